Source: an optimization exercise on an open RTL-to-GDS flow (aim: small area, a short achievable clock period and few clock cycles). Production flows keep margins and buffers that such runs may drop.
RTL that was checked went through simulation tests only; none was proved equivalent to the original.
The runs stand in the order in which they began. Some may have run side by side, so a run need not build on the results above it, and the first need not be the original design.
Not every run is shown, and edits may drop behaviour that the tests do not exercise.
No functional check of the RTL was part of runs 2 to 4 and 8.
Power and IR drop assume default switching activity.

===== design/flow/constraint.sdc =====
create_clock -name core_clock -period 9.5 [get_ports {clk}]
set_input_delay 1.9000 -clock core_clock [delete_from_list [all_inputs] [get_ports {clk}]]
set_output_delay 1.9000 -clock core_clock [all_outputs]
set_load 0.01 [all_outputs]

===== design/flow/design.v =====
`timescale 1ns / 1ps
module PC(reset, clk, PCWrite, PC_i, PC_o);
    input reset;             
    input clk;
    input PCWrite;
    input [31:0] PC_i;
    output reg [31:0] PC_o; 
    always@(posedge reset or posedge clk)
    begin
        if(reset) begin
            PC_o <= 0;
        end else if (PCWrite) begin
            PC_o <= PC_i;
        end else begin
            PC_o <= PC_o;
        end
    end
endmodule
`timescale 1ns / 1ps
module RegTemp(reset, clk, Data_i, Data_o);
    input reset;
    input clk;
    input [31:0] Data_i;
    output reg [31:0] Data_o;
    always@(posedge reset or posedge clk) begin
        if (reset) begin
            Data_o <= 32'h00000000;
        end else begin
            Data_o <= Data_i;
        end
    end
endmodule
`timescale 1ns / 1ps
module InstReg(reset, clk, IRWrite, Instruction, OpCode, rs, rt, rd, Shamt, Funct);
    input reset;
    input clk;
    input IRWrite;
    input [31:0] Instruction;
    output reg [5:0]  OpCode;
    output reg [4:0]  rs;
    output reg [4:0]  rt;
    output reg [4:0]  rd;
    output reg [4:0]  Shamt;
    output reg [5:0]  Funct;
    reg [31:0] instruction;
    always @(posedge reset or posedge clk) begin
        if (reset) begin
            OpCode <= 6'b000000;
            rs <= 5'b00000;
            rt <= 5'b00000;
            rd <= 5'b00000;
            Shamt <= 5'b00000;
            Funct <= 6'b000000;
            instruction <= 32'b0;
        end
        else if (IRWrite) begin
            OpCode <= Instruction[31:26];
            rs <= Instruction[25:21];
            rt <= Instruction[20:16];
            rd <= Instruction[15:11];
            Shamt <= Instruction[10:6];
            Funct <= Instruction[5:0];
            instruction <= Instruction;
        end
        else begin
            OpCode <= OpCode;
            rs <= rs;
            rt <= rt;
            rd <= rd;
            Shamt <= Shamt;
            Funct <= Funct;
            instruction <= instruction;
        end
    end
endmodule
`timescale 1ns / 1ps
module RegisterFile(reset, clk, RegWrite, Read_register1, Read_register2, Write_register, Write_data, Read_data1, Read_data2);
	input reset;
	input clk;
	input RegWrite;
	input [4:0] Read_register1;
	input [4:0] Read_register2; 
	input [4:0] Write_register;
	input [31:0] Write_data;
	output [31:0] Read_data1;
	output [31:0] Read_data2;
	reg [31:0] RF_data[31:0];
	assign Read_data1 = (Read_register1 == 5'b00000)? 32'h00000000: RF_data[Read_register1];
	assign Read_data2 = (Read_register2 == 5'b00000)? 32'h00000000: RF_data[Read_register2];
	integer i;
	always @(posedge reset or posedge clk) begin
		if (reset) begin
			for (i = 1; i < 32; i = i + 1) begin
				RF_data[i] <= 32'h00000000;
			end
		end else if (RegWrite && (Write_register != 5'b00000)) begin
			RF_data[Write_register] <= Write_data;
		end
	end
endmodule
`timescale 1ns / 1ps
module ImmProcess(ExtOp, LuiOp, Immediate, ImmExtOut, ImmExtShift); 
    input ExtOp;  
    input LuiOp;  
    input [15:0] Immediate;
    output [31:0] ImmExtOut;
    output [31:0] ImmExtShift;
    wire [31:0] ImmExt;
    assign ImmExt = {ExtOp? {16{Immediate[15]}}: 16'h0000, Immediate};
    assign ImmExtShift = ImmExt << 2;
    assign ImmExtOut = LuiOp? {Immediate, 16'h0000}: ImmExt;
endmodule
module ALU (
    ALUCtrl,
    Sign,
    in1,
    in2,
    out,
    zero
);
parameter ADD = 0;
parameter SUB = 1;
parameter AND = 2;
parameter OR = 3;
parameter XOR = 4;
parameter NOR = 5;
parameter SLL = 6;
parameter SRL = 7;
parameter SRA = 8;
parameter SLT = 9;
input [4:0] ALUCtrl;
input Sign;
input [31:0] in1;
input [31:0] in2;
output [31:0] out;
output zero;
reg [31:0] out;
assign zero = (out == 0);
wire lt_low31;
wire lt_sign;
assign lt_low31 = (in1[30:0] < in2[30:0]);
assign lt_sign = (
    (in1[31] ^ in2[31]) ? 
    (in1[31] > in2[31] ? 1 : 0)
    : lt_low31
);
always @(*) begin
    case(ALUCtrl)
    ADD: out <= in1 + in2;
    SUB: out <= in1 - in2;
    AND: out <= in1 & in2;
    OR: out <= in1 | in2;
    XOR: out <= in1 ^ in2;
    NOR: out <= ~(in1 | in2);
    SLL: out <= in2 << in1[4:0];
    SRL: out <= in2 >> in1[4:0];
    SRA: out <= {{32{in2[31]}}, in2} >> in1[4:0];
    SLT: out <= {31'h00000000, Sign ? lt_sign : in1 < in2};
    default: out <= 0;
    endcase
end
endmodule
module ALUControl (
    ALUOp,
    Funct,
    ALUCtrl,
    Sign
);
parameter ADD = 0;
parameter SUB = 1;
parameter AND = 2;
parameter OR = 3;
parameter XOR = 4;
parameter NOR = 5;
parameter SLL = 6;
parameter SRL = 7;
parameter SRA = 8;
parameter SLT = 9;
parameter ALUOp_ADD = 3'b000;
parameter ALUOp_NULL = 3'b001;
parameter ALUOp_SLT = 3'b010;
parameter ALUOp_SUB = 3'b011;
parameter ALUOp_AND = 3'b100;
input [3:0] ALUOp;
input [5:0] Funct;
output [4:0] ALUCtrl;
output Sign;
reg [4:0] ALUCtrl;
wire Sign;
assign Sign = (ALUOp[2:0] == ALUOp_NULL)? ~Funct[0]: ~ALUOp[3];   
reg [4:0] ALUConf;
always @(*) begin
    case(ALUOp[2:0]) 
        ALUOp_ADD: ALUCtrl <= ADD; 
        ALUOp_SUB: ALUCtrl <= SUB;  
        ALUOp_AND: ALUCtrl <= AND; 
        ALUOp_SLT: ALUCtrl <= SLT;  
        ALUOp_NULL: ALUCtrl <= ALUConf;
        default: ALUCtrl <= ADD;         
    endcase
end
always @(*) begin
    case(Funct)
        6'h20: ALUConf <= ADD;
        6'h21: ALUConf <= ADD;
        6'h22: ALUConf <= SUB;
        6'h23: ALUConf <= SUB;
        6'h24: ALUConf <= AND;
        6'h25: ALUConf <= OR;
        6'h26: ALUConf <= XOR;
        6'h27: ALUConf <= NOR;
        6'h00: ALUConf <= SLL;
        6'h02: ALUConf <= SRL;
        6'h03: ALUConf <= SRA;
        6'h2a: ALUConf <= SLT;
        6'h2b: ALUConf <= SLT;
        6'h08: ALUConf <= ADD;   
        6'h09: ALUConf <= ADD;   
        default: ALUConf <= ADD;
    endcase
end
endmodule
`timescale 1ns / 1ps
module Controller(reset, clk, OpCode, Funct, 
                PCWrite, PCWriteCond, IorD, MemWrite, MemRead,
                IRWrite, MemtoReg, RegDst, RegWrite, ExtOp, LuiOp,
                ALUSrcA, ALUSrcB, ALUOp, PCSource);
    input reset;
    input clk;
    input  [5:0] OpCode;
    input  [5:0] Funct;
    output reg PCWrite;
    output reg PCWriteCond;
    output reg IorD;
    output reg MemWrite;
    output reg MemRead;
    output reg IRWrite;
    output reg [1:0] MemtoReg;
    output reg [1:0] RegDst;
    output reg RegWrite;
    output reg ExtOp;
    output reg LuiOp;
    output reg [1:0] ALUSrcA;
    output reg [1:0] ALUSrcB;
    output reg [3:0] ALUOp;
    output reg [1:0] PCSource;
     reg [2:0] state;  
     reg [2:0] next_state;  
     parameter sIF = 3'b0 ,sID = 3'b1; 
    always @(posedge reset or posedge clk) 
    begin
        if (reset) 
            begin
                state <= 3'b0;
                next_state <=3'b0;
                PCWrite <= 1'b0;
                PCWriteCond <= 1'b0;
                IorD <= 1'b0;
                MemWrite <= 1'b0;
                MemRead <= 1'b0;
                IRWrite <= 1'b0;
                MemtoReg <= 2'b00;
                RegDst <= 2'b0;
                RegWrite <= 1'b0;
                ExtOp <= 1'b0;
                LuiOp <= 1'b0;
                ALUSrcA <= 2'b0;
                ALUSrcB <= 2'b0;
                PCSource <=2'b0;
            end
        else
        begin
            if (next_state == sIF) 
                begin
                    state <= next_state;
                    next_state <= next_state + 3'b1;
                    MemRead <= 1'b1;
                    IRWrite <= 1'b1;
                    PCWrite <= 1'b1;
                    PCSource <= 2'b00;
                    ALUSrcA <= 2'b00;
                    IorD <= 1'b0;
                    ALUSrcB <= 2'b01;
                    PCWriteCond <= 1'b0;
                    MemWrite <= 1'b0;
                    MemtoReg <= 2'b00;
                    RegDst <= 2'b0;
                    RegWrite <= 1'b0;
                    ExtOp <= 1'b0;
                    LuiOp <= 1'b0;
                end
            else if (next_state == sID) 
                begin
                    state <= next_state;
                    next_state <= next_state + 3'b1;
                    ALUSrcA <= 2'b00;
                    ALUSrcB <= 2'b11;    
                    ExtOp <= 1'b1;
                    PCWrite <= 1'b0;
                    PCWriteCond <= 1'b0;
                    IorD <= 1'b0;
                    MemWrite <= 1'b0;
                    MemRead <= 1'b0;
                    IRWrite <= 1'b0;
                    MemtoReg <= 2'b00;
                    RegDst <= 2'b0;
                    RegWrite <= 1'b0;
                    LuiOp <= 1'b0;
                    PCSource <=2'b0;
                end
            else if (next_state == 3'd2) 
                begin
                    state <= next_state;
                    case(OpCode)
                        6'h00: 
                            begin
                                ALUSrcA <= (Funct==6'h00 || Funct==6'h02 || Funct==6'h03 ) ? 2'b10 : 2'b01; 
                                ALUSrcB <= 2'b00;                       
                                case(Funct)
                                    6'h08:      
                                        begin
                                            PCSource <= 2'b11;
                                            PCWrite  <= 1'b1;
                                            next_state <= sIF;
                                        end
                                    6'h09:        
                                        begin
                                            PCSource <= 2'b11;
                                            PCWrite  <= 1'b1;
                                            next_state <= sIF;
                                            RegDst <= 2'b01;   
                                            MemtoReg <= 2'b10;
                                            RegWrite <= 1'b1;
                                        end
                                    default:
                                        begin
                                            next_state <= next_state + 3'b1;
                                        end
                                endcase
                            end
                        6'h23,6'h2b,6'h0f,6'h08,6'h09,6'h0c,6'h0b,6'h0a:      
                            begin
                                ALUSrcA <= 2'b01;   
                                ALUSrcB <= 2'b10;   
                                ExtOp <=((OpCode==6'h0c)? 0 : 1);      
                                LuiOp <=((OpCode==6'h0f)? 1 : 0);      
                                next_state <= next_state +3'b1;
                            end
                        6'h04: 
                            begin
                                PCWriteCond <= 1'b1;
                                ALUSrcA <= 2'b01;
                                ALUSrcB <= 2'b00;
                                PCSource <= 2'b01;
                                next_state <= sIF;
                            end
                        6'h02: 
                            begin
                                PCWrite <= 1'b1;
                                PCSource <= 2'b10;
                                next_state <= sIF;
                            end
                        6'h03: 
                            begin
                                PCWrite <= 1'b1;
                                PCSource <= 2'b10;
                                RegDst <=  2'b10;   
                                MemtoReg <= 2'b10;
                                RegWrite <= 1'b1;
                                next_state <= sIF;
                            end 
                        default: 
                            begin
                                next_state <= sIF;
                            end
                    endcase
                end
            else if (next_state == 3'd3) 
                begin
                    state<=next_state;
                    case(OpCode)
                        6'h00: 
                            begin
                                RegWrite <= 1'b1;
                                RegDst <= 2'b01;
                                MemtoReg <= 2'b01;
                                next_state <= sIF;
                            end
                        6'h2b:      
                            begin
                                MemWrite<=1'b1;
                                IorD <=1'b1;
                                next_state <= sIF;
                            end
                        6'h08,6'h09,6'h0c,6'h0b,6'h0a,6'h0f:      
                            begin
                                RegWrite <= 1'b1;
                                RegDst <= 2'b00;
                                MemtoReg <= 2'b01;
                                next_state <= sIF;
                            end
                        6'h23:      
                            begin
                                MemRead <= 1'b1;
                                IorD <= 1'b1;
                                IRWrite <=1'b0;
                                next_state <= next_state +3'b001;
                            end
                        default: 
                            begin
                                next_state <= sIF;
                            end
                    endcase
                end
            else if (next_state == 3'd4) 
                begin
                    state<=next_state;
                    case(OpCode)
                        6'h23: 
                            begin
                                RegWrite <= 1'b1;
                                RegDst <= 2'b00;
                                MemtoReg <= 2'b00;
                                next_state <= sIF;
                            end
                        default: 
                            begin
                                next_state <= sIF;
                            end
                    endcase
                end
         end
    end
    parameter ALUOp_ADD = 3'b000;
    parameter ALUOp_NULL = 3'b001;
    parameter ALUOp_SLT = 3'b010;
    parameter ALUOp_SUB = 3'b011;
    parameter ALUOp_AND = 3'b100;
    always @(*) begin
        ALUOp[3] = OpCode[0];           
        if (state == sIF || state == sID)    
            ALUOp[2:0] = ALUOp_ADD;
        else if (OpCode == 6'h00)    
            ALUOp[2:0] = ALUOp_NULL;
        else if (OpCode == 6'h0a || OpCode == 6'h0b)   
            ALUOp[2:0] = ALUOp_SLT;
        else if (OpCode == 6'h04)    
            ALUOp[2:0] = ALUOp_SUB;
        else if (OpCode == 6'h0c)    
            ALUOp[2:0] = ALUOp_AND;
        else 
            ALUOp[2:0] = ALUOp_ADD;     
    end
endmodule
`timescale 1ns / 1ps
module MultiCycleCPU (reset, clk, mem_addr, mem_wdata, mem_we, mem_rdata);
    input reset;
    input clk;
    output [31:0] mem_addr;
    output [31:0] mem_wdata;
    output mem_we;
    input [31:0] mem_rdata;
    wire reset;
    wire clk;
    wire  [5:0] OpCode;
    wire [4:0] rs;
    wire [4:0] rt;
    wire [4:0] rd;
    wire [4:0] Shamt;
    wire  [5:0] Funct;
    wire PCWrite;
    wire PCWriteCond;
    wire IorD;
    wire MemWrite;
    wire MemRead;
    wire IRWrite;
    wire [1:0] MemtoReg;
    wire [1:0] RegDst;
    wire RegWrite;
    wire ExtOp;
    wire LuiOp;
    wire [1:0] ALUSrcA;
    wire [1:0] ALUSrcB;
    wire [3:0] ALUOp;
    wire [1:0] PCSource;
    wire [31:0] Instruction;
    wire [31:0] Address;
    wire [31:0] MemData;
    wire [31:0] PC_now;
    wire [31:0] PC_new;
    wire [31:0] dataB;
    wire [31:0] dataA;
    assign Address = IorD ? ALUOutbeq : PC_now;
    assign mem_addr = Address;
    assign mem_wdata = dataB;
    assign mem_we = MemWrite;
    assign MemData = MemRead ? mem_rdata : 32'h00000000;
    assign Instruction = MemData;
    wire [31:0] MDRout;
    RegTemp MDR(reset, clk, MemData, MDRout);
    InstReg Decoder(reset, clk, IRWrite, Instruction, OpCode, 
                        rs, rt, rd, Shamt, Funct);
    Controller Ctrl1(reset, clk, OpCode, Funct, PCWrite, 
                        PCWriteCond, IorD, MemWrite, MemRead, IRWrite, 
                            MemtoReg, RegDst, RegWrite, ExtOp, LuiOp,
                                ALUSrcA, ALUSrcB, ALUOp, PCSource);
    wire [31:0] ImmExtOut;
    wire [31:0] ImmExtShift;
    ImmProcess Imm1(ExtOp, LuiOp, {rd, Shamt, Funct}, ImmExtOut, ImmExtShift);
    wire [4:0] Rw;     
    assign Rw = RegDst == 2'b00 ? rt : 
                    RegDst == 2'b01 ? rd : 31;
    wire [31:0] Write_data;
    assign Write_data = MemtoReg == 2'b10 ? PC_now:       
                           MemtoReg == 2'b00 ? MDRout : ALUOutput;
    RegisterFile RF1(reset, clk, RegWrite, rs, rt, 
                        Rw, Write_data, dataA, dataB);
    wire [31:0] dataA_out;
    wire [31:0] dataB_out;
    RegTemp dataAReg(reset, clk, dataA, dataA_out);
    RegTemp dataBReg(reset, clk, dataB, dataB_out);
    wire Sign;
    wire [4:0] ALUCtrl;
    ALUControl ALUController(ALUOp, Funct, ALUCtrl, Sign);
    wire [31:0] ALUinA;
    wire [31:0] ALUinB;
    assign ALUinA = ALUSrcA == 2'b10 ? {27'h0000000, Shamt} :
                        ALUSrcA == 2'b00 ? PC_now : dataA_out;
    assign ALUinB = ALUSrcB == 2'b11 ? ImmExtShift :
                        ALUSrcB == 2'b10 ? ImmExtOut :
                            ALUSrcB == 2'b01 ? 32'd04 : dataB_out;
    wire [31:0] ALUOutput;
    wire Zero;
    ALU ALU1(ALUCtrl, Sign, ALUinA, ALUinB, ALUOutput, Zero);
    wire [31:0] ALUOutbeq;
    RegTemp ALUOut1(reset, clk, ALUOutput, ALUOutbeq);
    assign PC_new = PCSource == 2'b10 ? {PC_now[31:28], rs, rt, rd, Shamt, Funct, 2'b00} : 
                        PCSource == 2'b01 ? ALUOutbeq : 
                            PCSource == 2'b11 ? dataA_out : ALUOutput;
    wire PCWrite_hat;
    assign PCWrite_hat = PCWrite | (Zero & PCWriteCond);
    PC PCController(reset, clk, PCWrite_hat, PC_new, PC_now);
endmodule

===== design/flow/config.mk =====
export PLATFORM = sky130hd
export DESIGN_NAME = MultiCycleCPU
export DESIGN_NICKNAME = MultiCycleCPU
export VERILOG_FILES = /design/flow/design.v
export SDC_FILE = /design/flow/constraint.sdc
export NUM_CORES = 8
export LEC_CHECK = 0
export CAP_MARGIN = 20
export CORE_MARGIN = 2
export CORE_UTILIZATION = 40
export SLEW_MARGIN = 20

===== design/flow/run.sh =====
#!/bin/bash
# synth_recipe.tcl (not shown) runs the flow's synth.tcl, then flattens the netlist and writes it again
# the make line also repeats each setting of config.mk as NAME=value (left out here)
make -C /OpenROAD-flow-scripts/flow DESIGN_CONFIG=/design/flow/config.mk WORK_HOME=/design/flow/orfs CLKGATE_MAP_FILE= SYNTH_SCRIPT=/design/flow/synth_recipe.tcl finish

==> results of run 1 <==
critical path, cell delays in order, from the launching register on:
cell and delay, ns:
dfrtp_1 0.67, buf_4 0.39, nand2b_1 0.33, a211oi_1 0.62, nor2_1 0.25, inv_1 0.13, ha_1 0.40, nor4_1 0.34
buf_4 0.19, nand3_1 0.08, a311o_1 0.39, and4_1 0.19, a21oi_1 0.36, a221oi_1 0.19, nor2_1 0.12, nor2_1 0.05
nor2_1 0.09, nor2_1 0.07, fa_1 0.54, nor3_1 0.06, o2111ai_1 0.22, nand4_1 0.10, or4b_2 0.74, nor2_1 0.13
nand4_1 0.19, o41a_4 0.75, mux2_4 0.40
path summary, 6_finish.rpt:
| path | start | end | cells after the start |
|---|---|---|---|
| worst max-delay path | Ctrl1.ALUSrcB[1] | PCController.PC_o[10] | 26 |
| worst min-delay path | RF1.RF_data[1][28] | RF1.RF_data[1][28] | 2 |
| worst max register to register | Ctrl1.ALUSrcB[1] | PCController.PC_o[10] | 26 |
| worst min register to register | RF1.RF_data[1][28] | RF1.RF_data[1][28] | 2 |
| max in group asynchronous | reset | RF1.RF_data[17][20] | 4 |
| min in group asynchronous | reset | RF1.RF_data[16][3] | 2 |
registers in the layout, indices dropped and copies added (netlist names), 2 cells and up:
| signal | count |
|---|---|
| Ctrl1.RegDst | 2 |
| Ctrl1.ALUSrcA | 2 |
| PCController.PC_o | 32 |
| MDR.Data_o | 32 |
| RF1.RF_data | 992 |
| dataAReg.Data_o | 32 |
| Ctrl1.MemtoReg | 2 |
| ALUOut1.Data_o | 32 |
| Ctrl1.PCSource | 2 |
| Decoder.rs | 5 |
| Decoder.Funct | 6 |
| Ctrl1.ALUSrcB | 2 |
| Ctrl1.next_state | 3 |
| Decoder.rt | 5 |
| Ctrl1.state | 2 |
| dataBReg.Data_o | 32 |
| Decoder.OpCode | 6 |
| Decoder.rd | 5 |
| Decoder.Shamt | 5 |
power breakdown:
part,switching (mW),internal [mW],leakage (nW)
registers,1.95,7.05,16.2
logic,11.8,4.93,13.1
clock network,2.20,2.81,1.99
total,16.0,14.8,31.2
cells by family after synthesis:
family,after synthesis,share of synthesized area
fa+ha+maj,104,0.0201
flops,1208,0.459
compound gates,2764,0.278
mux,215,0.0411
simple gates,2260,0.153
xor+xnor,22,0.00292
buf+inv,791,0.0464
cell type report:
type / instances / area (sq um)
diodes: 17 / 42.5
clock buffers: 176 / 3570
clock inverters: 46 / 508
fillers: 15700 / 89000
inverters: 121 / 458
multi-input cells: 5365 / 33600
flip-flops and latches: 1208 / 30200
well taps: 2175 / 2720
repair buffers: 351 / 3010
metrics by stage:
step	instance area [sq um]	setup WS [ns]	util	hold WS, ns
detailed placement	69900	1.50	0.429	0.488
finish	74200	1.33	0.455	0.500
global route	74100	1.07	0.454	0.525
floorplan	65900	-9.09	-	0.462
global placement	69900	1.32	0.428	0.480
CTS	74000	1.49	0.454	0.502
cell usage in the layout, fill, tap and decap left out, types with 123 or more instances in the layout:
master / Yosys / final
a22oi_1: 394 / 394
dfrtp_1: 1208 / 1201
clkbuf_16: 0 / 123
o21ai_0: 1146 / 1146
buf_4: 5 / 243
a221oi_1: 269 / 269
nor3_1: 168 / 153
a22o_1: 263 / 263
a21oi_1: 274 / 240
nand2_1: 1251 / 1226
nand4_1: 141 / 141
nor2_1: 317 / 253
layer usage:
layer  GRT usage  up-vias
li1            -    26900
met1       0.503    32100
met2       0.610     5322
met3       0.158     1772
met4       0.323       30
met5      0.0106        -
==> flow_metrics.py, run 1 <==
metrics = {
    "outcome": {
        "status": "complete, no violations",
    },
    "worst_setup_path": {
        "critPathLaunchType": "flip-flop",
        "cp-end-kind": "flip-flop",
        "cp_max_fo": 32,
        "reg2reg_setup_slack_ns": 1.33,
        "worstPathArrival_ns": 8.80,
        "crit_required_ns": 10.13,
        "crit_type": "reg -> reg",
    },
    "floorplanning": {
        "coreArea_sq_um": 163000,
        "row_count": 148,
        "dieArea_sq_um": 168000,
        "ios": 99,
        "start_util": 0.404,
        "die_x_um": 410,
        "die_h_um": 410,
    },
    "clock_network": {
        "cts_setup_buffers": 0,
        "clk_path_buf_depth": 3,
        "ctsHoldBuffers": 0,
        "ctsHtreeMaxLevel": 3,
        "worstSkewPairLatency_ns": 0.80,
        "cts_sinks": 1208,
        "ctsResizeCount": 0,
        "cts_buffers": 121,
        "tritoncts": "done",
        "path_clk_slew_ns": 0.06,
        "cts-root-buf": "clkbuf_16",
    },
    "detailed_routing": {
        "drc": 0,
        "dr_wl_met2_um": 150000,
        "wl_met3_um": 49300,
        "vias": 66100,
        "dr.pass1.iters": 10,
        "routed_via_density": 6.99,
        "drtIter0Drc": 10700,
        "met1_length_um": 126000,
        "ant_nets": 0,
        "drt-total-wl_um": 361000,
        "wl_per_cell_um": 38.2,
        "highest_layer": "met5",
    },
    "synthesis": {
        "yosysTopAreaCellShare": 0.459,
        "synth_seq_cells": 1208,
        "synth_edf_count": 0,
        "avgSynthCellArea_sq_um": 8.95,
        "syn_nets": 7502,
        "synthArstFlopShare": 1.00,
        "yosysTopAreaCell": "dfrtp_1",
        "synthTopCellsByCount": "nand2_1, dfrtp_1, o21ai_0",
        "synthCells": 7364,
        "yosysMostFrequentCell": "nand2_1",
        "synth.distinct_cells": 106,
        "netlist_area_sq_um": 65900,
        "yosysWarnings": 8,
        "synth_seq_area_share": 0.459,
        "ys.flop_type": "dfrtp_1",
        "synth_area_leaders": "dfrtp_1, o21ai_0, nand2_1",
    },
    "power": {
        "peakVddDrop_mv": 0.253,
        "powerDensity_nw_per_um2": 415,
        "power_leakage_nw": 31.2,
        "power_mw": 30.8,
    },
    "placed_design": {
        "io_buffers": 98,
        "dp.cells": 9219,
        "post-dp-hpwl_um": 229000,
        "gp_congestion": 1.02,
    },
    "timing": {
        "slew_violations": 0,
        "setup_viol": 0,
        "hold_viol": 0,
        "fin_skew_ns": 0.0563,
        "slew_headroom": 0.0859,
        "fin_tns_setup_ns": 0,
        "rsz0062_at_grt": "no",
        "period_needed_ns": 8.17,
        "finalCritPeriodShare": 0.860,
        "tightest_slew_ns": 1.36,
        "fmax_mhz": 122,
    },
    "global_routing": {
        "gr-total-overflow": 0,
        "grt_use_total": 0.420,
        "grt_max_degree": 162,
        "grt_pass1_vias": 62600,
        "antenna_found_initial": 30,
        "grt_pass1_wl_um": 501000,
    },
    "cells_and_area": {
        "area_growth_pct": 12.5,
        "final_nets": 7306,
        "fin_cells": 9459,
        "drive_gt1_frac": 0.109,
    },
    "run": {
        "drv_cap": 0,
    },
    "hold_path": {
        "hold_path_class": "reg -> reg",
    },
}
Testbench counts, summed over its fixed seeds: cycles 405,921.
==> inputs of run 2 (changes only) <==
==> design/flow/design.v (replaced) <==
`timescale 1ns / 1ps
module RegisterFile(reset, clk, we, wa, wd, nra1, nra2, rd1, rd2);
    input reset;
    input clk;
    input we;
    input [4:0] wa;
    input [31:0] wd;
    input [4:0] nra1;        
    input [4:0] nra2;
    output [31:0] rd1;
    output [31:0] rd2;
    reg [31:0] data [1:31];
    reg [31:1] valid;
    integer i;
    always @(posedge clk) begin
        for (i = 1; i < 32; i = i + 1)
            if (we && wa == i) data[i] <= wd;
    end
    always @(posedge clk or posedge reset) begin
        if (reset)
            valid <= 31'b0;
        else
            for (i = 1; i < 32; i = i + 1)
                if (we && wa == i) valid[i] <= 1'b1;
    end
    reg [31:1] s1, s2;
    always @(posedge clk) begin
        for (i = 1; i < 32; i = i + 1) begin
            s1[i] <= (nra1 == i) & (valid[i] | (we && wa == i));
            s2[i] <= (nra2 == i) & (valid[i] | (we && wa == i));
        end
    end
    genvar b, g;
    generate
        for (b = 0; b < 32; b = b + 1) begin : BIT
            wire [9:0] n1, n2;
            for (g = 0; g < 10; g = g + 1) begin : GRP
                wire [2:0] d = {data[3*g+3][b], data[3*g+2][b], data[3*g+1][b]};
                RdSel3 u1(.s(s1[3*g+3:3*g+1]), .d(d), .yn(n1[g]));
                RdSel3 u2(.s(s2[3*g+3:3*g+1]), .d(d), .yn(n2[g]));
            end
            assign rd1[b] = ~&n1 | (s1[31] & data[31][b]);
            assign rd2[b] = ~&n2 | (s2[31] & data[31][b]);
        end
    endgenerate
endmodule
module RdSel3(s, d, yn);
    input [2:0] s;
    input [2:0] d;
    output yn;
    assign yn = ~|(s & d);
endmodule
`timescale 1ns / 1ps
module ALU(a, b, sub, sltu, sel_slt, sel_logic, lop, sel_shift, shamt, sfn, y, sum);
    input [31:0] a;
    input [31:0] b;
    input sub;
    input sltu;
    input sel_slt;
    input sel_logic;
    input [1:0] lop;         
    input sel_shift;
    input [4:0] shamt;
    input [1:0] sfn;         
    output [31:0] y;
    output [31:0] sum;
    wire [31:0] bx = b ^ {32{sub}};
    wire [33:0] s = {1'b0, a, 1'b1} + {1'b0, bx, sub};
    assign sum = s[32:1];
    wire lt = sltu ? ~s[33] : ((a[31] ^ b[31]) ? a[31] : s[32]);
    reg [31:0] lg;
    always @(*) begin
        case (lop)
            2'b00: lg = a & b;
            2'b01: lg = a | b;
            2'b10: lg = a ^ b;
            default: lg = ~(a | b);
        endcase
    end
    wire [31:0] sh;
    Shifter SH1(.x(b), .n(shamt), .left(~sfn[1]), .arith(sfn[0]), .y(sh));
    assign y = sel_slt ? {31'h0, lt} : sel_logic ? lg : sel_shift ? sh : sum;
endmodule
module Shifter(x, n, left, arith, y);
    input [31:0] x;
    input [4:0] n;
    input left;
    input arith;
    output [31:0] y;
    function [31:0] rev(input [31:0] v);
        integer k;
        for (k = 0; k < 32; k = k + 1) rev[k] = v[31 - k];
    endfunction
    wire [31:0] xi = left ? rev(x) : x;
    wire fill = arith & x[31];
    wire [63:0] ext = {{32{fill}}, xi};
    wire [31:0] r = ext >> n;
    assign y = left ? rev(r) : r;
endmodule
`timescale 1ns / 1ps
module MultiCycleCPU (reset, clk, mem_addr, mem_wdata, mem_we, mem_rdata);
    input reset;
    input clk;
    output [31:0] mem_addr;
    output [31:0] mem_wdata;
    output mem_we;
    input [31:0] mem_rdata;
    reg  [29:0] fpc;          
    reg  [31:0] ir;           
    reg         dv;           
    reg  [29:0] dpc4;         
    reg  [31:0] ir2;          
    reg         dv2;
    reg  [29:0] dpc4_2;
    reg         ev;           
    reg  [31:0] e_a, e_b;     
    reg  [31:0] e_sd;         
    reg  [29:0] e_bt;         
    reg  [4:0]  e_wa;         
    reg         e_lw, e_sw, e_beq;
    reg         e_sub, e_sltu, e_slt, e_logic, e_shift;
    reg  [1:0]  e_lop, e_sfn;
    reg  [4:0]  e_sh;
    reg         ld_cyc;       
    reg         st_cyc;       
    reg  [31:0] ea_q;         
    reg  [31:0] sd_q;         
    reg  [4:0]  ldrt_q;       
    wire        m_cyc = ld_cyc | st_cyc;
    wire [5:0] op = ir[31:26];
    wire [4:0] rs = ir[25:21];
    wire [4:0] rt = ir[20:16];
    wire [4:0] rd = ir[15:11];
    wire [5:0] fn = ir[5:0];
    wire d_rtype = ~op[5] & ~op[3] & ~op[2] & ~op[1];       
    wire d_jump  = ~op[5] & ~op[3] & op[1];                 
    wire d_jal   = d_jump & op[0];                          
    wire d_beq   = ~op[5] & ~op[3] & op[2];                 
    wire d_itype = ~op[5] & op[3];                          
    wire d_lw    = op[5] & ~op[3];                          
    wire d_sw    = op[5] & op[3];                           
    wire d_jr    = d_rtype & ~fn[5] & fn[3];                
    wire d_fe    = rs == rt;                                
    wire r_alu   = d_rtype & fn[5];
    wire i_lui   = d_itype & op[2] & op[1];
    wire i_andi  = d_itype & op[2] & ~op[1];
    wire i_slt   = d_itype & ~op[2] & op[1];
    wire [4:0] d_wa = d_rtype ? rd : d_jal ? 5'd31 : (d_itype | d_lw) ? rt : 5'd0;
    wire [31:0] ra, rb;
    wire [31:0] e_y;
    wire        rf_we = ld_cyc | (ev & ~e_lw);
    wire [4:0]  rf_wa = ld_cyc ? ldrt_q : e_wa;
    wire [31:0] rf_wd = ld_cyc ? mem_rdata : e_y;
    wire e_taken    = ev & e_beq & (e_a == e_b);              
    wire e_mem      = ev & (e_lw | e_sw);                     
    wire d_adv      = dv & ~e_taken & ~e_mem;
    wire d_redirect = d_adv & (d_jr | (d_beq & d_fe));
    wire fetch_ok   = ~m_cyc & ~e_taken & ~d_redirect;        
    wire f_jump     = mem_rdata[31:27] == 5'b00001;           
    wire [31:0] nir = (d_adv | ~dv) ? (dv2 ? ir2 : mem_rdata) : ir;
    RegisterFile RF1(.reset(reset), .clk(clk), .we(rf_we), .wa(rf_wa), .wd(rf_wd),
                     .nra1(nir[25:21]), .nra2(nir[20:16]), .rd1(ra), .rd2(rb));
    wire fe_a = ev & ~e_lw & (e_wa == rs) & (rs != 5'd0);
    wire fe_b = ev & ~e_lw & (e_wa == rt) & (rt != 5'd0);
    wire fm_a = ld_cyc & (ldrt_q == rs) & (rs != 5'd0);
    wire fm_b = ld_cyc & (ldrt_q == rt) & (rt != 5'd0);
    wire [31:0] a_fwd = fe_a ? e_y : fm_a ? mem_rdata : ra;
    wire [31:0] b_fwd = fe_b ? e_y : fm_b ? mem_rdata : rb;
    wire [31:0] simm = {{16{ir[15]}}, ir[15:0]};
    wire [31:0] imm  = i_lui ? {ir[15:0], 16'h0000} : i_andi ? {16'h0000, ir[15:0]} : simm;
    wire [29:0] d_bt = dpc4 + simm[29:0];
    wire [29:0] fpc1 = fpc + 30'h1;
    always @(posedge clk or posedge reset) begin
        if (reset)
            fpc <= 30'h0;
        else if (e_taken)
            fpc <= e_bt;
        else if (d_redirect)
            fpc <= d_jr ? a_fwd[31:2] : d_bt;
        else if (fetch_ok)
            fpc <= f_jump ? {fpc[29:26], mem_rdata[25:0]} : fpc1;
    end
    always @(posedge clk or posedge reset) begin
        if (reset) begin
            dv  <= 1'b0;
            dv2 <= 1'b0;
        end else if (e_taken | d_redirect) begin
            dv  <= 1'b0;
            dv2 <= 1'b0;
        end else if (d_adv) begin
            dv  <= dv2 | fetch_ok;
            dv2 <= 1'b0;
        end else if (dv) begin
            dv2 <= dv2 | fetch_ok;
        end else begin
            dv  <= fetch_ok;
        end
    end
    always @(posedge clk) begin
        if (d_adv | ~dv) begin
            ir   <= dv2 ? ir2 : mem_rdata;
            dpc4 <= dv2 ? dpc4_2 : fpc1;
        end
        if (~dv2) begin
            ir2    <= mem_rdata;
            dpc4_2 <= fpc1;
        end
    end
    always @(posedge clk or posedge reset) begin
        if (reset)
            ev <= 1'b0;
        else
            ev <= d_adv;
    end
    always @(posedge clk) begin
        e_a     <= (d_jal | d_jr) ? 32'h0 : a_fwd;
        e_b     <= (d_rtype & ~d_jr) | d_beq ? b_fwd :
                   (d_jal | d_jr) ? {dpc4, 2'b00} : imm;
        e_sd    <= b_fwd;
        e_bt    <= d_bt;
        e_wa    <= d_wa;
        e_lw    <= d_lw;
        e_sw    <= d_sw;
        e_beq   <= d_beq & ~d_fe;
        e_sub   <= (r_alu & fn[1] & ~fn[2]) | (r_alu & fn[3]) | i_slt;
        e_sltu  <= d_rtype ? fn[0] : op[0];
        e_slt   <= (r_alu & fn[3]) | i_slt;
        e_logic <= (r_alu & fn[2] & ~fn[3]) | i_andi;
        e_lop   <= d_rtype ? fn[1:0] : 2'b00;
        e_shift <= d_rtype & ~fn[5] & ~fn[3];
        e_sfn   <= fn[1:0];
        e_sh    <= ir[10:6];
    end
    wire [31:0] e_sum;
    ALU ALU1(.a(e_a), .b(e_b), .sub(e_sub), .sltu(e_sltu),
             .sel_slt(e_slt), .sel_logic(e_logic), .lop(e_lop),
             .sel_shift(e_shift), .shamt(e_sh), .sfn(e_sfn),
             .y(e_y), .sum(e_sum));
    always @(posedge clk or posedge reset) begin
        if (reset) begin
            ld_cyc <= 1'b0;
            st_cyc <= 1'b0;
        end else begin
            ld_cyc <= ev & e_lw;
            st_cyc <= ev & e_sw;
        end
    end
    always @(posedge clk) begin
        ea_q   <= e_sum;
        sd_q   <= e_sd;
        ldrt_q <= e_wa;
    end
    assign mem_addr  = m_cyc ? ea_q : {fpc, 2'b00};
    assign mem_wdata = sd_q;
    assign mem_we    = st_cyc;
endmodule
--- a/design/flow/config.mk
+++ b/design/flow/config.mk
@@ -9,3 +9,6 @@
 export CORE_MARGIN = 2
 export CORE_UTILIZATION = 40
+export SETUP_SLACK_MARGIN = 5
 export SLEW_MARGIN = 20
+export SYNTH_HIERARCHICAL = 1
+export SYNTH_MINIMUM_KEEP_SIZE = 0
==> run 2 against run 1 <==
Compared with the run above: still clean on timing, DRC and antenna; critical path depth is 16 lower; hold slack worse by 0.18 ns; die area is 0.35% lower; maximum frequency is 81% higher; flip-flop and latch count is 251 higher; register-to-register slack gained 3.6 ns; area after synthesis is 0.35% lower.
==> flow_metrics.py, run 2 <==
metrics = {
    "timing": {
        "fin_tns_setup_ns": 0,
        "worst_slack_ns": 4.98,
        "period_needed_ns": 4.52,
        "tightest_slew_ns": 1.24,
        "fin_skew_ns": 0.0472,
        "setup_viol": 0,
        "fmax_mhz": 221,
        "finalCritPeriodShare": 0.476,
        "slew_headroom": 0.163,
        "hold_viol": 0,
        "rsz0062_at_grt": "yes",
        "slew_violations": 0,
    },
    "clock_network": {
        "ctsHoldBuffers": 0,
        "cts-root-buf": "clkbuf_16",
        "worstSkewPairLatency_ns": 0.82,
        "tritoncts": "done",
        "ctsHtreeMaxLevel": 4,
        "path_clk_slew_ns": 0.06,
        "cts_sinks": 1459,
        "cts_buffers": 149,
        "clk_path_buf_depth": 3,
    },
    "synthesis": {
        "synth_area_leaders": "edfxtp_1, dfxtp_1, a222oi_1",
        "yosysWarnings": 11,
        "synth_seq_area_share": 0.609,
        "synthCells": 5087,
        "synth.distinct_cells": 103,
        "syn_nets": 5255,
        "netlist_area_sq_um": 65700,
        "synthTopCellsByCount": "edfxtp_1, a222oi_1, nand2_1",
        "ys.flop_type": "edfxtp_1",
        "synth_seq_cells": 1459,
        "yosysTopAreaCell": "edfxtp_1",
        "synth_edf_count": 1043,
        "yosysMostFrequentCell": "edfxtp_1",
        "avgSynthCellArea_sq_um": 12.9,
        "synthArstFlopShare": 0.0452,
        "yosysTopAreaCellShare": 0.477,
    },
    "cells_and_area": {
        "final_cell_mix": "edfxtp_1, a222oi_1, nand2_1, dfxtp_1, nor2_1",
        "mostFrequentLayoutCell": "edfxtp_1",
        "largest_register_ffs": 992,
        "largest-register": "RF1.data",
        "drive_gt1_frac": 0.122,
        "final_nets": 5446,
        "final_area_sq_um": 75400,
        "area_growth_pct": 14.8,
    },
    "worst_setup_path": {
        "critPathLaunch": "e_sub",
        "crit_required_ns": 9.98,
        "worstPathArrival_ns": 5.00,
        "r2r_end": "RF1.data[1][13]",
        "crit_type": "reg -> reg",
        "reg2reg_setup_slack_ns": 4.98,
        "endpoint": "RF1.data[1][13]",
        "rr_startpoint": "e_sub",
        "cp-end-kind": "flip-flop",
        "ff2ff_path_depth": 10,
        "cp_max_fo": 35,
        "critPathLaunchType": "flip-flop",
    },
    "detailed_routing": {
        "ant_nets": 0,
        "drtIter0Drc": 10800,
        "drt-total-wl_um": 275000,
        "dr.pass1.iters": 12,
        "wl_per_cell_um": 36.3,
        "drc": 0,
        "routed_via_density": 6.93,
        "vias": 52500,
    },
    "floorplanning": {
        "row_count": 148,
        "ios": 99,
        "dieArea_sq_um": 167000,
        "coreArea_sq_um": 163000,
        "die_h_um": 409,
        "die_x_um": 409,
        "start_util": 0.403,
    },
    "global_routing": {
        "grt_use_total": 0.318,
        "grt_pass1_wl_um": 381000,
        "gr-total-overflow": 0,
        "grt_max_degree": 97,
        "antenna_found_initial": 15,
        "grt_pass1_vias": 49900,
    },
    "run": {
        "drv_cap": 0,
    },
    "placed_design": {
        "pre_cts_ws_ns": 4.41,
        "gp_congestion": 0.974,
        "post-dp-hpwl_um": 172000,
        "placed_area_sq_um": 69900,
        "io_buffers": 98,
    },
    "outcome": {
        "status": "complete, no violations",
    },
    "hold_path": {
        "min-delay-start": "e_sd[13]",
        "hold_path_class": "reg -> reg",
    },
}
## run 2: cell count changes after synthesis, sizes merged, moves of 82 or more
| cell | delta |
|---|---|
| nor3 | -82 |
| a222oi | +575 |
| a21oi | -86 |
| clkbuf | -436 |
| edfxtp | +1043 |
| nand2 | -785 |
| dfxtp | +350 |
| a221oi | -259 |
| a22oi | -372 |
| o21ai | -906 |
| dfrtp | -1142 |
| xor2 | +87 |
| a22o | -262 |
## run 2: how the worst min path moves through the flow
stage               endpoint  slack, ns  cells past startpoint
global placement     sd_q[5]       0.31                      0
detailed placement  sd_q[12]       0.31                      0
finish              sd_q[13]       0.32                      0
floorplan            sd_q[0]       0.31                      0
CTS                 sd_q[13]       0.32                      0
global route         sd_q[3]       0.33                      0
## run 2: kinds of logic after synthesis
family          synth area share
flops                      0.609
fa+ha+maj                 0.0257
xor+xnor                  0.0237
simple gates              0.0857
buf+inv                   0.0220
mux                       0.0510
compound gates             0.183
## run 2: critical path, stage by stage (launching register included)
cell       delay [ns]
dfxtp_2          0.34
buf_12           0.24
xor2_1           0.19
ha_1             0.33
a2111oi_4        0.41
o2111ai_1        0.23
a31oi_1          0.36
xnor2_1          0.27
nand2_1          0.09
a311oi_1         0.84
mux2_2           0.83
## run 2: final cells by class
type | count | area [sq um]
inverters | 155 | 596
fillers | 14600 | 87600
clock buffers | 201 | 4110
flip-flops and latches | 1459 | 40000
multi-input cells | 3266 | 24900
repair buffers | 247 | 2310
clock inverters | 73 | 726
well taps | 2175 | 2720
diodes | 3 | 7.51
## run 2: metal layers
layer	wire, um	global-route usage	up-vias
li1	-	-	21500
met1	99000	0.407	25900
met2	118000	0.473	4245
met3	38400	0.100	858
met4	18900	0.182	22
met5	228	0.000575	-
## run 2: repair_timing
item	4_1_cts	5_1_grt
gates cloned	5	0
setup buffers	3	1
gates resized for setup	70	70
pin swaps	2	5
hold endpoints to repair	0	0
setup endpoints to repair	1031	941
## run 2: per-module statistics from Yosys (local to each module, per instance)
module,area (sq um),flops+latches
ALU,4870,0
MultiCycleCPU,16600,374
RdSel3,10.0,0
RegisterFile,34800,1085
Shifter,2990,0
## run 2: per-stage QoR
step                 util  instances  hold WS, ns
finish              0.462       7579        0.325
detailed placement  0.429       7292        0.312
global route        0.462       7577        0.331
global placement    0.429       7292        0.312
floorplan               -       5087        0.310
CTS                 0.461       7574        0.325
Power of run 2 is not shown: the default activity estimate is doubtful for this run.
==> inputs of run 3 (changes only) <==
--- a/design/flow/design.v
+++ b/design/flow/design.v
@@ -52,5 +52,5 @@
 endmodule
 `timescale 1ns / 1ps
-module ALU(a, b, sub, sltu, sel_slt, sel_logic, lop, sel_shift, shamt, sfn, y, sum);
+module ALU(a, b, sub, sltu, sel_slt, sel_logic, lop, sel_shift, shamt, sfn, oth, sum);
     input [31:0] a;
     input [31:0] b;
@@ -63,10 +63,9 @@
     input [4:0] shamt;
     input [1:0] sfn;         
-    output [31:0] y;
+    output [31:0] oth;
     output [31:0] sum;
-    wire [31:0] bx = b ^ {32{sub}};
-    wire [33:0] s = {1'b0, a, 1'b1} + {1'b0, bx, sub};
+    wire [33:0] s = {1'b0, a, 1'b1} + {1'b0, b, sub};
     assign sum = s[32:1];
-    wire lt = sltu ? ~s[33] : ((a[31] ^ b[31]) ? a[31] : s[32]);
+    wire lt = sltu ? ~s[33] : ((a[31] == b[31]) ? a[31] : s[32]);
     reg [31:0] lg;
     always @(*) begin
@@ -80,5 +79,5 @@
     wire [31:0] sh;
     Shifter SH1(.x(b), .n(shamt), .left(~sfn[1]), .arith(sfn[0]), .y(sh));
-    assign y = sel_slt ? {31'h0, lt} : sel_logic ? lg : sel_shift ? sh : sum;
+    assign oth = sel_slt ? {31'h0, lt} : sel_logic ? lg : sh;
 endmodule
 module Shifter(x, n, left, arith, y);
@@ -112,5 +111,5 @@
     reg  [31:0] ir2;          
     reg         dv2;
-    reg  [29:0] dpc4_2;
+    reg         d_jpend;      
     reg         ev;           
     reg  [31:0] e_a, e_b;     
@@ -124,6 +123,5 @@
     reg         ld_cyc;       
     reg         st_cyc;       
-    reg  [31:0] ea_q;         
-    reg  [31:0] sd_q;         
+    reg  [31:0] addr_q;       
     reg  [4:0]  ldrt_q;       
     wire        m_cyc = ld_cyc | st_cyc;
@@ -148,36 +146,52 @@
     wire [4:0] d_wa = d_rtype ? rd : d_jal ? 5'd31 : (d_itype | d_lw) ? rt : 5'd0;
     wire [31:0] ra, rb;
-    wire [31:0] e_y;
+    wire [31:0] e_sum, e_oth;
+    reg         e_is_sum;
     wire        rf_we = ld_cyc | (ev & ~e_lw);
     wire [4:0]  rf_wa = ld_cyc ? ldrt_q : e_wa;
-    wire [31:0] rf_wd = ld_cyc ? mem_rdata : e_y;
+    wire [31:0] rf_wd = (~ld_cyc & e_is_sum) ? e_sum : (ld_cyc ? mem_rdata : e_oth);
     wire e_taken    = ev & e_beq & (e_a == e_b);              
     wire e_mem      = ev & (e_lw | e_sw);                     
-    wire d_adv      = dv & ~e_taken & ~e_mem;
-    wire d_redirect = d_adv & (d_jr | (d_beq & d_fe));
-    wire fetch_ok   = ~m_cyc & ~e_taken & ~d_redirect;        
+    wire fe_a, fm_a;
+    wire jr_wait    = d_jr & fe_a;
+    wire d_adv      = dv & ~e_taken & ~e_mem & ~jr_wait;
+    wire d_redirect = d_adv & (d_jr | (d_beq & d_fe) | (d_jump & d_jpend));
+    wire fetch_ok   = ~m_cyc & ~e_taken & ~d_redirect & ~(dv & jr_wait);
     wire f_jump     = mem_rdata[31:27] == 5'b00001;           
     wire [31:0] nir = (d_adv | ~dv) ? (dv2 ? ir2 : mem_rdata) : ir;
     RegisterFile RF1(.reset(reset), .clk(clk), .we(rf_we), .wa(rf_wa), .wd(rf_wd),
                      .nra1(nir[25:21]), .nra2(nir[20:16]), .rd1(ra), .rd2(rb));
-    wire fe_a = ev & ~e_lw & (e_wa == rs) & (rs != 5'd0);
-    wire fe_b = ev & ~e_lw & (e_wa == rt) & (rt != 5'd0);
-    wire fm_a = ld_cyc & (ldrt_q == rs) & (rs != 5'd0);
+    assign fe_a = ev & ~e_lw & (e_wa == rs) & (rs != 5'd0);
+    wire   fe_b = ev & ~e_lw & (e_wa == rt) & (rt != 5'd0);
+    assign fm_a = ld_cyc & (ldrt_q == rs) & (rs != 5'd0);
     wire fm_b = ld_cyc & (ldrt_q == rt) & (rt != 5'd0);
-    wire [31:0] a_fwd = fe_a ? e_y : fm_a ? mem_rdata : ra;
-    wire [31:0] b_fwd = fe_b ? e_y : fm_b ? mem_rdata : rb;
+    wire [31:0] a_fwd = (fe_a & e_is_sum) ? e_sum : fe_a ? e_oth : fm_a ? mem_rdata : ra;
+    wire [31:0] b_fwd = (fe_b & e_is_sum) ? e_sum : fe_b ? e_oth : fm_b ? mem_rdata : rb;
+    wire        d_sub = (r_alu & fn[1] & ~fn[2]) | (r_alu & fn[3]) | i_slt;
     wire [31:0] simm = {{16{ir[15]}}, ir[15:0]};
     wire [31:0] imm  = i_lui ? {ir[15:0], 16'h0000} : i_andi ? {16'h0000, ir[15:0]} : simm;
     wire [29:0] d_bt = dpc4 + simm[29:0];
     wire [29:0] fpc1 = fpc + 30'h1;
-    always @(posedge clk or posedge reset) begin
-        if (reset)
-            fpc <= 30'h0;
-        else if (e_taken)
-            fpc <= e_bt;
+    wire [31:0] jr_t = fm_a ? mem_rdata : ra;
+    wire        f_jmp_now = fetch_ok & f_jump & (d_adv | ~dv);
+    reg  [29:0] fpc_n;
+    always @(*) begin
+        if (e_taken)
+            fpc_n = e_bt;
         else if (d_redirect)
-            fpc <= d_jr ? a_fwd[31:2] : d_bt;
+            fpc_n = d_jr ? jr_t[31:2] : d_jump ? {dpc4[29:26], ir[25:0]} : d_bt;
         else if (fetch_ok)
-            fpc <= f_jump ? {fpc[29:26], mem_rdata[25:0]} : fpc1;
+            fpc_n = f_jmp_now ? {fpc[29:26], mem_rdata[25:0]} : fpc1;
+        else
+            fpc_n = fpc;
+    end
+    always @(posedge clk or posedge reset) begin
+        if (reset) begin
+            fpc    <= 30'h0;
+            addr_q <= 32'h0;
+        end else begin
+            fpc    <= fpc_n;
+            addr_q <= e_mem ? e_sum : {fpc_n, 2'b00};
+        end
     end
     always @(posedge clk or posedge reset) begin
@@ -199,11 +213,10 @@
     always @(posedge clk) begin
         if (d_adv | ~dv) begin
-            ir   <= dv2 ? ir2 : mem_rdata;
-            dpc4 <= dv2 ? dpc4_2 : fpc1;
-        end
-        if (~dv2) begin
-            ir2    <= mem_rdata;
-            dpc4_2 <= fpc1;
-        end
+            ir      <= dv2 ? ir2 : mem_rdata;
+            dpc4    <= dv2 ? fpc : fpc1;
+            d_jpend <= dv2;
+        end
+        if (~dv2)
+            ir2 <= mem_rdata;
     end
     always @(posedge clk or posedge reset) begin
@@ -214,8 +227,11 @@
     end
     always @(posedge clk) begin
+        if (d_adv)
+            e_sd <= b_fwd;
+    end
+    always @(posedge clk) begin
         e_a     <= (d_jal | d_jr) ? 32'h0 : a_fwd;
-        e_b     <= (d_rtype & ~d_jr) | d_beq ? b_fwd :
-                   (d_jal | d_jr) ? {dpc4, 2'b00} : imm;
-        e_sd    <= b_fwd;
+        e_b     <= ((d_rtype & ~d_jr) | d_beq ? b_fwd :
+                    (d_jal | d_jr) ? {dpc4, 2'b00} : imm) ^ {32{d_sub}};
         e_bt    <= d_bt;
         e_wa    <= d_wa;
@@ -223,5 +239,7 @@
         e_sw    <= d_sw;
         e_beq   <= d_beq & ~d_fe;
-        e_sub   <= (r_alu & fn[1] & ~fn[2]) | (r_alu & fn[3]) | i_slt;
+        e_sub   <= d_sub;
+        e_is_sum <= ~((r_alu & fn[3]) | i_slt | (r_alu & fn[2] & ~fn[3]) | i_andi |
+                      (d_rtype & ~fn[5] & ~fn[3]));
         e_sltu  <= d_rtype ? fn[0] : op[0];
         e_slt   <= (r_alu & fn[3]) | i_slt;
@@ -232,9 +250,8 @@
         e_sh    <= ir[10:6];
     end
-    wire [31:0] e_sum;
     ALU ALU1(.a(e_a), .b(e_b), .sub(e_sub), .sltu(e_sltu),
              .sel_slt(e_slt), .sel_logic(e_logic), .lop(e_lop),
              .sel_shift(e_shift), .shamt(e_sh), .sfn(e_sfn),
-             .y(e_y), .sum(e_sum));
+             .oth(e_oth), .sum(e_sum));
     always @(posedge clk or posedge reset) begin
         if (reset) begin
@@ -247,10 +264,8 @@
     end
     always @(posedge clk) begin
-        ea_q   <= e_sum;
-        sd_q   <= e_sd;
         ldrt_q <= e_wa;
     end
-    assign mem_addr  = m_cyc ? ea_q : {fpc, 2'b00};
-    assign mem_wdata = sd_q;
+    assign mem_addr  = addr_q;
+    assign mem_wdata = e_sd;
     assign mem_we    = st_cyc;
 endmodule
==> design/flow/flow/run.sh (new file) <==
#!/bin/bash
# Standard synthesis, then the standard layout steps with a larger setup
# margin for the timing repair (the constraints are unchanged).
set -euo pipefail
bash standard.sh synth > synth.log 2>&1
bash standard.sh SETUP_SLACK_MARGIN=7 finish > layout.log 2>&1
==> design/flow/standard.sh (new file) <==
#!/bin/bash
# synth_recipe.tcl (not shown) runs the flow's synth.tcl, then flattens the netlist and writes it again
# the make line also repeats each setting of config.mk as NAME=value (left out here)
make -C /OpenROAD-flow-scripts/flow DESIGN_CONFIG=/design/flow/config.mk WORK_HOME=/design/flow/orfs CLKGATE_MAP_FILE= SYNTH_SCRIPT=/design/flow/synth_recipe.tcl "${@:-finish}"
--- a/design/flow/config.mk
+++ b/design/flow/config.mk
@@ -13,2 +13,3 @@
 export SYNTH_HIERARCHICAL = 1
 export SYNTH_MINIMUM_KEEP_SIZE = 0
+export TNS_END_PERCENT = 5
removed: design/flow/run.sh
==> run 3 against run 2 <==
Compared with the run above: still clean; final cell count rose by 1.3%; first-iteration DRC count up 5.8%; sequential share of layout area down 2.8 points; global-route usage increased by 0.21 points; area after synthesis fell by 0.54%; synthesized cell count decreased by 0.88%; register-to-register slack gained 0.83 ns; critical path depth shrank 3; maximum frequency grew 22%; count of clock-buffer cells in the layout grew 4; flip-flop and latch count is 61 lower; critical path type is now in -> reg; highest routed layer unchanged.
==> flow_metrics.py, run 3 <==
metrics = {
    "outcome": {
        "status": "complete, no violations",
    },
    "timing": {
        "fin_tns_setup_ns": 0,
        "slew_violations": 0,
        "fmax_mhz": 270,
        "slew_headroom": 0.168,
        "fin_skew_ns": 0.0468,
        "finalCritPeriodShare": 0.390,
        "setup_viol": 0,
        "tightest_slew_ns": 1.25,
        "hold_viol": 0,
        "period_needed_ns": 3.70,
        "rsz0062_at_grt": "yes",
    },
    "cells_and_area": {
        "mostFrequentLayoutCell": "edfxtp_1",
        "multiInputGateArea_sq_um": 27100,
        "largest_register_ffs": 992,
        "fill_cells": 14200,
        "area_growth_pct": 19.8,
        "largest-register": "RF1.data",
        "final_cell_mix": "edfxtp_1, a222oi_1, nand2_1, nor2_1, buf_4",
        "seqCellArea_sq_um": 39400,
        "drive_gt1_frac": 0.201,
        "final_nets": 5508,
    },
    "run": {
        "drv_cap": 0,
    },
    "worst_setup_path": {
        "worstPathArrival_ns": 4.35,
        "ff2ff_path_depth": 12,
        "crit_slowest_cell": "clkdlybuf4s50_1",
        "cp-end-kind": "flip-flop",
        "reg2reg_setup_slack_ns": 5.81,
        "critPathLaunch": "mem_rdata[19]",
        "slowest_delay_ns": 0.74,
        "crit_required_ns": 10.15,
        "r2r_end": "RF1.data[12][24]",
        "cp_max_fo": 5,
        "critPathLaunchType": "input pin",
        "worstPathCellList": "clkdlybuf4s50_1 > mux2i_2 > a21oi_1 > a31oi_1 > a211oi_1 > a21o_1 > mux2_2",
        "rr_startpoint": "e_sfn[1]",
        "crit_type": "in -> reg",
        "endpoint": "addr_q[19]",
    },
    "floorplanning": {
        "dieArea_sq_um": 167000,
        "row_count": 148,
        "start_util": 0.402,
        "ios": 99,
        "die_h_um": 408,
        "die_x_um": 408,
        "coreArea_sq_um": 162000,
    },
    "clock_network": {
        "cts_sinks": 1398,
        "path_clk_slew_ns": 0.06,
        "ctsHtreeMaxLevel": 4,
        "clk_path_buf_depth": 3,
        "ctsHoldBuffers": 0,
        "cts-root-buf": "clkbuf_16",
        "cts_buffers": 146,
        "tritoncts": "done",
        "worstSkewPairLatency_ns": 0.80,
    },
    "global_routing": {
        "grt_pass1_vias": 50000,
        "antenna_found_initial": 15,
        "grt_use_total": 0.320,
        "gr-total-overflow": 0,
        "grt_pass1_wl_um": 383000,
        "grt_max_degree": 97,
    },
    "detailed_routing": {
        "highest_layer": "met5",
        "wl_met3_um": 44400,
        "wl_per_cell_um": 36.3,
        "ant_nets": 0,
        "drt-total-wl_um": 279000,
        "dr_wl_met2_um": 119000,
        "routed_via_density": 7.00,
        "vias": 53700,
        "met1_length_um": 101000,
        "dr.pass1.iters": 14,
        "drc": 0,
        "drtIter0Drc": 11400,
    },
    "placed_design": {
        "io_buffers": 98,
        "post-dp-hpwl_um": 172000,
        "gp_congestion": 1.05,
    },
    "synthesis": {
        "avgSynthCellArea_sq_um": 13.0,
        "netlist_area_sq_um": 65300,
        "syn_nets": 5176,
        "synthCells": 5042,
        "yosysWarnings": 11,
    },
    "hold_path": {
        "hold_path_class": "reg -> reg",
    },
}
## run 3: repair_timing
item	in CTS	in global routing
pin swaps	62	44
setup endpoints to repair	2436	2467
resized for setup	461	121
buffers inserted	99	24
cloned	40	6
## run 3: how the worst min path moves through the flow
| stage | startpoint | end | slack [ns] | cells past startpoint |
|---|---|---|---|---|
| global placement | e_wa[0] | ldrt_q[0] | 0.40 | 0 |
| finish | e_wa[0] | ldrt_q[0] | 0.42 | 0 |
| detailed placement | e_wa[0] | ldrt_q[0] | 0.41 | 0 |
| CTS | e_wa[0] | ldrt_q[0] | 0.42 | 0 |
| floorplan | e_wa[3] | ldrt_q[3] | 0.38 | 0 |
| global route | e_wa[0] | ldrt_q[0] | 0.43 | 0 |
## run 3: stage by stage
stage               cell area (sq um)  utilization  hold WS (ns)  setup WS, ns  std cells
CTS                             77400        0.477         0.416          5.88       7634
global route                    78200        0.482         0.427          5.80       7664
floorplan                       65600            -         0.382          5.90       5042
global placement                69600        0.429         0.403          4.28       7232
detailed placement              69600        0.429         0.406          4.20       7232
finish                          78300        0.482         0.415          5.80       7674
## run 3: critical path: cells and delay by family
family          cells  cell delay [ns]
buf+inv             1             0.74
compound gates      4             0.82
mux                 2             0.87
## run 3: routing by layer
layer | up-vias | track usage
met2 | 4439 | 0.475
met1 | 26600 | 0.418
li1 | 21900 | -
met3 | 737 | 0.118
met4 | 18 | 0.137
met5 | - | 0.00431
## run 3: layout make-up
type                            count  area share
Tap cell                         2175      0.0348
Sequential cell                  1398       0.503
Clock inverter                     58     0.00819
Timing Repair Buffer              371      0.0460
Clock buffer                      205      0.0527
Inverter                          160     0.00806
Multi-Input combinational cell   3296       0.346
Timing Repair inverter              1    0.000112
Antenna cell                       10    0.000320
Power of run 3 is not shown: the default activity estimate is doubtful for this run.
==> inputs of run 4 (changes only) <==
==> design/flow/run.sh (new file) <==
#!/bin/bash
# synth_recipe.tcl (not shown) runs the flow's synth.tcl, then flattens the netlist and writes it again
# the make line also repeats each setting of config.mk as NAME=value (left out here)
make -C /OpenROAD-flow-scripts/flow DESIGN_CONFIG=/design/flow/config.mk WORK_HOME=/design/flow/orfs CLKGATE_MAP_FILE= SYNTH_SCRIPT=/design/flow/synth_recipe.tcl finish
removed: design/flow/flow/run.sh
removed: design/flow/standard.sh
==> run 4 against run 3 <==
Compared with the run above: maximum frequency fell by 19%; sequential share of layout area rose by 2.5 points; clock skew up 0.029 ns; critical path depth up 8; synthesized cell count unchanged; routed wire length down 4.9%; final cell count is 2.1% lower; global-route usage decreased by 1.2 points; critical endpoint is now e_b[25]; register-to-register slack worse by 0.89 ns; worst setup slack lost 0.88 ns.
==> flow_metrics.py, run 4 <==
metrics = {
    "worst_setup_path": {
        "r2r_end": "e_b[25]",
        "crit_type": "reg -> reg",
        "rr_startpoint": "e_b[1]",
        "critPathLaunch": "e_b[1]",
        "crit_required_ns": 10.16,
        "cp_max_fo": 8,
        "critPathLaunchType": "flip-flop",
        "crit_slowest_cell": "a21oi_1",
        "ff2ff_path_depth": 15,
        "slowest_delay_ns": 0.54,
        "reg2reg_setup_slack_ns": 4.92,
        "worstPathCellList": "inv_1 > ha_1 > nor2b_1 > o31ai_1 > a31oi_1 > a211o_1 > a21oi_2 > o211ai_1 > a21oi_1 > xnor2_1 > mux2_2 > nor2_1 > a21oi_1 > a21oi_1 > xnor2_1",
        "cp-end-kind": "flip-flop",
        "timing.critical_path.mode_cell": "a21oi_1",
        "worstPathArrival_ns": 5.24,
    },
    "detailed_routing": {
        "ant_nets": 0,
        "wl_met3_um": 36400,
        "routed_via_density": 6.94,
        "wl_per_cell_um": 35.3,
        "dr.pass1.iters": 12,
        "highest_layer": "met5",
        "drt-total-wl_um": 265000,
        "drtIter0Drc": 11300,
        "met1_length_um": 97200,
        "dr_wl_met2_um": 116000,
        "drc": 0,
        "vias": 52200,
    },
    "floorplanning": {
        "die_h_um": 408,
        "start_util": 0.402,
        "die_x_um": 408,
        "row_count": 148,
        "dieArea_sq_um": 167000,
        "ios": 99,
        "coreArea_sq_um": 162000,
    },
    "timing": {
        "setup_viol": 0,
        "fin_skew_ns": 0.0760,
        "slew_violations": 0,
        "tightest_slew_ns": 1.05,
        "finalCritPeriodShare": 0.482,
        "slew_headroom": 0.277,
        "fmax_mhz": 218,
        "fin_tns_setup_ns": 0,
        "rsz0062_at_grt": "yes",
        "period_needed_ns": 4.58,
        "hold_viol": 0,
    },
    "global_routing": {
        "grt_pass1_wl_um": 371000,
        "grt_pass1_vias": 49300,
        "gr-total-overflow": 0,
        "grt_max_degree": 97,
        "antenna_found_initial": 7,
        "grt_use_total": 0.308,
    },
    "synthesis": {
        "yosysWarnings": 11,
        "avgSynthCellArea_sq_um": 13.0,
        "synthCells": 5042,
        "netlist_area_sq_um": 65300,
        "syn_nets": 5176,
    },
    "cells_and_area": {
        "mostFrequentLayoutCell": "edfxtp_1",
        "fill_cells": 14600,
        "largest-register": "RF1.data",
        "final_cell_mix": "edfxtp_1, a222oi_1, nor2_1, nand2_1, a21oi_1",
        "drive_gt1_frac": 0.122,
        "largest_register_ffs": 992,
        "final_util": 0.457,
        "final_nets": 5346,
        "area_growth_pct": 13.7,
    },
    "clock_network": {
        "clk_path_buf_depth": 3,
        "cts_buffers": 148,
        "ctsHtreeMaxLevel": 4,
        "worstSkewPairLatency_ns": 0.82,
        "cts_sinks": 1398,
        "cts_setup_buffers": 0,
        "cts-root-buf": "clkbuf_16",
        "tritoncts": "done",
        "path_clk_slew_ns": 0.06,
    },
    "hold_path": {
        "hold_path_class": "reg -> reg",
        "whs_endpoint": "ldrt_q[0]",
        "hold_depth": 0,
        "min-delay-start": "e_wa[0]",
    },
    "outcome": {
        "status": "complete, no violations",
    },
    "run": {
        "drv_cap": 0,
    },
    "placed_design": {
        "post-dp-hpwl_um": 171000,
        "io_buffers": 98,
        "gp_congestion": 1.02,
    },
}
==> run 4: changes by cell type in the layout (fill, tap and decap cells not counted), sizes merged, moves of 2 or more <==
cell / before / now
bufbuf: 5 / 0
clkdlybuf4s15: 2 / 0
inv: 163 / 165
buf: 272 / 144
clkinv: 48 / 59
diode: 10 / 5
clkdlybuf4s50: 57 / 98
dlygate4sd2: 33 / 0
mux2: 195 / 163
clkinvlp: 3 / 1
clkbuf: 207 / 201
==> run 4: area by class of cell <==
| class | instances | area, sq um | area share |
|---|---|---|---|
| clock buffer | 201 | 4090 | 0.0550 |
| sequential | 1398 | 39300 | 0.529 |
| timing repair buffer | 242 | 2090 | 0.0282 |
| multi-input combinational | 3262 | 24800 | 0.334 |
| antenna | 5 | 12.5 | 0.000169 |
| clock inverter | 69 | 672 | 0.00905 |
| tap | 2175 | 2720 | 0.0367 |
| inverter | 160 | 603 | 0.00813 |
==> run 4: worst max-delay path: cells and delay by family (launching register included) <==
kind            cells  cell delay (ns)
compound gates      8             2.40
simple gates        2             0.22
fa+ha+maj           1             0.34
mux                 1             0.41
xor+xnor            2             0.49
flops               1             0.52
buf+inv             1             0.09
==> run 4: timing repair <==
action                     CTS  global route
hold buffers                 0             0
setup endpoints to repair  827           635
gates resized for setup      6             7
==> run 4: worst max-delay path by stage <==
stage | slack [ns] | cells past startpoint | end
2_1_floorplan | 5.70 | 14 | RF1.s1[2]
3_3_place_gp | 4.45 | 8 | addr_q[19]
3_5_place_dp | 4.32 | 8 | addr_q[19]
4_1_cts | 4.91 | 12 | RF1.data[7][29]
5_1_grt | 4.81 | 15 | e_b[27]
6_report | 4.92 | 15 | e_b[25]
==> run 4: per-stage QoR <==
stage,hold slack [ns],area [sq um],cells,setup slack [ns]
floorplan,0.382,65300,5042,5.70
global placement,0.412,69400,7236,4.45
detailed placement,0.411,69400,7236,4.32
CTS,0.421,74200,7506,4.91
global route,0.430,74200,7507,4.81
finish,0.426,74200,7512,4.92
==> run 4: metal layers <==
layer	GRT usage	vias up
met1	0.405	25800
met4	0.164	4
met5	0	-
met3	0.0849	739
met2	0.461	4088
li1	-	21500
Power of run 4 is not shown: the default activity estimate is doubtful for this run.
==> inputs of run 5 (changes only) <==
--- a/design/flow/design.v
+++ b/design/flow/design.v
@@ -150,5 +150,7 @@
     wire        rf_we = ld_cyc | (ev & ~e_lw);
     wire [4:0]  rf_wa = ld_cyc ? ldrt_q : e_wa;
-    wire [31:0] rf_wd = (~ld_cyc & e_is_sum) ? e_sum : (ld_cyc ? mem_rdata : e_oth);
+    wire [31:0] rf_wd = ({32{~ld_cyc & e_is_sum}} & e_sum) |
+                        ({32{~ld_cyc & ~e_is_sum}} & e_oth) |
+                        ({32{ld_cyc}} & mem_rdata);
     wire e_taken    = ev & e_beq & (e_a == e_b);              
     wire e_mem      = ev & (e_lw | e_sw);                     
@@ -166,5 +168,4 @@
     assign fm_a = ld_cyc & (ldrt_q == rs) & (rs != 5'd0);
     wire fm_b = ld_cyc & (ldrt_q == rt) & (rt != 5'd0);
-    wire [31:0] a_fwd = (fe_a & e_is_sum) ? e_sum : fe_a ? e_oth : fm_a ? mem_rdata : ra;
     wire [31:0] b_fwd = (fe_b & e_is_sum) ? e_sum : fe_b ? e_oth : fm_b ? mem_rdata : rb;
     wire        d_sub = (r_alu & fn[1] & ~fn[2]) | (r_alu & fn[3]) | i_slt;
@@ -172,18 +173,32 @@
     wire [31:0] imm  = i_lui ? {ir[15:0], 16'h0000} : i_andi ? {16'h0000, ir[15:0]} : simm;
     wire [29:0] d_bt = dpc4 + simm[29:0];
+    wire        a_zero = d_jal | d_jr;            
+    wire        use_rb = (d_rtype & ~d_jr) | d_beq;
+    wire [31:0] kb     = a_zero ? {dpc4, 2'b00} : imm;
+    wire [31:0] e_a_n  = ({32{~a_zero & fe_a & e_is_sum}} & e_sum) |
+                         ({32{~a_zero & fe_a & ~e_is_sum}} & e_oth) |
+                         ({32{~a_zero & ~fe_a & fm_a}} & mem_rdata) |
+                         ({32{~a_zero & ~fe_a & ~fm_a}} & ra);
+    wire [31:0] e_b_n  = (({32{use_rb & fe_b & e_is_sum}} & e_sum) |
+                          ({32{use_rb & fe_b & ~e_is_sum}} & e_oth) |
+                          ({32{use_rb & ~fe_b & fm_b}} & mem_rdata) |
+                          ({32{use_rb & ~fe_b & ~fm_b}} & rb) |
+                          ({32{~use_rb}} & kb)) ^ {32{d_sub}};
     wire [29:0] fpc1 = fpc + 30'h1;
     wire [31:0] jr_t = fm_a ? mem_rdata : ra;
     wire        f_jmp_now = fetch_ok & f_jump & (d_adv | ~dv);
-    reg  [29:0] fpc_n;
+    wire [29:0] f_jt = {fpc[29:26], mem_rdata[25:0]};
+    reg  [29:0] fpc_b;
     always @(*) begin
         if (e_taken)
-            fpc_n = e_bt;
+            fpc_b = e_bt;
         else if (d_redirect)
-            fpc_n = d_jr ? jr_t[31:2] : d_jump ? {dpc4[29:26], ir[25:0]} : d_bt;
+            fpc_b = d_jr ? jr_t[31:2] : d_jump ? {dpc4[29:26], ir[25:0]} : d_bt;
         else if (fetch_ok)
-            fpc_n = f_jmp_now ? {fpc[29:26], mem_rdata[25:0]} : fpc1;
+            fpc_b = fpc1;
         else
-            fpc_n = fpc;
-    end
+            fpc_b = fpc;
+    end
+    wire [29:0] fpc_n = f_jmp_now ? f_jt : fpc_b;
     always @(posedge clk or posedge reset) begin
         if (reset) begin
@@ -192,5 +207,6 @@
         end else begin
             fpc    <= fpc_n;
-            addr_q <= e_mem ? e_sum : {fpc_n, 2'b00};
+            addr_q <= (f_jmp_now & ~e_mem) ? {f_jt, 2'b00} :
+                      e_mem ? e_sum : {fpc_b, 2'b00};
         end
     end
@@ -231,7 +247,6 @@
     end
     always @(posedge clk) begin
-        e_a     <= (d_jal | d_jr) ? 32'h0 : a_fwd;
-        e_b     <= ((d_rtype & ~d_jr) | d_beq ? b_fwd :
-                    (d_jal | d_jr) ? {dpc4, 2'b00} : imm) ^ {32{d_sub}};
+        e_a     <= e_a_n;
+        e_b     <= e_b_n;
         e_bt    <= d_bt;
         e_wa    <= d_wa;
==> design/flow/flow/run.sh (new file) <==
#!/bin/bash
# Standard synthesis, then the standard layout steps with a larger setup
# margin for the timing repair, sizing not limited to the cell footprint,
# and buf_4 port buffers. The constraints are unchanged.
set -euo pipefail
bash standard.sh synth > synth.log 2>&1
bash standard.sh SETUP_SLACK_MARGIN=7 "MATCH_CELL_FOOTPRINT=" \
    "BUFFER_PORTS_ARGS=-buffer_cell sky130_fd_sc_hd__buf_4" finish > layout.log 2>&1
==> design/flow/standard.sh (new file) <==
#!/bin/bash
# synth_recipe.tcl (not shown) runs the flow's synth.tcl, then flattens the netlist and writes it again
# the make line also repeats each setting of config.mk as NAME=value (left out here)
make -C /OpenROAD-flow-scripts/flow DESIGN_CONFIG=/design/flow/config.mk WORK_HOME=/design/flow/orfs CLKGATE_MAP_FILE= SYNTH_SCRIPT=/design/flow/synth_recipe.tcl "${@:-finish}"
removed: design/flow/run.sh
==> run 5 against run 4 <==
Compared with the run above: core utilization is 1.5 points higher; worst setup slack better by 0.87 ns; synthesized cell count down 0.50%; count of clock-buffer cells in the layout fell by 14; still clean on timing, DRC and antenna; clock skew decreased by 0.0081 ns; flip-flop and latch count did not move; final area increased by 3.2%; sequential share of layout area is 1.5 points lower; die area is 0.22% lower.
==> flow_metrics.py, run 5 <==
metrics = {
    "hold_path": {
        "hold_depth": 0,
        "hold_path_class": "reg -> reg",
        "whs_endpoint": "ldrt_q[1]",
        "min-delay-start": "e_wa[1]",
    },
    "floorplanning": {
        "die_h_um": 408,
        "ios": 99,
        "coreArea_sq_um": 162000,
        "dieArea_sq_um": 166000,
        "start_util": 0.402,
        "row_count": 148,
        "die_x_um": 408,
    },
    "cells_and_area": {
        "largest-register": "RF1.data",
        "drive_gt1_frac": 0.196,
        "mostFrequentLayoutCell": "edfxtp_1",
        "area_growth_pct": 17.6,
        "largest_register_ffs": 992,
        "final_cell_mix": "edfxtp_1, a222oi_1, nand2_1, buf_4, nor2_1",
        "final_nets": 5431,
        "final_area_sq_um": 76600,
    },
    "timing": {
        "hold_viol": 0,
        "setup_viol": 0,
        "finalCritPeriodShare": 0.391,
        "rsz0062_at_grt": "yes",
        "fin_tns_setup_ns": 0,
        "period_needed_ns": 3.71,
        "tightest_slew_ns": 1.23,
        "fmax_mhz": 270,
        "slew_headroom": 0.180,
        "fin_skew_ns": 0.0680,
        "slew_violations": 0,
    },
    "synthesis": {
        "avgSynthCellArea_sq_um": 13.0,
        "netlist_area_sq_um": 65200,
        "synthCells": 5017,
        "syn_nets": 5151,
        "yosysWarnings": 11,
    },
    "placed_design": {
        "io_buffers": 98,
        "gp_congestion": 1.01,
        "placed_area_sq_um": 69100,
        "post-dp-hpwl_um": 175000,
    },
    "clock_network": {
        "cts_buffers": 147,
        "cts_sinks": 1398,
        "clk_path_buf_depth": 3,
        "tritoncts": "done",
        "worstSkewPairLatency_ns": 0.81,
        "path_clk_slew_ns": 0.06,
        "cts-root-buf": "clkbuf_16",
        "ctsHtreeMaxLevel": 4,
    },
    "worst_setup_path": {
        "cp-end-kind": "flip-flop",
        "critPathLaunchType": "flip-flop",
        "crit_type": "reg -> reg",
        "worstPathArrival_ns": 4.37,
        "reg2reg_setup_slack_ns": 5.79,
        "cp_max_fo": 32,
        "r2r_end": "addr_q[19]",
        "crit_required_ns": 10.16,
        "critPathLaunch": "RF1.s1[10]",
        "ff2ff_path_depth": 10,
        "rr_startpoint": "RF1.s1[10]",
    },
    "global_routing": {
        "gr-total-overflow": 0,
        "grt_max_degree": 97,
        "grt_use_total": 0.323,
        "grt_pass1_wl_um": 383000,
        "grt_pass1_vias": 49700,
        "antenna_found_initial": 28,
    },
    "run": {
        "drv_cap": 0,
    },
    "detailed_routing": {
        "vias": 53600,
        "ant_nets": 0,
        "wl_per_cell_um": 37.6,
        "drt-total-wl_um": 285000,
        "drtIter0Drc": 11000,
        "routed_via_density": 7.06,
        "drc": 0,
        "dr.pass1.iters": 11,
    },
    "outcome": {
        "status": "complete, no violations",
    },
}
==> run 5: cell count changes in the layout (fill, tap and decap cells not counted), moves of 49 or more <==
cell	before	now
buf_4	140	268
clkdlybuf4s50_1	98	0
mux2_4	3	88
dfxtp_1	218	159
nor2_1	304	253
mux2_2	150	101
==> run 5: area by class of cell <==
class                   count  area (sq um)
repair inverters            1          8.76
inverters                 158           621
flip-flops and latches   1398         39400
well taps                2175          2720
clock inverters            78           759
multi-input cells        3281         26300
fillers                 14600         85600
diodes                      4          10.0
clock buffers             187          3980
repair buffers            310          2790
==> run 5: repair_timing <==
action                     in CTS  in global routing
setup buffers                  47                 27
pin swaps                      38                 59
setup endpoints to repair    2380               2393
gates resized for setup       226                192
hold buffers                    0                  0
cloned                         23                 20
==> run 5: worst max path at each step <==
| stage | endpoint | cells past startpoint |
|---|---|---|
| CTS | RF1.data[11][0] | 14 |
| global placement | RF1.s2[2] | 10 |
| detailed placement | RF1.data[10][0] | 13 |
| finish | addr_q[19] | 10 |
| floorplan | addr_q[9] | 8 |
| global route | e_b[20] | 16 |
==> run 5: per-stage QoR <==
step / hold slack, ns / std cells / setup WS (ns) / utilization
5_1_grt: 0.431 / 7589 / 5.77 / 0.472
3_5_place_dp: 0.421 / 7205 / 4.53 / 0.426
2_1_floorplan: 0.383 / 5017 / 6.09 / -
6_report: 0.428 / 7592 / 5.79 / 0.472
3_3_place_gp: 0.422 / 7204 / 4.43 / 0.426
4_1_cts: 0.429 / 7540 / 5.87 / 0.465
==> run 5: critical path: stages, from the launching register on <==
cell and delay [ns]:
dfxtp_1 0.34, buf_8 0.20, a222oi_1 0.46, nand4_1 0.40, a2111o_1 0.51, mux2i_2 0.45, o21ai_0 0.23, o311a_1 0.18
a21oi_1 0.32, a21oi_2 0.13, mux2_2 0.29
==> run 5: layer usage <==
layer	vias to the layer above	wire length, um	GRT usage
met5	-	354	0
met4	34	15600	0.159
met3	807	43300	0.108
met2	4370	124000	0.485
met1	26700	102000	0.417
li1	21700	-	-
Testbench counts for the RTL of run 5, summed over its fixed seeds: cycles 137,311.
Power of run 5 is not shown: the default activity estimate is doubtful for this run.
==> inputs of run 6 (changes only) <==
--- a/design/flow/config.mk
+++ b/design/flow/config.mk
@@ -8,5 +8,7 @@
 export CAP_MARGIN = 20
 export CORE_MARGIN = 2
-export CORE_UTILIZATION = 40
+export CORE_UTILIZATION = 55
+export CTS_CLUSTER_DIAMETER = 100
+export CTS_CLUSTER_SIZE = 22
 export SETUP_SLACK_MARGIN = 5
 export SLEW_MARGIN = 20
==> run 6 against run 5 <==
Compared with the run above: first-iteration DRC count increased by 18%; area after synthesis unchanged; worst setup slack got worse by 0.077 ns; final cell count decreased by 9.5%; routed wire length increased by 4.2%; die area decreased by 27%; global-route usage increased by 15 points; non-clock buffer count increased by 53; register-to-register slack got worse by 0.08 ns; hold slack got worse by 0.016 ns; sequential share of layout area increased by 1.8 points; critical path type unchanged; highest routed layer unchanged.
==> flow_metrics.py, run 6 <==
metrics = {
    "floorplanning": {
        "start_util": 0.553,
        "die_h_um": 348,
        "coreArea_sq_um": 118000,
        "die_x_um": 348,
        "dieArea_sq_um": 121000,
        "ios": 99,
        "row_count": 126,
    },
    "cells_and_area": {
        "mostFrequentLayoutCell": "edfxtp_1",
        "fill_cells": 9114,
        "multiInputGateArea_sq_um": 26600,
        "area_growth_pct": 13.8,
        "final_area_sq_um": 74100,
        "seqCellArea_sq_um": 39400,
        "largest_register_ffs": 992,
        "final_cell_mix": "edfxtp_1, a222oi_1, nand2_1, buf_4, nor2_1",
        "drive_gt1_frac": 0.197,
        "final_nets": 5409,
        "largest-register": "RF1.data",
    },
    "timing": {
        "fmax_mhz": 264,
        "slew_headroom": 0.195,
        "slew_violations": 0,
        "tightest_slew_ns": 1.21,
        "fin_skew_ns": 0.0529,
        "setup_viol": 0,
        "fin_tns_setup_ns": 0,
        "period_needed_ns": 3.79,
        "rsz0062_at_grt": "yes",
        "finalCritPeriodShare": 0.399,
        "hold_viol": 0,
    },
    "clock_network": {
        "cts-root-buf": "clkbuf_16",
        "ctsHoldBuffers": 0,
        "clk_path_buf_depth": 3,
        "cts_sinks": 1398,
        "worstSkewPairLatency_ns": 0.72,
        "ctsHtreeMaxLevel": 3,
        "cts_buffers": 75,
        "tritoncts": "done",
        "path_clk_slew_ns": 0.09,
    },
    "worst_setup_path": {
        "cp-end-kind": "flip-flop",
        "crit_slowest_cell": "dfxtp_2",
        "critPathLaunchType": "flip-flop",
        "worstPathArrival_ns": 4.38,
        "slowest_delay_ns": 0.55,
        "crit_required_ns": 10.10,
        "timing.critical_path.mode_cell": "a21o_1",
        "cp_max_fo": 21,
        "crit_type": "reg -> reg",
        "worstPathCellList": "buf_4 > a222oi_1 > nand4_1 > a2111o_1 > mux2i_2 > a2bb2oi_1 > a21o_1 > o31ai_1 > a21o_1 > mux2_2",
    },
    "detailed_routing": {
        "vias": 55000,
        "ant_nets": 0,
        "wl_per_cell_um": 43.3,
        "drc": 0,
        "drtIter0Drc": 12900,
        "drt-total-wl_um": 298000,
        "dr.pass1.iters": 13,
        "routed_via_density": 8.01,
    },
    "run": {
        "drv_cap": 0,
    },
    "global_routing": {
        "grt_pass1_wl_um": 395000,
        "grt_max_degree": 97,
        "grt_use_total": 0.469,
        "gr-total-overflow": 0,
        "grt_pass1_vias": 50300,
        "antenna_found_initial": 19,
    },
    "placed_design": {
        "post-dp-hpwl_um": 181000,
        "gp_congestion": 1.03,
        "placed_area_sq_um": 68400,
        "io_buffers": 98,
    },
    "synthesis": {
        "synthCells": 5017,
        "syn_nets": 5151,
        "avgSynthCellArea_sq_um": 13.0,
        "netlist_area_sq_um": 65200,
        "yosysWarnings": 11,
    },
    "hold_path": {
        "hold_path_class": "reg -> reg",
    },
    "outcome": {
        "status": "complete, no violations",
    },
}
[run 6: path summary, 6_finish.rpt]
check	startpoint	end	slack (ns)	cells past startpoint
setup / recovery	RF1.s1[14]	addr_q[10]	5.71	10
hold reg to reg	e_wa[1]	ldrt_q[1]	0.41	0
setup reg to reg	RF1.s1[14]	addr_q[10]	5.71	10
max in group asynchronous	reset	ld_cyc	7.19	3
hold / removal	e_wa[1]	ldrt_q[1]	0.41	0
min in group asynchronous	reset	addr_q[31]	1.22	2
[run 6: area by class of cell]
cell class,count,area share
timing repair buffer,363,0.0446
antenna,14,0.000473
clock inverter,9,0.00154
sequential,1398,0.532
clock buffer,114,0.0286
inverter,158,0.00832
tap,1536,0.0259
multi-input combinational,3276,0.358
timing repair inverter,3,0.000355
[run 6: worst max-delay path, delay by kind of cell (launching register included)]
family	cells	cell delay, ns
AO/OA/AOI/OAI	6	1.60
multiplexers	2	0.73
flip-flops	1	0.55
buffers and inverters	1	0.38
AND/OR/NAND/NOR	1	0.32
[run 6: what timing repair did]
item / in CTS / in global routing
gates resized for setup: 250 / 243
pin swaps: 33 / 48
buffers inserted: 43 / 64
cloned: 27 / 18
setup endpoints to repair: 2383 / 2398
[run 6: metal layers]
layer | GRT usage | share of wire | wire, um
met4 | 0.327 | 0.091 | 27000
met3 | 0.188 | 0.17 | 49800
met1 | 0.588 | 0.33 | 98700
met2 | 0.661 | 0.41 | 122000
met5 | 0.00560 | 0.0014 | 417
[run 6: per-stage QoR]
stage | hold slack [ns] | worst slack (ns) | std cells | util
3_3_place_gp | 0.391 | 4.49 | 6581 | 0.581
4_1_cts | 0.414 | 5.87 | 6774 | 0.614
6_report | 0.413 | 5.71 | 6871 | 0.629
2_1_floorplan | 0.383 | 6.09 | 5017 | -
5_1_grt | 0.422 | 5.74 | 6858 | 0.629
3_5_place_dp | 0.407 | 4.40 | 6581 | 0.581
Power of run 6 is not shown: the default activity estimate is doubtful for this run.
==> inputs of run 7 (changes only) <==
--- a/design/flow/config.mk
+++ b/design/flow/config.mk
@@ -8,5 +8,5 @@
 export CAP_MARGIN = 20
 export CORE_MARGIN = 2
-export CORE_UTILIZATION = 55
+export CORE_UTILIZATION = 40
 export CTS_CLUSTER_DIAMETER = 100
 export CTS_CLUSTER_SIZE = 22
==> run 7 against run 6 <==
Compared with the run above: non-clock buffer count is 55 lower; worst setup slack lost 0.0088 ns; critical endpoint is now addr_q[2]; critical path type unchanged; flip-flop and latch count did not move; core utilization fell by 17 points.
==> flow_metrics.py, run 7 <==
metrics = {
    "clock_network": {
        "tritoncts": "done",
        "worstSkewPairLatency_ns": 0.75,
        "ctsHtreeMaxLevel": 3,
        "path_clk_slew_ns": 0.09,
        "ctsHoldBuffers": 0,
        "cts-root-buf": "clkbuf_16",
        "clk_path_buf_depth": 3,
        "cts_sinks": 1398,
        "cts_buffers": 77,
    },
    "worst_setup_path": {
        "cp-end-kind": "flip-flop",
        "crit_slowest_cell": "mux2i_1",
        "crit_type": "reg -> reg",
        "crit_buf_inv": 1,
        "slowest_delay_ns": 0.64,
        "worstPathCellList": "buf_4 > a222oi_1 > nand4_1 > a2111o_1 > mux2i_1 > nand2_1 > a21oi_1 > o21a_1 > nor3_1 > mux2_2",
        "critPathLaunchType": "flip-flop",
        "cp_max_fo": 32,
        "crit_family": "compound AO/OA/AOI/OAI gates",
        "worstPathArrival_ns": 4.37,
        "crit_required_ns": 10.08,
    },
    "detailed_routing": {
        "wl_per_cell_um": 37.7,
        "ant_nets": 0,
        "vias": 52800,
        "drc": 0,
        "drt-total-wl_um": 281000,
        "routed_via_density": 7.10,
        "drtIter0Drc": 10700,
        "dr.pass1.iters": 10,
    },
    "timing": {
        "slew_headroom": 0.196,
        "hold_viol": 0,
        "finalCritPeriodShare": 0.400,
        "fin_skew_ns": 0.0704,
        "fin_tns_setup_ns": 0,
        "setup_viol": 0,
        "slew_violations": 0,
        "rsz0062_at_grt": "yes",
        "fmax_mhz": 263,
        "tightest_slew_ns": 1.20,
        "period_needed_ns": 3.80,
    },
    "cells_and_area": {
        "seqCellArea_sq_um": 39400,
        "area_growth_pct": 13.5,
        "largest-register": "RF1.data",
        "final_nets": 5355,
        "final_util": 0.456,
        "final_cell_mix": "edfxtp_1, a222oi_1, nand2_1, buf_4, nor2_1",
        "largest_register_ffs": 992,
        "multiInputGateArea_sq_um": 26300,
        "fin_cells": 7440,
        "drive_gt1_frac": 0.181,
        "fill_cells": 14800,
        "mostFrequentLayoutCell": "edfxtp_1",
    },
    "floorplanning": {
        "row_count": 148,
        "dieArea_sq_um": 166000,
        "die_x_um": 408,
        "ios": 99,
        "start_util": 0.402,
        "die_h_um": 408,
        "coreArea_sq_um": 162000,
    },
    "hold_path": {
        "hold_path_class": "reg -> reg",
    },
    "global_routing": {
        "grt_pass1_wl_um": 381000,
        "antenna_found_initial": 23,
        "grt_use_total": 0.321,
        "gr-total-overflow": 0,
        "grt_pass1_vias": 48900,
        "grt_max_degree": 97,
    },
    "synthesis": {
        "avgSynthCellArea_sq_um": 13.0,
        "synthCells": 5017,
        "netlist_area_sq_um": 65200,
        "yosysWarnings": 11,
        "syn_nets": 5151,
    },
    "outcome": {
        "status": "complete, no violations",
    },
    "placed_design": {
        "io_buffers": 98,
        "post-dp-hpwl_um": 175000,
        "gp_congestion": 1.01,
        "dp.cells": 7205,
    },
    "run": {
        "drv_cap": 0,
    },
}
==> run 7: changes by cell type in the layout (fill, tap and decap cells not counted), moves of 9 or more <==
cell,previous run,this run
buf_4,305,276
dfxtp_4,34,25
dfxtp_1,149,158
clkbuf_1,34,24
buf_12,19,8
diode_2,14,5
==> run 7: layout make-up <==
type | instances | area share
sequential | 1398 | 0.533
clock inverter | 14 | 0.00305
antenna | 5 | 0.000169
clock buffer | 104 | 0.0283
inverter | 158 | 0.00839
timing repair inverter | 1 | 0.000118
tap | 2175 | 0.0368
multi-input combinational | 3277 | 0.355
timing repair buffer | 308 | 0.0353
==> run 7: path summary, 6_finish.rpt <==
path,startpoint,depth (start not counted),endpoint,slack [ns]
max in group asynchronous,reset,3,addr_q[1],7.32
min in group asynchronous,reset,2,RF1.valid[20],1.30
hold / removal,e_wa[1],0,ldrt_q[1],0.42
hold reg to reg,e_wa[1],0,ldrt_q[1],0.42
setup / recovery,RF1.s1[11],10,addr_q[2],5.70
setup reg to reg,RF1.s1[11],10,addr_q[2],5.70
==> run 7: per-stage QoR <==
stage / hold WS (ns) / instance area, sq um / worst slack [ns]
finish: 0.415 / 73900 / 5.70
global route: 0.439 / 73900 / 5.80
CTS: 0.424 / 73000 / 5.87
detailed placement: 0.421 / 69100 / 4.53
global placement: 0.422 / 69100 / 4.43
floorplan: 0.383 / 65500 / 6.09
==> run 7: routing by layer <==
layer,part of all wire,up-vias,track usage,wire (um)
li1,-,21400,-,-
met1,0.36,26400,0.418,101000
met2,0.44,4270,0.486,122000
met3,0.15,730,0.105,42000
met4,0.054,26,0.145,15100
met5,0.00063,-,0,178
==> run 7: repair_timing <==
action / CTS / global route
pin swaps: 33 / 51
buffers inserted: 49 / 27
resized for setup: 231 / 162
cloned: 25 / 10
endpoints found under the setup margin: 2383 / 2391
==> run 7: worst reg2reg max path, cell delays in order, from the launching register on <==
cell and delay (ns):
dfxtp_1 0.32, buf_4 0.26, a222oi_1 0.56, nand4_1 0.41
a2111o_1 0.52, mux2i_1 0.64, nand2_1 0.14, a21oi_1 0.24
o21a_1 0.19, nor3_1 0.08, mux2_2 0.30
Power of run 7 is not shown: the default activity estimate is doubtful for this run.
==> inputs of run 8 (changes only) <==
--- a/design/flow/design.v
+++ b/design/flow/design.v
@@ -52,48 +52,122 @@
 endmodule
 `timescale 1ns / 1ps
-module ALU(a, b, sub, sltu, sel_slt, sel_logic, lop, sel_shift, shamt, sfn, oth, sum);
+module ALU(a, b, sub, sltu, sel_logic, lop, shamt, sfn, oth, lt, sum);
     input [31:0] a;
     input [31:0] b;
     input sub;
     input sltu;
-    input sel_slt;
     input sel_logic;
     input [1:0] lop;         
-    input sel_shift;
     input [4:0] shamt;
     input [1:0] sfn;         
-    output [31:0] oth;
+    output [31:0] oth;       
+    output lt;               
     output [31:0] sum;
-    wire [33:0] s = {1'b0, a, 1'b1} + {1'b0, b, sub};
-    assign sum = s[32:1];
-    wire lt = sltu ? ~s[33] : ((a[31] == b[31]) ? a[31] : s[32]);
+    wire [31:0] andn, orn, x;
+    wire c32;
+    KSAdder ADD(.a(a), .b(b), .cin(sub), .sum(sum), .cout(c32),
+                .andn(andn), .orn(orn), .x(x));
+    assign lt = sltu ? ~c32 : ((a[31] == b[31]) ? a[31] : sum[31]);
     reg [31:0] lg;
     always @(*) begin
         case (lop)
-            2'b00: lg = a & b;
-            2'b01: lg = a | b;
-            2'b10: lg = a ^ b;
-            default: lg = ~(a | b);
+            2'b00: lg = ~andn;
+            2'b01: lg = ~orn;
+            2'b10: lg = x;
+            default: lg = orn;
         endcase
     end
-    wire [31:0] sh;
-    Shifter SH1(.x(b), .n(shamt), .left(~sfn[1]), .arith(sfn[0]), .y(sh));
-    assign oth = sel_slt ? {31'h0, lt} : sel_logic ? lg : sh;
-endmodule
-module Shifter(x, n, left, arith, y);
-    input [31:0] x;
-    input [4:0] n;
-    input left;
-    input arith;
-    output [31:0] y;
-    function [31:0] rev(input [31:0] v);
-        integer k;
-        for (k = 0; k < 32; k = k + 1) rev[k] = v[31 - k];
-    endfunction
-    wire [31:0] xi = left ? rev(x) : x;
-    wire fill = arith & x[31];
-    wire [63:0] ext = {{32{fill}}, xi};
-    wire [31:0] r = ext >> n;
-    assign y = left ? rev(r) : r;
+    wire [31:0] shl = b << shamt;
+    wire [63:0] ext = {{32{sfn[0] & b[31]}}, b};
+    wire [63:0] shr = ext >> shamt;
+    wire sel_shl = ~sel_logic & ~sfn[1];
+    wire sel_shr = ~sel_logic & sfn[1];
+    assign oth = ({32{sel_logic}} & lg) | ({32{sel_shl}} & shl) | ({32{sel_shr}} & shr[31:0]);
+endmodule
+module KSAdder(a, b, cin, sum, cout, andn, orn, x);
+    input [31:0] a;
+    input [31:0] b;
+    input cin;
+    output [31:0] sum;
+    output cout;
+    output [31:0] andn;       
+    output [31:0] orn;        
+    output [31:0] x;          
+    wire [32:0] g [0:5];
+    wire [32:0] p [0:5];
+    assign g[0][0] = ~cin;
+    assign p[0][0] = 1'b1;
+    genvar i, k;
+    generate
+        for (i = 0; i < 32; i = i + 1) begin : PG
+            PgN u(.a(a[i]), .b(b[i]), .gn(g[0][i+1]), .pn(p[0][i+1]));
+            Xor2 t(.a(a[i]), .b(b[i]), .y(x[i]));
+        end
+        assign andn = g[0][32:1];
+        assign orn  = p[0][32:1];
+        for (k = 1; k <= 5; k = k + 1) begin : LV
+            for (i = 0; i <= 32; i = i + 1) begin : N
+                if (i < (1 << (k - 1))) begin : PASS
+                    Inv1 u(.x(g[k-1][i]), .y(g[k][i]));
+                    assign p[k][i] = 1'b0;
+                end else if (i < (1 << k)) begin : GO
+                    if (k % 2 == 1)
+                        GN2P u(.gh(g[k-1][i]), .ph(p[k-1][i]), .gl(g[k-1][i-(1<<(k-1))]), .g(g[k][i]));
+                    else
+                        GP2N u(.gh(g[k-1][i]), .ph(p[k-1][i]), .gl(g[k-1][i-(1<<(k-1))]), .gn(g[k][i]));
+                    assign p[k][i] = 1'b0;
+                end else begin : GP
+                    if (k % 2 == 1)
+                        CN2P u(.gh(g[k-1][i]), .ph(p[k-1][i]), .gl(g[k-1][i-(1<<(k-1))]),
+                               .pl(p[k-1][i-(1<<(k-1))]), .g(g[k][i]), .p(p[k][i]));
+                    else
+                        CP2N u(.gh(g[k-1][i]), .ph(p[k-1][i]), .gl(g[k-1][i-(1<<(k-1))]),
+                               .pl(p[k-1][i-(1<<(k-1))]), .gn(g[k][i]), .pn(p[k][i]));
+                end
+            end
+        end
+        for (i = 0; i < 32; i = i + 1) begin : S
+            Xor2 u(.a(x[i]), .b(g[5][i]), .y(sum[i]));
+        end
+    endgenerate
+    assign cout = g[5][32] | (p[5][32] & g[5][0]);
+endmodule
+module PgN(a, b, gn, pn);
+    input a, b;
+    output gn, pn;
+    assign gn = ~(a & b);
+    assign pn = ~(a | b);
+endmodule
+module CN2P(gh, ph, gl, pl, g, p);
+    input gh, ph, gl, pl;
+    output g, p;
+    assign g = ~(gh & (ph | gl));
+    assign p = ~(ph | pl);
+endmodule
+module GN2P(gh, ph, gl, g);
+    input gh, ph, gl;
+    output g;
+    assign g = ~(gh & (ph | gl));
+endmodule
+module CP2N(gh, ph, gl, pl, gn, pn);
+    input gh, ph, gl, pl;
+    output gn, pn;
+    assign gn = ~(gh | (ph & gl));
+    assign pn = ~(ph & pl);
+endmodule
+module GP2N(gh, ph, gl, gn);
+    input gh, ph, gl;
+    output gn;
+    assign gn = ~(gh | (ph & gl));
+endmodule
+module Inv1(x, y);
+    input x;
+    output y;
+    assign y = ~x;
+endmodule
+module Xor2(a, b, y);
+    input a, b;
+    output y;
+    assign y = a ^ b;
 endmodule
 `timescale 1ns / 1ps
@@ -118,5 +192,5 @@
     reg  [4:0]  e_wa;         
     reg         e_lw, e_sw, e_beq;
-    reg         e_sub, e_sltu, e_slt, e_logic, e_shift;
+    reg         e_sub, e_sltu, e_logic;
     reg  [1:0]  e_lop, e_sfn;
     reg  [4:0]  e_sh;
@@ -125,4 +199,7 @@
     reg  [31:0] addr_q;       
     reg  [4:0]  ldrt_q;       
+    reg         w_v;          
+    reg  [4:0]  w_wa;         
+    reg  [31:0] w_y;
     wire        m_cyc = ld_cyc | st_cyc;
     wire [5:0] op = ir[31:26];
@@ -147,10 +224,27 @@
     wire [31:0] ra, rb;
     wire [31:0] e_sum, e_oth;
-    reg         e_is_sum;
-    wire        rf_we = ld_cyc | (ev & ~e_lw);
-    wire [4:0]  rf_wa = ld_cyc ? ldrt_q : e_wa;
-    wire [31:0] rf_wd = ({32{~ld_cyc & e_is_sum}} & e_sum) |
-                        ({32{~ld_cyc & ~e_is_sum}} & e_oth) |
-                        ({32{ld_cyc}} & mem_rdata);
+    wire        e_lt;
+    reg         e_is_sum, e_is_slt;
+    wire        e_is_oth = ~e_is_sum & ~e_is_slt;
+    wire        rf_we = w_v;
+    wire [4:0]  rf_wa = w_wa;
+    wire [31:0] rf_wd = w_y;
+    wire [31:0] w_n;
+    always @(posedge clk or posedge reset) begin
+        if (reset)
+            w_v <= 1'b0;
+        else
+            w_v <= ld_cyc | (ev & ~e_lw);
+    end
+    always @(posedge clk) begin
+        w_wa <= ld_cyc ? ldrt_q : e_wa;
+        w_y  <= w_n;
+    end
+    Pick3 #(31) WDH(.d0(e_sum[31:1]), .d1(e_oth[31:1]), .d2(mem_rdata[31:1]),
+                    .s0(~ld_cyc & e_is_sum), .s1(~ld_cyc & e_is_oth), .s2(ld_cyc),
+                    .y(w_n[31:1]));
+    Pick4 #(1) WDL(.d0(e_sum[0]), .d1(e_oth[0]), .d2(mem_rdata[0]), .d3(e_lt),
+                   .s0(~ld_cyc & e_is_sum), .s1(~ld_cyc & e_is_oth), .s2(ld_cyc),
+                   .s3(~ld_cyc & e_is_slt), .y(w_n[0]));
     wire e_taken    = ev & e_beq & (e_a == e_b);              
     wire e_mem      = ev & (e_lw | e_sw);                     
@@ -168,5 +262,10 @@
     assign fm_a = ld_cyc & (ldrt_q == rs) & (rs != 5'd0);
     wire fm_b = ld_cyc & (ldrt_q == rt) & (rt != 5'd0);
-    wire [31:0] b_fwd = (fe_b & e_is_sum) ? e_sum : fe_b ? e_oth : fm_b ? mem_rdata : rb;
+    wire fw_a = w_v & (w_wa == rs) & (rs != 5'd0);
+    wire fw_b = w_v & (w_wa == rt) & (rt != 5'd0);
+    wire [31:0] ra_w = fw_a ? w_y : ra;
+    wire [31:0] rb_w = fw_b ? w_y : rb;
+    wire [31:0] e_y = e_is_sum ? e_sum : e_is_slt ? {31'h0, e_lt} : e_oth;
+    wire [31:0] b_fwd = fe_b ? e_y : fm_b ? mem_rdata : rb_w;
     wire        d_sub = (r_alu & fn[1] & ~fn[2]) | (r_alu & fn[3]) | i_slt;
     wire [31:0] simm = {{16{ir[15]}}, ir[15:0]};
@@ -176,15 +275,27 @@
     wire        use_rb = (d_rtype & ~d_jr) | d_beq;
     wire [31:0] kb     = a_zero ? {dpc4, 2'b00} : imm;
-    wire [31:0] e_a_n  = ({32{~a_zero & fe_a & e_is_sum}} & e_sum) |
-                         ({32{~a_zero & fe_a & ~e_is_sum}} & e_oth) |
-                         ({32{~a_zero & ~fe_a & fm_a}} & mem_rdata) |
-                         ({32{~a_zero & ~fe_a & ~fm_a}} & ra);
-    wire [31:0] e_b_n  = (({32{use_rb & fe_b & e_is_sum}} & e_sum) |
-                          ({32{use_rb & fe_b & ~e_is_sum}} & e_oth) |
-                          ({32{use_rb & ~fe_b & fm_b}} & mem_rdata) |
-                          ({32{use_rb & ~fe_b & ~fm_b}} & rb) |
-                          ({32{~use_rb}} & kb)) ^ {32{d_sub}};
+    wire [31:0] e_a_n, e_b_n;
+    wire sa_sum = ~a_zero & fe_a & e_is_sum;
+    wire sa_oth = ~a_zero & fe_a & e_is_oth;
+    wire sa_lt  = ~a_zero & fe_a & e_is_slt;
+    wire sa_mem = ~a_zero & ~fe_a & fm_a;
+    wire sa_rf  = ~a_zero & ~fe_a & ~fm_a;
+    Pick4 #(31) OPAH(.d0(e_sum[31:1]), .d1(e_oth[31:1]), .d2(mem_rdata[31:1]), .d3(ra_w[31:1]),
+                     .s0(sa_sum), .s1(sa_oth), .s2(sa_mem), .s3(sa_rf), .y(e_a_n[31:1]));
+    Pick5 #(1) OPAL(.d0(e_sum[0]), .d1(e_oth[0]), .d2(mem_rdata[0]), .d3(ra_w[0]), .d4(e_lt),
+                    .s0(sa_sum), .s1(sa_oth), .s2(sa_mem), .s3(sa_rf), .s4(sa_lt), .y(e_a_n[0]));
+    wire sb_sum = use_rb & fe_b & e_is_sum;
+    wire sb_oth = use_rb & fe_b & e_is_oth;
+    wire sb_lt  = use_rb & fe_b & e_is_slt;
+    wire sb_mem = use_rb & ~fe_b & fm_b;
+    wire sb_rf  = use_rb & ~fe_b & ~fm_b;
+    Pick5x #(31) OPBH(.d0(e_sum[31:1]), .d1(e_oth[31:1]), .d2(mem_rdata[31:1]), .d3(rb_w[31:1]),
+                      .d4(kb[31:1]), .s0(sb_sum), .s1(sb_oth), .s2(sb_mem), .s3(sb_rf),
+                      .s4(~use_rb), .inv(d_sub), .y(e_b_n[31:1]));
+    Pick6x #(1) OPBL(.d0(e_sum[0]), .d1(e_oth[0]), .d2(mem_rdata[0]), .d3(rb_w[0]),
+                     .d4(kb[0]), .d5(e_lt), .s0(sb_sum), .s1(sb_oth), .s2(sb_mem), .s3(sb_rf),
+                     .s4(~use_rb), .s5(sb_lt), .inv(d_sub), .y(e_b_n[0]));
     wire [29:0] fpc1 = fpc + 30'h1;
-    wire [31:0] jr_t = fm_a ? mem_rdata : ra;
+    wire [31:0] jr_t = fm_a ? mem_rdata : ra_w;
     wire        f_jmp_now = fetch_ok & f_jump & (d_adv | ~dv);
     wire [29:0] f_jt = {fpc[29:26], mem_rdata[25:0]};
@@ -257,16 +368,14 @@
         e_is_sum <= ~((r_alu & fn[3]) | i_slt | (r_alu & fn[2] & ~fn[3]) | i_andi |
                       (d_rtype & ~fn[5] & ~fn[3]));
+        e_is_slt <= (r_alu & fn[3]) | i_slt;
         e_sltu  <= d_rtype ? fn[0] : op[0];
-        e_slt   <= (r_alu & fn[3]) | i_slt;
         e_logic <= (r_alu & fn[2] & ~fn[3]) | i_andi;
         e_lop   <= d_rtype ? fn[1:0] : 2'b00;
-        e_shift <= d_rtype & ~fn[5] & ~fn[3];
         e_sfn   <= fn[1:0];
         e_sh    <= ir[10:6];
     end
     ALU ALU1(.a(e_a), .b(e_b), .sub(e_sub), .sltu(e_sltu),
-             .sel_slt(e_slt), .sel_logic(e_logic), .lop(e_lop),
-             .sel_shift(e_shift), .shamt(e_sh), .sfn(e_sfn),
-             .oth(e_oth), .sum(e_sum));
+             .sel_logic(e_logic), .lop(e_lop), .shamt(e_sh), .sfn(e_sfn),
+             .oth(e_oth), .lt(e_lt), .sum(e_sum));
     always @(posedge clk or posedge reset) begin
         if (reset) begin
@@ -285,2 +394,40 @@
     assign mem_we    = st_cyc;
 endmodule
+module Pick3(d0, d1, d2, s0, s1, s2, y);
+    parameter W = 32;
+    input [W-1:0] d0, d1, d2;
+    input s0, s1, s2;
+    output [W-1:0] y;
+    assign y = ({W{s0}} & d0) | ({W{s1}} & d1) | ({W{s2}} & d2);
+endmodule
+module Pick4(d0, d1, d2, d3, s0, s1, s2, s3, y);
+    parameter W = 32;
+    input [W-1:0] d0, d1, d2, d3;
+    input s0, s1, s2, s3;
+    output [W-1:0] y;
+    assign y = ({W{s0}} & d0) | ({W{s1}} & d1) | ({W{s2}} & d2) | ({W{s3}} & d3);
+endmodule
+module Pick5(d0, d1, d2, d3, d4, s0, s1, s2, s3, s4, y);
+    parameter W = 32;
+    input [W-1:0] d0, d1, d2, d3, d4;
+    input s0, s1, s2, s3, s4;
+    output [W-1:0] y;
+    assign y = ({W{s0}} & d0) | ({W{s1}} & d1) | ({W{s2}} & d2) | ({W{s3}} & d3) |
+               ({W{s4}} & d4);
+endmodule
+module Pick5x(d0, d1, d2, d3, d4, s0, s1, s2, s3, s4, inv, y);
+    parameter W = 32;
+    input [W-1:0] d0, d1, d2, d3, d4;
+    input s0, s1, s2, s3, s4, inv;
+    output [W-1:0] y;
+    assign y = (({W{s0}} & d0) | ({W{s1}} & d1) | ({W{s2}} & d2) | ({W{s3}} & d3) |
+                ({W{s4}} & d4)) ^ {W{inv}};
+endmodule
+module Pick6x(d0, d1, d2, d3, d4, d5, s0, s1, s2, s3, s4, s5, inv, y);
+    parameter W = 32;
+    input [W-1:0] d0, d1, d2, d3, d4, d5;
+    input s0, s1, s2, s3, s4, s5, inv;
+    output [W-1:0] y;
+    assign y = (({W{s0}} & d0) | ({W{s1}} & d1) | ({W{s2}} & d2) | ({W{s3}} & d3) |
+                ({W{s4}} & d4) | ({W{s5}} & d5)) ^ {W{inv}};
+endmodule
--- a/design/flow/config.mk
+++ b/design/flow/config.mk
@@ -9,6 +9,4 @@
 export CORE_MARGIN = 2
 export CORE_UTILIZATION = 40
-export CTS_CLUSTER_DIAMETER = 100
-export CTS_CLUSTER_SIZE = 22
 export SETUP_SLACK_MARGIN = 5
 export SLEW_MARGIN = 20
==> run 8 against run 7 <==
Compared with the run above: still clean; via count increased by 11%; flip-flop and latch count up 38; critical path depth down 2; count of clock-buffer cells in the layout up 99; first-iteration DRC count rose by 25%; non-clock buffer count rose by 180.
==> flow_metrics.py, run 8 <==
metrics = {
    "floorplanning": {
        "row_count": 152,
        "coreArea_sq_um": 171000,
        "dieArea_sq_um": 175000,
        "die_h_um": 418,
        "ios": 99,
        "start_util": 0.402,
        "die_x_um": 418,
    },
    "clock_network": {
        "cts_sinks": 1436,
        "ctsHoldBuffers": 0,
        "path_clk_slew_ns": 0.06,
        "cts-root-buf": "clkbuf_16",
        "ctsHtreeMaxLevel": 4,
        "clk_path_buf_depth": 3,
        "cts_buffers": 158,
        "tritoncts": "done",
        "worstSkewPairLatency_ns": 0.84,
    },
    "detailed_routing": {
        "drc": 0,
        "ant_nets": 0,
        "drtIter0Drc": 13500,
        "routed_via_density": 7.12,
        "dr.pass1.iters": 11,
        "vias": 58400,
        "wl_per_cell_um": 38.5,
        "drt-total-wl_um": 316000,
    },
    "cells_and_area": {
        "drive_gt1_frac": 0.252,
        "final_cell_mix": "edfxtp_1, a222oi_1, nand2_1, buf_4, nor2_1",
        "largest-register": "RF1.data",
        "final_nets": 5893,
        "area_growth_pct": 20.3,
        "mostFrequentLayoutCell": "edfxtp_1",
        "largest_register_ffs": 992,
    },
    "synthesis": {
        "synthArstFlopShare": 0.0689,
        "synthTopCellsByCount": "edfxtp_1, a222oi_1, nand2_1",
        "yosysTopAreaCell": "edfxtp_1",
        "syn_nets": 5514,
        "synth_edf_count": 1076,
        "synthCells": 5445,
        "synth_compound_area_frac": 0.200,
        "synth_area_leaders": "edfxtp_1, a222oi_1, dfxtp_1",
        "synth_seq_cells": 1436,
        "synth_top_family_by_area": "compound AO/OA/AOI/OAI gates",
        "netlist_area_sq_um": 68700,
        "yosysTopAreaCellShare": 0.470,
        "synth.distinct_cells": 100,
        "avgSynthCellArea_sq_um": 12.6,
        "ys.flop_type": "edfxtp_1",
        "synth.area.mux_share": 0.0566,
        "synth_seq_area_share": 0.582,
        "yosysMostFrequentCell": "edfxtp_1",
        "synthAdderAreaFrac": 0.00663,
        "yosysWarnings": 11,
        "yosys.area_share.simple": 0.0914,
        "synthXorXnorAreaFrac": 0.0345,
    },
    "worst_setup_path": {
        "reg2reg_setup_slack_ns": 5.84,
        "endpoint": "e_b[23]",
        "crit_required_ns": 10.20,
        "cp-end-kind": "flip-flop",
        "critPathLaunch": "RF1.s2[8]",
        "rr_startpoint": "RF1.s2[8]",
        "crit_type": "reg -> reg",
        "critPathLaunchType": "flip-flop",
        "ff2ff_path_depth": 8,
        "worstPathArrival_ns": 4.35,
        "cp_max_fo": 32,
        "r2r_end": "e_b[23]",
    },
    "timing": {
        "rsz0062_at_grt": "yes",
        "fin_skew_ns": 0.0606,
        "worst_slack_ns": 5.84,
        "slew_headroom": 0.212,
        "tightest_slew_ns": 1.18,
        "fmax_mhz": 274,
        "fin_tns_setup_ns": 0,
        "hold_viol": 0,
        "period_needed_ns": 3.66,
        "finalCritPeriodShare": 0.385,
        "slew_violations": 0,
        "setup_viol": 0,
    },
    "global_routing": {
        "grt_pass1_wl_um": 422000,
        "antenna_found_initial": 28,
        "grt_max_degree": 65,
        "gr-total-overflow": 0,
        "grt_use_total": 0.343,
        "grt_pass1_vias": 53900,
    },
    "placed_design": {
        "post-dp-hpwl_um": 198000,
        "io_buffers": 98,
        "gp_congestion": 1.04,
        "pre_cts_ws_ns": 4.51,
    },
    "hold_path": {
        "hold_path_class": "reg -> reg",
    },
    "run": {
        "drv_cap": 0,
    },
    "outcome": {
        "status": "complete, no violations",
    },
}
==> run 8: worst min-delay path by stage <==
stage,startpoint,endpoint,slack (ns),cells past startpoint
2_1_floorplan,e_wa[2],ldrt_q[2],0.36,0
3_3_place_gp,e_wa[2],ldrt_q[2],0.39,0
3_5_place_dp,e_wa[2],ldrt_q[2],0.38,0
4_1_cts,e_wa[2],ldrt_q[2],0.39,0
5_1_grt,e_wa[2],ldrt_q[2],0.39,0
6_report,e_wa[2],ldrt_q[2],0.39,0
==> run 8: metrics by stage <==
| step | std cells | hold WS [ns] | utilization | cell area (sq um) |
|---|---|---|---|---|
| 3_3_place_gp | 7704 | 0.385 | 0.426 | 72800 |
| 2_1_floorplan | 5445 | 0.363 | - | 68900 |
| 6_report | 8204 | 0.389 | 0.483 | 82700 |
| 4_1_cts | 8080 | 0.388 | 0.469 | 80300 |
| 5_1_grt | 8191 | 0.393 | 0.483 | 82700 |
| 3_5_place_dp | 7705 | 0.379 | 0.426 | 72900 |
==> run 8: area by class of cell <==
type                    count  area [sq um]
clock buffers             203          4300
flip-flops and latches   1436         40300
repair buffers            488          4860
clock inverters            85           822
inverters                 156           604
repair inverters            2          15.0
multi-input cells        3582         29000
fillers                 15000         88500
diodes                     19          47.5
well taps                2233          2790
==> run 8: critical path: stages, from the launching register on <==
cell and delay [ns]:
dfxtp_1 0.30, buf_4 0.31, a222oi_1 0.34, nand4_1 0.38
a2111o_1 0.58, mux2_4 0.35, a222oi_1 0.68, nand2_1 0.24
xor2_2 0.32
==> run 8: cell families after synthesis <==
kind of cell               count (synthesis)
xor gates and xnor gates                 271
adders and majority gates                 36
muxes                                    316
buffers and inverters                    431
and+or+nand+nor                         1332
AOI/OAI and AO/OA                       1623
DFF                                     1436
==> run 8: metal layers <==
layer  routed length [um]  vias up  track usage
met3                44800     1041        0.105
met1               111000    29000        0.434
met4                26000       16        0.224
met5                  103        -            0
met2               134000     4914        0.505
li1                     -    23500            -
==> run 8: modules after synthesis, one instance, submodules excluded, excerpt <==
module / cell area, sq um / copies in the design / flops+latches
PgN: 7.51 / 32 / 0
ALU: 5000 / 1 / 0
RegisterFile: 34800 / 1 / 1085
Xor2: 8.76 / 64 / 0
GP2N: 8.76 / 10 / 0
KSAdder: 251 / 1 / 0
CP2N: 12.5 / 46 / 0
RdSel3: 10.0 / 640 / 0
MultiCycleCPU: 17600 / 1 / 351
Inv1: 3.75 / 31 / 0
CN2P: 12.5 / 57 / 0
GN2P: 5.00 / 21 / 0
==> run 8: what timing repair did <==
item,CTS,global route
setup buffers,77,84
pin swaps,77,176
resized for setup,422,292
cloned,10,20
endpoints found under the setup margin,1334,1023
Power of run 8 is not shown: the default activity estimate is doubtful for this run.
==> inputs of run 9 (changes only) <==
==> design/flow/design.v (replaced) <==
`timescale 1ns / 1ps
module RegisterFile(reset, clk, we, wa, wd, nra1, nra2, rd1, rd2);
    input reset;
    input clk;
    input we;
    input [4:0] wa;
    input [31:0] wd;
    input [4:0] nra1;        
    input [4:0] nra2;
    output [31:0] rd1;
    output [31:0] rd2;
    reg [31:0] data [1:31];
    reg [31:1] valid;
    integer i;
    always @(posedge clk) begin
        for (i = 1; i < 32; i = i + 1)
            if (we && wa == i) data[i] <= wd;
    end
    always @(posedge clk or posedge reset) begin
        if (reset)
            valid <= 31'b0;
        else
            for (i = 1; i < 32; i = i + 1)
                if (we && wa == i) valid[i] <= 1'b1;
    end
    reg [31:1] s1, s2;
    always @(posedge clk) begin
        for (i = 1; i < 32; i = i + 1) begin
            s1[i] <= (nra1 == i) & (valid[i] | (we && wa == i));
            s2[i] <= (nra2 == i) & (valid[i] | (we && wa == i));
        end
    end
    genvar b, g;
    generate
        for (b = 0; b < 32; b = b + 1) begin : BIT
            wire [9:0] n1, n2;
            for (g = 0; g < 10; g = g + 1) begin : GRP
                wire [2:0] d = {data[3*g+3][b], data[3*g+2][b], data[3*g+1][b]};
                RdSel3 u1(.s(s1[3*g+3:3*g+1]), .d(d), .yn(n1[g]));
                RdSel3 u2(.s(s2[3*g+3:3*g+1]), .d(d), .yn(n2[g]));
            end
            assign rd1[b] = ~&n1 | (s1[31] & data[31][b]);
            assign rd2[b] = ~&n2 | (s2[31] & data[31][b]);
        end
    endgenerate
endmodule
module RdSel3(s, d, yn);
    input [2:0] s;
    input [2:0] d;
    output yn;
    assign yn = ~|(s & d);
endmodule
`timescale 1ns / 1ps
module ALU(a, b, sub, sltu, sel_slt, sel_logic, lop, sel_shift, shamt, sfn, oth, sum);
    input [31:0] a;
    input [31:0] b;
    input sub;
    input sltu;
    input sel_slt;
    input sel_logic;
    input [1:0] lop;         
    input sel_shift;
    input [4:0] shamt;
    input [1:0] sfn;         
    output [31:0] oth;
    output [31:0] sum;
    wire [33:0] s = {1'b0, a, 1'b1} + {1'b0, b, sub};
    assign sum = s[32:1];
    wire lt = sltu ? ~s[33] : ((a[31] == b[31]) ? a[31] : s[32]);
    reg [31:0] lg;
    always @(*) begin
        case (lop)
            2'b00: lg = a & b;
            2'b01: lg = a | b;
            2'b10: lg = a ^ b;
            default: lg = ~(a | b);
        endcase
    end
    wire [31:0] sh;
    Shifter SH1(.x(b), .n(shamt), .left(~sfn[1]), .arith(sfn[0]), .y(sh));
    assign oth = sel_slt ? {31'h0, lt} : sel_logic ? lg : sh;
endmodule
module Shifter(x, n, left, arith, y);
    input [31:0] x;
    input [4:0] n;
    input left;
    input arith;
    output [31:0] y;
    function [31:0] rev(input [31:0] v);
        integer k;
        for (k = 0; k < 32; k = k + 1) rev[k] = v[31 - k];
    endfunction
    wire [31:0] xi = left ? rev(x) : x;
    wire fill = arith & x[31];
    wire [63:0] ext = {{32{fill}}, xi};
    wire [31:0] r = ext >> n;
    assign y = left ? rev(r) : r;
endmodule
`timescale 1ns / 1ps
module MultiCycleCPU (reset, clk, mem_addr, mem_wdata, mem_we, mem_rdata);
    input reset;
    input clk;
    output [31:0] mem_addr;
    output [31:0] mem_wdata;
    output mem_we;
    input [31:0] mem_rdata;
    reg  [29:0] fpc;          
    reg  [31:0] ir;           
    reg         dv;           
    reg  [29:0] dpc4;         
    reg  [31:0] ir2;          
    reg         dv2;
    reg         d_jpend;      
    reg         ev;           
    reg  [31:0] e_a, e_b;     
    reg  [31:0] e_sd;         
    reg  [29:0] e_bt;         
    reg  [4:0]  e_wa;         
    reg         e_lw, e_sw, e_beq;
    reg         e_sub, e_sltu, e_slt, e_logic, e_shift;
    reg  [1:0]  e_lop, e_sfn;
    reg  [4:0]  e_sh;
    reg         ld_cyc;       
    reg         st_cyc;       
    reg  [31:0] addr_q;       
    reg  [4:0]  ldrt_q;       
    wire        m_cyc = ld_cyc | st_cyc;
    wire [5:0] op = ir[31:26];
    wire [4:0] rs = ir[25:21];
    wire [4:0] rt = ir[20:16];
    wire [4:0] rd = ir[15:11];
    wire [5:0] fn = ir[5:0];
    wire d_rtype = ~op[5] & ~op[3] & ~op[2] & ~op[1];       
    wire d_jump  = ~op[5] & ~op[3] & op[1];                 
    wire d_jal   = d_jump & op[0];                          
    wire d_beq   = ~op[5] & ~op[3] & op[2];                 
    wire d_itype = ~op[5] & op[3];                          
    wire d_lw    = op[5] & ~op[3];                          
    wire d_sw    = op[5] & op[3];                           
    wire d_jr    = d_rtype & ~fn[5] & fn[3];                
    wire d_fe    = rs == rt;                                
    wire r_alu   = d_rtype & fn[5];
    wire i_lui   = d_itype & op[2] & op[1];
    wire i_andi  = d_itype & op[2] & ~op[1];
    wire i_slt   = d_itype & ~op[2] & op[1];
    wire [4:0] d_wa = d_rtype ? rd : d_jal ? 5'd31 : (d_itype | d_lw) ? rt : 5'd0;
    wire [31:0] ra, rb;
    wire [31:0] e_sum, e_oth;
    reg         e_is_sum;
    wire        rf_we = ld_cyc | (ev & ~e_lw);
    wire [4:0]  rf_wa = ld_cyc ? ldrt_q : e_wa;
    wire [31:0] rf_wd = ({32{~ld_cyc & e_is_sum}} & e_sum) |
                        ({32{~ld_cyc & ~e_is_sum}} & e_oth) |
                        ({32{ld_cyc}} & mem_rdata);
    wire e_taken    = ev & e_beq & (e_a == e_b);              
    wire e_mem      = ev & (e_lw | e_sw);                     
    wire fe_a, fm_a;
    wire jr_wait    = d_jr & fe_a;
    wire d_adv      = dv & ~e_taken & ~e_mem & ~jr_wait;
    wire [31:0] e_x = e_a ^ e_b;
    wire [31:0] e_k = {e_a[30:0] | e_b[30:0], e_sub};
    wire        e_zero = e_x == e_k;
    wire fe_b, fm_b;
    wire d_bq_now = d_beq & ~d_fe & e_is_sum &
                    ((fe_a & (rt == 5'd0)) | (fe_b & (rs == 5'd0)));
    wire d_redirect = d_adv & (d_jr | (d_beq & d_fe) | (d_jump & d_jpend) |
                               (d_bq_now & e_zero));
    wire fetch_ok   = ~m_cyc & ~e_taken & ~d_redirect & ~(dv & jr_wait);
    wire f_jump     = mem_rdata[31:27] == 5'b00001;           
    wire [31:0] nir = (d_adv | ~dv) ? (dv2 ? ir2 : mem_rdata) : ir;
    RegisterFile RF1(.reset(reset), .clk(clk), .we(rf_we), .wa(rf_wa), .wd(rf_wd),
                     .nra1(nir[25:21]), .nra2(nir[20:16]), .rd1(ra), .rd2(rb));
    assign fe_a = ev & ~e_lw & (e_wa == rs) & (rs != 5'd0);
    assign fe_b = ev & ~e_lw & (e_wa == rt) & (rt != 5'd0);
    assign fm_a = ld_cyc & (ldrt_q == rs) & (rs != 5'd0);
    assign fm_b = ld_cyc & (ldrt_q == rt) & (rt != 5'd0);
    wire [31:0] b_fwd = (fe_b & e_is_sum) ? e_sum : fe_b ? e_oth : fm_b ? mem_rdata : rb;
    wire        d_sub = (r_alu & fn[1] & ~fn[2]) | (r_alu & fn[3]) | i_slt;
    wire [31:0] simm = {{16{ir[15]}}, ir[15:0]};
    wire [31:0] imm  = i_lui ? {ir[15:0], 16'h0000} : i_andi ? {16'h0000, ir[15:0]} : simm;
    wire [29:0] d_bt = dpc4 + simm[29:0];
    wire        a_zero = d_jal | d_jr;            
    wire        use_rb = (d_rtype & ~d_jr) | d_beq;
    wire [31:0] kb     = a_zero ? {dpc4, 2'b00} : imm;
    wire [31:0] e_a_n  = ({32{~a_zero & fe_a & e_is_sum}} & e_sum) |
                         ({32{~a_zero & fe_a & ~e_is_sum}} & e_oth) |
                         ({32{~a_zero & ~fe_a & fm_a}} & mem_rdata) |
                         ({32{~a_zero & ~fe_a & ~fm_a}} & ra);
    wire [31:0] e_b_n  = (({32{use_rb & fe_b & e_is_sum}} & e_sum) |
                          ({32{use_rb & fe_b & ~e_is_sum}} & e_oth) |
                          ({32{use_rb & ~fe_b & fm_b}} & mem_rdata) |
                          ({32{use_rb & ~fe_b & ~fm_b}} & rb) |
                          ({32{~use_rb}} & kb)) ^ {32{d_sub}};
    wire [29:0] fpc1 = fpc + 30'h1;
    wire [31:0] jr_t = fm_a ? mem_rdata : ra;
    wire        f_jmp_now = fetch_ok & f_jump & (d_adv | ~dv);
    wire [29:0] f_jt = {fpc[29:26], mem_rdata[25:0]};
    reg  [29:0] fpc_b;
    always @(*) begin
        if (e_taken)
            fpc_b = e_bt;
        else if (d_redirect)
            fpc_b = d_jr ? jr_t[31:2] : d_jump ? {dpc4[29:26], ir[25:0]} : d_bt;
        else if (fetch_ok)
            fpc_b = fpc1;
        else
            fpc_b = fpc;
    end
    wire [29:0] fpc_n = f_jmp_now ? f_jt : fpc_b;
    always @(posedge clk or posedge reset) begin
        if (reset) begin
            fpc    <= 30'h0;
            addr_q <= 32'h0;
        end else begin
            fpc    <= fpc_n;
            addr_q <= (f_jmp_now & ~e_mem) ? {f_jt, 2'b00} :
                      e_mem ? e_sum : {fpc_b, 2'b00};
        end
    end
    always @(posedge clk or posedge reset) begin
        if (reset) begin
            dv  <= 1'b0;
            dv2 <= 1'b0;
        end else if (e_taken | d_redirect) begin
            dv  <= 1'b0;
            dv2 <= 1'b0;
        end else if (d_adv) begin
            dv  <= dv2 | fetch_ok;
            dv2 <= 1'b0;
        end else if (dv) begin
            dv2 <= dv2 | fetch_ok;
        end else begin
            dv  <= fetch_ok;
        end
    end
    always @(posedge clk) begin
        if (d_adv | ~dv) begin
            ir      <= dv2 ? ir2 : mem_rdata;
            dpc4    <= dv2 ? fpc : fpc1;
            d_jpend <= dv2;
        end
        if (~dv2)
            ir2 <= mem_rdata;
    end
    always @(posedge clk or posedge reset) begin
        if (reset)
            ev <= 1'b0;
        else
            ev <= d_adv;
    end
    always @(posedge clk) begin
        if (d_adv)
            e_sd <= b_fwd;
    end
    always @(posedge clk) begin
        e_a     <= e_a_n;
        e_b     <= e_b_n;
        e_bt    <= d_bt;
        e_wa    <= d_wa;
        e_lw    <= d_lw;
        e_sw    <= d_sw;
        e_beq   <= d_beq & ~d_fe & ~d_bq_now;
        e_sub   <= d_sub;
        e_is_sum <= ~((r_alu & fn[3]) | i_slt | (r_alu & fn[2] & ~fn[3]) | i_andi |
                      (d_rtype & ~fn[5] & ~fn[3]));
        e_sltu  <= d_rtype ? fn[0] : op[0];
        e_slt   <= (r_alu & fn[3]) | i_slt;
        e_logic <= (r_alu & fn[2] & ~fn[3]) | i_andi;
        e_lop   <= d_rtype ? fn[1:0] : 2'b00;
        e_shift <= d_rtype & ~fn[5] & ~fn[3];
        e_sfn   <= fn[1:0];
        e_sh    <= ir[10:6];
    end
    ALU ALU1(.a(e_a), .b(e_b), .sub(e_sub), .sltu(e_sltu),
             .sel_slt(e_slt), .sel_logic(e_logic), .lop(e_lop),
             .sel_shift(e_shift), .shamt(e_sh), .sfn(e_sfn),
             .oth(e_oth), .sum(e_sum));
    always @(posedge clk or posedge reset) begin
        if (reset) begin
            ld_cyc <= 1'b0;
            st_cyc <= 1'b0;
        end else begin
            ld_cyc <= ev & e_lw;
            st_cyc <= ev & e_sw;
        end
    end
    always @(posedge clk) begin
        ldrt_q <= e_wa;
    end
    assign mem_addr  = addr_q;
    assign mem_wdata = e_sd;
    assign mem_we    = st_cyc;
endmodule
--- a/design/flow/config.mk
+++ b/design/flow/config.mk
@@ -9,4 +9,6 @@
 export CORE_MARGIN = 2
 export CORE_UTILIZATION = 40
+export CTS_CLUSTER_DIAMETER = 100
+export CTS_CLUSTER_SIZE = 22
 export SETUP_SLACK_MARGIN = 5
 export SLEW_MARGIN = 20
==> run 9 against run 8 <==
Compared with the run above: final cell count is 7.1% lower; routed wire length is 11% lower; critical path depth is 2 higher; first-iteration DRC count is 15% lower; flip-flop and latch count is 38 lower; core utilization is 1.1 points lower; worst setup slack worse by 0.11 ns; final area is 7.1% lower; register-to-register slack worse by 0.11 ns.
==> flow_metrics.py, run 9 <==
metrics = {
    "clock_network": {
        "worstSkewPairLatency_ns": 0.75,
        "cts-root-buf": "clkbuf_16",
        "cts_buffers": 76,
        "clk_path_buf_depth": 3,
        "cts_sinks": 1398,
        "path_clk_slew_ns": 0.10,
        "ctsHtreeMaxLevel": 3,
        "tritoncts": "done",
    },
    "worst_setup_path": {
        "rr_startpoint": "e_sh[4]",
        "worstPathArrival_ns": 4.24,
        "ff2ff_path_depth": 10,
        "crit_slowest_cell": "a211oi_1",
        "reg2reg_setup_slack_ns": 5.74,
        "crit_required_ns": 9.98,
        "critPathLaunchType": "flip-flop",
        "slowest_delay_ns": 0.52,
        "cp_max_fo": 31,
        "r2r_end": "RF1.data[18][24]",
        "crit_buf_inv": 2,
        "cp-end-kind": "flip-flop",
        "worstPathCellList": "buf_4 > clkinvlp_4 > nand2_1 > o2bb2ai_1 > a211o_1 > o22ai_1 > nor2_1 > a211oi_1 > mux2_2 > mux2_4",
        "crit_family": "compound AO/OA/AOI/OAI gates",
        "crit_type": "reg -> reg",
    },
    "timing": {
        "slew_headroom": 0.212,
        "holdWs_ns": 0.378,
        "fmax_mhz": 266,
        "fin_skew_ns": 0.0623,
        "setup_viol": 0,
        "hold_viol": 0,
        "period_needed_ns": 3.76,
        "tightest_slew_ns": 1.18,
        "fin_tns_setup_ns": 0,
        "rsz0062_at_grt": "yes",
        "slew_violations": 0,
        "finalCritPeriodShare": 0.396,
    },
    "cells_and_area": {
        "mostFrequentLayoutCell": "edfxtp_1",
        "largest_register_ffs": 992,
        "drive_gt1_frac": 0.218,
        "largest-register": "RF1.data",
        "fin_cells": 7624,
        "final_util": 0.472,
        "final_nets": 5566,
        "seqCellArea_sq_um": 39500,
        "fill_cells": 14200,
        "multiInputGateArea_sq_um": 27400,
        "area_growth_pct": 17.2,
        "final_cell_mix": "edfxtp_1, a222oi_1, buf_4, nand2_1, nor2_1",
    },
    "synthesis": {
        "synthCells": 5084,
        "avgSynthCellArea_sq_um": 12.9,
        "yosysWarnings": 11,
        "syn_nets": 5249,
        "netlist_area_sq_um": 65600,
    },
    "floorplanning": {
        "ios": 99,
        "coreArea_sq_um": 163000,
        "dieArea_sq_um": 167000,
        "die_x_um": 409,
        "start_util": 0.403,
        "die_h_um": 409,
        "row_count": 148,
    },
    "detailed_routing": {
        "vias": 54000,
        "drc": 0,
        "dr.pass1.iters": 13,
        "routed_via_density": 7.08,
        "drtIter0Drc": 11400,
        "drt-total-wl_um": 280000,
        "ant_nets": 0,
        "wl_per_cell_um": 36.8,
    },
    "global_routing": {
        "grt_use_total": 0.319,
        "gr-total-overflow": 0,
        "grt_max_degree": 67,
        "grt_pass1_vias": 50000,
        "antenna_found_initial": 15,
        "grt_pass1_wl_um": 383000,
    },
    "placed_design": {
        "io_buffers": 98,
        "gp_congestion": 1.01,
        "dp.cells": 7290,
        "post-dp-hpwl_um": 176000,
    },
    "hold_path": {
        "min-delay-start": "e_wa[1]",
        "hold_depth": 0,
        "hold_path_class": "reg -> reg",
        "whs_endpoint": "ldrt_q[1]",
    },
    "outcome": {
        "status": "complete, no violations",
    },
    "run": {
        "drv_cap": 0,
    },
}
## run 9: cell count changes in the layout (fill, tap and decap cells not counted), moves of 45 or more
cell       previous run  this run
a211oi_1             17        86
a21oi_1             120       201
a21oi_2              75        29
a222oi_1            706       640
a22oi_1             114        19
buf_6                78        19
clkbuf_16           179        94
ha_1                 27        82
inv_1               148       199
nand2_1             485       323
o21ai_2              63        18
xor2_1              124        68
## run 9: repair_timing
item	in CTS	in global routing
gates resized for setup	541	101
hold buffers	0	0
setup buffers	141	20
gates cloned	38	9
endpoints found under the setup margin	2401	2418
pin swaps	98	45
## run 9: final cells by class
type,instances,area share
inverters,214,0.0112
flip-flops and latches,1398,0.514
repair buffers,434,0.0527
repair inverters,2,0.000261
multi-input cells,3275,0.357
diodes,4,0.000130
clock buffers,106,0.0263
clock inverters,16,0.00324
well taps,2175,0.0354
## run 9: metrics by stage
| step | setup WS, ns | instance area [sq um] |
|---|---|---|
| after floorplan | 6.04 | 65900 |
| after global placement | 4.58 | 69700 |
| after detailed placement | 4.51 | 69700 |
| after CTS | 5.91 | 76100 |
| after global routing | 5.76 | 76800 |
| final | 5.74 | 76800 |
## run 9: how the worst max path moves through the flow
stage	start	end	slack [ns]	depth (start not counted)
finish	e_sh[4]	RF1.data[18][24]	5.74	10
global route	e_sfn[1]	RF1.data[18][7]	5.76	12
CTS	e_sfn[1]	RF1.data[20][0]	5.91	13
detailed placement	e_sfn[1]	e_b[23]	4.51	15
global placement	e_sfn[1]	e_b[23]	4.58	15
floorplan	mem_rdata[30]	addr_q[29]	6.04	8
## run 9: layer usage
layer | vias to the layer above | GRT usage | share of wire
met2 | 4507 | 0.482 | 0.43
met5 | - | 0 | 0.00047
li1 | 21800 | - | -
met3 | 779 | 0.101 | 0.15
met4 | 22 | 0.160 | 0.061
met1 | 26800 | 0.411 | 0.36
Testbench counts for the RTL of run 9, summed over its fixed seeds: cycles 135,038.
Power of run 9 is not shown: the default activity estimate is doubtful for this run.
==> inputs of run 10 (changes only) <==
--- a/design/flow/design.v
+++ b/design/flow/design.v
@@ -158,12 +158,5 @@
     wire jr_wait    = d_jr & fe_a;
     wire d_adv      = dv & ~e_taken & ~e_mem & ~jr_wait;
-    wire [31:0] e_x = e_a ^ e_b;
-    wire [31:0] e_k = {e_a[30:0] | e_b[30:0], e_sub};
-    wire        e_zero = e_x == e_k;
-    wire fe_b, fm_b;
-    wire d_bq_now = d_beq & ~d_fe & e_is_sum &
-                    ((fe_a & (rt == 5'd0)) | (fe_b & (rs == 5'd0)));
-    wire d_redirect = d_adv & (d_jr | (d_beq & d_fe) | (d_jump & d_jpend) |
-                               (d_bq_now & e_zero));
+    wire d_redirect = d_adv & (d_jr | (d_beq & d_fe) | (d_jump & d_jpend));
     wire fetch_ok   = ~m_cyc & ~e_taken & ~d_redirect & ~(dv & jr_wait);
     wire f_jump     = mem_rdata[31:27] == 5'b00001;           
@@ -172,7 +165,7 @@
                      .nra1(nir[25:21]), .nra2(nir[20:16]), .rd1(ra), .rd2(rb));
     assign fe_a = ev & ~e_lw & (e_wa == rs) & (rs != 5'd0);
-    assign fe_b = ev & ~e_lw & (e_wa == rt) & (rt != 5'd0);
+    wire   fe_b = ev & ~e_lw & (e_wa == rt) & (rt != 5'd0);
     assign fm_a = ld_cyc & (ldrt_q == rs) & (rs != 5'd0);
-    assign fm_b = ld_cyc & (ldrt_q == rt) & (rt != 5'd0);
+    wire fm_b = ld_cyc & (ldrt_q == rt) & (rt != 5'd0);
     wire [31:0] b_fwd = (fe_b & e_is_sum) ? e_sum : fe_b ? e_oth : fm_b ? mem_rdata : rb;
     wire        d_sub = (r_alu & fn[1] & ~fn[2]) | (r_alu & fn[3]) | i_slt;
@@ -260,5 +253,5 @@
         e_lw    <= d_lw;
         e_sw    <= d_sw;
-        e_beq   <= d_beq & ~d_fe & ~d_bq_now;
+        e_beq   <= d_beq & ~d_fe;
         e_sub   <= d_sub;
         e_is_sum <= ~((r_alu & fn[3]) | i_slt | (r_alu & fn[2] & ~fn[3]) | i_andi |
==> design/flow/flow/run.sh (replaced) <==
#!/bin/bash
# Standard synthesis, then the standard layout steps with a larger setup
# margin for the timing repair, sizing not limited to the cell footprint,
# and buf_2 port buffers. The constraints are unchanged.
set -euo pipefail
bash standard.sh synth > synth.log 2>&1
bash standard.sh SETUP_SLACK_MARGIN=7 "MATCH_CELL_FOOTPRINT=" \
    "BUFFER_PORTS_ARGS=-buffer_cell sky130_fd_sc_hd__buf_2" finish > layout.log 2>&1
--- a/design/flow/config.mk
+++ b/design/flow/config.mk
@@ -15,3 +15,3 @@
 export SYNTH_HIERARCHICAL = 1
 export SYNTH_MINIMUM_KEEP_SIZE = 0
-export TNS_END_PERCENT = 5
+export TNS_END_PERCENT = 0
==> run 10 against run 9 <==
Compared with the run above: routed wire length is 1.4% lower; hold slack better by 0.039 ns; critical path depth stayed put; critical endpoint is now addr_q[9].
==> flow_metrics.py, run 10 <==
metrics = {
    "outcome": {
        "status": "complete, no violations",
    },
    "floorplanning": {
        "die_x_um": 408,
        "row_count": 148,
        "die_h_um": 408,
        "dieArea_sq_um": 166000,
        "ios": 99,
        "coreArea_sq_um": 162000,
        "start_util": 0.402,
    },
    "cells_and_area": {
        "fill_cells": 14800,
        "final_cell_mix": "edfxtp_1, a222oi_1, nand2_1, nor2_1, a21oi_1",
        "area_growth_pct": 12.0,
        "drive_gt1_frac": 0.170,
        "multiInputGateArea_sq_um": 25900,
        "largest-register": "RF1.data",
        "final_nets": 5332,
        "seqCellArea_sq_um": 39400,
        "mostFrequentLayoutCell": "edfxtp_1",
        "fin_cells": 7420,
        "largest_register_ffs": 992,
    },
    "placed_design": {
        "pre_cts_ws_ns": 4.55,
        "io_buffers": 98,
        "gp_congestion": 1.04,
        "post-dp-hpwl_um": 171000,
        "dp.cells": 7206,
    },
    "global_routing": {
        "antenna_found_initial": 19,
        "grt_pass1_wl_um": 378000,
        "gr-total-overflow": 0,
        "grt_max_degree": 97,
        "grt_pass1_vias": 49100,
        "grt_use_total": 0.318,
    },
    "timing": {
        "period_needed_ns": 3.71,
        "worst_slack_ns": 5.79,
        "finalCritPeriodShare": 0.391,
        "tightest_slew_ns": 1.07,
        "slew_headroom": 0.271,
        "rsz0062_at_grt": "yes",
        "fin_skew_ns": 0.0696,
        "hold_viol": 0,
        "fmax_mhz": 270,
        "setup_viol": 0,
        "slew_violations": 0,
        "fin_tns_setup_ns": 0,
    },
    "clock_network": {
        "cts-root-buf": "clkbuf_16",
        "worstSkewPairLatency_ns": 0.75,
        "path_clk_slew_ns": 0.09,
        "clk_path_buf_depth": 3,
        "ctsHoldBuffers": 0,
        "tritoncts": "done",
        "ctsHtreeMaxLevel": 3,
        "cts_sinks": 1398,
        "cts_buffers": 75,
    },
    "detailed_routing": {
        "routed_via_density": 7.09,
        "drc": 0,
        "wl_per_cell_um": 37.2,
        "drtIter0Drc": 11500,
        "drt-total-wl_um": 276000,
        "dr.pass1.iters": 14,
        "vias": 52600,
        "ant_nets": 0,
    },
    "run": {
        "drv_cap": 0,
    },
    "worst_setup_path": {
        "crit_type": "reg -> reg",
        "critPathLaunchType": "flip-flop",
        "cp_max_fo": 17,
        "worstPathArrival_ns": 4.34,
        "cp-end-kind": "flip-flop",
        "crit_required_ns": 10.13,
    },
    "synthesis": {
        "avgSynthCellArea_sq_um": 13.0,
        "syn_nets": 5151,
        "netlist_area_sq_um": 65200,
        "synthCells": 5017,
        "yosysWarnings": 11,
    },
    "hold_path": {
        "hold_path_class": "reg -> reg",
    },
}
[run 10: worst max-delay path: stages (launching register included)]
cell and delay (ns):
dfxtp_2 0.52, buf_6 0.30, a222oi_1 0.32, nand4_1 0.30, a2111o_1 0.59, mux2i_4 0.42
o21ai_2 0.15, a211oi_1 0.27, a211oi_1 0.08, a221o_1 0.32, mux2_4 0.27
[run 10: layer usage]
| metal | GRT usage | wire length, um |
|---|---|---|
| met1 | 0.413 | 98900 |
| met2 | 0.477 | 119000 |
| met3 | 0.100 | 41100 |
| met4 | 0.164 | 17300 |
| met5 | 0.00374 | 167 |
[run 10: metrics by stage]
stage	area, sq um	hold WS (ns)	util
2_1_floorplan	65300	0.383	-
3_3_place_gp	68700	0.401	0.424
3_5_place_dp	68800	0.408	0.424
4_1_cts	72600	0.417	0.448
5_1_grt	73000	0.425	0.450
6_report	73000	0.416	0.450
[run 10: final cells by class]
| type | count | share of cell area |
|---|---|---|
| timing repair buffer | 291 | 0.0291 |
| multi-input combinational | 3272 | 0.355 |
| antenna | 9 | 0.000309 |
| sequential | 1398 | 0.540 |
| tap | 2175 | 0.0373 |
| clock buffer | 106 | 0.0279 |
| clock inverter | 9 | 0.00223 |
| timing repair inverter | 2 | 0.000240 |
| inverter | 158 | 0.00845 |
[run 10: path summary, 6_finish.rpt]
| kind | startpoint | end | slack, ns | cells past startpoint |
|---|---|---|---|---|
| min in group asynchronous | reset | RF1.valid[24] | 1.27 | 2 |
| min | e_wa[1] | ldrt_q[1] | 0.42 | 0 |
| max reg2reg | RF1.s1[24] | addr_q[9] | 5.79 | 10 |
| max | RF1.s1[24] | addr_q[9] | 5.79 | 10 |
| min reg2reg | e_wa[1] | ldrt_q[1] | 0.42 | 0 |
| max in group asynchronous | reset | dv2 | 7.34 | 3 |
[run 10: repair_timing]
item	CTS	global route
gates resized for setup	259	72
gates cloned	29	3
pin swaps	34	30
endpoints found under the setup margin	2383	2392
setup buffers	47	11
Testbench counts for the RTL of run 10, summed over its fixed seeds: cycles 137,311.
Power of run 10 is not shown: the default activity estimate is doubtful for this run.
==> inputs of run 11 (changes only) <==
--- a/design/flow/design.v
+++ b/design/flow/design.v
@@ -158,5 +158,12 @@
     wire jr_wait    = d_jr & fe_a;
     wire d_adv      = dv & ~e_taken & ~e_mem & ~jr_wait;
-    wire d_redirect = d_adv & (d_jr | (d_beq & d_fe) | (d_jump & d_jpend));
+    wire [31:0] e_x = e_a ^ e_b;
+    wire [31:0] e_k = {e_a[30:0] | e_b[30:0], e_sub};
+    wire        e_zero = e_x == e_k;
+    wire fe_b, fm_b;
+    wire d_bq_now = d_beq & ~d_fe & e_is_sum &
+                    ((fe_a & (rt == 5'd0)) | (fe_b & (rs == 5'd0)));
+    wire d_redirect = d_adv & (d_jr | (d_beq & d_fe) | (d_jump & d_jpend) |
+                               (d_bq_now & e_zero));
     wire fetch_ok   = ~m_cyc & ~e_taken & ~d_redirect & ~(dv & jr_wait);
     wire f_jump     = mem_rdata[31:27] == 5'b00001;           
@@ -165,7 +172,7 @@
                      .nra1(nir[25:21]), .nra2(nir[20:16]), .rd1(ra), .rd2(rb));
     assign fe_a = ev & ~e_lw & (e_wa == rs) & (rs != 5'd0);
-    wire   fe_b = ev & ~e_lw & (e_wa == rt) & (rt != 5'd0);
+    assign fe_b = ev & ~e_lw & (e_wa == rt) & (rt != 5'd0);
     assign fm_a = ld_cyc & (ldrt_q == rs) & (rs != 5'd0);
-    wire fm_b = ld_cyc & (ldrt_q == rt) & (rt != 5'd0);
+    assign fm_b = ld_cyc & (ldrt_q == rt) & (rt != 5'd0);
     wire [31:0] b_fwd = (fe_b & e_is_sum) ? e_sum : fe_b ? e_oth : fm_b ? mem_rdata : rb;
     wire        d_sub = (r_alu & fn[1] & ~fn[2]) | (r_alu & fn[3]) | i_slt;
@@ -253,5 +260,5 @@
         e_lw    <= d_lw;
         e_sw    <= d_sw;
-        e_beq   <= d_beq & ~d_fe;
+        e_beq   <= d_beq & ~d_fe & ~d_bq_now;
         e_sub   <= d_sub;
         e_is_sum <= ~((r_alu & fn[3]) | i_slt | (r_alu & fn[2] & ~fn[3]) | i_andi |
==> run 11 against run 10 <==
Compared with the run above: first-iteration DRC count down 10%; register-to-register slack worse by 0.06 ns; non-clock buffer count down 6; core utilization up 0.27 points; sequential share of layout area down 0.54 points; area after synthesis up 0.64%; hold slack worse by 0.0067 ns; maximum frequency down 1.5%; die area up 0.63%; flip-flop and latch count unchanged; critical path type unchanged.
==> flow_metrics.py, run 11 <==
metrics = {
    "outcome": {
        "status": "complete, no violations",
    },
    "timing": {
        "fmax_mhz": 265,
        "tightest_slew_ns": 1.12,
        "fin_tns_setup_ns": 0,
        "setup_viol": 0,
        "holdWs_ns": 0.410,
        "finalCritPeriodShare": 0.397,
        "slew_headroom": 0.253,
        "fin_skew_ns": 0.0699,
        "slew_violations": 0,
        "hold_viol": 0,
        "rsz0062_at_grt": "yes",
        "period_needed_ns": 3.77,
    },
    "worst_setup_path": {
        "rr_startpoint": "e_sfn[1]",
        "r2r_end": "RF1.data[11][28]",
        "ff2ff_path_depth": 12,
        "critPathLaunchType": "flip-flop",
        "crit_type": "reg -> reg",
        "cp_max_fo": 8,
        "crit_required_ns": 9.93,
        "cp-end-kind": "flip-flop",
        "worstPathArrival_ns": 4.20,
        "reg2reg_setup_slack_ns": 5.73,
    },
    "clock_network": {
        "cts_sinks": 1398,
        "clk_path_buf_depth": 3,
        "path_clk_slew_ns": 0.10,
        "ctsHoldBuffers": 0,
        "worstSkewPairLatency_ns": 0.75,
        "cts-root-buf": "clkbuf_16",
        "tritoncts": "done",
        "ctsHtreeMaxLevel": 3,
        "cts_buffers": 75,
    },
    "detailed_routing": {
        "ant_nets": 0,
        "vias": 52000,
        "dr.pass1.iters": 10,
        "drc": 0,
        "wl_per_cell_um": 35.9,
        "routed_via_density": 6.96,
        "drtIter0Drc": 10300,
        "drt-total-wl_um": 268000,
    },
    "cells_and_area": {
        "largest_register_ffs": 992,
        "largest-register": "RF1.data",
        "fill_cells": 14600,
        "drive_gt1_frac": 0.171,
        "mostFrequentLayoutCell": "edfxtp_1",
        "final_nets": 5419,
        "fin_cells": 7472,
        "area_growth_pct": 12.4,
        "final_area_sq_um": 73700,
        "final_cell_mix": "edfxtp_1, a222oi_1, nand2_1, nor2_1, a21oi_1",
    },
    "hold_path": {
        "hold_depth": 0,
        "hold_path_class": "reg -> reg",
        "whs_endpoint": "ldrt_q[1]",
        "min-delay-start": "e_wa[1]",
    },
    "global_routing": {
        "gr-total-overflow": 0,
        "grt_pass1_wl_um": 368000,
        "grt_use_total": 0.306,
        "grt_pass1_vias": 47800,
        "grt_max_degree": 97,
        "antenna_found_initial": 24,
    },
    "floorplanning": {
        "dieArea_sq_um": 167000,
        "coreArea_sq_um": 163000,
        "ios": 99,
        "die_h_um": 409,
        "die_x_um": 409,
        "start_util": 0.403,
        "row_count": 148,
    },
    "synthesis": {
        "yosysWarnings": 11,
        "avgSynthCellArea_sq_um": 12.9,
        "syn_nets": 5249,
        "netlist_area_sq_um": 65600,
        "synthCells": 5084,
    },
    "placed_design": {
        "post-dp-hpwl_um": 170000,
        "io_buffers": 98,
        "placed_area_sq_um": 69100,
        "gp_congestion": 0.998,
        "dp.cells": 7268,
    },
    "run": {
        "drv_cap": 0,
    },
}
[run 11: cell types whose count changed in the layout (fill, tap and decap cells not counted), sizes merged, moves of 12 or more]
| cell | previous run | this run |
|---|---|---|
| nor2b | 32 | 19 |
| nand2 | 352 | 340 |
| nor2 | 305 | 292 |
| inv | 161 | 222 |
| ha | 98 | 129 |
| xor2 | 56 | 73 |
[run 11: layer usage]
| layer | vias to the layer above | GRT usage | routed length (um) |
|---|---|---|---|
| met5 | - | 0 | 115 |
| li1 | 21500 | - | - |
| met1 | 26000 | 0.418 | 101000 |
| met3 | 490 | 0.0904 | 38800 |
| met4 | 14 | 0.119 | 12500 |
| met2 | 3985 | 0.457 | 116000 |
[run 11: worst max path at each step]
stage | endpoint | startpoint | depth (start not counted) | slack, ns
final | RF1.data[11][28] | e_sfn[1] | 12 | 5.73
after global routing | RF1.data[5][31] | e_b[24] | 11 | 5.69
after CTS | e_b[20] | e_sfn[1] | 15 | 5.84
after detailed placement | RF1.s1[6] | e_b[29] | 13 | 4.61
after global placement | e_b[21] | e_sfn[1] | 15 | 4.65
after floorplan | addr_q[29] | mem_rdata[30] | 8 | 6.04
[run 11: worst max-delay path, cell delays in order, from the launching register on]
cell	delay, ns
dfxtp_4	0.48
inv_16	0.06
clkbuf_16	0.17
mux2_1	0.31
mux4_2	0.53
a32oi_1	0.19
nand2_1	0.15
o221ai_2	0.28
a21oi_1	0.12
nor2_2	0.27
a211oi_1	0.10
mux2_4	0.41
mux2_2	0.40
[run 11: per-stage QoR]
| stage | setup slack (ns) | utilization |
|---|---|---|
| 6_report | 5.73 | 0.453 |
| 5_1_grt | 5.69 | 0.453 |
| 4_1_cts | 5.84 | 0.448 |
| 3_5_place_dp | 4.61 | 0.425 |
| 3_3_place_gp | 4.65 | 0.425 |
| 2_1_floorplan | 6.04 | - |
[run 11: area by class of cell]
type / count / area (sq um) / area share
timing repair buffer: 285 / 2110 / 0.0286
sequential: 1398 / 39400 / 0.534
clock buffer: 101 / 1980 / 0.0269
inverter: 214 / 840 / 0.0114
tap: 2175 / 2720 / 0.0369
timing repair inverter: 4 / 46.3 / 0.000628
antenna: 5 / 12.5 / 0.000170
clock inverter: 14 / 220 / 0.00299
multi-input combinational: 3276 / 26400 / 0.358
[run 11: repair_timing]
item	CTS	global route
setup endpoints to repair	2404	2401
gates resized for setup	271	148
cloned	26	6
pin swaps	31	55
setup buffers	35	17
Testbench counts for the RTL of run 11, summed over its fixed seeds: cycles 135,038.
Power of run 11 is not shown: the default activity estimate is doubtful for this run.
==> inputs of run 12 (changes only) <==
--- a/design/flow/design.v
+++ b/design/flow/design.v
@@ -158,12 +158,5 @@
     wire jr_wait    = d_jr & fe_a;
     wire d_adv      = dv & ~e_taken & ~e_mem & ~jr_wait;
-    wire [31:0] e_x = e_a ^ e_b;
-    wire [31:0] e_k = {e_a[30:0] | e_b[30:0], e_sub};
-    wire        e_zero = e_x == e_k;
-    wire fe_b, fm_b;
-    wire d_bq_now = d_beq & ~d_fe & e_is_sum &
-                    ((fe_a & (rt == 5'd0)) | (fe_b & (rs == 5'd0)));
-    wire d_redirect = d_adv & (d_jr | (d_beq & d_fe) | (d_jump & d_jpend) |
-                               (d_bq_now & e_zero));
+    wire d_redirect = d_adv & (d_jr | (d_beq & d_fe) | (d_jump & d_jpend));
     wire fetch_ok   = ~m_cyc & ~e_taken & ~d_redirect & ~(dv & jr_wait);
     wire f_jump     = mem_rdata[31:27] == 5'b00001;           
@@ -172,7 +165,7 @@
                      .nra1(nir[25:21]), .nra2(nir[20:16]), .rd1(ra), .rd2(rb));
     assign fe_a = ev & ~e_lw & (e_wa == rs) & (rs != 5'd0);
-    assign fe_b = ev & ~e_lw & (e_wa == rt) & (rt != 5'd0);
+    wire   fe_b = ev & ~e_lw & (e_wa == rt) & (rt != 5'd0);
     assign fm_a = ld_cyc & (ldrt_q == rs) & (rs != 5'd0);
-    assign fm_b = ld_cyc & (ldrt_q == rt) & (rt != 5'd0);
+    wire fm_b = ld_cyc & (ldrt_q == rt) & (rt != 5'd0);
     wire [31:0] b_fwd = (fe_b & e_is_sum) ? e_sum : fe_b ? e_oth : fm_b ? mem_rdata : rb;
     wire        d_sub = (r_alu & fn[1] & ~fn[2]) | (r_alu & fn[3]) | i_slt;
@@ -260,5 +253,5 @@
         e_lw    <= d_lw;
         e_sw    <= d_sw;
-        e_beq   <= d_beq & ~d_fe & ~d_bq_now;
+        e_beq   <= d_beq & ~d_fe;
         e_sub   <= d_sub;
         e_is_sum <= ~((r_alu & fn[3]) | i_slt | (r_alu & fn[2] & ~fn[3]) | i_andi |
--- a/design/flow/config.mk
+++ b/design/flow/config.mk
@@ -9,6 +9,6 @@
 export CORE_MARGIN = 2
 export CORE_UTILIZATION = 40
-export CTS_CLUSTER_DIAMETER = 100
-export CTS_CLUSTER_SIZE = 22
+export CTS_CLUSTER_DIAMETER = 110
+export CTS_CLUSTER_SIZE = 26
 export SETUP_SLACK_MARGIN = 5
 export SLEW_MARGIN = 20
==> run 12 against run 11 <==
Compared with the run above: final cell count is 0.64% lower; critical path type unchanged; routed wire length is 3.5% higher; count of clock-buffer cells in the layout is 11 lower; still clean on timing, DRC and antenna; synthesized cell count is 1.3% lower; global-route usage is 1.2 points higher; via count is 0.92% higher; area after synthesis is 0.63% lower; worst setup slack better by 0.076 ns; critical endpoint is now addr_q[9]; non-clock buffer count is 19 higher.
==> flow_metrics.py, run 12 <==
metrics = {
    "floorplanning": {
        "row_count": 148,
        "dieArea_sq_um": 166000,
        "die_h_um": 408,
        "coreArea_sq_um": 162000,
        "die_x_um": 408,
        "start_util": 0.402,
        "ios": 99,
    },
    "cells_and_area": {
        "final_nets": 5336,
        "final_cell_mix": "edfxtp_1, a222oi_1, nand2_1, nor2_1, a21oi_1",
        "drive_gt1_frac": 0.173,
        "multiInputGateArea_sq_um": 26100,
        "largest-register": "RF1.data",
        "final_area_sq_um": 72900,
        "area_growth_pct": 11.9,
        "largest_register_ffs": 992,
        "fill_cells": 14800,
        "seqCellArea_sq_um": 39400,
        "mostFrequentLayoutCell": "edfxtp_1",
    },
    "clock_network": {
        "cts_sinks": 1398,
        "cts-root-buf": "clkbuf_16",
        "ctsHoldBuffers": 0,
        "ctsHtreeMaxLevel": 2,
        "clk_path_buf_depth": 3,
        "worstSkewPairLatency_ns": 0.81,
        "tritoncts": "done",
        "path_clk_slew_ns": 0.11,
        "cts_buffers": 61,
    },
    "synthesis": {
        "yosysWarnings": 11,
        "avgSynthCellArea_sq_um": 13.0,
        "syn_nets": 5151,
        "synthCells": 5017,
        "netlist_area_sq_um": 65200,
    },
    "hold_path": {
        "hold_path_class": "reg -> reg",
    },
    "timing": {
        "tightest_slew_ns": 1.08,
        "slew_headroom": 0.258,
        "setup_viol": 0,
        "holdWs_ns": 0.421,
        "hold_viol": 0,
        "finalCritPeriodShare": 0.389,
        "fin_tns_setup_ns": 0,
        "fin_skew_ns": 0.104,
        "rsz0062_at_grt": "yes",
        "slew_violations": 0,
        "fmax_mhz": 271,
        "period_needed_ns": 3.69,
    },
    "detailed_routing": {
        "vias": 52500,
        "dr.pass1.iters": 13,
        "ant_nets": 0,
        "drc": 0,
        "routed_via_density": 7.06,
        "drt-total-wl_um": 277000,
        "drtIter0Drc": 11800,
        "wl_per_cell_um": 37.4,
    },
    "global_routing": {
        "gr-total-overflow": 0,
        "grt_pass1_vias": 48700,
        "grt_pass1_wl_um": 377000,
        "grt_max_degree": 97,
        "grt_use_total": 0.318,
        "antenna_found_initial": 18,
    },
    "worst_setup_path": {
        "critPathLaunchType": "flip-flop",
        "crit_type": "reg -> reg",
        "cp_max_fo": 17,
        "cp-end-kind": "flip-flop",
        "crit_required_ns": 10.17,
        "worstPathArrival_ns": 4.37,
    },
    "placed_design": {
        "gp_congestion": 1.04,
        "placed_area_sq_um": 68800,
        "io_buffers": 98,
        "post-dp-hpwl_um": 171000,
    },
    "outcome": {
        "status": "complete, no violations",
    },
    "run": {
        "drv_cap": 0,
    },
}
run 12: metrics by stage:
step                      std cells   util  setup WS (ns)
final                          7424  0.449           5.81
after floorplan                5017      -           6.09
after detailed placement       7206  0.424           4.55
after global placement         7206  0.424           4.75
after global routing           7414  0.449           5.81
after CTS                      7383  0.445           5.95
run 12: critical path, stage by stage (launching register included):
cell      delay, ns
dfxtp_1        0.31
buf_4          0.23
buf_6          0.25
a222oi_1       0.35
nand4_1        0.32
a2111o_1       0.60
mux2i_4        0.22
buf_12         0.14
o21ai_1        0.14
a211oi_1       0.30
a211oi_1       0.08
a221o_1        0.33
mux2_4         0.27
run 12: repair_timing:
| action | in CTS | in global routing |
|---|---|---|
| cloned | 30 | 8 |
| setup buffers | 48 | 22 |
| setup endpoints to repair | 2383 | 2386 |
| gates resized for setup | 259 | 96 |
| pin swaps | 33 | 45 |
run 12: final cells by class:
class                      count  share of cell area
sequential                  1398               0.541
multi-input combinational   3276               0.358
inverter                     158             0.00851
clock buffer                  90              0.0224
timing repair buffer         304              0.0305
timing repair inverter         3            0.000360
clock inverter                 9             0.00228
tap                         2175              0.0373
antenna                       11            0.000378
run 12: path summary, 6_finish.rpt:
kind / depth (start not counted) / slack, ns / endpoint / from
min: 0 / 0.42 / ldrt_q[3] / e_wa[3]
min reg2reg: 0 / 0.42 / ldrt_q[3] / e_wa[3]
max reg2reg: 12 / 5.81 / addr_q[9] / RF1.s1[22]
min in group asynchronous: 2 / 1.24 / RF1.valid[24] / reset
max: 12 / 5.81 / addr_q[9] / RF1.s1[22]
max in group asynchronous: 3 / 7.40 / dv2 / reset
run 12: metal layers:
layer,vias to the layer above,track usage,share of wire
met1,26100,0.415,0.36
li1,21400,-,-
met5,-,0.00374,0.00061
met2,4189,0.477,0.43
met4,14,0.160,0.063
met3,736,0.0983,0.15
Testbench counts for the RTL of run 12, summed over its fixed seeds: cycles 137,311.
Power of run 12 is not shown: the default activity estimate is doubtful for this run.
==> inputs of run 13 (changes only) <==
--- a/design/flow/flow/run.sh
+++ b/design/flow/flow/run.sh
@@ -5,4 +5,4 @@
 set -euo pipefail
 bash standard.sh synth > synth.log 2>&1
-bash standard.sh SETUP_SLACK_MARGIN=7 "MATCH_CELL_FOOTPRINT=" \
+bash standard.sh SETUP_SLACK_MARGIN=6.5 "MATCH_CELL_FOOTPRINT=" \
     "BUFFER_PORTS_ARGS=-buffer_cell sky130_fd_sc_hd__buf_2" finish > layout.log 2>&1
--- a/design/flow/config.mk
+++ b/design/flow/config.mk
@@ -9,6 +9,6 @@
 export CORE_MARGIN = 2
 export CORE_UTILIZATION = 40
-export CTS_CLUSTER_DIAMETER = 110
-export CTS_CLUSTER_SIZE = 26
+export CTS_CLUSTER_DIAMETER = 100
+export CTS_CLUSTER_SIZE = 22
 export SETUP_SLACK_MARGIN = 5
 export SLEW_MARGIN = 20
==> run 13 against run 12 <==
Compared with the run above: final cell count down 0.38%; largest cell class unchanged; still clean on timing, DRC and antenna; maximum frequency down 1.6%; highest routed layer unchanged; first-iteration DRC count decreased by 8.7%; global-route usage decreased by 0.95 points; critical path depth shrank 4; critical path type unchanged.
==> flow_metrics.py, run 13 <==
metrics = {
    "cells_and_area": {
        "largest_register_ffs": 992,
        "final_cell_mix": "edfxtp_1, a222oi_1, nand2_1, nor2_1, a21oi_1",
        "drive_gt1_frac": 0.161,
        "largest-register": "RF1.data",
        "mostFrequentLayoutCell": "edfxtp_1",
        "final_nets": 5314,
        "area_growth_pct": 11.7,
    },
    "timing": {
        "fin_tns_setup_ns": 0,
        "holdWs_ns": 0.416,
        "fin_skew_ns": 0.0750,
        "setup_viol": 0,
        "period_needed_ns": 3.75,
        "hold_viol": 0,
        "finalCritPeriodShare": 0.395,
        "rsz0062_at_grt": "yes",
        "slew_headroom": 0.177,
        "worst_slack_ns": 5.75,
        "slew_violations": 0,
        "fmax_mhz": 266,
        "tightest_slew_ns": 1.23,
    },
    "worst_setup_path": {
        "crit_slowest_cell": "a2111oi_2",
        "critPathLaunchType": "flip-flop",
        "slowest_delay_ns": 0.62,
        "crit_required_ns": 10.10,
        "cp_max_fo": 63,
        "worstPathArrival_ns": 4.35,
        "crit_type": "reg -> reg",
        "worstPathCellList": "buf_8 > nand4_1 > nor4_4 > buf_6 > mux2i_1 > a2111oi_2 > nor3_1 > o31ai_1",
        "cp-end-kind": "flip-flop",
    },
    "global_routing": {
        "grt_use_total": 0.308,
        "grt_max_degree": 97,
        "antenna_found_initial": 15,
        "grt_pass1_vias": 48400,
        "grt_pass1_wl_um": 370000,
        "gr-total-overflow": 0,
    },
    "clock_network": {
        "clk_path_buf_depth": 3,
        "cts_sinks": 1398,
        "ctsHtreeMaxLevel": 3,
        "cts-root-buf": "clkbuf_16",
        "tritoncts": "done",
        "worstSkewPairLatency_ns": 0.75,
        "cts_buffers": 75,
        "path_clk_slew_ns": 0.09,
    },
    "outcome": {
        "status": "complete, no violations",
    },
    "detailed_routing": {
        "vias": 51800,
        "drt-total-wl_um": 268000,
        "routed_via_density": 7.00,
        "ant_nets": 0,
        "wl_per_cell_um": 36.3,
        "dr.pass1.iters": 14,
        "drtIter0Drc": 10800,
        "drc": 0,
    },
    "run": {
        "drv_cap": 0,
    },
    "floorplanning": {
        "die_x_um": 408,
        "die_h_um": 408,
        "start_util": 0.402,
        "dieArea_sq_um": 166000,
        "coreArea_sq_um": 162000,
        "ios": 99,
        "row_count": 148,
    },
    "placed_design": {
        "post-dp-hpwl_um": 171000,
        "gp_congestion": 1.02,
        "pre_cts_ws_ns": 4.66,
        "io_buffers": 98,
    },
    "synthesis": {
        "synthCells": 5017,
        "syn_nets": 5151,
        "avgSynthCellArea_sq_um": 13.0,
        "netlist_area_sq_um": 65200,
        "yosysWarnings": 11,
    },
    "hold_path": {
        "hold_path_class": "reg -> reg",
    },
}
## run 13: metal layers
metal | part of all wire | global-route usage | vias to the layer above
li1 | - | - | 21300
met4 | 0.050 | 0.127 | 12
met1 | 0.37 | 0.410 | 26000
met2 | 0.43 | 0.463 | 3939
met5 | 0.00029 | 0 | -
met3 | 0.15 | 0.102 | 558
## run 13: critical path, delay by kind of cell, from the launching register on
kind	cells	cell delay, ns
AOI/OAI and AO/OA	2	1.07
DFF	1	0.37
and+or+nand+nor	3	0.65
muxes	1	0.45
buffers and inverters	2	0.96
## run 13: cell type report
type | count | area [sq um]
Tap cell | 2175 | 2720
Timing Repair Buffer | 273 | 1980
Clock inverter | 12 | 221
Multi-Input combinational cell | 3271 | 25800
Fill cell | 14800 | 89400
Inverter | 158 | 617
Antenna cell | 5 | 12.5
Timing Repair inverter | 3 | 26.3
Clock buffer | 101 | 1980
Sequential cell | 1398 | 39400
## run 13: stage by stage
step                       util  instances  area, sq um
after floorplan               -       5017        65200
after global placement    0.424       7211        68700
after detailed placement  0.424       7211        68700
after CTS                 0.446       7377        72400
after global routing      0.449       7392        72800
final                     0.449       7396        72800
## run 13: worst paths after layout
check	from	cells after the start	slack, ns	end
max in group asynchronous	reset	3	7.36	addr_q[1]
max	ld_cyc	8	5.75	addr_q[11]
min in group asynchronous	reset	3	1.27	RF1.valid[31]
min reg2reg	e_wa[1]	0	0.42	ldrt_q[1]
max reg2reg	ld_cyc	8	5.75	addr_q[11]
min	e_wa[1]	0	0.42	ldrt_q[1]
## run 13: timing repair
item	4_1_cts	5_1_grt
resized for setup	258	54
hold buffers	0	0
gates cloned	26	5
endpoints found under the setup margin	2300	2265
buffers inserted	27	9
pin swaps	33	21
Power of run 13 is not shown: the default activity estimate is doubtful for this run.
==> inputs of run 14 (changes only) <==
--- a/design/flow/flow/run.sh
+++ b/design/flow/flow/run.sh
@@ -5,4 +5,4 @@
 set -euo pipefail
 bash standard.sh synth > synth.log 2>&1
-bash standard.sh SETUP_SLACK_MARGIN=6.5 "MATCH_CELL_FOOTPRINT=" \
+bash standard.sh SETUP_SLACK_MARGIN=7 "MATCH_CELL_FOOTPRINT=" \
     "BUFFER_PORTS_ARGS=-buffer_cell sky130_fd_sc_hd__buf_2" finish > layout.log 2>&1
--- a/design/flow/config.mk
+++ b/design/flow/config.mk
@@ -11,4 +11,5 @@
 export CTS_CLUSTER_DIAMETER = 100
 export CTS_CLUSTER_SIZE = 22
+export GPL_ROUTABILITY_DRIVEN = 0
 export SETUP_SLACK_MARGIN = 5
 export SLEW_MARGIN = 20
==> run 14 against run 13 <==
Compared with the run above: flip-flop and latch count stayed put; register-to-register slack better by 0.02 ns; maximum frequency is 0.51% higher; hold slack better by 0.011 ns; die area stayed put; global-route usage is 0.19 points lower; non-clock buffer count is 27 higher; core utilization is 0.073 points higher; synthesized cell count stayed put; final area is 0.16% higher; first-iteration DRC count is 1.9% higher.
==> flow_metrics.py, run 14 <==
metrics = {
    "synthesis": {
        "netlist_area_sq_um": 65200,
        "yosysWarnings": 11,
        "synthCells": 5017,
        "avgSynthCellArea_sq_um": 13.0,
        "syn_nets": 5151,
    },
    "detailed_routing": {
        "drt-total-wl_um": 268000,
        "dr.pass1.iters": 14,
        "ant_nets": 0,
        "drtIter0Drc": 11000,
        "vias": 52500,
        "wl_per_cell_um": 36.1,
        "met1_length_um": 95100,
        "dr_wl_met2_um": 115000,
        "highest_layer": "met5",
        "drc": 0,
        "routed_via_density": 7.08,
        "wl_met3_um": 40400,
    },
    "global_routing": {
        "grt_use_total": 0.307,
        "antenna_found_initial": 11,
        "gr-total-overflow": 0,
        "grt_max_degree": 97,
        "grt_pass1_vias": 48400,
        "grt_pass1_wl_um": 368000,
    },
    "timing": {
        "finalCritPeriodShare": 0.393,
        "holdWs_ns": 0.427,
        "period_needed_ns": 3.73,
        "rsz0062_at_grt": "yes",
        "hold_viol": 0,
        "slew_headroom": 0.101,
        "fin_tns_setup_ns": 0,
        "fmax_mhz": 268,
        "slew_violations": 0,
        "tightest_slew_ns": 1.34,
        "worst_slack_ns": 5.77,
        "fin_skew_ns": 0.0750,
        "setup_viol": 0,
    },
    "cells_and_area": {
        "largest-register": "RF1.data",
        "final_nets": 5333,
        "largest_register_ffs": 992,
        "fill_cells": 14700,
        "area_growth_pct": 11.9,
        "final_area_sq_um": 72900,
        "final_cell_mix": "edfxtp_1, a222oi_1, nand2_1, nor2_1, a21oi_1",
        "mostFrequentLayoutCell": "edfxtp_1",
        "drive_gt1_frac": 0.165,
    },
    "placed_design": {
        "post-dp-hpwl_um": 166000,
        "io_buffers": 98,
        "placed_area_sq_um": 68800,
        "pre_cts_ws_ns": 4.72,
    },
    "clock_network": {
        "path_clk_slew_ns": 0.10,
        "tritoncts": "done",
        "worstSkewPairLatency_ns": 0.75,
        "ctsHtreeMaxLevel": 3,
        "ctsHoldBuffers": 0,
        "clk_path_buf_depth": 3,
        "cts-root-buf": "clkbuf_16",
        "cts_sinks": 1398,
        "cts_buffers": 76,
    },
    "worst_setup_path": {
        "cp_max_fo": 32,
        "cp-end-kind": "flip-flop",
        "worstPathArrival_ns": 4.34,
        "critPathLaunchType": "flip-flop",
        "crit_required_ns": 10.11,
        "crit_type": "reg -> reg",
    },
    "floorplanning": {
        "dieArea_sq_um": 166000,
        "ios": 99,
        "start_util": 0.402,
        "coreArea_sq_um": 162000,
        "die_x_um": 408,
        "die_h_um": 408,
        "row_count": 148,
    },
    "hold_path": {
        "hold_path_class": "reg -> reg",
    },
    "run": {
        "drv_cap": 0,
    },
    "outcome": {
        "status": "complete, no violations",
    },
}
-- run 14: worst max-delay path, cell delays in order (launching register included) --
cell	delay (ns)
dfxtp_1	0.31
buf_4	0.29
a222oi_1	0.47
nand4_1	0.43
a2111o_1	0.53
mux2i_1	0.60
a22oi_1	0.20
o31ai_1	0.10
nor3_1	0.14
a211oi_1	0.34
o31ai_1	0.13
-- run 14: through the flow --
stage,utilization,instances
after detailed placement,0.424,7208
after global placement,0.424,7207
after floorplan,-,5017
final,0.449,7419
after CTS,0.445,7376
after global routing,0.449,7413
-- run 14: worst paths after layout --
kind                       depth (start not counted)       from  slack [ns]       endpoint
max reg2reg                                       10  RF1.s1[7]        5.77     addr_q[29]
min reg2reg                                        0    e_wa[1]        0.43      ldrt_q[1]
min                                                0    e_wa[1]        0.43      ldrt_q[1]
max in group asynchronous                          3      reset        7.33            dv2
max                                               10  RF1.s1[7]        5.77     addr_q[29]
min in group asynchronous                          2      reset        1.19  RF1.valid[30]
-- run 14: cell type report --
class | instances | area (sq um) | share of cell area
flip-flops and latches | 1398 | 39400 | 0.540
multi-input cells | 3264 | 25700 | 0.353
well taps | 2175 | 2720 | 0.0373
repair buffers | 300 | 2210 | 0.0303
clock buffers | 106 | 2040 | 0.0279
inverters | 158 | 617 | 0.00846
clock inverters | 10 | 184 | 0.00252
diodes | 7 | 17.5 | 0.000240
repair inverters | 1 | 8.76 | 0.000120
-- run 14: timing repair --
item / in CTS / in global routing
pin swaps: 23 / 27
setup buffers: 35 / 30
setup endpoints to repair: 2380 / 2392
gates cloned: 17 / 6
gates resized for setup: 194 / 103
-- run 14: per-layer routing --
metal  vias up  global-route usage
met5         -            0.000862
met1     25900               0.395
met4         8               0.170
met2      4407               0.453
met3       825               0.102
li1      21300                   -
Power of run 14 is not shown: the default activity estimate is doubtful for this run.
==> inputs of run 15 (changes only) <==
--- a/design/flow/config.mk
+++ b/design/flow/config.mk
@@ -8,8 +8,7 @@
 export CAP_MARGIN = 20
 export CORE_MARGIN = 2
-export CORE_UTILIZATION = 40
+export CORE_UTILIZATION = 45
 export CTS_CLUSTER_DIAMETER = 100
 export CTS_CLUSTER_SIZE = 22
-export GPL_ROUTABILITY_DRIVEN = 0
 export SETUP_SLACK_MARGIN = 5
 export SLEW_MARGIN = 20
==> run 15 against run 14 <==
Compared with the run above: still clean on timing, DRC and antenna; hold slack hardly changed; worst setup slack lost 0.015 ns; die area decreased by 11%; clock skew shrank 0.032 ns; via count decreased by 0.18%; register-to-register slack worse by 0.02 ns; final area rose by 0.21%; count of clock-buffer cells in the layout down 1.
==> flow_metrics.py, run 15 <==
metrics = {
    "detailed_routing": {
        "ant_nets": 0,
        "wl_per_cell_um": 37.3,
        "drtIter0Drc": 10700,
        "dr.pass1.iters": 20,
        "routed_via_density": 7.31,
        "drc": 0,
        "vias": 52400,
        "drt-total-wl_um": 268000,
    },
    "placed_design": {
        "gp_congestion": 1.08,
        "placed_area_sq_um": 68500,
        "post-dp-hpwl_um": 171000,
        "pre_cts_ws_ns": 4.61,
        "io_buffers": 98,
    },
    "hold_path": {
        "min-delay-start": "e_wa[4]",
        "whs_endpoint": "ldrt_q[4]",
        "hold_path_class": "reg -> reg",
        "hold_depth": 0,
    },
    "worst_setup_path": {
        "reg2reg_setup_slack_ns": 5.75,
        "worstPathArrival_ns": 4.35,
        "crit_type": "reg -> reg",
        "rr_startpoint": "RF1.s1[10]",
        "cp_max_fo": 25,
        "ff2ff_path_depth": 9,
        "crit_required_ns": 10.10,
        "cp-end-kind": "flip-flop",
        "r2r_end": "addr_q[25]",
        "critPathLaunchType": "flip-flop",
    },
    "global_routing": {
        "grt_use_total": 0.348,
        "antenna_found_initial": 16,
        "grt_pass1_wl_um": 367000,
        "grt_pass1_vias": 48300,
        "gr-total-overflow": 0,
        "grt_max_degree": 97,
    },
    "cells_and_area": {
        "mostFrequentLayoutCell": "edfxtp_1",
        "largest-register": "RF1.data",
        "final_nets": 5357,
        "area_growth_pct": 12.1,
        "final_cell_mix": "edfxtp_1, a222oi_1, nand2_1, nor2_1, a21oi_1",
        "final_area_sq_um": 73100,
        "drive_gt1_frac": 0.173,
        "largest_register_ffs": 992,
    },
    "floorplanning": {
        "coreArea_sq_um": 144000,
        "die_x_um": 385,
        "ios": 99,
        "start_util": 0.454,
        "row_count": 139,
        "dieArea_sq_um": 148000,
        "die_h_um": 385,
    },
    "timing": {
        "setup_viol": 0,
        "hold_viol": 0,
        "rsz0062_at_grt": "yes",
        "fin_tns_setup_ns": 0,
        "holdWs_ns": 0.427,
        "period_needed_ns": 3.75,
        "fin_skew_ns": 0.0430,
        "slew_headroom": 0.296,
        "fmax_mhz": 267,
        "finalCritPeriodShare": 0.395,
        "slew_violations": 0,
        "tightest_slew_ns": 1.06,
        "worst_slack_ns": 5.75,
    },
    "clock_network": {
        "tritoncts": "done",
        "ctsHtreeMaxLevel": 3,
        "clk_path_buf_depth": 3,
        "cts-root-buf": "clkbuf_16",
        "cts_buffers": 75,
        "worstSkewPairLatency_ns": 0.75,
        "cts_sinks": 1398,
        "path_clk_slew_ns": 0.11,
    },
    "outcome": {
        "status": "complete, no violations",
    },
    "run": {
        "drv_cap": 0,
    },
    "synthesis": {
        "synthCells": 5017,
        "syn_nets": 5151,
        "avgSynthCellArea_sq_um": 13.0,
        "yosysWarnings": 11,
        "netlist_area_sq_um": 65200,
    },
}
==> run 15: cell type report <==
type | instances | area [sq um]
Timing Repair inverter | 3 | 26.3
Sequential cell | 1398 | 39400
Timing Repair Buffer | 311 | 2350
Fill cell | 12400 | 70600
Clock inverter | 9 | 173
Clock buffer | 105 | 2030
Inverter | 158 | 621
Multi-Input combinational cell | 3276 | 26100
Antenna cell | 7 | 17.5
Tap cell | 1903 | 2380
==> run 15: repair_timing <==
action | in CTS | in global routing
pin swaps | 30 | 41
hold buffers | 0 | 0
buffers inserted | 42 | 22
resized for setup | 258 | 95
setup endpoints to repair | 2378 | 2393
cloned | 27 | 10
==> run 15: metal layers <==
layer,vias up,part of all wire,track usage,routed length [um]
met2,4174,0.43,0.527,116000
met4,10,0.058,0.167,15600
li1,21400,-,-,-
met5,-,0.00026,0,69
met1,26100,0.36,0.461,97400
met3,729,0.14,0.0959,38300
==> run 15: through the flow <==
| stage | utilization | instances |
|---|---|---|
| 2_1_floorplan | - | 5017 |
| 4_1_cts | 0.504 | 7131 |
| 5_1_grt | 0.508 | 7163 |
| 3_5_place_dp | 0.477 | 6948 |
| 3_3_place_gp | 0.477 | 6947 |
| 6_report | 0.509 | 7170 |
==> run 15: worst max path at each step <==
stage	from	end	cells after the start	slack (ns)
after floorplan	mem_rdata[29]	addr_q[9]	8	6.09
after global placement	ir[23]	RF1.s2[2]	9	4.67
after detailed placement	ir[23]	RF1.s2[2]	9	4.61
after CTS	e_a[1]	RF1.data[31][0]	12	5.92
after global routing	e_sh[4]	e_b[19]	14	5.82
final	RF1.s1[10]	addr_q[25]	9	5.75
==> run 15: worst max-delay path, cell delays in order, from the launching register on <==
cell and delay (ns):
dfxtp_2 0.46, buf_6 0.27, a222oi_1 0.45, nand4_1 0.47, a2111o_1 0.53, mux2i_2 0.44
nor2_1 0.09, a221oi_1 0.48, a21o_1 0.27, a21oi_1 0.12
Power of run 15 is not shown: the default activity estimate is doubtful for this run.

## separate check: timing with driven ports
In the flow no input, the clock included, has a driving cell. The finished layouts below were timed again as built, in two steps. Step 1: set_driving_cell puts a clkbuf_16 on clk and a buf_2 on each other input, an assumption about the parent block. Step 2 times the ports against the registers' clock, not the clock port: input delays grow and output delays shrink by t, the midpoint of the rising clock arrivals with the driver on. a / b / c = ideal ports / drivers / drivers and shift; a / b = the first two.
run	t, ns	setup WS [ns]	worst setup path after step 2	worst slew at a driven data input, ns	pins driven straight from the clock port
run 1	0.855	1.333 / 1.333 / 1.333	register to register	0.07	1
run 2	0.878	4.977 / 4.936 / 4.732	input to register	0.06	1
run 3	0.859	5.798 / 5.810 / 4.993	input to register	0.09	1
run 4	0.867	4.922 / 4.922 / 4.243	input to register	0.13	1
run 5	0.853	5.790 / 5.790 / 5.364	input to register	0.04	1
run 6	0.766	5.713 / 5.713 / 5.404	input to register	0.09	1
run 7	0.795	5.704 / 5.704 / 5.396	input to register	0.04	1
run 8	0.888	5.845 / 5.845 / 5.428	input to register	0.15	1
run 9	0.796	5.736 / 5.736 / 5.299	input to register	0.06	1
run 10	0.806	5.789 / 5.789 / 5.073	input to register	0.17	1
run 11	0.797	5.731 / 5.731 / 5.055	input to register	0.18	1
run 12	0.838	5.807 / 5.807 / 5.060	input to register	0.17	1
run 13	0.794	5.747 / 5.747 / 5.140	input to register	0.07	1
run 14	0.797	5.766 / 5.766 / 5.132	input to register	0.17	1
run 15	0.814	5.750 / 5.750 / 5.085	input to register	0.16	1
After both steps every run listed still meets setup and hold. For run 3, which loses most, drivers alone change the setup slack by +0.012 ns; drivers and shift together by -0.805 ns.
